What follows belongs to an exercise in optimizing a design on an open flow for small area, a short achievable clock period and few clock cycles; a production flow would make more cautious choices.
Where RTL was checked, it was by simulation tests only, not by an equivalence proof against the original.
Runs are listed by start time; runs that overlapped did not see each other's results, and the first one shown may already differ from the original design.
Not every run is shown, and edits may drop behaviour that the tests do not exercise.
Only the layout flow was run in runs 2 to 9, 11 and 12; the RTL was not checked for function there.
Power figures rest on the tool's default switching activity, not on a simulated workload.

==> flow/design.v <==
module MCPU_Alu(in1, in2, imm, mem, s_and, s_or, s_xor, s_add, s_lsl, s_rsl, s_mov, s_load, s_short, out);
input [15:0] in1, in2, mem;
input [7:0] imm;
input s_and, s_or, s_xor, s_add, s_lsl, s_rsl, s_mov, s_load, s_short;
output [15:0] out;
wire big = |in2[15:4];
wire [15:0] shl = big ? 16'd0 : (in1 << in2[3:0]);
wire [15:0] shr = big ? 16'd0 : (in1 >> in2[3:0]);
wire [15:0] sum = in1 + in2;
assign out = ({16{s_and}}   & (in1 & in2))
           | ({16{s_or}}    & (in1 | in2))
           | ({16{s_xor}}   & (in1 ^ in2))
           | ({16{s_add}}   & sum)
           | ({16{s_lsl}}   & shl)
           | ({16{s_rsl}}   & shr)
           | ({16{s_mov}}   & in1)
           | ({16{s_load}}  & mem)
           | ({16{s_short}} & {8'd0, imm});
endmodule
module MCPU_Registerfile(clk, rs1, rs2, we, wd, rd1, rd2);
input clk;
input [3:0] rs1, rs2;
input [15:0] we;
input [15:0] wd;
output [15:0] rd1, rd2;
reg [15:0] R [0:15];
assign rd1 = R[rs1];
assign rd2 = R[rs2];
integer i;
always @(posedge clk)
  for (i = 0; i < 16; i = i + 1)
    if (we[i]) R[i] <= wd;
endmodule
module MCPU(clk, reset, imem_addr, imem_rdata, dmem_addr, dmem_we, dmem_wdata, dmem_rdata);
input clk;
input reset;
output [7:0]  imem_addr;
input  [15:0] imem_rdata;
output [7:0]  dmem_addr;
output        dmem_we;
output [15:0] dmem_wdata;
input  [15:0] dmem_rdata;
localparam [3:0] OP_AND = 0, OP_OR = 1, OP_XOR = 2, OP_ADD = 3, OP_LSL = 4,
                 OP_RSL = 5, OP_MOV = 6, OP_LOAD = 7, OP_STORE = 8,
                 OP_SHORT = 9, OP_BNZ = 10;
reg  [7:0] pc;
assign imem_addr = pc;
wire [3:0] op  = imem_rdata[15:12];
wire [3:0] fa  = imem_rdata[11:8];
wire [3:0] fb  = imem_rdata[7:4];
wire [3:0] fc  = imem_rdata[3:0];
wire [7:0] fimm = imem_rdata[7:0];
wire f_writes = (op <= OP_LOAD) | (op == OP_SHORT);
wire f_bnz    = (op == OP_BNZ);
wire f_store  = (op == OP_STORE);
reg [15:0] x_we;       
reg [3:0]  x_rs1;      
reg [3:0]  x_rs2;      
reg [7:0]  x_imm;
reg [7:0]  x_pc1;      
reg        x_store, x_bnz;
reg        x_and, x_or, x_xor, x_add, x_lsl, x_rsl, x_mov, x_load, x_short;
wire [15:0] r1, r2;
wire [15:0] res;
MCPU_Registerfile rf(.clk(clk), .rs1(x_rs1), .rs2(x_rs2), .we(x_we), .wd(res), .rd1(r1), .rd2(r2));
MCPU_Alu alu(.in1(r1), .in2(r2), .imm(x_imm), .mem(dmem_rdata),
             .s_and(x_and), .s_or(x_or), .s_xor(x_xor), .s_add(x_add), .s_lsl(x_lsl),
             .s_rsl(x_rsl), .s_mov(x_mov), .s_load(x_load), .s_short(x_short), .out(res));
assign dmem_addr  = x_imm;
assign dmem_we    = x_store;
assign dmem_wdata = r1;
wire mispredict = x_bnz & ~(|r1);          
wire smc        = x_store & (x_imm == pc);  
wire squash     = mispredict | smc;
always @(posedge clk or posedge reset) begin
  if (reset) begin
    pc      <= 8'd0;
    x_we    <= 16'd0;
    x_store <= 1'b0;
    x_bnz   <= 1'b0;
  end else begin
    if (mispredict)  pc <= x_pc1;
    else if (smc)    pc <= pc;
    else if (f_bnz)  pc <= fimm;
    else             pc <= pc + 8'd1;
    x_we    <= (squash | ~f_writes) ? 16'd0 : (16'd1 << fa);
    x_store <= ~squash & f_store;
    x_bnz   <= ~squash & f_bnz;
  end
end
always @(posedge clk) begin
  x_rs1   <= (f_store | f_bnz) ? fa : fb;
  x_rs2   <= fc;
  x_imm   <= fimm;
  x_pc1   <= pc + 8'd1;
  x_and   <= (op == OP_AND);
  x_or    <= (op == OP_OR);
  x_xor   <= (op == OP_XOR);
  x_add   <= (op == OP_ADD);
  x_lsl   <= (op == OP_LSL);
  x_rsl   <= (op == OP_RSL);
  x_mov   <= (op == OP_MOV);
  x_load  <= (op == OP_LOAD);
  x_short <= (op == OP_SHORT);
end
endmodule
==> flow/run.sh <==
#!/bin/bash
# synth_recipe.tcl (not shown) runs the flow's synth.tcl, then flattens the netlist and writes it again
# the make line also repeats each setting of config.mk as NAME=value (left out here)
make -C /OpenROAD-flow-scripts/flow DESIGN_CONFIG=/design/flow/config.mk WORK_HOME=/design/flow/orfs CLKGATE_MAP_FILE= SYNTH_SCRIPT=/design/flow/synth_recipe.tcl finish
==> flow/config.mk <==
export PLATFORM = sky130hd
export DESIGN_NAME = MCPU
export DESIGN_NICKNAME = MCPU
export VERILOG_FILES = /design/flow/design.v
export SDC_FILE = /design/flow/constraint.sdc
export NUM_CORES = 4
export LEC_CHECK = 0
export CAP_MARGIN = 20
export CORE_MARGIN = 2
export CORE_UTILIZATION = 40
export SLEW_MARGIN = 20
==> flow/constraint.sdc <==
create_clock -name core_clock -period 5.5 [get_ports {clk}]
set_input_delay 1.1000 -clock core_clock [delete_from_list [all_inputs] [get_ports {clk}]]
set_output_delay 1.1000 -clock core_clock [all_outputs]
set_load 0.01 [all_outputs]
==> impl_metrics.env, run 1 <==
export IMPL_critPathArrivalTime_ns=5.60
export IMPL_synthToLayoutAreaGrowth_pct=16.35
export IMPL_slew_headroom_pct=19.43
export IMPL_grt_first_pass_wirelength_um=108600
export IMPL_grt_max_degree=40
export IMPL_critPathMaxStageDelay_ns=0.84
export IMPL_ios=67
export IMPL_hold_ws_ns=0.4352
export IMPL_ys_warn_count=3
export IMPL_drt_pre_antenna_iters=8
export IMPL_antenna_found_initial=1
export IMPL_synthesis_instances=1589
export IMPL_required_ns=5.80
export IMPL_synth_nets=1658
export IMPL_path_class="reg2reg"
export IMPL_cts_setup_buffers=0
export IMPL_via_count=15550
export IMPL_fin_tns_setup_ns=0
export IMPL_ys_flop_type="edfxtp_1"
export IMPL_clock_path_buffers=3
export IMPL_htree_num_levels=2
export IMPL_synth_area_um2=17700
export IMPL_place_port_buffers=66
export IMPL_route_detailed_drc=0
export IMPL_cts_tree="yes"
export IMPL_final_hold_viol_count=0
export IMPL_gp_congestion=1.040
export IMPL_cpMostUsedCell="a21oi_1"
export IMPL_critical_path_top_delay_family="compound AO/OA/AOI/OAI gates"
export IMPL_die_x_um=214.4
export IMPL_crit_path_cell_trace="nand3b_1 -> o221ai_1 -> a22oi_1 -> a31oi_2 -> ha_1 -> a21oi_1 -> o22ai_1 -> nor4_1 -> o31a_1 -> a21boi_0 -> nand2_1 -> a21oi_1 -> xor2_1 -> a221oi_1 -> o21ai_1 -> buf_4"
export IMPL_final_nets=1767
export IMPL_p_per_area_nw_per_um2=330.2
export IMPL_max_cap_violations=0
export IMPL_critPathBufInv=1
export IMPL_cts_reportedPaths_clkPinSlew_ns=0.06
export IMPL_drt_total_wl_um=76070
export IMPL_async_flop_share_pct=8.360
export IMPL_cp_slowest_cell="dfxtp_2"
export IMPL_path_depth=16
export IMPL_worstPathMaxFanout=31
export IMPL_fin_skew_ns=0.02197
export IMPL_clock_root_buffer="clkbuf_16"
export IMPL_max_vdd_ir_drop_mv=0.3003
export IMPL_antennaDiodeCount=0
export IMPL_grt_pass1_vias=14930
export IMPL_finalPower_mw=6.801
export IMPL_overflow=0
export IMPL_clkSinkCount=311
export IMPL_outcome="no timing/DRC/antenna violations"
export IMPL_synth_edf_count=256
export IMPL_p_leak_nw=7.386
export IMPL_synth_seq_area_share_pct=50.38
export IMPL_grt_util_all_layers_pct=32.60
export IMPL_wl_per_cell_um=32.80
export IMPL_ys_types=89
export IMPL_clock_latency_ns=0.57
export IMPL_ys_ff_latch=311
export IMPL_cts_buffers_inserted=37
export IMPL_avgSynthCellArea_um2=11.14
export IMPL_startpoint_type="flip-flop"
export IMPL_post_route_period_util_pct=96.41
export IMPL_min_period_ns=5.302
export IMPL_row_count=77
export IMPL_layout_drive_gt1_share_pct=16.33
export IMPL_dp_hpwl_um=53530
export IMPL_maxSlewViolCount=0
export IMPL_vias_per_cell=6.704
export IMPL_end_kind="flip-flop"
export IMPL_worstHoldPathType="reg2reg"
export IMPL_coreArea_um2=43930
export IMPL_max_clock_freq_mhz=188.6
export IMPL_ant_nets=0
export IMPL_r2r_cells=16
export IMPL_rsz0062_at_grt="no"
export IMPL_holdPathStages=2
export IMPL_start_util_pct=40.30
export IMPL_die_area_um2=45960
export IMPL_die_h_um=214.4
export IMPL_drtIter0Drc=2483
export IMPL_setup_viol=0
export IMPL_tightest_slew_ns=1.204
[sequential cells by signal (all words and copies together), names as in the netlist, 4 cells and up]
register / count
x_we: 16
x_rs1: 4
rf.R: 256
x_imm: 8
x_pc1: 8
pc: 8
[final timing paths]
check                           startpoint      endpoint  slack (ns)
worst max-delay path              x_rs1[2]  rf.R[12][15]        0.20
worst min-delay path              x_pc1[5]         pc[5]        0.44
worst max register to register    x_rs1[2]  rf.R[12][15]        0.20
worst min register to register    x_pc1[5]         pc[5]        0.44
max in group asynchronous            reset      x_we[13]        4.32
min in group asynchronous            reset         pc[6]        0.78
[timing repair]
item | CTS | global route
resized for setup | 0 | 4
hold buffers | 0 | 0
endpoints found under the setup margin | 0 | 16
[through the flow]
stage	util, %	worst slack, ns	std cells	area [um^2]
final	46.89	0.1977	2319	20600
after global routing	46.89	0.001664	2319	20600
after CTS	46.80	0.1934	2318	20560
after detailed placement	44.24	0.2027	2250	19440
after global placement	44.24	0.1726	2250	19440
after floorplan	-	0.9099	1589	17700
[power by group]
group | switching [mW] | internal [mW] | total [mW] | leakage (nW)
Combinational | 1.00 | 0.663 | 1.66 | 3.90
Sequential | 0.146 | 2.71 | 2.85 | 2.95
Clock | 1.02 | 1.26 | 2.29 | 0.530
Total | 2.17 | 4.63 | 6.80 | 7.39
[synth_stat cells, types with 13 or more instances]
cell	number	area share, %
edfxtp_1	256	43
nand2_1	97	2.1
nor2_1	84	1.8
mux2i_1	77	4.4
o21ai_0	70	2.0
a21oi_1	65	1.8
buf_2	54	1.5
inv_1	53	1.1
mux2_2	50	3.2
nand3_1	50	1.4
a22oi_1	47	2.0
clkbuf_1	40	0.85
ha_1	34	2.4
a221oi_1	30	1.5
nor2b_1	30	1.1
o22ai_1	30	1.1
dfxtp_1	29	3.3
nand2b_1	28	0.99
dfrtp_1	26	3.7
a31oi_1	25	0.88
nor4_1	23	0.81
a22o_1	22	1.1
nor3_1	22	0.62
a32oi_1	19	0.94
a32o_1	15	0.85
a221o_1	14	0.79
and2_1	14	0.49
o211ai_1	14	0.59
xor2_1	14	0.69
and3_1	13	0.46
nand3b_1	13	0.55
[cells in the final DEF (no fill, tap or decap), drive strengths merged, types with 15 or more instances in the layout]
master         synthesis  routed
o21ai                 77      77
mux2                  54      54
inv                   58      62
nor4                  25      25
a32oi                 19      19
o22ai                 30      30
edfxtp               256     256
buf                   82     126
a22o                  22      22
nor2b                 30      30
dfxtp                 29      29
a32o                  15      15
clkinv                 2      15
and2                  15      15
mux2i                 77      77
nor3                  23      23
nand2                 97      97
ha                    34      34
clkdlybuf4s50          0      66
nor2                  85      85
clkbuf                40      44
a22oi                 47      47
nand2b                28      28
a221oi                30      30
a21oi                 65      65
a31oi                 28      28
dfrtp                 26      26
nand3                 50      50
[kinds of logic after synthesis]
kind of cell / after synthesis / share of synthesized area (%)
compound gates: 473 / 19.73
buf+inv: 182 / 4.919
mux: 138 / 8.700
xor+xnor: 25 / 1.237
flops: 311 / 50.38
fa+ha+maj: 35 / 2.516
simple gates: 425 / 12.52
[cell type report]
class	instances	area, um^2
Fill cell	4130	23330
Sequential cell	311	8939
Multi-Input combinational cell	1096	7931
Timing Repair Buffer	192	1639
Clock buffer	44	952.2
Tap cell	592	740.7
Inverter	60	225.2
Clock inverter	24	171.4
[routing by layer]
layer | part of all wire [%] | GRT usage [%] | up-vias
met1 | 40 | 45.41 | 7684
li1 | - | - | 6444
met5 | 0.011 | 0 | -
met3 | 12 | 7.447 | 272
met4 | 5.4 | 14.68 | 2
met2 | 43 | 48.47 | 1145
[worst register-to-register path: cells and delay by family (launching register included)]
kind / cells / cell delay (ns)
adder cells (fa/ha/maj): 1 / 0.38
AO/OA/AOI/OAI: 10 / 2.53
flip-flops: 1 / 0.84
buffers and inverters: 1 / 0.29
XOR/XNOR: 1 / 0.15
AND/OR/NAND/NOR: 3 / 0.86
Testbench counts, summed over its fixed seeds: cycles 30,096.
==> run 2, diff against run 1 <==
==> flow/design.v (replaced) <==
module MCPU_Alu(in1, in2, imm, mem, s_and, s_or, s_xor, s_add, s_lsl, s_rsl, s_mov, s_load, s_short, out);
input [15:0] in1, in2, mem;
input [7:0] imm;
input s_and, s_or, s_xor, s_add, s_lsl, s_rsl, s_mov, s_load, s_short;
output [15:0] out;
wire big = |in2[15:4];
wire [15:0] shl = big ? 16'd0 : (in1 << in2[3:0]);
wire [15:0] shr = big ? 16'd0 : (in1 >> in2[3:0]);
wire [15:0] sum = in1 + in2;
assign out = ({16{s_and}}   & (in1 & in2))
           | ({16{s_or}}    & (in1 | in2))
           | ({16{s_xor}}   & (in1 ^ in2))
           | ({16{s_add}}   & sum)
           | ({16{s_lsl}}   & shl)
           | ({16{s_rsl}}   & shr)
           | ({16{s_mov}}   & in1)
           | ({16{s_load}}  & mem)
           | ({16{s_short}} & {8'd0, imm});
endmodule
module MCPU_Registerfile(clk, rs1, rs2, we, rd, wd, rd1, rd2);
input clk;
input [3:0] rs1, rs2;
input we;
input [3:0] rd;
input [15:0] wd;
output [15:0] rd1, rd2;
reg [255:0] R;
assign rd1 = R[{rs1, 4'd0} +: 16];
assign rd2 = R[{rs2, 4'd0} +: 16];
genvar i;
generate
  for (i = 0; i < 16; i = i + 1) begin : g_reg
    always @(posedge clk)
      if (we && rd == i) R[16*i +: 16] <= wd;
  end
endgenerate
endmodule
module MCPU(clk, reset, imem_addr, imem_rdata, dmem_addr, dmem_we, dmem_wdata, dmem_rdata);
input clk;
input reset;
output [7:0]  imem_addr;
input  [15:0] imem_rdata;
output [7:0]  dmem_addr;
output        dmem_we;
output [15:0] dmem_wdata;
input  [15:0] dmem_rdata;
localparam [3:0] OP_AND = 0, OP_OR = 1, OP_XOR = 2, OP_ADD = 3, OP_LSL = 4,
                 OP_RSL = 5, OP_MOV = 6, OP_LOAD = 7, OP_STORE = 8,
                 OP_SHORT = 9, OP_BNZ = 10;
reg  [7:0] pc;
assign imem_addr = pc;
wire [3:0] f_op  = imem_rdata[15:12];
wire       f_ra  = (f_op == OP_STORE) | (f_op == OP_BNZ);
reg        d_v;        
reg [15:0] d_ins;
reg [3:0]  d_rs1;      
reg [7:0]  d_pc;
wire [3:0] d_op  = d_ins[15:12];
wire [3:0] d_a   = d_ins[11:8];
wire [3:0] d_rs2 = d_ins[3:0];
wire [7:0] d_imm = d_ins[7:0];
reg        e_wr;       
reg        e_store, e_bnz;
reg [3:0]  e_rd;
reg [15:0] e_op1, e_op2;
reg [7:0]  e_imm;
reg [7:0]  e_pc;
reg        e_and, e_or, e_xor, e_add, e_lsl, e_rsl, e_mov, e_load, e_short;
wire [15:0] res;
wire [15:0] r1, r2;
MCPU_Registerfile rf(.clk(clk), .rs1(d_rs1), .rs2(d_rs2), .we(e_wr), .rd(e_rd), .wd(res), .rd1(r1), .rd2(r2));
MCPU_Alu alu(.in1(e_op1), .in2(e_op2), .imm(e_imm), .mem(dmem_rdata),
             .s_and(e_and), .s_or(e_or), .s_xor(e_xor), .s_add(e_add), .s_lsl(e_lsl),
             .s_rsl(e_rsl), .s_mov(e_mov), .s_load(e_load), .s_short(e_short), .out(res));
assign dmem_addr  = e_imm;
assign dmem_we    = e_store;
assign dmem_wdata = e_op1;
wire mispredict = e_bnz & ~(|e_op1);                         
wire smc        = e_store & ((e_imm == d_pc) | (e_imm == pc));  
wire squash     = mispredict | smc;
wire fwd1 = e_wr & (e_rd == d_rs1);
wire fwd2 = e_wr & (e_rd == d_rs2);
wire d_live = d_v & ~squash;
always @(posedge clk or posedge reset) begin
  if (reset) begin
    pc      <= 8'd0;
    d_v     <= 1'b0;
    e_wr    <= 1'b0;
    e_store <= 1'b0;
    e_bnz   <= 1'b0;
  end else begin
    if (mispredict)             pc <= e_pc + 8'd1;
    else if (smc)               pc <= d_pc;
    else if (f_op == OP_BNZ)    pc <= imem_rdata[7:0];
    else                        pc <= pc + 8'd1;
    d_v     <= ~squash;
    e_wr    <= d_live & ((d_op <= OP_LOAD) | (d_op == OP_SHORT));
    e_store <= d_live & (d_op == OP_STORE);
    e_bnz   <= d_live & (d_op == OP_BNZ);
  end
end
always @(posedge clk) begin
  d_ins   <= imem_rdata;
  d_rs1   <= f_ra ? imem_rdata[11:8] : imem_rdata[7:4];
  d_pc    <= pc;
  e_rd    <= d_a;
  e_op1   <= fwd1 ? res : r1;
  e_op2   <= fwd2 ? res : r2;
  e_imm   <= d_imm;
  e_pc    <= d_pc;
  e_and   <= (d_op == OP_AND);
  e_or    <= (d_op == OP_OR);
  e_xor   <= (d_op == OP_XOR);
  e_add   <= (d_op == OP_ADD);
  e_lsl   <= (d_op == OP_LSL);
  e_rsl   <= (d_op == OP_RSL);
  e_mov   <= (d_op == OP_MOV);
  e_load  <= (d_op == OP_LOAD);
  e_short <= (d_op == OP_SHORT);
end
endmodule
==> run 2 against run 1 <==
  * Clock skew grew 0.0041 ns
  * Global-route usage is 11 points lower
  * Count of clock-buffer cells in the layout grew 5
  * Combinational power fell by 11%
  * Critical path type unchanged
  * Largest power group unchanged
==> impl_metrics.env, run 2 <==
export IMPL_outcome="no timing/DRC/antenna violations"
export IMPL_clock_root_buffer="clkbuf_16"
export IMPL_cts_hold_buf=0
export IMPL_antennaDiodeCount=0
export IMPL_fin_skew_ns=0.02606
export IMPL_critPathArrivalTime_ns=4.00
export IMPL_row_count=78
export IMPL_post_route_period_util_pct=68.71
export IMPL_p_seq_share_pct=45.5
export IMPL_ys_ff_latch=357
export IMPL_crit_path_cell_trace="clkinv_1 -> ha_1 -> a21o_1 -> a21oi_1 -> a21oi_1 -> o22ai_1 -> nor3_1 -> a311oi_1 -> o21bai_2"
export IMPL_fin_tns_setup_ns=0
export IMPL_end_kind="flip-flop"
export IMPL_finalPower_mw=7.556
export IMPL_layout_cells_non_filler=1902
export IMPL_required_ns=5.72
export IMPL_clockPowerShare_pct=35.0
export IMPL_ys_flop_type="edfxtp_1"
export IMPL_die_h_um=217.3
export IMPL_rsz0062_at_grt="no"
export IMPL_synth_area_um2=18200
export IMPL_synth_nets=1283
export IMPL_holdPathStages=0
export IMPL_die_area_um2=47210
export IMPL_slew_headroom_pct=31.39
export IMPL_largest_reg_flops=256
export IMPL_route_detailed_drc=0
export IMPL_r2r_end="rf.R[29]"
export IMPL_switching_power_mw=2.139
export IMPL_vias_per_cell=6.050
export IMPL_synth_edf_count=256
export IMPL_wl_per_cell_um=26.56
export IMPL_ys_warn_count=2
export IMPL_avgSynthCellArea_um2=15.00
export IMPL_p_sw_share_pct=28.31
export IMPL_antenna_found_initial=0
export IMPL_die_x_um=217.3
export IMPL_cts_buffers_inserted=39
export IMPL_p_leak_nw=7.129
export IMPL_startpoint_type="flip-flop"
export IMPL_max_vdd_ir_drop_mv=0.3190
export IMPL_coreArea_um2=45190
export IMPL_async_flop_share_pct=3.361
export IMPL_r2r_cells=9
export IMPL_largest_register="rf.R"
export IMPL_final_nets=1345
export IMPL_htree_num_levels=2
export IMPL_overflow=0
export IMPL_yosys_area_top_type="edfxtp_1"
export IMPL_fillCellCount=3899
export IMPL_start_util_pct=40.27
export IMPL_via_count=11510
export IMPL_ant_nets=0
export IMPL_ios=67
export IMPL_synth_commonest_cells="edfxtp_1 (256), mux4_2 (172), dfxtp_1 (89)"
export IMPL_drt_total_wl_um=50510
export IMPL_r2r_setup_slack_ns=1.72
export IMPL_max_clock_freq_mhz=264.6
export IMPL_critPathMaxStageDelay_ns=0.77
export IMPL_layout_common_cells="edfxtp_1 (256), mux4_2 (172), dfxtp_1 (84), nand2_1 (77), clkdlybuf4s50_1 (66)"
export IMPL_max_cap_violations=0
export IMPL_synthToLayoutAreaGrowth_pct=14.87
export IMPL_final_hold_viol_count=0
export IMPL_place_port_buffers=66
export IMPL_min_from="d_ins[7]"
export IMPL_ys_types=70
export IMPL_drtIter0Drc=1150
export IMPL_cts_repair_resized=0
export IMPL_setup_viol=0
export IMPL_cts_tree="yes"
export IMPL_cts_reportedPaths_clkPinSlew_ns=0.07
export IMPL_netlist_area_leader_share_pct=42.24
export IMPL_synth_most_common_cell="edfxtp_1"
export IMPL_worstHoldPathType="reg2reg"
export IMPL_grt_first_pass_wirelength_um=76030
export IMPL_layout_drive_gt1_share_pct=26.34
export IMPL_clkSinkCount=357
export IMPL_cp_slowest_cell="dfxtp_1"
export IMPL_cpMostUsedCell="a21oi_1"
export IMPL_final_common_cell="edfxtp_1"
export IMPL_min_period_ns=3.779
export IMPL_grt_max_degree=43
export IMPL_synthTopCellsByArea="edfxtp_1 (42%), mux4_2 (21%), dfxtp_1 (9.8%)"
export IMPL_path_class="reg2reg"
export IMPL_maxSlewViolCount=0
export IMPL_tightest_slew_ns=1.029
export IMPL_worstPathMaxFanout=20
export IMPL_r2r_start="e_op2[3]"
export IMPL_gp_congestion=0.9365
export IMPL_synthesis_instances=1213
export IMPL_dpl_cell_count=1832
export IMPL_grt_util_all_layers_pct=21.68
export IMPL_cts_setup_buffers=0
export IMPL_clock_path_buffers=3
export IMPL_grt_pass1_vias=11510
export IMPL_pwr_share_comb_pct=19.5
export IMPL_p_per_area_nw_per_um2=361.4
export IMPL_hold_end="e_imm[7]"
export IMPL_clock_latency_ns=0.57
export IMPL_drt_pre_antenna_iters=5
export IMPL_p_int_mw=5.417
export IMPL_synth_seq_area_share_pct=53.69
export IMPL_dp_hpwl_um=31710
-- run 2: layout make-up --
cell class	instances	area (um^2)	area share, %
multi-input cells	732	7990	38.22
clock buffers	49	1066	5.100
repair buffers	107	968.4	4.633
clock inverters	19	205.2	0.9816
inverters	38	142.6	0.6823
flip-flops and latches	357	9781	46.79
well taps	600	750.7	3.591
-- run 2: cell families after synthesis --
group / share of synthesized area (%)
mux: 25.91
flops: 53.69
buf+inv: 2.888
fa+ha+maj: 2.517
compound gates: 7.013
xor+xnor: 2.070
simple gates: 5.920
-- run 2: worst max-delay path, delay by kind of cell, from the launching register on --
family	cells	cell delay, ns
compound gates	6	1.65
flops	1	0.77
fa+ha+maj	1	0.47
buf+inv	1	0.44
simple gates	1	0.08
-- run 2: power by group through the flow --
| stage | combinational (mW) | sequential [mW] | clock [mW] |
|---|---|---|---|
| floorplan | 1.06 | 3.35 | 0 |
| global placement | 1.46 | 3.48 | 0 |
| detailed placement | 1.46 | 3.49 | 0 |
| CTS | 1.47 | 3.43 | 2.69 |
| global route | 1.61 | 3.46 | 2.80 |
| finish | 1.48 | 3.43 | 2.64 |
-- run 2: per-stage QoR --
step | cell area [um^2] | utilization, % | setup WS (ns) | hold WS (ns)
6_report | 20900 | 46.26 | 1.721 | 0.3226
5_1_grt | 20900 | 46.26 | 1.346 | 0.3306
4_1_cts | 20890 | 46.22 | 1.386 | 0.3261
3_5_place_dp | 19610 | 43.41 | 1.415 | 0.3121
3_3_place_gp | 19610 | 43.39 | 1.611 | 0.3102
2_1_floorplan | 18200 | - | 2.366 | 0.3096
-- run 2: worst max-delay path by stage --
stage	from	endpoint	slack, ns
finish	e_op2[3]	rf.R[29]	1.72
global route	e_op2[3]	rf.R[29]	1.35
CTS	e_op2[3]	rf.R[29]	1.39
detailed placement	e_op2[3]	rf.R[189]	1.41
global placement	e_op2[3]	rf.R[109]	1.61
floorplan	e_op1[8]	e_op1[11]	2.37
-- run 2: routing by layer --
metal	track usage [%]	part of all wire [%]
met5	0	0
met4	6.164	2.9
met3	3.005	6.8
met2	36.36	49
met1	29.60	41
==> run 3, diff against run 2 <==
--- a/flow/config.mk
+++ b/flow/config.mk
@@ -7,5 +7,7 @@
 export LEC_CHECK = 0
+export ABC_CLOCK_PERIOD_IN_PS = 2500
 export CAP_MARGIN = 20
 export CORE_MARGIN = 2
-export CORE_UTILIZATION = 40
+export CORE_UTILIZATION = 55
+export SETUP_SLACK_MARGIN = 2.5
 export SLEW_MARGIN = 20
==> run 3 against run 2 <==
  * Combinational power increased by 7%
  * Via count increased by 2.7%
  * Final area is 0.55% higher
==> impl_metrics.env, run 3 <==
export IMPL_grt_pass1_vias=11470
export IMPL_start_util_pct=55.93
export IMPL_dpl_cell_area_um2=19410
export IMPL_coreArea_um2=32540
export IMPL_drtIter0Drc=1237
export IMPL_ys_flop_type="edfxtp_1"
export IMPL_ant_nets=0
export IMPL_dpl_cell_count=1675
export IMPL_final_common_cell="edfxtp_1"
export IMPL_synth_nets=1283
export IMPL_required_ns=4.40
export IMPL_synthTopCellsByArea="edfxtp_1 (42%), mux4_2 (21%), dfxtp_1 (9.8%)"
export IMPL_p_per_area_nw_per_um2=361.0
export IMPL_ys_ff_latch=357
export IMPL_final_nets=1356
export IMPL_avgSynthCellArea_um2=15.00
export IMPL_end_kind="output port"
export IMPL_dp_hpwl_um=32460
export IMPL_drt_total_wl_um=50770
export IMPL_ys_types=70
export IMPL_largest_register="rf.R"
export IMPL_max_cap_violations=0
export IMPL_row_count=66
export IMPL_rsz0062_at_grt="no"
export IMPL_vias_per_cell=6.721
export IMPL_place_ws_ns=1.713
export IMPL_die_x_um=185.9
export IMPL_cts_buffers_inserted=39
export IMPL_min_period_ns=2.959
export IMPL_tightest_slew_ns=0.8918
export IMPL_fin_area_um2=21020
export IMPL_setup_ws_ns=2.541
export IMPL_clock_latency_ns=0.56
export IMPL_path_class="reg2out"
export IMPL_critical_path_top_delay_family="flip-flops"
export IMPL_htree_num_levels=2
export IMPL_p_leak_nw=7.206
export IMPL_startpoint_type="flip-flop"
export IMPL_cts_reportedPaths_clkPinSlew_ns=0.06
export IMPL_antenna_found_initial=0
export IMPL_clock_root_buffer="clkbuf_16"
export IMPL_critPathArrivalTime_ns=1.86
export IMPL_grt_max_degree=53
export IMPL_max_clock_freq_mhz=338.0
export IMPL_critPathBufInv=1
export IMPL_fillCellCount=2391
export IMPL_synth_edf_count=256
export IMPL_netlist_area_leader_share_pct=42.24
export IMPL_synth_area_um2=18200
export IMPL_critPathMaxStageDelay_ns=0.66
export IMPL_die_area_um2=34560
export IMPL_gp_congestion=0.9435
export IMPL_worstHoldPathType="reg2reg"
export IMPL_grt_util_all_layers_pct=29.81
export IMPL_drt_pre_antenna_iters=5
export IMPL_clock_path_buffers=3
export IMPL_post_route_period_util_pct=53.79
export IMPL_fin_skew_ns=0.02979
export IMPL_wl_per_cell_um=28.88
export IMPL_slew_headroom_pct=40.23
export IMPL_finalPower_mw=7.587
export IMPL_overflow=0
export IMPL_yosys_area_top_type="edfxtp_1"
export IMPL_synth_most_common_cell="edfxtp_1"
export IMPL_setup_viol=0
export IMPL_clkSinkCount=357
export IMPL_synth_seq_area_share_pct=53.69
export IMPL_cp_slowest_cell="dfxtp_1"
export IMPL_fin_tns_setup_ns=0
export IMPL_ios=67
export IMPL_ys_warn_count=2
export IMPL_layout_drive_gt1_share_pct=29.79
export IMPL_maxSlewViolCount=0
export IMPL_largest_reg_flops=256
export IMPL_synth_commonest_cells="edfxtp_1 (256), mux4_2 (172), dfxtp_1 (89)"
export IMPL_max_vdd_ir_drop_mv=0.2810
export IMPL_via_count=11820
export IMPL_grt_first_pass_wirelength_um=74410
export IMPL_final_hold_viol_count=0
export IMPL_layout_common_cells="edfxtp_1 (256), mux4_2 (172), nand2_1 (77), dfxtp_1 (69), clkdlybuf4s50_1 (66)"
export IMPL_antennaDiodeCount=0
export IMPL_route_detailed_drc=0
export IMPL_async_flop_share_pct=3.361
export IMPL_synthesis_instances=1213
export IMPL_crit_path_cell_trace="clkdlybuf4s50_1"
export IMPL_place_port_buffers=66
export IMPL_cts_tree="yes"
export IMPL_synthToLayoutAreaGrowth_pct=15.50
export IMPL_worstPathMaxFanout=10
export IMPL_outcome="no timing/DRC/antenna violations"
export IMPL_layout_cells_non_filler=1758
export IMPL_die_h_um=185.9
==> run 3: kinds of logic (layout without fill, tap and decap cells) <==
| family | after synthesis | after routing | synth area share (%) |
|---|---|---|---|
| AO/OA/AOI/OAI | 189 | 189 | 7.013 |
| flip-flops | 357 | 357 | 53.69 |
| adder cells (fa/ha/maj) | 36 | 36 | 2.517 |
| buffers and inverters | 124 | 227 | 2.888 |
| multiplexers | 246 | 246 | 25.91 |
| AND/OR/NAND/NOR | 218 | 218 | 5.920 |
| XOR/XNOR | 43 | 43 | 2.070 |
==> run 3: final timing paths <==
| check | slack [ns] | cells past startpoint | endpoint | start |
|---|---|---|---|---|
| setup reg to reg | 2.60 | 10 | rf.R[30] | e_op2[0] |
| max in group asynchronous | 4.28 | 2 | d_v | reset |
| hold reg to reg | 0.33 | 0 | e_imm[4] | d_ins[4] |
| setup / recovery | 2.54 | 1 | dmem_wdata[15] | e_op1[15] |
| min in group asynchronous | 0.86 | 2 | pc[7] | reset |
| hold / removal | 0.33 | 0 | e_imm[4] | d_ins[4] |
==> run 3: routing by layer <==
layer | GRT usage [%] | vias up | share of wire (%)
met3 | 4.637 | 130 | 8.7
met2 | 47.02 | 617 | 47
met1 | 42.33 | 6043 | 40
li1 | - | 5026 | -
met5 | 0 | - | 0
met4 | 11.18 | 0 | 3.9
==> run 3: power breakdown <==
| part | switching (mW) | internal [mW] | leakage [nW] | total (mW) |
|---|---|---|---|---|
| combinational | 0.825 | 0.769 | 3.35 | 1.59 |
| sequential | 0.296 | 3.14 | 3.25 | 3.43 |
| clock | 1.10 | 1.46 | 0.603 | 2.56 |
| total | 2.22 | 5.37 | 7.21 | 7.59 |
==> run 3: layout make-up <==
type                    count  area (um^2)  share of cell area [%]
flip-flops and latches    357         9814                   46.69
multi-input cells         732         8098                   38.53
repair buffers            118         1149                   5.465
clock buffers              50         1047                   4.982
well taps                 442        553.0                   2.631
clock inverters            21        206.4                  0.9822
inverters                  38        151.4                  0.7203
==> run 3: timing repair <==
action                     CTS  global route
pin swaps                    3             4
hold buffers                 0             0
setup endpoints to repair  259           102
buffers inserted             7             3
cloned                       0             2
gates resized for setup     33            32
==> run 3: metrics by stage <==
stage | utilization [%] | hold slack, ns
finish | 64.60 | 0.3284
global route | 64.60 | 0.3323
CTS | 64.07 | 0.3280
detailed placement | 59.65 | 0.3128
global placement | 59.65 | 0.3100
floorplan | - | 0.3096
==> run 4, diff against run 3 <==
--- a/flow/design.v
+++ b/flow/design.v
@@ -1,10 +1,16 @@
-module MCPU_Alu(in1, in2, imm, mem, s_and, s_or, s_xor, s_add, s_lsl, s_rsl, s_mov, s_load, s_short, out);
+module MCPU_Alu(in1, in2, imm, mem, s_and, s_or, s_xor, s_add, s_sh, s_right, s_mov, s_load, s_short, out);
 input [15:0] in1, in2, mem;
 input [7:0] imm;
-input s_and, s_or, s_xor, s_add, s_lsl, s_rsl, s_mov, s_load, s_short;
+input s_and, s_or, s_xor, s_add, s_sh, s_right, s_mov, s_load, s_short;
 output [15:0] out;
-wire big = |in2[15:4];
-wire [15:0] shl = big ? 16'd0 : (in1 << in2[3:0]);
-wire [15:0] shr = big ? 16'd0 : (in1 >> in2[3:0]);
+function [15:0] rev16(input [15:0] x);
+  integer k;
+  for (k = 0; k < 16; k = k + 1) rev16[k] = x[15-k];
+endfunction
+wire        big = |in2[15:4];
+wire [15:0] sin = s_right ? rev16(in1) : in1;
+wire [15:0] sl  = sin << in2[3:0];
+wire [15:0] sh  = s_right ? rev16(sl) : sl;
 wire [15:0] sum = in1 + in2;
+wire        s_shv = s_sh & ~big;
 assign out = ({16{s_and}}   & (in1 & in2))
@@ -13,4 +19,3 @@
            | ({16{s_add}}   & sum)
-           | ({16{s_lsl}}   & shl)
-           | ({16{s_rsl}}   & shr)
+           | ({16{s_shv}}   & sh)
            | ({16{s_mov}}   & in1)
@@ -19,5 +24,5 @@
 endmodule
-module MCPU_Registerfile(clk, rs1, rs2, we, rd, wd, rd1, rd2);
+module MCPU_Registerfile(clk, sel1, sel2, we, rd, wd, rd1, rd2);
 input clk;
-input [3:0] rs1, rs2;
+input [15:0] sel1, sel2;    
 input we;
@@ -25,6 +30,13 @@
 input [15:0] wd;
-output [15:0] rd1, rd2;
+output reg [15:0] rd1, rd2;
 reg [255:0] R;
-assign rd1 = R[{rs1, 4'd0} +: 16];
-assign rd2 = R[{rs2, 4'd0} +: 16];
+integer k;
+always @(*) begin
+  rd1 = 16'd0;
+  rd2 = 16'd0;
+  for (k = 0; k < 16; k = k + 1) begin
+    rd1 = rd1 | ({16{sel1[k]}} & R[16*k +: 16]);
+    rd2 = rd2 | ({16{sel2[k]}} & R[16*k +: 16]);
+  end
+end
 genvar i;
@@ -55,3 +67,4 @@
 reg [15:0] d_ins;
-reg [3:0]  d_rs1;      
+reg [15:0] d_sel1;     
+reg [15:0] d_sel2;     
 reg [7:0]  d_pc;
@@ -59,3 +72,2 @@
 wire [3:0] d_a   = d_ins[11:8];
-wire [3:0] d_rs2 = d_ins[3:0];
 wire [7:0] d_imm = d_ins[7:0];
@@ -67,9 +79,9 @@
 reg [7:0]  e_pc;
-reg        e_and, e_or, e_xor, e_add, e_lsl, e_rsl, e_mov, e_load, e_short;
+reg        e_and, e_or, e_xor, e_add, e_sh, e_right, e_mov, e_load, e_short;
 wire [15:0] res;
 wire [15:0] r1, r2;
-MCPU_Registerfile rf(.clk(clk), .rs1(d_rs1), .rs2(d_rs2), .we(e_wr), .rd(e_rd), .wd(res), .rd1(r1), .rd2(r2));
+MCPU_Registerfile rf(.clk(clk), .sel1(d_sel1), .sel2(d_sel2), .we(e_wr), .rd(e_rd), .wd(res), .rd1(r1), .rd2(r2));
 MCPU_Alu alu(.in1(e_op1), .in2(e_op2), .imm(e_imm), .mem(dmem_rdata),
-             .s_and(e_and), .s_or(e_or), .s_xor(e_xor), .s_add(e_add), .s_lsl(e_lsl),
-             .s_rsl(e_rsl), .s_mov(e_mov), .s_load(e_load), .s_short(e_short), .out(res));
+             .s_and(e_and), .s_or(e_or), .s_xor(e_xor), .s_add(e_add), .s_sh(e_sh),
+             .s_right(e_right), .s_mov(e_mov), .s_load(e_load), .s_short(e_short), .out(res));
 assign dmem_addr  = e_imm;
@@ -80,4 +92,4 @@
 wire squash     = mispredict | smc;
-wire fwd1 = e_wr & (e_rd == d_rs1);
-wire fwd2 = e_wr & (e_rd == d_rs2);
+wire fwd1 = e_wr & d_sel1[e_rd];
+wire fwd2 = e_wr & d_sel2[e_rd];
 wire d_live = d_v & ~squash;
@@ -103,3 +115,4 @@
   d_ins   <= imem_rdata;
-  d_rs1   <= f_ra ? imem_rdata[11:8] : imem_rdata[7:4];
+  d_sel1  <= 16'd1 << (f_ra ? imem_rdata[11:8] : imem_rdata[7:4]);
+  d_sel2  <= 16'd1 << imem_rdata[3:0];
   d_pc    <= pc;
@@ -114,4 +127,4 @@
   e_add   <= (d_op == OP_ADD);
-  e_lsl   <= (d_op == OP_LSL);
-  e_rsl   <= (d_op == OP_RSL);
+  e_sh    <= (d_op == OP_LSL) | (d_op == OP_RSL);
+  e_right <= (d_op == OP_RSL);
   e_mov   <= (d_op == OP_MOV);
--- a/flow/config.mk
+++ b/flow/config.mk
@@ -7,7 +7,6 @@
 export LEC_CHECK = 0
-export ABC_CLOCK_PERIOD_IN_PS = 2500
 export CAP_MARGIN = 20
 export CORE_MARGIN = 2
-export CORE_UTILIZATION = 55
-export SETUP_SLACK_MARGIN = 2.5
+export CORE_UTILIZATION = 60
+export SETUP_SLACK_MARGIN = 2.8
 export SLEW_MARGIN = 20
==> run 4 against run 3 <==
  * Utilization rose by 7.3 points
  * Clock skew is 0.0048 ns higher
  * Count of clock-buffer cells in the layout down 1
  * Global-route usage grew 9.9 points
  * Sequential power is 6.7% higher
  * Die area shrank 9.2%
  * Combinational power grew 6%
  * Synthesized area down 1.2%
  * Critical path depth is 8 higher
  * Register-to-register slack improved by 0.18 ns
  * Fmax grew 8.8%
  * Clock power hardly changed
==> impl_metrics.env, run 4 <==
export IMPL_final_common_cell="edfxtp_1"
export IMPL_setup_viol=0
export IMPL_slew_headroom_pct=37.13
export IMPL_ys_warn_count=3
export IMPL_clock_path_buffers=3
export IMPL_cp_slowest_cell="mux4_2"
export IMPL_ys_types=68
export IMPL_synth_area_um2=17990
export IMPL_yosys_area_share_simple_pct=9.732
export IMPL_cts_reportedPaths_clkPinSlew_ns=0.07
export IMPL_fin_skew_ns=0.03464
export IMPL_met1_usage_pct=52.45
export IMPL_grt_max_degree=31
export IMPL_switching_power_mw=2.356
export IMPL_layout_drive_gt1_share_pct=19.24
export IMPL_gp_congestion=0.9374
export IMPL_start_util_pct=60.85
export IMPL_grt_first_pass_wirelength_um=90330
export IMPL_clkSinkCount=385
export IMPL_route_detailed_drc=0
export IMPL_row_count=63
export IMPL_muxShareOfSynthArea_pct=5.510
export IMPL_final_hold_viol_count=0
export IMPL_synth_commonest_cells="edfxtp_1 (256), a22oi_1 (161), dfxtp_1 (117)"
export IMPL_max_vdd_ir_drop_mv=0.3336
export IMPL_ant_nets=0
export IMPL_required_ns=5.72
export IMPL_min_period_ns=2.719
export IMPL_synthesis_instances=1512
export IMPL_met3_usage_pct=10.85
export IMPL_startpoint_type="flip-flop"
export IMPL_max_clock_freq_mhz=367.8
export IMPL_clock_latency_ns=0.55
export IMPL_p_sw_share_pct=29.84
export IMPL_synth_xor_area_share_pct=1.656
export IMPL_cts_buffers_inserted=39
export IMPL_grt_pass1_vias=13870
export IMPL_htree_num_levels=2
export IMPL_fin_tns_setup_ns=0
export IMPL_yosys_area_top_type="edfxtp_1"
export IMPL_clockPowerShare_pct=32.4
export IMPL_path_class="reg2reg"
export IMPL_synth_seq_area_share_pct=57.43
export IMPL_pwr_share_comb_pct=21.3
export IMPL_place_port_buffers=66
export IMPL_cts_hold_buf=0
export IMPL_die_h_um=177.1
export IMPL_cts_tree="yes"
export IMPL_netlist_area_leader_share_pct=42.74
export IMPL_synth_adder_area_share_pct=2.477
export IMPL_vias_per_cell=7.440
export IMPL_synthTopCellsByArea="edfxtp_1 (43%), dfxtp_1 (13%), a22oi_1 (6.7%)"
export IMPL_fillCellCount=2124
export IMPL_critPathBufInv=3
export IMPL_largest_reg_flops=256
export IMPL_tightest_slew_ns=0.9409
export IMPL_overflow=0
export IMPL_die_area_um2=31380
export IMPL_post_route_period_util_pct=49.43
export IMPL_p_per_area_nw_per_um2=371.3
export IMPL_finalPower_mw=7.895
export IMPL_coreArea_um2=29560
export IMPL_synth_most_common_cell="edfxtp_1"
export IMPL_outcome="no timing/DRC/antenna violations"
export IMPL_grt_util_all_layers_pct=39.69
export IMPL_final_nets=1665
export IMPL_synth_nets=1581
export IMPL_critPathArrivalTime_ns=2.93
export IMPL_critical_path_top_delay_family="compound AO/OA/AOI/OAI gates"
export IMPL_avgSynthCellArea_um2=11.90
export IMPL_p_seq_share_pct=46.3
export IMPL_rsz0062_at_grt="yes"
export IMPL_ys_ff_latch=385
export IMPL_grt_busiest_layer="met2"
export IMPL_end_kind="flip-flop"
export IMPL_async_flop_share_pct=3.117
export IMPL_use_met2_pct=60.12
export IMPL_ys_flop_type="edfxtp_1"
export IMPL_antenna_found_initial=2
export IMPL_drtIter0Drc=2298
export IMPL_drt_pre_antenna_iters=6
export IMPL_ios=67
export IMPL_p_leak_nw=7.468
export IMPL_via_count=15010
export IMPL_synth_compound_area_share_pct=19.45
export IMPL_largest_register="rf.R"
export IMPL_p_int_mw=5.539
export IMPL_multi_input_area_um2=7420
export IMPL_critPathMaxStageDelay_ns=0.53
export IMPL_seqCellArea_um2=10440
export IMPL_worstHoldPathType="reg2reg"
export IMPL_layout_common_cells="edfxtp_1 (256), a22oi_1 (161), dfxtp_1 (79), buf_4 (74), nand2_1 (70)"
export IMPL_clock_root_buffer="clkbuf_16"
export IMPL_synthToLayoutAreaGrowth_pct=18.21
export IMPL_maxSlewViolCount=0
export IMPL_worstPathMaxFanout=15
export IMPL_die_x_um=177.1
export IMPL_synth_edf_count=256
export IMPL_synth_top_family_by_area="compound AO/OA/AOI/OAI gates"
export IMPL_crit_path_cell_trace="buf_12 -> mux4_2 -> a22o_1 -> a31oi_1 -> o211ai_1 -> buf_4 -> a21oi_2 -> buf_6 -> nand3_2"
export IMPL_dp_hpwl_um=37720
export IMPL_max_cap_violations=0
export IMPL_wl_per_cell_um=31.77
export IMPL_drt_total_wl_um=64110
[run 4: worst paths after layout]
check	from	to	slack (ns)	depth (start not counted)
worst min register to register	d_ins[1]	e_imm[1]	0.31	0
max in group asynchronous	reset	pc[1]	4.17	2
worst max-delay path	e_right	rf.R[111]	2.78	9
worst max register to register	e_right	rf.R[111]	2.78	9
worst min-delay path	d_ins[1]	e_imm[1]	0.31	0
min in group asynchronous	reset	pc[2]	0.92	2
[run 4: through the flow]
step / util, % / setup WS [ns] / hold WS, ns / area [um^2] / std cells
finish: 71.93 / 2.781 / 0.3141 / 21260 / 2018
global route: 71.93 / 2.747 / 0.3107 / 21260 / 2018
CTS: 70.32 / 2.800 / 0.3167 / 20780 / 1987
detailed placement: 64.65 / 1.643 / 0.3121 / 19110 / 1900
global placement: 64.65 / 1.727 / 0.3106 / 19110 / 1900
floorplan: - / 2.809 / 0.3096 / 18020 / 1512
[run 4: cell families after synthesis]
logic type               count (synthesis)
buffers and inverters                  167
AND/OR/NAND/NOR                        357
AO/OA/AOI/OAI                          464
XOR/XNOR                                34
multiplexers                            70
flip-flops                             385
adder cells (fa/ha/maj)                 35
[run 4: metal layers]
| metal | up-vias | wire length, um |
|---|---|---|
| met5 | - | 33 |
| met4 | 4 | 4062 |
| met3 | 342 | 9132 |
| met2 | 1392 | 27790 |
| met1 | 7120 | 23080 |
| li1 | 6156 | - |
[run 4: layout make-up]
type | instances | share of cell area [%]
well taps | 390 | 2.295
clock inverters | 23 | 0.9533
clock buffers | 49 | 4.861
flip-flops and latches | 385 | 49.09
repair buffers | 153 | 6.856
multi-input cells | 962 | 34.90
inverters | 55 | 1.042
diodes | 1 | 0.01177
[run 4: timing repair]
item | 4_1_cts | 5_1_grt
gates resized for setup | 104 | 43
buffers inserted | 15 | 24
gates cloned | 0 | 6
pin swaps | 12 | 15
setup endpoints to repair | 322 | 281
[run 4: power groups by stage]
stage	combinational, mW	clock, mW	sequential (mW)
2_1_floorplan	0.966	0	3.57
3_3_place_gp	1.42	0	3.69
3_5_place_dp	1.42	0	3.69
4_1_cts	1.52	2.57	3.64
5_1_grt	1.79	2.67	3.67
6_report	1.68	2.55	3.66
==> run 5, diff against run 4 <==
--- a/flow/config.mk
+++ b/flow/config.mk
@@ -10,3 +10,3 @@
 export CORE_UTILIZATION = 60
-export SETUP_SLACK_MARGIN = 2.8
+export SETUP_SLACK_MARGIN = 3.2
 export SLEW_MARGIN = 20
==> run 5 against run 4 <==
  * Count of clock-buffer cells in the layout up 5
  * Synthesized cell count unchanged
  * Utilization increased by 7.9 points
  * Power rose by 11%
  * Largest cell class unchanged
  * Largest power group unchanged
  * Highest routed layer unchanged
==> impl_metrics.env, run 5 <==
export IMPL_worstHoldPathType="reg2reg"
export IMPL_critPathBufInv=6
export IMPL_outcome="no timing/DRC/antenna violations"
export IMPL_antenna_found_initial=2
export IMPL_rsz0062_at_grt="yes"
export IMPL_ys_warn_count=3
export IMPL_cts_reportedPaths_clkPinSlew_ns=0.07
export IMPL_p_sw_share_pct=30.88
export IMPL_maxSlewViolCount=0
export IMPL_post_route_period_util_pct=47.57
export IMPL_via_count=16180
export IMPL_cp_slowest_cell="dfxtp_4"
export IMPL_ios=67
export IMPL_avgSynthCellArea_um2=11.90
export IMPL_fin_tns_setup_ns=0
export IMPL_drt_total_wl_um=71330
export IMPL_synth_nets=1581
export IMPL_layout_common_cells="edfxtp_1 (256), a22oi_1 (161), buf_4 (137), dfxtp_1 (82), nand2_1 (67)"
export IMPL_drt_pre_antenna_iters=8
export IMPL_die_h_um=177.1
export IMPL_synthTopCellsByArea="edfxtp_1 (43%), dfxtp_1 (13%), a22oi_1 (6.7%)"
export IMPL_die_area_um2=31380
export IMPL_synth_commonest_cells="edfxtp_1 (256), a22oi_1 (161), dfxtp_1 (117)"
export IMPL_start_util_pct=60.85
export IMPL_worstPathMaxFanout=11
export IMPL_max_clock_freq_mhz=382.2
export IMPL_cts_tree="yes"
export IMPL_vias_per_cell=7.560
export IMPL_pwr_share_comb_pct=27.7
export IMPL_r2r_cells=11
export IMPL_synthToLayoutAreaGrowth_pct=31.14
export IMPL_cts_hold_buf=0
export IMPL_clock_latency_ns=0.56
export IMPL_max_vdd_ir_drop_mv=0.3188
export IMPL_final_nets=1788
export IMPL_fillCellCount=1718
export IMPL_path_class="reg2reg"
export IMPL_largest_register="rf.R"
export IMPL_final_hold_viol_count=0
export IMPL_ys_ff_latch=385
export IMPL_p_int_mw=6.059
export IMPL_route_detailed_drc=0
export IMPL_overflow=0
export IMPL_synth_area_um2=17990
export IMPL_drtIter0Drc=3104
export IMPL_grt_first_pass_wirelength_um=98500
export IMPL_setup_viol=0
export IMPL_required_ns=5.89
export IMPL_htree_num_levels=2
export IMPL_grt_max_degree=32
export IMPL_clkSinkCount=385
export IMPL_critPathMaxStageDelay_ns=0.39
export IMPL_antennaDiodeCount=0
export IMPL_holdPathStages=0
export IMPL_r2r_setup_slack_ns=2.88
export IMPL_synth_most_common_cell="edfxtp_1"
export IMPL_crit_path_cell_trace="buf_6 -> buf_12 -> clkinvlp_4 -> buf_4 -> nand3_1 -> and2_1 -> a221o_1 -> a211oi_2 -> buf_6 -> buf_6 -> a21oi_4"
export IMPL_ys_flop_type="edfxtp_1"
export IMPL_grt_pass1_vias=15140
export IMPL_tightest_slew_ns=0.9742
export IMPL_synth_edf_count=256
export IMPL_switching_power_mw=2.707
export IMPL_yosys_area_top_type="edfxtp_1"
export IMPL_async_flop_share_pct=3.117
export IMPL_die_x_um=177.1
export IMPL_min_from="d_ins[7]"
export IMPL_cpMostUsedCell="buf_6"
export IMPL_critical_path_top_delay_family="buffers and inverters"
export IMPL_hold_ws_ns=0.3250
export IMPL_clock_path_buffers=3
export IMPL_r2r_start="e_right"
export IMPL_slew_headroom_pct=34.90
export IMPL_wl_per_cell_um=33.33
export IMPL_end_kind="flip-flop"
export IMPL_gp_congestion=0.9680
export IMPL_synth_seq_area_share_pct=57.43
export IMPL_place_port_buffers=66
export IMPL_r2r_end="e_op2[12]"
export IMPL_fin_skew_ns=0.03815
export IMPL_p_leak_nw=8.496
export IMPL_max_cap_violations=0
export IMPL_ant_nets=0
export IMPL_final_common_cell="edfxtp_1"
export IMPL_clockPowerShare_pct=31.6
export IMPL_critPathArrivalTime_ns=3.00
export IMPL_largest_reg_flops=256
export IMPL_clock_root_buffer="clkbuf_16"
export IMPL_hold_end="e_imm[7]"
export IMPL_min_period_ns=2.617
export IMPL_startpoint_type="flip-flop"
export IMPL_synthesis_instances=1512
export IMPL_dp_hpwl_um=38660
export IMPL_ys_types=68
export IMPL_grt_util_all_layers_pct=43.58
export IMPL_netlist_area_leader_share_pct=42.74
export IMPL_layout_drive_gt1_share_pct=31.20
export IMPL_cts_buffers_inserted=39
export IMPL_p_per_area_nw_per_um2=371.6
export IMPL_p_seq_share_pct=40.7
export IMPL_coreArea_um2=29560
export IMPL_row_count=63
==> run 5: cell counts after synthesis <==
Identical to the previous run, type by type.
==> run 5: worst max-delay path by stage <==
stage	endpoint	depth (start not counted)	slack [ns]	start
floorplan	pc[1]	6	2.90	imem_rdata[14]
global placement	pc[1]	6	1.74	imem_rdata[14]
detailed placement	pc[1]	6	1.64	imem_rdata[14]
CTS	rf.R[157]	8	2.94	e_op2[1]
global route	e_op2[12]	11	2.81	e_right
finish	e_op2[12]	11	2.88	e_right
==> run 5: layer usage <==
metal  share of wire, %  global-route usage (%)  up-vias
met4                8.1                   25.72        6
met2                 43                   65.90     1660
li1                   -                       -     6416
met3                 15                   12.01      448
met5               0.10                   1.282        -
met1                 34                   56.30     7648
==> run 5: cell type report <==
type | instances | area (um^2) | area share (%)
clock inverters | 18 | 192.7 | 0.8169
repair buffers | 269 | 2549 | 10.81
inverters | 55 | 260.3 | 1.103
flip-flops and latches | 385 | 10450 | 44.31
clock buffers | 54 | 1166 | 4.944
well taps | 390 | 488.0 | 2.069
repair inverters | 2 | 22.52 | 0.09548
multi-input cells | 967 | 8457 | 35.85
==> run 5: cells by family after synthesis <==
| group | share of synthesized area [%] |
|---|---|
| adders and majority gates | 2.477 |
| muxes | 5.510 |
| AOI/OAI and AO/OA | 19.45 |
| and+or+nand+nor | 9.732 |
| xor gates and xnor gates | 1.656 |
| DFF | 57.43 |
| buffers and inverters | 3.743 |
==> run 5: power by group through the flow <==
stage / clock (mW) / combinational, mW / sequential (mW)
after detailed placement: 0 / 1.48 / 3.71
after CTS: 2.76 / 2.01 / 3.55
after global routing: 2.88 / 2.52 / 3.58
final: 2.77 / 2.43 / 3.57
after global placement: 0 / 1.46 / 3.70
after floorplan: 0 / 1.03 / 3.57
==> run 5: timing repair <==
item | CTS | global route
resized for setup | 271 | 156
endpoints found under the setup margin | 386 | 334
cloned | 4 | 8
buffers inserted | 110 | 40
pin swaps | 42 | 51
==> run 5: worst reg2reg max path, cell delays in order, from the launching register on <==
cell	delay (ns)
dfxtp_4	0.39
buf_6	0.15
buf_12	0.12
clkinvlp_4	0.10
buf_4	0.22
nand3_1	0.24
and2_1	0.29
a221o_1	0.34
a211oi_2	0.22
buf_6	0.21
buf_6	0.14
a21oi_4	0.05
==> run 5: metrics by stage <==
stage	instances	cell area, um^2	util (%)	setup WS, ns	total power, mW
after floorplan	1512	18220	-	2.898	4.597
after global routing	2140	23590	79.80	2.807	8.978
after CTS	2092	22450	75.96	2.939	8.329
after global placement	1906	19320	65.35	1.736	5.160
after detailed placement	1906	19320	65.35	1.637	5.183
final	2140	23590	79.80	2.883	8.766
==> run 6, diff against run 5 <==
--- a/flow/design.v
+++ b/flow/design.v
@@ -80,5 +80,8 @@
 reg        e_and, e_or, e_xor, e_add, e_sh, e_right, e_mov, e_load, e_short;
+reg        w_wr;
+reg [3:0]  w_rd;
+reg [15:0] w_res;
 wire [15:0] res;
 wire [15:0] r1, r2;
-MCPU_Registerfile rf(.clk(clk), .sel1(d_sel1), .sel2(d_sel2), .we(e_wr), .rd(e_rd), .wd(res), .rd1(r1), .rd2(r2));
+MCPU_Registerfile rf(.clk(clk), .sel1(d_sel1), .sel2(d_sel2), .we(w_wr), .rd(w_rd), .wd(w_res), .rd1(r1), .rd2(r2));
 MCPU_Alu alu(.in1(e_op1), .in2(e_op2), .imm(e_imm), .mem(dmem_rdata),
@@ -94,3 +97,9 @@
 wire fwd2 = e_wr & d_sel2[e_rd];
+wire fww1 = w_wr & d_sel1[w_rd];
+wire fww2 = w_wr & d_sel2[w_rd];
+wire [15:0] q1 = fww1 ? w_res : r1;
+wire [15:0] q2 = fww2 ? w_res : r2;
 wire d_live = d_v & ~squash;
+wire       f_bnz  = (f_op == OP_BNZ);
+wire [7:0] pc_seq = mispredict ? e_pc + 8'd1 : smc ? d_pc : pc + 8'd1;
 always @(posedge clk or posedge reset) begin
@@ -102,7 +111,5 @@
     e_bnz   <= 1'b0;
+    w_wr    <= 1'b0;
   end else begin
-    if (mispredict)             pc <= e_pc + 8'd1;
-    else if (smc)               pc <= d_pc;
-    else if (f_op == OP_BNZ)    pc <= imem_rdata[7:0];
-    else                        pc <= pc + 8'd1;
+    pc      <= (f_bnz & ~squash) ? imem_rdata[7:0] : pc_seq;
     d_v     <= ~squash;
@@ -111,2 +118,3 @@
     e_bnz   <= d_live & (d_op == OP_BNZ);
+    w_wr    <= e_wr;
   end
@@ -119,4 +127,6 @@
   e_rd    <= d_a;
-  e_op1   <= fwd1 ? res : r1;
-  e_op2   <= fwd2 ? res : r2;
+  e_op1   <= fwd1 ? res : q1;
+  e_op2   <= fwd2 ? res : q2;
+  w_rd    <= e_rd;
+  w_res   <= res;
   e_imm   <= d_imm;
--- a/flow/config.mk
+++ b/flow/config.mk
@@ -10,3 +10,3 @@
 export CORE_UTILIZATION = 60
-export SETUP_SLACK_MARGIN = 3.2
+export SETUP_SLACK_MARGIN = 3.0
 export SLEW_MARGIN = 20
==> run 6 against run 5 <==
  * Still clean
  * First-iteration DRC count shrank 9.5%
  * Cell count down 3.4%
  * Count of clock-buffer cells in the layout unchanged
  * Register-to-register slack hardly changed
  * Via count down 4.8%
  * Final area fell by 6.6%
  * Sequential power is 11% higher
  * Utilization is 9.4 points lower
  * Critical endpoint is now e_op2[4]
  * Largest power group unchanged
==> impl_metrics.env, run 6 <==
export IMPL_synth_xor_area_share_pct=1.574
export IMPL_fin_area_um2=22030
export IMPL_async_flop_share_pct=3.202
export IMPL_route_detailed_drc=0
export IMPL_r2r_end="e_op2[4]"
export IMPL_synth_nets=1618
export IMPL_holdPathStages=0
export IMPL_netlist_area_leader_share_pct=40.63
export IMPL_muxShareOfSynthArea_pct=6.607
export IMPL_coreArea_um2=31310
export IMPL_final_common_cell="edfxtp_1"
export IMPL_via_count=15400
export IMPL_dp_hpwl_um=39880
export IMPL_clkSinkCount=406
export IMPL_yosys_area_share_simple_pct=8.631
export IMPL_clock_path_buffers=3
export IMPL_startpoint_type="flip-flop"
export IMPL_place_ws_ns=1.671
export IMPL_ys_ff_latch=406
export IMPL_yosys_area_top_type="edfxtp_1"
export IMPL_required_ns=5.94
export IMPL_start_util_pct=60.42
export IMPL_drt_total_wl_um=65770
export IMPL_worstHoldPathType="reg2reg"
export IMPL_ys_types=74
export IMPL_max_cap_violations=0
export IMPL_antenna_found_initial=1
export IMPL_ios=67
export IMPL_grt_pass1_vias=14720
export IMPL_cts_buffers_inserted=43
export IMPL_pwr_share_comb_pct=20.4
export IMPL_post_route_period_util_pct=47.45
export IMPL_synthToLayoutAreaGrowth_pct=16.44
export IMPL_htree_num_levels=2
export IMPL_fin_skew_ns=0.01437
export IMPL_tightest_slew_ns=0.8897
export IMPL_rsz0062_at_grt="yes"
export IMPL_gp_congestion=0.9698
export IMPL_drtIter0Drc=2809
export IMPL_synth_adder_area_share_pct=2.354
export IMPL_p_per_area_nw_per_um2=383.6
export IMPL_place_port_buffers=66
export IMPL_die_x_um=181.6
export IMPL_layout_common_cells="edfxtp_1 (256), a22o_1 (125), a221oi_1 (125), dfxtp_1 (97), nor2_1 (84)"
export IMPL_antennaDiodeCount=0
export IMPL_grt_util_all_layers_pct=39.53
export IMPL_dpl_cell_area_um2=20060
export IMPL_layout_drive_gt1_share_pct=17.90
export IMPL_drt_pre_antenna_iters=6
export IMPL_largest_register="rf.R"
export IMPL_synth_compound_area_share_pct=20.56
export IMPL_die_h_um=181.6
export IMPL_cts_reportedPaths_clkPinSlew_ns=0.06
export IMPL_p_int_mw=5.893
export IMPL_clock_latency_ns=0.56
export IMPL_worstPathMaxFanout=5
export IMPL_grt_first_pass_wirelength_um=95230
export IMPL_synthTopCellsByArea="edfxtp_1 (41%), dfxtp_1 (14%), a221oi_1 (5.9%)"
export IMPL_final_hold_viol_count=0
export IMPL_synth_seq_area_share_pct=56.85
export IMPL_cts_tree="yes"
export IMPL_r2r_start="e_op2[0]"
export IMPL_outcome="no timing/DRC/antenna violations"
export IMPL_fin_tns_setup_ns=0
export IMPL_vias_per_cell=7.452
export IMPL_ys_flop_type="edfxtp_1"
export IMPL_synth_commonest_cells="edfxtp_1 (256), dfxtp_1 (137), a221oi_1 (128)"
export IMPL_hold_end="e_rd[3]"
export IMPL_switching_power_mw=2.556
export IMPL_r2r_setup_slack_ns=2.89
export IMPL_p_leak_nw=7.981
export IMPL_end_kind="flip-flop"
export IMPL_min_period_ns=2.610
export IMPL_min_from="d_ins[11]"
export IMPL_row_count=65
export IMPL_setup_ws_ns=2.890
export IMPL_avgSynthCellArea_um2=12.21
export IMPL_synth_area_um2=18920
export IMPL_path_class="reg2reg"
export IMPL_largest_reg_flops=256
export IMPL_maxSlewViolCount=0
export IMPL_clockPowerShare_pct=32.6
export IMPL_overflow=0
export IMPL_grt_max_degree=23
export IMPL_max_clock_freq_mhz=383.2
export IMPL_ys_warn_count=3
export IMPL_clock_root_buffer="clkbuf_16"
export IMPL_setup_viol=0
export IMPL_p_seq_share_pct=46.9
export IMPL_ant_nets=0
export IMPL_synthesis_instances=1549
export IMPL_final_nets=1700
export IMPL_die_area_um2=32970
export IMPL_wl_per_cell_um=31.82
export IMPL_slew_headroom_pct=40.36
export IMPL_r2r_cells=7
export IMPL_max_vdd_ir_drop_mv=0.3182
export IMPL_synth_edf_count=256
export IMPL_synth_top_family_by_area="compound AO/OA/AOI/OAI gates"
export IMPL_p_sw_share_pct=30.25
export IMPL_critPathArrivalTime_ns=3.05
export IMPL_synth_most_common_cell="edfxtp_1"
run 6: cell count changes in the layout (fill, tap and decap cells not counted), moves of 19 or more:
| cell | delta |
|---|---|
| a221oi_1 | +68 |
| a22o_1 | +66 |
| a22oi_1 | -126 |
| buf_4 | -66 |
| buf_6 | -41 |
| dlygate4sd2_1 | +24 |
| mux2_2 | +19 |
| nand3_1 | -37 |
| nor2_1 | +32 |
run 6: through the flow:
stage               hold slack (ns)  total power, mW  utilization (%)  cells
finish                       0.3215            8.449            70.35   2067
global route                 0.3263            8.734            70.35   2067
CTS                          0.3230            8.344            69.77   2058
detailed placement           0.3121            5.550            64.06   1951
global placement             0.3104            5.530            63.99   1950
floorplan                    0.3096            4.902                -   1549
run 6: kinds of logic (layout without fill, tap and decap cells):
| kind of cell | after synthesis | after routing |
|---|---|---|
| fa+ha+maj | 35 | 35 |
| compound gates | 485 | 485 |
| simple gates | 337 | 337 |
| mux | 87 | 87 |
| xor+xnor | 34 | 34 |
| flops | 406 | 406 |
| buf+inv | 165 | 281 |
run 6: worst max path at each step:
| stage | start | to | slack [ns] | cells after the start |
|---|---|---|---|---|
| after CTS | e_op2[0] | e_op2[4] | 2.91 | 7 |
| after global placement | imem_rdata[15] | pc[1] | 1.87 | 6 |
| after global routing | e_op2[0] | e_op2[4] | 2.87 | 7 |
| after detailed placement | imem_rdata[15] | pc[1] | 1.67 | 6 |
| after floorplan | e_op2[2] | w_res[14] | 3.02 | 9 |
| final | e_op2[0] | e_op2[4] | 2.89 | 7 |
run 6: power by group through the flow:
stage / combinational, mW / clock, mW / sequential, mW
finish: 1.73 / 2.76 / 3.96
global route: 1.85 / 2.91 / 3.98
detailed placement: 1.54 / 0 / 4.01
global placement: 1.52 / 0 / 4.01
floorplan: 1.07 / 0 / 3.83
CTS: 1.64 / 2.77 / 3.94
run 6: timing repair:
item / CTS / global route
buffers inserted: 27 / 7
pin swaps: 7 / 10
gates resized for setup: 136 / 22
hold buffers: 0 / 0
endpoints found under the setup margin: 139 / 31
cloned: 1 / 2
run 6: layer usage:
metal	track usage [%]	share of wire, %
met3	10.83	15
met5	0	0
met2	57.03	43
met1	55.38	37
met4	19.64	5.3
run 6: cell type report:
type / instances / area (um^2)
clock buffers: 54 / 1169
clock inverters: 25 / 172.7
fillers: 2212 / 9283
inverters: 54 / 216.5
multi-input cells: 978 / 7734
flip-flops and latches: 406 / 10900
well taps: 402 / 503.0
repair buffers: 148 / 1339
run 6: critical path, stage by stage (launching register included):
cell	delay (ns)
dfxtp_4	0.39
buf_12	0.13
mux4_2	0.54
mux4_2	0.50
a22oi_2	0.18
mux2i_1	0.16
a221o_1	0.39
o21a_1	0.21
==> run 7, diff against run 6 <==
--- a/flow/config.mk
+++ b/flow/config.mk
@@ -10,3 +10,3 @@
 export CORE_UTILIZATION = 60
-export SETUP_SLACK_MARGIN = 3.0
+export SETUP_SLACK_MARGIN = 2.6
 export SLEW_MARGIN = 20
==> run 7 against run 6 <==
  * Sequential power is essentially flat
  * Sequential share of layout area up 0.60 points
  * Count of clock-buffer cells in the layout shrank 6
  * Critical path depth down 6
  * Largest cell class unchanged
  * Highest routed layer unchanged
  * Die area stayed put
  * Non-clock buffer count shrank 32
  * Wire length down 0.17%
  * Hold slack about the same
  * First-iteration DRC count down 3.3%
==> impl_metrics.env, run 7 <==
export IMPL_ys_ff_latch=406
export IMPL_pwr_share_comb_pct=18.9
export IMPL_tightest_slew_ns=1.338
export IMPL_p_int_mw=5.893
export IMPL_outcome="no timing/DRC/antenna violations"
export IMPL_place_port_buffers=66
export IMPL_wl_per_cell_um=32.28
export IMPL_final_common_cell="edfxtp_1"
export IMPL_grt_pass1_vias=14520
export IMPL_die_h_um=181.6
export IMPL_setup_ws_ns=2.631
export IMPL_final_hold_viol_count=0
export IMPL_worstPathMaxFanout=9
export IMPL_p_seq_share_pct=47.3
export IMPL_synth_seq_area_share_pct=56.85
export IMPL_post_route_period_util_pct=52.17
export IMPL_path_class="reg2out"
export IMPL_crit_path_cell_trace="clkdlybuf4s50_1"
export IMPL_htree_num_levels=2
export IMPL_critPathArrivalTime_ns=1.77
export IMPL_utilization_pct=68.78
export IMPL_dp_hpwl_um=40270
export IMPL_grt_util_all_layers_pct=39.29
export IMPL_rsz0062_at_grt="no"
export IMPL_min_period_ns=2.869
export IMPL_max_vdd_ir_drop_mv=0.4143
export IMPL_cts_tree="yes"
export IMPL_slew_headroom_pct=10.66
export IMPL_ios=67
export IMPL_largest_reg_flops=256
export IMPL_synth_commonest_cells="edfxtp_1 (256), dfxtp_1 (137), a221oi_1 (128)"
export IMPL_overflow=0
export IMPL_ys_flop_type="edfxtp_1"
export IMPL_fin_tns_setup_ns=0
export IMPL_finalPower_mw=8.409
export IMPL_clockPowerShare_pct=33.8
export IMPL_yosys_area_top_type="edfxtp_1"
export IMPL_synth_edf_count=256
export IMPL_p_per_area_nw_per_um2=390.5
export IMPL_die_area_um2=32970
export IMPL_startpoint_type="flip-flop"
export IMPL_layout_drive_gt1_share_pct=13.17
export IMPL_max_cap_violations=0
export IMPL_ys_types=74
export IMPL_p_leak_nw=7.703
export IMPL_clkSinkCount=406
export IMPL_coreArea_um2=31310
export IMPL_critical_path_top_delay_family="buffers and inverters"
export IMPL_layout_cells_non_filler=2034
export IMPL_clock_root_buffer="clkbuf_16"
export IMPL_cts_reportedPaths_clkPinSlew_ns=0.06
export IMPL_drt_total_wl_um=65660
export IMPL_route_detailed_drc=0
export IMPL_vias_per_cell=7.484
export IMPL_cp_slowest_cell="clkdlybuf4s50_1"
export IMPL_max_clock_freq_mhz=348.5
export IMPL_netlist_area_leader_share_pct=40.63
export IMPL_required_ns=4.40
export IMPL_antenna_found_initial=0
export IMPL_critPathBufInv=1
export IMPL_drt_pre_antenna_iters=7
export IMPL_clock_latency_ns=0.57
export IMPL_gp_congestion=0.9692
export IMPL_place_ws_ns=2.167
export IMPL_cts_buffers_inserted=42
export IMPL_setup_viol=0
export IMPL_critPathMaxStageDelay_ns=0.62
export IMPL_end_kind="output port"
export IMPL_worstHoldPathType="reg2reg"
export IMPL_drtIter0Drc=2715
export IMPL_largest_register="rf.R"
export IMPL_avgSynthCellArea_um2=12.21
export IMPL_synth_area_um2=18920
export IMPL_synthesis_instances=1549
export IMPL_grt_first_pass_wirelength_um=94620
export IMPL_start_util_pct=60.42
export IMPL_layout_common_cells="edfxtp_1 (256), a221oi_1 (128), a22o_1 (125), dfxtp_1 (122), nor2_1 (85)"
export IMPL_switching_power_mw=2.515
export IMPL_dpl_cell_count=1954
export IMPL_via_count=15220
export IMPL_p_sw_share_pct=29.91
export IMPL_clock_path_buffers=3
export IMPL_async_flop_share_pct=3.202
export IMPL_ant_nets=0
export IMPL_die_x_um=181.6
export IMPL_row_count=65
export IMPL_synthTopCellsByArea="edfxtp_1 (41%), dfxtp_1 (14%), a221oi_1 (5.9%)"
export IMPL_synth_most_common_cell="edfxtp_1"
export IMPL_synth_nets=1618
export IMPL_fin_skew_ns=0.03031
export IMPL_maxSlewViolCount=0
export IMPL_ys_warn_count=3
export IMPL_synthToLayoutAreaGrowth_pct=13.84
export IMPL_cts_hold_buf=0
export IMPL_final_nets=1667
export IMPL_grt_max_degree=23
export IMPL_antennaDiodeCount=0
==> run 7: area by class of cell <==
class	instances	area, um^2
multi-input cells	978	7587
clock inverters	30	277.8
fillers	2242	9776
inverters	54	210.2
well taps	402	503.0
clock buffers	48	1125
repair buffers	116	1052
flip-flops and latches	406	10780
==> run 7: per-layer routing <==
layer | vias to the layer above | global-route usage [%] | part of all wire (%)
li1 | 6318 | - | -
met1 | 7398 | 54.90 | 38
met2 | 1222 | 58.28 | 43
met3 | 285 | 9.146 | 13
met4 | 0 | 18.99 | 5.7
met5 | - | 0 | 0
==> run 7: final timing paths <==
check / from / end / slack, ns / depth (start not counted)
worst max-delay path: e_op1[9] / dmem_wdata[9] / 2.63 / 1
worst min-delay path: d_ins[4] / e_imm[4] / 0.32 / 0
worst max register to register: d_sel2[6] / e_op2[3] / 2.69 / 7
worst min register to register: d_ins[4] / e_imm[4] / 0.32 / 0
max in group asynchronous: reset / e_store / 4.20 / 2
min in group asynchronous: reset / pc[2] / 0.90 / 2
==> run 7: power groups by stage <==
stage          sequential [mW]  combinational [mW]  clock (mW)
2_1_floorplan             3.83                1.07           0
3_3_place_gp              4.01                1.52           0
3_5_place_dp              4.02                1.54           0
4_1_cts                   3.96                1.55        2.86
5_1_grt                   4.00                1.70        2.98
6_report                  3.98                1.59        2.84
==> run 7: stage by stage <==
| step | hold WS [ns] | instance area [um^2] |
|---|---|---|
| floorplan | 0.3096 | 18920 |
| global placement | 0.3101 | 20050 |
| detailed placement | 0.3121 | 20060 |
| CTS | 0.3265 | 21480 |
| global route | 0.3228 | 21540 |
| finish | 0.3217 | 21540 |
==> run 7: cell families (layout without fill, tap and decap cells) <==
kind of cell             count (synthesis)  after routing  share of synthesized area (%)
AO/OA/AOI/OAI                          485            485                          20.56
XOR/XNOR                                34             34                          1.574
adder cells (fa/ha/maj)                 35             35                          2.355
buffers and inverters                  165            248                          3.426
flip-flops                             406            406                          56.85
multiplexers                            87             87                          6.607
AND/OR/NAND/NOR                        337            337                          8.631
==> run 7: repair_timing <==
item,4_1_cts,5_1_grt
setup endpoints to repair,49,44
buffers inserted,0,2
resized for setup,12,12
cloned,0,0
pin swaps,0,0
hold endpoints to repair,0,0
==> run 8, diff against run 7 <==
--- a/flow/config.mk
+++ b/flow/config.mk
@@ -10,3 +10,4 @@
 export CORE_UTILIZATION = 60
-export SETUP_SLACK_MARGIN = 2.6
+export CTS_BUF_LIST = sky130_fd_sc_hd__clkbuf_4 sky130_fd_sc_hd__clkbuf_8
+export SETUP_SLACK_MARGIN = 3.0
 export SLEW_MARGIN = 20
==> run 8 against run 7 <==
  * Via count up 2.8%
  * Critical path type is now reg2reg
  * Combinational power up 11%
  * Register-to-register slack better by 0.23 ns
  * First-iteration DRC count up 2.9%
  * Critical path depth up 9
  * Die area unchanged
  * Non-clock buffer count up 39
  * Sequential power about the same
  * Power up 0.44%
  * Still clean on timing, DRC and antenna
  * Fmax up 11%
==> impl_metrics.env, run 8 <==
export IMPL_outcome="no timing/DRC/antenna violations"
export IMPL_drt_pre_antenna_iters=7
export IMPL_ios=67
export IMPL_use_met2_pct=57.59
export IMPL_place_port_buffers=66
export IMPL_worstHoldPathType="reg2reg"
export IMPL_cts_reportedPaths_clkPinSlew_ns=0.07
export IMPL_final_hold_viol_count=0
export IMPL_wl_per_cell_um=31.25
export IMPL_yosys_area_top_type="edfxtp_1"
export IMPL_r2r_end="e_op1[8]"
export IMPL_setup_viol=0
export IMPL_drtIter0Drc=2795
export IMPL_p_leak_nw=8.069
export IMPL_place_ws_ns=1.671
export IMPL_fin_tns_setup_ns=0
export IMPL_synthesis_instances=1549
export IMPL_startpoint_type="flip-flop"
export IMPL_dp_hpwl_um=39880
export IMPL_clock_root_buffer="clkbuf_8"
export IMPL_post_route_period_util_pct=46.94
export IMPL_met3_usage_pct=11.85
export IMPL_critPathArrivalTime_ns=3.06
export IMPL_synth_edf_count=256
export IMPL_via_count=15650
export IMPL_ant_nets=0
export IMPL_maxSlewViolCount=0
export IMPL_tightest_slew_ns=0.8082
export IMPL_synth_nets=1618
export IMPL_ys_warn_count=3
export IMPL_avgSynthCellArea_um2=12.21
export IMPL_max_vdd_ir_drop_mv=0.2989
export IMPL_setup_ws_ns=2.918
export IMPL_path_class="reg2reg"
export IMPL_grt_busiest_layer="met2"
export IMPL_required_ns=5.98
export IMPL_htree_num_levels=3
export IMPL_r2r_setup_slack_ns=2.92
export IMPL_grt_pass1_vias=14880
export IMPL_layout_common_cells="edfxtp_1 (256), a221oi_1 (126), a22o_1 (125), dfxtp_1 (96), nor2_1 (84)"
export IMPL_critPathCapture="e_op1[8]"
export IMPL_row_count=65
export IMPL_largest_reg_flops=256
export IMPL_p_per_area_nw_per_um2=381.3
export IMPL_cts_hold_buf=0
export IMPL_fillCellCount=2190
export IMPL_met1_usage_pct=54.69
export IMPL_max_cap_violations=0
export IMPL_layout_cells_non_filler=2112
export IMPL_clkSinkCount=406
export IMPL_synth_area_um2=18920
export IMPL_start_util_pct=60.42
export IMPL_largest_register="rf.R"
export IMPL_antenna_found_initial=3
export IMPL_grt_util_all_layers_pct=39.66
export IMPL_r2r_start="e_op2[0]"
export IMPL_layout_drive_gt1_share_pct=21.30
export IMPL_synth_most_common_cell="edfxtp_1"
export IMPL_final_common_cell="edfxtp_1"
export IMPL_r2r_cells=10
export IMPL_utilization_pct=70.73
export IMPL_ys_ff_latch=406
export IMPL_crit_path_start="e_op2[0]"
export IMPL_vias_per_cell=7.411
export IMPL_route_detailed_drc=0
export IMPL_slew_headroom_pct=45.83
export IMPL_end_kind="flip-flop"
export IMPL_clock_path_buffers=3
export IMPL_cts_buffers_inserted=67
export IMPL_coreArea_um2=31310
export IMPL_dpl_cell_count=1951
export IMPL_fin_skew_ns=0.01969
export IMPL_grt_first_pass_wirelength_um=95490
export IMPL_worstPathMaxFanout=6
export IMPL_clock_latency_ns=0.59
export IMPL_max_clock_freq_mhz=387.3
export IMPL_die_x_um=181.6
export IMPL_synth_commonest_cells="edfxtp_1 (256), dfxtp_1 (137), a221oi_1 (128)"
export IMPL_die_area_um2=32970
export IMPL_grt_max_degree=23
export IMPL_drt_total_wl_um=65990
export IMPL_synthTopCellsByArea="edfxtp_1 (41%), dfxtp_1 (14%), a221oi_1 (5.9%)"
export IMPL_finalPower_mw=8.446
export IMPL_ys_types=74
export IMPL_final_nets=1731
export IMPL_synth_seq_area_share_pct=56.85
export IMPL_cts_tree="yes"
export IMPL_rsz0062_at_grt="yes"
export IMPL_ys_flop_type="edfxtp_1"
export IMPL_synthToLayoutAreaGrowth_pct=17.07
export IMPL_async_flop_share_pct=3.202
export IMPL_die_h_um=181.6
export IMPL_overflow=0
export IMPL_min_period_ns=2.582
export IMPL_netlist_area_leader_share_pct=40.63
export IMPL_gp_congestion=0.9698
## run 8: cell counts after synthesis
No cell type changed its count.
## run 8: metal layers
| layer | vias up | part of all wire [%] |
|---|---|---|
| met5 | - | 0.020 |
| met4 | 2 | 5.4 |
| met3 | 278 | 14 |
| met2 | 1389 | 43 |
| met1 | 7528 | 38 |
| li1 | 6456 | - |
## run 8: cells by family (layout without fill, tap and decap cells)
family / Yosys count / in the layout / share of synthesized area (%)
AO/OA/AOI/OAI: 485 / 485 / 20.56
flip-flops: 406 / 406 / 56.85
AND/OR/NAND/NOR: 337 / 337 / 8.631
buffers and inverters: 165 / 325 / 3.426
multiplexers: 87 / 87 / 6.607
adder cells (fa/ha/maj): 35 / 35 / 2.355
XOR/XNOR: 34 / 34 / 1.574
other: 0 / 1 / 0
## run 8: critical path, cell delays in order (launching register included)
cell	delay [ns]
dfxtp_4	0.35
buf_12	0.13
buf_8	0.13
ha_4	0.17
fa_2	0.42
a21oi_4	0.16
o211a_1	0.21
a21oi_2	0.09
xor2_1	0.17
a221o_1	0.42
o21a_1	0.20
## run 8: worst min-delay path by stage
stage                   from       end  slack [ns]  cells past startpoint
CTS                 d_ins[3]  e_imm[3]        0.33                      0
detailed placement  d_ins[8]   e_rd[0]        0.31                      0
global placement    d_ins[5]  e_imm[5]        0.31                      0
finish              d_ins[3]  e_imm[3]        0.32                      0
global route        d_ins[5]  e_imm[5]        0.33                      0
floorplan           d_ins[0]  e_imm[0]        0.31                      0
## run 8: report_power, final
group / leakage, nW / internal, mW / total (mW) / switching, mW
Clock: 0.730 / 1.53 / 2.71 / 1.19
Combinational: 3.67 / 0.801 / 1.77 / 0.968
Sequential: 3.67 / 3.55 / 3.96 / 0.407
Total: 8.07 / 5.89 / 8.45 / 2.56
## run 8: area by class of cell
cell class                      instances  area [um^2]  share of cell area [%]
Clock buffer                           97         1229                   5.548
Antenna cell                            1        2.502                 0.01130
Timing Repair Buffer                  155         1370                   6.186
Tap cell                              402        503.0                   2.271
Multi-Input combinational cell        978         7787                   35.16
Inverter                               54        214.0                  0.9660
Sequential cell                       406        10890                   49.19
Clock inverter                         19        147.6                  0.6666
## run 8: per-stage QoR
stage / hold slack [ns] / instance area (um^2)
3_3_place_gp: 0.3104 / 20040
6_report: 0.3248 / 22150
3_5_place_dp: 0.3121 / 20060
2_1_floorplan: 0.3096 / 18930
5_1_grt: 0.3292 / 22150
4_1_cts: 0.3251 / 21880
## run 8: repair_timing
action	CTS	global route
pin swaps	8	23
hold endpoints to repair	0	0
cloned	1	1
gates resized for setup	140	39
endpoints found under the setup margin	119	28
setup buffers	28	14
==> run 9, diff against run 8 <==
--- a/flow/config.mk
+++ b/flow/config.mk
@@ -10,4 +10,3 @@
 export CORE_UTILIZATION = 60
-export CTS_BUF_LIST = sky130_fd_sc_hd__clkbuf_4 sky130_fd_sc_hd__clkbuf_8
-export SETUP_SLACK_MARGIN = 3.0
+export SETUP_SLACK_MARGIN = 3.2
 export SLEW_MARGIN = 20
==> run 9 against run 8 <==
  * Die area unchanged
  * Flip-flop and latch count unchanged
  * Still clean
  * Non-clock buffer count increased by 69
  * Combinational power increased by 18%
  * Count of clock-buffer cells in the layout decreased by 38
  * Synthesized cell count unchanged
  * Register-to-register slack about the same
  * Largest power group unchanged
==> impl_metrics.env, run 9 <==
export IMPL_avgSynthCellArea_um2=12.21
export IMPL_startpoint_type="flip-flop"
export IMPL_fin_skew_ns=0.02156
export IMPL_drt_total_wl_um=68540
export IMPL_crit_path_start="e_op2[0]"
export IMPL_synth_most_common_cell="edfxtp_1"
export IMPL_slew_headroom_pct=41.20
export IMPL_grt_util_all_layers_pct=41.15
export IMPL_crit_path_cell_trace="buf_12 -> mux4_2 -> mux4_2 -> a22oi_2 -> mux2i_1 -> a221o_1 -> o21a_1"
export IMPL_min_period_ns=2.588
export IMPL_vias_per_cell=7.461
export IMPL_synth_edf_count=256
export IMPL_dpl_cell_area_um2=20130
export IMPL_pwr_share_comb_pct=23.5
export IMPL_rsz0062_at_grt="yes"
export IMPL_drt_pre_antenna_iters=8
export IMPL_yosys_area_top_type="edfxtp_1"
export IMPL_cp_slowest_cell="mux4_2"
export IMPL_die_x_um=181.6
export IMPL_ant_nets=0
export IMPL_synthTopCellsByArea="edfxtp_1 (41%), dfxtp_1 (14%), a221oi_1 (5.9%)"
export IMPL_overflow=0
export IMPL_required_ns=5.95
export IMPL_final_common_cell="edfxtp_1"
export IMPL_ys_types=74
export IMPL_largest_register="rf.R"
export IMPL_switching_power_mw=2.690
export IMPL_ys_warn_count=3
export IMPL_worstPathMaxFanout=5
export IMPL_min_from="d_ins[5]"
export IMPL_clockPowerShare_pct=32.6
export IMPL_max_vdd_ir_drop_mv=0.3844
export IMPL_antenna_found_initial=1
export IMPL_end_kind="flip-flop"
export IMPL_cpMostUsedCell="mux4_2"
export IMPL_final_nets=1774
export IMPL_critical_path_top_delay_family="multiplexers"
export IMPL_r2r_cells=7
export IMPL_path_depth=7
export IMPL_htree_num_levels=2
export IMPL_ys_ff_latch=406
export IMPL_largest_reg_flops=256
export IMPL_place_ws_ns=1.979
export IMPL_p_int_mw=6.201
export IMPL_cts_reportedPaths_clkPinSlew_ns=0.06
export IMPL_critPathBufInv=1
export IMPL_fin_tns_setup_ns=0
export IMPL_finalPower_mw=8.891
export IMPL_cts_tree="yes"
export IMPL_row_count=65
export IMPL_netlist_area_leader_share_pct=40.63
export IMPL_holdPathStages=0
export IMPL_synth_nets=1618
export IMPL_critPathArrivalTime_ns=3.04
export IMPL_dp_hpwl_um=39700
export IMPL_synth_commonest_cells="edfxtp_1 (256), dfxtp_1 (137), a221oi_1 (128)"
export IMPL_start_util_pct=60.42
export IMPL_ios=67
export IMPL_grt_first_pass_wirelength_um=98890
export IMPL_synth_seq_area_share_pct=56.85
export IMPL_place_port_buffers=66
export IMPL_post_route_period_util_pct=47.06
export IMPL_grt_max_degree=23
export IMPL_clock_latency_ns=0.56
export IMPL_p_seq_share_pct=43.9
export IMPL_via_count=15970
export IMPL_setup_ws_ns=2.912
export IMPL_max_clock_freq_mhz=386.4
export IMPL_p_sw_share_pct=30.25
export IMPL_maxSlewViolCount=0
export IMPL_outcome="no timing/DRC/antenna violations"
export IMPL_worstHoldPathType="reg2reg"
export IMPL_grt_pass1_vias=15160
export IMPL_clock_root_buffer="clkbuf_16"
export IMPL_critPathMaxStageDelay_ns=0.53
export IMPL_r2r_start="e_op2[0]"
export IMPL_die_h_um=181.6
export IMPL_drtIter0Drc=2749
export IMPL_synth_area_um2=18920
export IMPL_tightest_slew_ns=0.8800
export IMPL_fin_area_um2=23070
export IMPL_layout_common_cells="edfxtp_1 (256), a221oi_1 (126), a22o_1 (125), buf_4 (124), dfxtp_1 (101)"
export IMPL_ys_flop_type="edfxtp_1"
export IMPL_synthesis_instances=1549
export IMPL_synthToLayoutAreaGrowth_pct=21.94
export IMPL_async_flop_share_pct=3.202
export IMPL_route_detailed_drc=0
export IMPL_p_per_area_nw_per_um2=385.4
export IMPL_hold_ws_ns=0.3250
export IMPL_cts_buffers_inserted=41
export IMPL_coreArea_um2=31310
export IMPL_max_cap_violations=0
export IMPL_die_area_um2=32970
export IMPL_gp_congestion=0.9585
export IMPL_path_class="reg2reg"
export IMPL_layout_drive_gt1_share_pct=25.32
export IMPL_p_leak_nw=8.449
export IMPL_setup_viol=0
export IMPL_wl_per_cell_um=32.01
export IMPL_clkSinkCount=406
export IMPL_clock_path_buffers=3
export IMPL_final_hold_viol_count=0
## run 9: cell counts after synthesis
Identical to the previous run, type by type.
## run 9: layout make-up
type | instances | area, um^2
clock buffer | 59 | 1185
clock inverter | 17 | 219.0
fill | 2091 | 8243
inverter | 54 | 222.7
tap | 402 | 503.0
sequential | 406 | 10890
timing repair buffer | 224 | 2036
antenna | 1 | 2.502
multi-input combinational | 978 | 8011
## run 9: what timing repair did
item,4_1_cts,5_1_grt
hold buffers,0,0
buffers inserted,79,27
resized for setup,244,85
endpoints found under the setup margin,224,102
pin swaps,28,30
cloned,2,0
## run 9: power groups by stage
stage / sequential (mW) / clock [mW] / combinational, mW
after floorplan: 3.83 / 0 / 1.08
after global placement: 4.01 / 0 / 1.52
after detailed placement: 4.02 / 0 / 1.54
after CTS: 3.89 / 2.91 / 1.84
after global routing: 3.92 / 3.02 / 2.20
final: 3.90 / 2.90 / 2.09
## run 9: cells by family (layout without fill, tap and decap cells)
kind of cell	Yosys count	after routing	synth area share [%]
AOI/OAI and AO/OA	485	485	20.56
DFF	406	406	56.85
and+or+nand+nor	337	337	8.631
buffers and inverters	165	354	3.426
muxes	87	87	6.607
adders and majority gates	35	35	2.355
xor gates and xnor gates	34	34	1.574
other	0	1	0
## run 9: layer usage
| layer | GRT usage [%] | up-vias | wire length, um | part of all wire (%) |
|---|---|---|---|---|
| met5 | 0 | - | 0 | 0 |
| met3 | 12.11 | 367 | 10000 | 15 |
| li1 | - | 6533 | - | - |
| met4 | 22.34 | 0 | 4548 | 6.6 |
| met1 | 56.83 | 7661 | 25500 | 37 |
| met2 | 58.74 | 1413 | 28490 | 42 |
## run 9: path summary, 6_finish.rpt
check,end,slack [ns]
max in group asynchronous,e_store,4.23
min in group asynchronous,pc[2],0.88
setup reg to reg,e_op2[4],2.91
setup / recovery,e_op2[4],2.91
hold reg to reg,e_imm[5],0.32
hold / removal,e_imm[5],0.32
## run 9: metrics by stage
stage,std cells,utilization (%)
2_1_floorplan,1549,-
3_3_place_gp,1956,64.29
3_5_place_dp,1956,64.29
4_1_cts,2113,71.93
5_1_grt,2140,73.67
6_report,2141,73.67
==> run 10, diff against run 9 <==
--- a/flow/design.v
+++ b/flow/design.v
@@ -1,5 +1,6 @@
-module MCPU_Alu(in1, in2, imm, mem, s_and, s_or, s_xor, s_add, s_sh, s_right, s_mov, s_load, s_short, out);
+module MCPU_Alu(in1, in2, imm, mem, tt, s_add, s_sh, s_right, s_load, s_short, out);
 input [15:0] in1, in2, mem;
 input [7:0] imm;
-input s_and, s_or, s_xor, s_add, s_sh, s_right, s_mov, s_load, s_short;
+input [3:1] tt;         
+input s_add, s_sh, s_right, s_load, s_short;
 output [15:0] out;
@@ -15,8 +16,8 @@
 wire        s_shv = s_sh & ~big;
-assign out = ({16{s_and}}   & (in1 & in2))
-           | ({16{s_or}}    & (in1 | in2))
-           | ({16{s_xor}}   & (in1 ^ in2))
+wire [15:0] lg = ({16{tt[3]}} &  in1 &  in2)
+               | ({16{tt[2]}} &  in1 & ~in2)
+               | ({16{tt[1]}} & ~in1 &  in2);
+assign out = lg
            | ({16{s_add}}   & sum)
            | ({16{s_shv}}   & sh)
-           | ({16{s_mov}}   & in1)
            | ({16{s_load}}  & mem)
@@ -69,3 +70,2 @@
 reg [15:0] d_sel2;     
-reg [7:0]  d_pc;
 wire [3:0] d_op  = d_ins[15:12];
@@ -78,4 +78,4 @@
 reg [7:0]  e_imm;
-reg [7:0]  e_pc;
-reg        e_and, e_or, e_xor, e_add, e_sh, e_right, e_mov, e_load, e_short;
+reg [3:1]  e_tt;       
+reg        e_add, e_sh, e_right, e_load, e_short;
 reg        w_wr;
@@ -87,4 +87,4 @@
 MCPU_Alu alu(.in1(e_op1), .in2(e_op2), .imm(e_imm), .mem(dmem_rdata),
-             .s_and(e_and), .s_or(e_or), .s_xor(e_xor), .s_add(e_add), .s_sh(e_sh),
-             .s_right(e_right), .s_mov(e_mov), .s_load(e_load), .s_short(e_short), .out(res));
+             .tt(e_tt), .s_add(e_add), .s_sh(e_sh),
+             .s_right(e_right), .s_load(e_load), .s_short(e_short), .out(res));
 assign dmem_addr  = e_imm;
@@ -92,5 +92,6 @@
 assign dmem_wdata = e_op1;
-wire mispredict = e_bnz & ~(|e_op1);                         
-wire smc        = e_store & ((e_imm == d_pc) | (e_imm == pc));  
-wire squash     = mispredict | smc;
+wire mispredict = e_bnz & ~(|e_op1);       
+wire smc_e  = e_store & (e_imm == pc);
+wire smc_d  = d_v & (d_op == OP_STORE) & (d_imm == pc);
+wire squash = mispredict | smc_e | smc_d;
 wire fwd1 = e_wr & d_sel1[e_rd];
@@ -101,5 +102,5 @@
 wire [15:0] q2 = fww2 ? w_res : r2;
-wire d_live = d_v & ~squash;
+wire d_live = d_v & ~mispredict;
 wire       f_bnz  = (f_op == OP_BNZ);
-wire [7:0] pc_seq = mispredict ? e_pc + 8'd1 : smc ? d_pc : pc + 8'd1;
+wire [7:0] pc_seq = mispredict ? e_imm : (smc_e | smc_d) ? pc : pc + 8'd1;
 always @(posedge clk or posedge reset) begin
@@ -122,6 +123,5 @@
 always @(posedge clk) begin
-  d_ins   <= imem_rdata;
+  d_ins   <= {imem_rdata[15:8], f_bnz ? pc + 8'd1 : imem_rdata[7:0]};
   d_sel1  <= 16'd1 << (f_ra ? imem_rdata[11:8] : imem_rdata[7:4]);
   d_sel2  <= 16'd1 << imem_rdata[3:0];
-  d_pc    <= pc;
   e_rd    <= d_a;
@@ -132,6 +132,5 @@
   e_imm   <= d_imm;
-  e_pc    <= d_pc;
-  e_and   <= (d_op == OP_AND);
-  e_or    <= (d_op == OP_OR);
-  e_xor   <= (d_op == OP_XOR);
+  e_tt[3] <= (d_op == OP_AND) | (d_op == OP_OR) | (d_op == OP_MOV);
+  e_tt[2] <= (d_op == OP_OR) | (d_op == OP_XOR) | (d_op == OP_MOV);
+  e_tt[1] <= (d_op == OP_OR) | (d_op == OP_XOR);
   e_add   <= (d_op == OP_ADD);
@@ -139,3 +138,2 @@
   e_right <= (d_op == OP_RSL);
-  e_mov   <= (d_op == OP_MOV);
   e_load  <= (d_op == OP_LOAD);
--- a/flow/config.mk
+++ b/flow/config.mk
@@ -10,3 +10,3 @@
 export CORE_UTILIZATION = 60
-export SETUP_SLACK_MARGIN = 3.2
+export SETUP_SLACK_MARGIN = 3.0
 export SLEW_MARGIN = 20
==> run 10 against run 9 <==
  * Still clean on timing, DRC and antenna
  * Register-to-register slack gained 0.11 ns
  * Global-route usage is 0.97 points lower
  * Fmax is 4.2% higher
  * Critical path type unchanged
  * Critical endpoint is now e_op2[12]
  * Largest cell class unchanged
==> impl_metrics.env, run 10 <==
export IMPL_finalPower_mw=8.926
export IMPL_setup_viol=0
export IMPL_ys_warn_count=3
export IMPL_synthesis_instances=1556
export IMPL_worstPathMaxFanout=7
export IMPL_fin_skew_ns=0.02503
export IMPL_clock_path_buffers=3
export IMPL_via_count=15680
export IMPL_end_kind="flip-flop"
export IMPL_gp_congestion=0.9926
export IMPL_path_depth=8
export IMPL_utilization_pct=71.85
export IMPL_tightest_slew_ns=0.9497
export IMPL_worstHoldPathType="reg2reg"
export IMPL_max_clock_freq_mhz=402.7
export IMPL_clkSinkCount=389
export IMPL_final_hold_viol_count=0
export IMPL_r2r_start="e_op2[0]"
export IMPL_ys_types=89
export IMPL_synthToLayoutAreaGrowth_pct=18.76
export IMPL_r2r_setup_slack_ns=3.02
export IMPL_largest_reg_flops=256
export IMPL_dpl_cell_count=1939
export IMPL_row_count=65
export IMPL_antenna_found_initial=2
export IMPL_synth_nets=1607
export IMPL_critPathMaxStageDelay_ns=0.42
export IMPL_async_flop_share_pct=3.342
export IMPL_startpoint_type="flip-flop"
export IMPL_synth_seq_area_share_pct=54.98
export IMPL_avgSynthCellArea_um2=12.17
export IMPL_cts_buffers_inserted=39
export IMPL_p_leak_nw=8.050
export IMPL_max_cap_violations=0
export IMPL_overflow=0
export IMPL_wl_per_cell_um=32.43
export IMPL_slew_headroom_pct=36.54
export IMPL_critPathCapture="e_op2[12]"
export IMPL_yosys_area_top_type="edfxtp_1"
export IMPL_max_vdd_ir_drop_mv=0.3869
export IMPL_maxSlewViolCount=0
export IMPL_coreArea_um2=31310
export IMPL_largest_register="rf.R"
export IMPL_critPathArrivalTime_ns=2.88
export IMPL_layout_common_cells="edfxtp_1 (256), buf_4 (119), a221oi_1 (112), a22o_1 (107), dfxtp_1 (87)"
export IMPL_synth_most_common_cell="edfxtp_1"
export IMPL_vias_per_cell=7.491
export IMPL_die_area_um2=33010
export IMPL_synthTopCellsByArea="edfxtp_1 (41%), dfxtp_1 (13%), a221oi_1 (5.2%)"
export IMPL_post_route_period_util_pct=45.15
export IMPL_drtIter0Drc=2290
export IMPL_place_port_buffers=66
export IMPL_die_x_um=181.7
export IMPL_synth_edf_count=256
export IMPL_grt_first_pass_wirelength_um=96170
export IMPL_layout_drive_gt1_share_pct=21.72
export IMPL_grt_util_all_layers_pct=40.18
export IMPL_route_detailed_drc=0
export IMPL_netlist_area_leader_share_pct=40.58
export IMPL_critical_path_top_delay_family="compound AO/OA/AOI/OAI gates"
export IMPL_final_nets=1710
export IMPL_die_h_um=181.7
export IMPL_ios=67
export IMPL_crit_path_start="e_op2[0]"
export IMPL_fin_tns_setup_ns=0
export IMPL_critPathBufInv=0
export IMPL_cts_tree="yes"
export IMPL_final_common_cell="edfxtp_1"
export IMPL_dp_hpwl_um=38290
export IMPL_rsz0062_at_grt="yes"
export IMPL_synth_commonest_cells="edfxtp_1 (256), dfxtp_1 (120), a221oi_1 (112)"
export IMPL_grt_max_degree=34
export IMPL_ys_flop_type="edfxtp_1"
export IMPL_drt_pre_antenna_iters=6
export IMPL_ant_nets=0
export IMPL_r2r_end="e_op2[12]"
export IMPL_p_per_area_nw_per_um2=396.8
export IMPL_crit_path_cell_trace="ha_4 -> fa_2 -> a211oi_4 -> o211a_1 -> o311ai_2 -> a21o_1 -> a311oi_4 -> a21oi_1"
export IMPL_min_period_ns=2.483
export IMPL_path_class="reg2reg"
export IMPL_clock_latency_ns=0.55
export IMPL_clock_root_buffer="clkbuf_16"
export IMPL_outcome="no timing/DRC/antenna violations"
export IMPL_start_util_pct=60.50
export IMPL_cp_slowest_cell="fa_2"
export IMPL_ys_ff_latch=389
export IMPL_layout_cells_non_filler=2093
export IMPL_htree_num_levels=2
export IMPL_cts_reportedPaths_clkPinSlew_ns=0.06
export IMPL_synth_area_um2=18940
export IMPL_drt_total_wl_um=67870
export IMPL_required_ns=5.89
export IMPL_grt_pass1_vias=14790
export IMPL_r2r_cells=8
[run 10: cell count changes after synthesis, moves of 11 or more]
cell	delta
mux2i_1	+21
inv_1	-25
xor2_1	+11
dfxtp_1	-17
buf_2	+19
xnor2_1	-15
a21oi_1	+46
ha_1	-18
nand2b_1	+11
o21ai_0	-16
a221oi_1	-16
nor2_1	-15
a22o_1	-18
a22oi_1	+11
[run 10: final cells by class]
cell class                      instances  area (um^2)
Fill cell                            2214         8815
Sequential cell                       389        10520
Multi-Input combinational cell       1000         8195
Tap cell                              402        503.0
Clock inverter                         25        240.2
Clock buffer                           47         1079
Inverter                               27        105.1
Timing Repair Buffer                  202         1851
Antenna cell                            1        2.502
[run 10: through the flow]
stage	worst slack [ns]	instance area (um^2)	hold WS, ns
after global placement	1.772	19970	0.3161
final	3.017	22500	0.3315
after detailed placement	1.712	19970	0.3135
after CTS	2.919	21930	0.3323
after global routing	2.941	22490	0.3355
after floorplan	2.945	18980	0.3096
[run 10: how the worst min path moves through the flow]
stage	from	end	slack, ns	cells past startpoint
3_3_place_gp	d_ins[8]	e_rd[0]	0.32	0
6_report	d_ins[10]	e_rd[2]	0.33	0
2_1_floorplan	d_ins[8]	e_rd[0]	0.31	0
3_5_place_dp	d_ins[9]	e_rd[1]	0.31	0
5_1_grt	d_ins[11]	e_rd[3]	0.34	0
4_1_cts	d_ins[11]	e_rd[3]	0.33	0
[run 10: what timing repair did]
item	CTS	global route
cloned	3	3
setup endpoints to repair	103	59
pin swaps	9	22
setup buffers	39	36
hold buffers	0	0
gates resized for setup	125	43
[run 10: cell families (layout without fill, tap and decap cells)]
logic type               after synthesis  after routing  synth area share, %
buffers and inverters                167            301                3.897
AO/OA/AOI/OAI                        492            492                20.64
multiplexers                         110            110                8.302
XOR/XNOR                              31             31                1.473
flip-flops                           389            389                54.98
AND/OR/NAND/NOR                      350            350                9.544
other                                  0              1                    0
adder cells (fa/ha/maj)               17             17                1.162
[run 10: power by group]
part | internal, mW | switching, mW | leakage, nW
clock network | 1.59 | 1.11 | 0.651
logic | 1.06 | 1.28 | 3.91
registers | 3.49 | 0.395 | 3.49
[run 10: worst reg2reg max path: stages, from the launching register on]
cell,delay [ns]
dfxtp_4,0.40
ha_4,0.19
fa_2,0.42
a211oi_4,0.28
o211a_1,0.23
o311ai_2,0.13
a21o_1,0.24
a311oi_4,0.35
a21oi_1,0.12
[run 10: per-layer routing]
metal  global-route usage [%]  part of all wire [%]  up-vias
li1                         -                     -     6484
met1                    52.36                    36     7531
met2                    61.66                    45     1339
met3                    11.37                    14      323
met4                    20.98                   6.0        2
met5                        0                 0.018        -
Testbench counts for the RTL of run 10, summed over its fixed seeds: cycles 31,575.
==> run 11, diff against run 10 <==
--- a/flow/design.v
+++ b/flow/design.v
@@ -25,5 +25,7 @@
 endmodule
-module MCPU_Registerfile(clk, sel1, sel2, we, rd, wd, rd1, rd2);
+module MCPU_Registerfile(clk, rs1, rs2, we, rd, wd, rd1, rd2);
 input clk;
-input [15:0] sel1, sel2;    
+input [3:0] rs1, rs2;
+wire [15:0] sel1 = 16'd1 << rs1;
+wire [15:0] sel2 = 16'd1 << rs2;
 input we;
@@ -68,4 +70,4 @@
 reg [15:0] d_ins;
-reg [15:0] d_sel1;     
-reg [15:0] d_sel2;     
+reg [3:0]  d_rs1;      
+wire [3:0] d_rs2 = d_ins[3:0];
 wire [3:0] d_op  = d_ins[15:12];
@@ -85,3 +87,3 @@
 wire [15:0] r1, r2;
-MCPU_Registerfile rf(.clk(clk), .sel1(d_sel1), .sel2(d_sel2), .we(w_wr), .rd(w_rd), .wd(w_res), .rd1(r1), .rd2(r2));
+MCPU_Registerfile rf(.clk(clk), .rs1(d_rs1), .rs2(d_rs2), .we(w_wr), .rd(w_rd), .wd(w_res), .rd1(r1), .rd2(r2));
 MCPU_Alu alu(.in1(e_op1), .in2(e_op2), .imm(e_imm), .mem(dmem_rdata),
@@ -96,6 +98,6 @@
 wire squash = mispredict | smc_e | smc_d;
-wire fwd1 = e_wr & d_sel1[e_rd];
-wire fwd2 = e_wr & d_sel2[e_rd];
-wire fww1 = w_wr & d_sel1[w_rd];
-wire fww2 = w_wr & d_sel2[w_rd];
+wire fwd1 = e_wr & (e_rd == d_rs1);
+wire fwd2 = e_wr & (e_rd == d_rs2);
+wire fww1 = w_wr & (w_rd == d_rs1);
+wire fww2 = w_wr & (w_rd == d_rs2);
 wire [15:0] q1 = fww1 ? w_res : r1;
@@ -124,4 +126,3 @@
   d_ins   <= {imem_rdata[15:8], f_bnz ? pc + 8'd1 : imem_rdata[7:0]};
-  d_sel1  <= 16'd1 << (f_ra ? imem_rdata[11:8] : imem_rdata[7:4]);
-  d_sel2  <= 16'd1 << imem_rdata[3:0];
+  d_rs1   <= f_ra ? imem_rdata[11:8] : imem_rdata[7:4];
   e_rd    <= d_a;
==> run 11 against run 10 <==
  * Largest power group unchanged
  * Combinational power rose by 21%
  * Still clean on timing, DRC and antenna
  * Cell count up 5.5%
  * Flip-flop and latch count shrank 28
  * Hold slack lost 0.0054 ns
  * Fmax is 6.4% lower
  * Critical path type unchanged
  * Count of clock-buffer cells in the layout rose by 3
  * Die area fell by 0.44%
==> impl_metrics.env, run 11 <==
export IMPL_grt_first_pass_wirelength_um=108500
export IMPL_final_nets=1832
export IMPL_worstPathMaxFanout=8
export IMPL_coreArea_um2=30750
export IMPL_critPathArrivalTime_ns=3.06
export IMPL_cts_hold_buf=0
export IMPL_fin_area_um2=23030
export IMPL_critPathMaxStageDelay_ns=0.49
export IMPL_synth_adder_area_share_pct=1.168
export IMPL_gp_congestion=1.052
export IMPL_overflow=0
export IMPL_place_ws_ns=1.455
export IMPL_path_class="reg2reg"
export IMPL_startpoint_type="flip-flop"
export IMPL_maxSlewViolCount=0
export IMPL_final_hold_viol_count=0
export IMPL_cts_reportedPaths_clkPinSlew_ns=0.06
export IMPL_fin_tns_setup_ns=0
export IMPL_required_ns=5.91
export IMPL_post_route_period_util_pct=48.25
export IMPL_setup_ws_ns=2.846
export IMPL_fin_skew_ns=0.02551
export IMPL_yosys_area_share_simple_pct=10.20
export IMPL_outcome="no timing/DRC/antenna violations"
export IMPL_async_flop_share_pct=3.601
export IMPL_ys_flop_type="edfxtp_1"
export IMPL_r2r_setup_slack_ns=2.85
export IMPL_layout_cells_non_filler=2208
export IMPL_tightest_slew_ns=1.163
export IMPL_clock_root_buffer="clkbuf_16"
export IMPL_max_vdd_ir_drop_mv=0.3610
export IMPL_largest_reg_flops=256
export IMPL_p_per_area_nw_per_um2=401.7
export IMPL_dpl_cell_count=2020
export IMPL_cpMostUsedCell="buf_6"
export IMPL_ant_nets=0
export IMPL_worstHoldPathType="reg2reg"
export IMPL_grt_max_degree=36
export IMPL_die_h_um=181.3
export IMPL_hold_ws_ns=0.3261
export IMPL_clkSinkCount=361
export IMPL_synth_top_family_by_area="compound AO/OA/AOI/OAI gates"
export IMPL_synthTopCellsByArea="edfxtp_1 (41%), dfxtp_1 (9.8%), mux2_2 (3.5%)"
export IMPL_avgSynthCellArea_um2=11.51
export IMPL_drt_pre_antenna_iters=9
export IMPL_dpl_cell_area_um2=19960
export IMPL_rsz0062_at_grt="yes"
export IMPL_setup_viol=0
export IMPL_layout_common_cells="edfxtp_1 (256), buf_4 (128), a21oi_1 (77), nor2_1 (76), nand2_1 (74)"
export IMPL_yosys_area_top_type="edfxtp_1"
export IMPL_start_util_pct=61.33
export IMPL_end_kind="flip-flop"
export IMPL_layout_drive_gt1_share_pct=26.41
export IMPL_max_clock_freq_mhz=376.8
export IMPL_largest_register="rf.R"
export IMPL_ios=67
export IMPL_grt_util_all_layers_pct=45.53
export IMPL_netlist_area_leader_share_pct=40.76
export IMPL_synth_xor_area_share_pct=2.322
export IMPL_cts_tree="yes"
export IMPL_muxShareOfSynthArea_pct=10.36
export IMPL_clock_path_buffers=3
export IMPL_p_leak_nw=8.260
export IMPL_finalPower_mw=9.251
export IMPL_via_count=17490
export IMPL_cts_buffers_inserted=38
export IMPL_min_period_ns=2.654
export IMPL_synth_seq_area_share_pct=52.26
export IMPL_clock_latency_ns=0.56
export IMPL_synth_edf_count=256
export IMPL_die_x_um=181.3
export IMPL_synthesis_instances=1638
export IMPL_cp_slowest_cell="mux4_2"
export IMPL_drtIter0Drc=3620
export IMPL_dp_hpwl_um=47590
export IMPL_route_detailed_drc=0
export IMPL_synth_nets=1689
export IMPL_ys_warn_count=3
export IMPL_place_port_buffers=66
export IMPL_synth_most_common_cell="edfxtp_1"
export IMPL_vias_per_cell=7.923
export IMPL_synthToLayoutAreaGrowth_pct=22.12
export IMPL_drt_total_wl_um=79130
export IMPL_antenna_found_initial=1
export IMPL_wl_per_cell_um=35.84
export IMPL_htree_num_levels=2
export IMPL_synth_commonest_cells="edfxtp_1 (256), nor2_1 (103), dfxtp_1 (92)"
export IMPL_synth_area_um2=18860
export IMPL_grt_pass1_vias=15920
export IMPL_ys_types=80
export IMPL_final_common_cell="edfxtp_1"
export IMPL_utilization_pct=74.89
export IMPL_row_count=64
export IMPL_slew_headroom_pct=22.21
export IMPL_die_area_um2=32860
export IMPL_ys_ff_latch=361
export IMPL_crit_path_cell_trace="buf_12 -> buf_6 -> buf_6 -> mux4_2 -> o211a_1 -> a311o_1 -> a22o_1 -> a21oi_4 -> o22ai_1"
export IMPL_synth_compound_area_share_pct=20.21
export IMPL_max_cap_violations=0
-- run 11: cell types whose count changed in the layout (fill, tap and decap cells not counted), sizes merged, moves of 22 or more --
| cell | change |
|---|---|
| nand4 | -22 |
| o21ai | +58 |
| a221oi | -84 |
| a22o | -60 |
| a32oi | +28 |
| mux2 | +39 |
| buf | +28 |
| dfxtp | -28 |
| a22oi | +28 |
-- run 11: cells by family (layout without fill, tap and decap cells) --
family                     Yosys count  in the layout
AOI/OAI and AO/OA                  517            517
xor gates and xnor gates            50             50
adders and majority gates           17             17
buffers and inverters              158            326
DFF                                361            361
muxes                              150            150
other                                0              2
and+or+nand+nor                    385            389
-- run 11: final timing paths --
check | cells after the start | end | start
max | 9 | e_op2[1] | e_op2[0]
min | 0 | e_rd[2] | d_ins[10]
max reg2reg | 9 | e_op2[1] | e_op2[0]
min reg2reg | 0 | e_rd[2] | d_ins[10]
max in group asynchronous | 2 | pc[7] | reset
min in group asynchronous | 2 | pc[5] | reset
-- run 11: what timing repair did --
action                     CTS  global route
buffers inserted            78            35
setup endpoints to repair   89            50
cloned                       1             3
resized for setup          179            76
pin swaps                   17            36
-- run 11: critical path, delay by kind of cell, from the launching register on --
kind                   cells  cell delay (ns)
DFF                        1             0.41
muxes                      1             0.49
buffers and inverters      3             0.36
AOI/OAI and AO/OA          5             1.26
-- run 11: cell type report --
class | count | area, um^2
Inverter | 31 | 120.1
Timing Repair Buffer | 226 | 2083
Fill cell | 2045 | 7720
Clock buffer | 50 | 1049
Sequential cell | 361 | 9976
Clock inverter | 19 | 197.7
Antenna cell | 2 | 5.005
Tap cell | 396 | 495.5
Multi-Input combinational cell | 1123 | 9104
-- run 11: power by group --
group	leakage [nW]	internal, mW	total, mW	switching [mW]
registers	3.27	3.32	3.78	0.461
logic	4.38	1.23	2.84	1.61
clock network	0.612	1.50	2.63	1.13
total	8.26	6.05	9.25	3.20
-- run 11: layer usage --
metal / vias to the layer above / global-route usage (%) / wire [um]
met2: 1945 / 62.34 / 31350
li1: 6812 / - / -
met3: 422 / 18.12 / 14440
met1: 8310 / 62.01 / 27410
met4: 4 / 23.84 / 5751
met5: - / 2.074 / 170
==> run 12, diff against run 11 <==
--- a/flow/design.v
+++ b/flow/design.v
@@ -1,6 +1,5 @@
-module MCPU_Alu(in1, in2, imm, mem, tt, s_add, s_sh, s_right, s_load, s_short, out);
+module MCPU_Alu(in1, in2, mem, tt, s_add, s_sh, s_right, s_load, out);
 input [15:0] in1, in2, mem;
-input [7:0] imm;
 input [3:1] tt;         
-input s_add, s_sh, s_right, s_load, s_short;
+input s_add, s_sh, s_right, s_load;
 output [15:0] out;
@@ -22,4 +21,3 @@
            | ({16{s_shv}}   & sh)
-           | ({16{s_load}}  & mem)
-           | ({16{s_short}} & {8'd0, imm});
+           | ({16{s_load}}  & mem);
 endmodule
@@ -79,5 +77,4 @@
 reg [15:0] e_op1, e_op2;
-reg [7:0]  e_imm;
 reg [3:1]  e_tt;       
-reg        e_add, e_sh, e_right, e_load, e_short;
+reg        e_add, e_sh, e_right, e_load;
 reg        w_wr;
@@ -88,5 +85,6 @@
 MCPU_Registerfile rf(.clk(clk), .rs1(d_rs1), .rs2(d_rs2), .we(w_wr), .rd(w_rd), .wd(w_res), .rd1(r1), .rd2(r2));
-MCPU_Alu alu(.in1(e_op1), .in2(e_op2), .imm(e_imm), .mem(dmem_rdata),
+MCPU_Alu alu(.in1(e_op1), .in2(e_op2), .mem(dmem_rdata),
              .tt(e_tt), .s_add(e_add), .s_sh(e_sh),
-             .s_right(e_right), .s_load(e_load), .s_short(e_short), .out(res));
+             .s_right(e_right), .s_load(e_load), .out(res));
+wire [7:0] e_imm  = e_op2[7:0];
 assign dmem_addr  = e_imm;
@@ -99,3 +97,4 @@
 wire fwd1 = e_wr & (e_rd == d_rs1);
-wire fwd2 = e_wr & (e_rd == d_rs2);
+wire d_imm_op = (d_op == OP_LOAD) | (d_op == OP_STORE) | (d_op == OP_SHORT) | (d_op == OP_BNZ);
+wire fwd2 = e_wr & (e_rd == d_rs2) & ~d_imm_op;
 wire fww1 = w_wr & (w_rd == d_rs1);
@@ -103,3 +102,3 @@
 wire [15:0] q1 = fww1 ? w_res : r1;
-wire [15:0] q2 = fww2 ? w_res : r2;
+wire [15:0] q2 = d_imm_op ? {8'd0, d_imm} : fww2 ? w_res : r2;
 wire d_live = d_v & ~mispredict;
@@ -132,6 +131,5 @@
   w_res   <= res;
-  e_imm   <= d_imm;
-  e_tt[3] <= (d_op == OP_AND) | (d_op == OP_OR) | (d_op == OP_MOV);
+  e_tt[3] <= (d_op == OP_AND) | (d_op == OP_OR) | (d_op == OP_MOV) | (d_op == OP_SHORT);
   e_tt[2] <= (d_op == OP_OR) | (d_op == OP_XOR) | (d_op == OP_MOV);
-  e_tt[1] <= (d_op == OP_OR) | (d_op == OP_XOR);
+  e_tt[1] <= (d_op == OP_OR) | (d_op == OP_XOR) | (d_op == OP_SHORT);
   e_add   <= (d_op == OP_ADD);
@@ -140,3 +138,2 @@
   e_load  <= (d_op == OP_LOAD);
-  e_short <= (d_op == OP_SHORT);
 end
==> run 12 against run 11 <==
  * Clock skew up 0.0060 ns
  * Final area down 0.72%
  * Synthesized area up 0.25%
  * Utilization down 0.73 points
  * Cell count up 0.68%
  * Fmax up 1.2%
  * Register-to-register slack better by 0.03 ns
  * Critical path type unchanged
  * Sequential power down 4%
  * Still clean on timing, DRC and antenna
  * Clock power about the same
  * Non-clock buffer count down 12
  * Combinational power about the same
  * Synthesized cell count up 3.4%
==> impl_metrics.env, run 12 <==
export IMPL_synthesis_instances=1694
export IMPL_max_cap_violations=0
export IMPL_start_util_pct=61.32
export IMPL_avgSynthCellArea_um2=11.16
export IMPL_row_count=64
export IMPL_fillCellCount=2083
export IMPL_async_flop_share_pct=3.693
export IMPL_fin_skew_ns=0.03155
export IMPL_use_met2_pct=63.28
export IMPL_clock_path_buffers=3
export IMPL_vias_per_cell=7.885
export IMPL_maxSlewViolCount=0
export IMPL_ys_types=80
export IMPL_p_leak_nw=8.271
export IMPL_critPathMaxStageDelay_ns=0.51
export IMPL_largest_register="rf.R"
export IMPL_drt_pre_antenna_iters=7
export IMPL_clkSinkCount=352
export IMPL_slew_headroom_pct=29.22
export IMPL_end_kind="flip-flop"
export IMPL_critPathArrivalTime_ns=3.00
export IMPL_grt_first_pass_wirelength_um=109400
export IMPL_cts_buffers_inserted=37
export IMPL_p_per_area_nw_per_um2=397.7
export IMPL_post_route_period_util_pct=47.68
export IMPL_layout_common_cells="edfxtp_1 (256), buf_4 (118), nand2_1 (104), nor2_1 (98), a21oi_1 (75)"
export IMPL_grt_pass1_vias=16320
export IMPL_route_detailed_drc=0
export IMPL_largest_reg_flops=256
export IMPL_wl_per_cell_um=34.94
export IMPL_met1_usage_pct=63.19
export IMPL_final_nets=1849
export IMPL_yosys_area_top_type="edfxtp_1"
export IMPL_min_period_ns=2.622
export IMPL_synth_nets=1745
export IMPL_utilization_pct=74.16
export IMPL_max_clock_freq_mhz=381.3
export IMPL_met3_usage_pct=15.30
export IMPL_synthToLayoutAreaGrowth_pct=20.93
export IMPL_outcome="no timing/DRC/antenna violations"
export IMPL_via_count=17530
export IMPL_synth_most_common_cell="edfxtp_1"
export IMPL_ys_flop_type="edfxtp_1"
export IMPL_path_class="reg2reg"
export IMPL_cts_hold_buf=0
export IMPL_ios=67
export IMPL_place_port_buffers=66
export IMPL_worstPathMaxFanout=7
export IMPL_drt_total_wl_um=77670
export IMPL_tightest_slew_ns=1.059
export IMPL_grt_util_all_layers_pct=45.68
export IMPL_die_x_um=181.5
export IMPL_die_area_um2=32950
export IMPL_fin_area_um2=22860
export IMPL_die_h_um=181.5
export IMPL_crit_path_cell_trace="buf_6 -> mux4_2 -> mux2_4 -> a21bo_1 -> a211o_1 -> a221o_1 -> nor2_1 -> a21oi_1"
export IMPL_htree_num_levels=2
export IMPL_dpl_cell_area_um2=19910
export IMPL_synth_area_um2=18910
export IMPL_ys_warn_count=3
export IMPL_dp_hpwl_um=46750
export IMPL_synth_edf_count=256
export IMPL_cp_slowest_cell="mux4_2"
export IMPL_synth_commonest_cells="edfxtp_1 (256), nor2_1 (124), nand2_1 (107)"
export IMPL_antenna_found_initial=2
export IMPL_ant_nets=0
export IMPL_synthTopCellsByArea="edfxtp_1 (41%), dfxtp_1 (8.8%), mux4_2 (4.3%)"
export IMPL_final_hold_viol_count=0
export IMPL_grt_max_degree=38
export IMPL_required_ns=5.88
export IMPL_gp_congestion=1.014
export IMPL_cts_tree="yes"
export IMPL_netlist_area_leader_share_pct=40.66
export IMPL_rsz0062_at_grt="yes"
export IMPL_fin_tns_setup_ns=0
export IMPL_setup_viol=0
export IMPL_grt_busiest_layer="met2"
export IMPL_startpoint_type="flip-flop"
export IMPL_final_common_cell="edfxtp_1"
export IMPL_ys_ff_latch=352
export IMPL_synth_seq_area_share_pct=51.17
export IMPL_layout_drive_gt1_share_pct=24.38
export IMPL_drtIter0Drc=3656
export IMPL_overflow=0
export IMPL_cts_reportedPaths_clkPinSlew_ns=0.07
export IMPL_max_vdd_ir_drop_mv=0.3283
export IMPL_coreArea_um2=30830
export IMPL_clock_root_buffer="clkbuf_16"
export IMPL_worstHoldPathType="reg2reg"
export IMPL_clock_latency_ns=0.54
export IMPL_hold_ws_ns=0.3265
## run 12: cell types whose count changed in the layout (fill, tap and decap cells not counted), sizes merged, moves of 10 or more
cell,previous run,this run
a22o,47,28
a31oi,7,21
a32oi,28,18
buf,159,144
mux2,58,43
mux2i,62,79
nand2,76,107
nor2,103,124
## run 12: worst paths after layout
path,cells past startpoint,endpoint,startpoint,slack [ns]
worst max-delay path,8,e_op2[0],e_op2[0],2.88
worst min-delay path,0,e_rd[2],d_ins[10],0.33
worst max register to register,8,e_op2[0],e_op2[0],2.88
worst min register to register,0,e_rd[2],d_ins[10],0.33
max in group asynchronous,2,pc[3],reset,4.17
min in group asynchronous,2,pc[2],reset,0.92
## run 12: layout make-up
cell class              count  area [um^2]  share of cell area (%)
flip-flops and latches    352         9802                   42.87
multi-input cells        1163         9092                   39.77
repair buffers            214         2083                   9.112
clock buffers              53         1111                   4.860
well taps                 396        495.5                   2.167
clock inverters            13        157.7                  0.6895
inverters                  30        116.4                  0.5089
diodes                      2        5.005                 0.02189
## run 12: kinds of logic after synthesis
group	Yosys count	synth area share (%)
DFF	352	51.17
and+or+nand+nor	445	11.47
xor gates and xnor gates	50	2.316
adders and majority gates	17	1.165
AOI/OAI and AO/OA	492	18.97
muxes	158	11.03
buffers and inverters	180	3.872
## run 12: what timing repair did
item | in CTS | in global routing
endpoints found under the setup margin | 89 | 50
cloned | 4 | 2
endpoints found under the hold margin | 0 | 0
gates resized for setup | 198 | 53
pin swaps | 14 | 22
buffers inserted | 75 | 25
## run 12: metal layers
layer  vias to the layer above  part of all wire (%)
met5                         -                 0.070
met4                         2                   7.3
met2                      1884                    40
met3                       430                    17
met1                      8324                    35
li1                       6888                     -
## run 12: metrics by stage
stage          std cells  total power [mW]  setup slack [ns]
3_5_place_dp        2049             5.849             1.831
6_report            2223             9.092             2.878
5_1_grt             2221             9.289             2.821
2_1_floorplan       1694             4.997             3.002
4_1_cts             2194             8.776             2.855
3_3_place_gp        2049             5.819             1.891
## run 12: power breakdown
part	internal (mW)	leakage [nW]	switching (mW)
logic	1.23	4.45	1.61
clock network	1.55	0.618	1.07
registers	3.22	3.20	0.412
## run 12: worst max-delay path: cells and delay by family, from the launching register on
family,cells,cell delay [ns]
AOI/OAI and AO/OA,4,0.95
muxes,2,0.83
DFF,1,0.43
buffers and inverters,1,0.15
and+or+nand+nor,1,0.11
==> run 13, diff against run 12 <==
==> flow/design.v: back to that of run 10 <==
==> flow/flow/run.sh (new file) <==
#!/bin/bash
# The standard layout, with the port buffers made of plain buffers
# (buffer_ports otherwise picks a slow delay buffer for every port).
set -euo pipefail
export BUFFER_PORTS_ARGS="-buffer_cell sky130_fd_sc_hd__buf_2"
bash standard.sh > standard.log 2>&1
==> flow/standard.sh (new file) <==
#!/bin/bash
# synth_recipe.tcl (not shown) runs the flow's synth.tcl, then flattens the netlist and writes it again
# the make line also repeats each setting of config.mk as NAME=value (left out here)
make -C /OpenROAD-flow-scripts/flow DESIGN_CONFIG=/design/flow/config.mk WORK_HOME=/design/flow/orfs CLKGATE_MAP_FILE= SYNTH_SCRIPT=/design/flow/synth_recipe.tcl "${@:-finish}"
removed: flow/run.sh
==> run 13 against run 12 <==
  * Fmax grew 4.5%
  * Count of clock-buffer cells in the layout unchanged
  * Combinational power decreased by 32%
  * First-iteration DRC count fell by 30%
  * Flip-flop and latch count increased by 37
  * Die area grew 0.19%
  * Cell count is 8.3% lower
  * Sequential share of layout area increased by 5.5 points
  * Wire length down 15%
  * Global-route usage decreased by 6.6 points
==> impl_metrics.env, run 13 <==
export IMPL_utilization_pct=69.08
export IMPL_die_area_um2=33010
export IMPL_synth_commonest_cells="edfxtp_1 (256), dfxtp_1 (120), a221oi_1 (112)"
export IMPL_p_leak_nw=7.687
export IMPL_row_count=65
export IMPL_critPathArrivalTime_ns=2.96
export IMPL_overflow=0
export IMPL_grt_pass1_vias=14290
export IMPL_synthesis_instances=1556
export IMPL_ant_nets=0
export IMPL_critPathMaxStageDelay_ns=0.42
export IMPL_clock_root_buffer="clkbuf_16"
export IMPL_max_cap_violations=0
export IMPL_place_port_buffers=66
export IMPL_grt_first_pass_wirelength_um=94480
export IMPL_cp_slowest_cell="a221o_1"
export IMPL_die_h_um=181.7
export IMPL_synthToLayoutAreaGrowth_pct=14.19
export IMPL_max_clock_freq_mhz=398.3
export IMPL_synthTopCellsByArea="edfxtp_1 (41%), dfxtp_1 (13%), a221oi_1 (5.2%)"
export IMPL_min_from="d_ins[10]"
export IMPL_cts_hold_buf=0
export IMPL_gp_congestion=0.9481
export IMPL_final_common_cell="edfxtp_1"
export IMPL_critical_path_top_delay_family="compound AO/OA/AOI/OAI gates"
export IMPL_worstHoldPathType="reg2reg"
export IMPL_crit_path_cell_trace="buf_12 -> ha_4 -> and3_1 -> a221o_1 -> a221oi_4 -> o211ai_1 -> buf_4 -> a211o_1 -> nand4_1"
export IMPL_netlist_area_leader_share_pct=40.58
export IMPL_startpoint_type="flip-flop"
export IMPL_yosys_area_top_type="edfxtp_1"
export IMPL_coreArea_um2=31310
export IMPL_cts_buffers_inserted=40
export IMPL_post_route_period_util_pct=45.64
export IMPL_antenna_found_initial=1
export IMPL_hold_ws_ns=0.3283
export IMPL_r2r_end="e_op1[13]"
export IMPL_max_vdd_ir_drop_mv=0.3291
export IMPL_die_x_um=181.7
export IMPL_clkSinkCount=389
export IMPL_dp_hpwl_um=38700
export IMPL_cts_reportedPaths_clkPinSlew_ns=0.06
export IMPL_worstPathMaxFanout=5
export IMPL_r2r_setup_slack_ns=2.99
export IMPL_antennaDiodeCount=0
export IMPL_avgSynthCellArea_um2=12.17
export IMPL_ys_flop_type="edfxtp_1"
export IMPL_min_period_ns=2.510
export IMPL_fin_tns_setup_ns=0
export IMPL_drt_pre_antenna_iters=7
export IMPL_route_detailed_drc=0
export IMPL_required_ns=5.95
export IMPL_synth_nets=1607
export IMPL_layout_common_cells="edfxtp_1 (256), a221oi_1 (112), a22o_1 (107), dfxtp_1 (91)"
export IMPL_slew_headroom_pct=46.79
export IMPL_crit_path_start="e_op2[2]"
export IMPL_layout_drive_gt1_share_pct=21.64
export IMPL_ios=67
export IMPL_drtIter0Drc=2547
export IMPL_path_depth=9
export IMPL_vias_per_cell=7.541
export IMPL_fillCellCount=2309
export IMPL_r2r_cells=9
export IMPL_wl_per_cell_um=32.37
export IMPL_drt_total_wl_um=65970
export IMPL_rsz0062_at_grt="yes"
export IMPL_ys_types=89
export IMPL_final_hold_viol_count=0
export IMPL_outcome="no timing/DRC/antenna violations"
export IMPL_largest_register="rf.R"
export IMPL_maxSlewViolCount=0
export IMPL_critPathBufInv=2
export IMPL_clock_path_buffers=3
export IMPL_p_per_area_nw_per_um2=405.9
export IMPL_setup_viol=0
export IMPL_clock_latency_ns=0.56
export IMPL_end_kind="flip-flop"
export IMPL_via_count=15370
export IMPL_path_class="reg2reg"
export IMPL_synth_area_um2=18940
export IMPL_ys_ff_latch=389
export IMPL_grt_util_all_layers_pct=39.11
export IMPL_synth_most_common_cell="edfxtp_1"
export IMPL_async_flop_share_pct=3.342
export IMPL_holdPathStages=0
export IMPL_start_util_pct=60.50
export IMPL_cts_tree="yes"
export IMPL_synth_edf_count=256
export IMPL_ys_warn_count=3
export IMPL_synth_seq_area_share_pct=54.98
export IMPL_hold_end="e_rd[2]"
export IMPL_largest_reg_flops=256
export IMPL_final_nets=1655
export IMPL_htree_num_levels=2
export IMPL_tightest_slew_ns=0.7971
export IMPL_r2r_start="e_op2[2]"
export IMPL_fin_skew_ns=0.03993
export IMPL_grt_max_degree=34
-- run 13: cell types whose count changed after synthesis, moves of 25 or more --
cell / delta
a22o_1: +79
a221oi_1: +82
o21ai_0: -51
nand2_1: -39
nand4_1: +25
dfxtp_1: +37
nor2_1: -42
-- run 13: how the worst max path moves through the flow --
stage                endpoint  slack, ns
floorplan               pc[4]       2.94
global placement        pc[7]       2.18
detailed placement      pc[7]       2.08
CTS                 e_op2[12]       2.95
global route        e_op2[12]       2.90
finish              e_op1[13]       2.99
-- run 13: layout make-up --
type | instances | area (um^2) | share of cell area (%)
clock buffer | 53 | 1111 | 5.137
clock inverter | 21 | 275.3 | 1.273
inverter | 27 | 105.1 | 0.4859
multi-input combinational | 1000 | 8059 | 37.26
sequential | 389 | 10470 | 48.42
tap | 402 | 503.0 | 2.325
timing repair buffer | 146 | 1104 | 5.102
-- run 13: worst register-to-register path, stage by stage (launching register included) --
cell and delay [ns]:
dfxtp_4 0.37, buf_12 0.14, ha_4 0.24, and3_1 0.17, a221o_1 0.42, a221oi_4 0.33
o211ai_1 0.23, buf_4 0.20, a211o_1 0.25, nand4_1 0.08
-- run 13: layer usage --
metal / global-route usage, % / part of all wire (%) / vias to the layer above
li1: - / - / 6377
met1: 53.72 / 37 / 7462
met2: 59.95 / 45 / 1309
met3: 9.968 / 14 / 221
met4: 15.67 / 4.3 / 0
met5: 0 / 0 / -
-- run 13: kinds of logic after synthesis --
kind of cell,Yosys count,share of synthesized area [%]
DFF,389,54.98
buffers and inverters,167,3.897
AOI/OAI and AO/OA,492,20.64
and+or+nand+nor,350,9.544
adders and majority gates,17,1.162
xor gates and xnor gates,31,1.473
muxes,110,8.302
-- run 13: where the power goes --
part | leakage (nW) | internal, mW | switching [mW] | total (mW)
combinational | 3.53 | 0.876 | 1.07 | 1.94
clock | 0.660 | 1.67 | 1.15 | 2.83
sequential | 3.50 | 3.48 | 0.535 | 4.01
total | 7.69 | 6.03 | 2.75 | 8.78
-- run 13: stage by stage --
stage          setup slack (ns)  power, mW  cell area (um^2)  instances
2_1_floorplan             2.945      5.100             18980       1556
6_report                  2.990      8.780             21630       2038
5_1_grt                   2.902      9.059             21630       2038
3_3_place_gp              2.177      5.684             19620       1935
3_5_place_dp              2.082      5.713             19620       1935
4_1_cts                   2.946      8.597             21270       2018
-- run 13: repair_timing --
item	in CTS	in global routing
endpoints found under the setup margin	66	39
resized for setup	52	30
gates cloned	1	3
pin swaps	7	14
setup buffers	8	17
Testbench counts for the RTL of run 13, summed over its fixed seeds: cycles 31,575.
==> run 14, diff against run 13 <==
--- a/flow/config.mk
+++ b/flow/config.mk
@@ -10,3 +10,3 @@
 export CORE_UTILIZATION = 60
-export SETUP_SLACK_MARGIN = 3.0
+export SETUP_SLACK_MARGIN = 3.2
 export SLEW_MARGIN = 20
==> run 14 against run 13 <==
  * Still clean
  * Final area grew 5.3%
  * Hold slack lost 0.0048 ns
  * Critical path depth shrank 1
  * Global-route usage grew 1.6 points
  * Clock power grew 3%
  * Critical endpoint is now e_op1[2]
==> impl_metrics.env, run 14 <==
export IMPL_outcome="no timing/DRC/antenna violations"
export IMPL_finalPower_mw=9.405
export IMPL_die_x_um=181.7
export IMPL_via_count=15940
export IMPL_cts_hold_buf=0
export IMPL_row_count=65
export IMPL_avgSynthCellArea_um2=12.17
export IMPL_r2r_end="e_op1[2]"
export IMPL_post_route_period_util_pct=46.70
export IMPL_drtIter0Drc=2360
export IMPL_r2r_setup_slack_ns=2.93
export IMPL_synth_area_um2=18940
export IMPL_overflow=0
export IMPL_synthTopCellsByArea="edfxtp_1 (41%), dfxtp_1 (13%), a221oi_1 (5.2%)"
export IMPL_holdPathStages=0
export IMPL_synth_commonest_cells="edfxtp_1 (256), dfxtp_1 (120), a221oi_1 (112)"
export IMPL_crit_path_cell_trace="buf_4 -> buf_4 -> mux4_2 -> nor2b_1 -> a21oi_1 -> o211ai_1 -> a31o_2 -> o21a_1"
export IMPL_ant_nets=0
export IMPL_cpMostUsedCell="buf_4"
export IMPL_start_util_pct=60.50
export IMPL_grt_util_all_layers_pct=40.67
export IMPL_startpoint_type="flip-flop"
export IMPL_multi_input_area_um2=8539
export IMPL_setup_viol=0
export IMPL_rsz0062_at_grt="yes"
export IMPL_layout_drive_gt1_share_pct=27.57
export IMPL_cts_buffers_inserted=41
export IMPL_route_detailed_drc=0
export IMPL_synth_most_common_cell="edfxtp_1"
export IMPL_place_port_buffers=66
export IMPL_final_nets=1721
export IMPL_min_from="d_ins[10]"
export IMPL_async_flop_share_pct=3.342
export IMPL_ys_warn_count=3
export IMPL_dpl_cell_count=1940
export IMPL_seqCellArea_um2=10520
export IMPL_synth_edf_count=256
export IMPL_critPathArrivalTime_ns=3.01
export IMPL_yosys_area_top_type="edfxtp_1"
export IMPL_fin_area_um2=22780
export IMPL_worstHoldPathType="reg2reg"
export IMPL_clock_root_buffer="clkbuf_16"
export IMPL_p_per_area_nw_per_um2=412.8
export IMPL_min_period_ns=2.569
export IMPL_synthToLayoutAreaGrowth_pct=20.28
export IMPL_final_common_cell="edfxtp_1"
export IMPL_critPathMaxStageDelay_ns=0.46
export IMPL_path_class="reg2reg"
export IMPL_critical_path_top_delay_family="compound AO/OA/AOI/OAI gates"
export IMPL_p_leak_nw=8.159
export IMPL_largest_reg_flops=256
export IMPL_die_h_um=181.7
export IMPL_fillCellCount=2116
export IMPL_drt_pre_antenna_iters=9
export IMPL_worstPathMaxFanout=5
export IMPL_tightest_slew_ns=0.9023
export IMPL_maxSlewViolCount=0
export IMPL_slew_headroom_pct=39.70
export IMPL_dpl_cell_area_um2=19670
export IMPL_coreArea_um2=31310
export IMPL_max_clock_freq_mhz=389.3
export IMPL_gp_congestion=0.9867
export IMPL_drt_total_wl_um=68600
export IMPL_final_hold_viol_count=0
export IMPL_htree_num_levels=2
export IMPL_netlist_area_leader_share_pct=40.58
export IMPL_max_vdd_ir_drop_mv=0.3121
export IMPL_ys_ff_latch=389
export IMPL_ys_flop_type="edfxtp_1"
export IMPL_fin_tns_setup_ns=0
export IMPL_vias_per_cell=7.577
export IMPL_clkSinkCount=389
export IMPL_dp_hpwl_um=38900
export IMPL_cts_reportedPaths_clkPinSlew_ns=0.06
export IMPL_grt_first_pass_wirelength_um=98390
export IMPL_synthesis_instances=1556
export IMPL_largest_register="rf.R"
export IMPL_synth_seq_area_share_pct=54.98
export IMPL_critPathBufInv=2
export IMPL_layout_cells_non_filler=2104
export IMPL_r2r_start="e_op1[1]"
export IMPL_grt_max_degree=31
export IMPL_fin_skew_ns=0.04414
export IMPL_die_area_um2=33010
export IMPL_layout_common_cells="edfxtp_1 (256), a221oi_1 (111), buf_4 (111), a22o_1 (107), dfxtp_1 (90)"
export IMPL_end_kind="flip-flop"
export IMPL_ios=67
export IMPL_r2r_cells=8
export IMPL_antenna_found_initial=3
export IMPL_hold_end="e_rd[2]"
export IMPL_clock_path_buffers=3
export IMPL_cp_slowest_cell="mux4_2"
export IMPL_synth_nets=1607
export IMPL_clock_latency_ns=0.55
export IMPL_cts_tree="yes"
export IMPL_max_cap_violations=0
export IMPL_required_ns=5.94
export IMPL_ys_types=89
export IMPL_grt_pass1_vias=15080
export IMPL_wl_per_cell_um=32.60
[run 14: cell counts after synthesis]
No cell type changed its count.
[run 14: where the power goes]
part	switching, mW	total, mW	internal [mW]
registers	0.477	3.97	3.49
clock network	1.14	2.92	1.78
logic	1.34	2.52	1.18
total	2.96	9.41	6.45
[run 14: worst register-to-register path: stages (launching register included)]
cell and delay (ns):
dfxtp_4 0.38, buf_4 0.15, buf_4 0.13, mux4_2 0.46
nor2b_1 0.17, a21oi_1 0.46, o211ai_1 0.20, a31o_2 0.30
o21a_1 0.20
[run 14: metal layers]
metal	vias to the layer above	track usage [%]	wire length (um)
met2	1406	61.76	30310
met3	357	11.03	9373
li1	6521	-	-
met5	-	0	13
met1	7656	53.57	24400
met4	2	22.11	4506
[run 14: how the worst max path moves through the flow]
| stage | startpoint | to | slack (ns) | cells after the start |
|---|---|---|---|---|
| after detailed placement | imem_rdata[14] | pc[6] | 2.09 | 6 |
| after global placement | imem_rdata[14] | pc[6] | 2.18 | 6 |
| after CTS | e_op2[0] | e_op2[10] | 3.01 | 10 |
| final | e_op1[1] | e_op1[2] | 2.93 | 8 |
| after floorplan | imem_rdata[14] | pc[4] | 2.95 | 6 |
| after global routing | e_op1[1] | e_op1[13] | 2.87 | 8 |
[run 14: timing repair]
item	in CTS	in global routing
gates cloned	4	1
gates resized for setup	137	67
pin swaps	46	45
buffers inserted	46	38
setup endpoints to repair	110	86
[run 14: final cells by class]
cell class | count | area share [%]
Sequential cell | 389 | 46.15
Multi-Input combinational cell | 1002 | 37.48
Timing Repair Buffer | 209 | 7.435
Clock buffer | 54 | 4.948
Tap cell | 402 | 2.208
Clock inverter | 20 | 1.307
Inverter | 27 | 0.4613
Antenna cell | 1 | 0.01098
[run 14: per-stage QoR]
step | util [%] | hold WS [ns] | setup WS [ns]
after global placement | 62.81 | 0.3137 | 2.180
after detailed placement | 62.81 | 0.3193 | 2.087
after floorplan | - | 0.3096 | 2.946
after CTS | 70.69 | 0.3258 | 3.007
final | 72.77 | 0.3235 | 2.931
after global routing | 72.77 | 0.3275 | 2.873
[run 14: cell families after synthesis]
family,after synthesis,synth area share (%)
AOI/OAI and AO/OA,492,20.64
DFF,389,54.98
and+or+nand+nor,350,9.544
buffers and inverters,167,3.897
muxes,110,8.302
xor gates and xnor gates,31,1.473
adders and majority gates,17,1.162
==> run 15, diff against run 14 <==
--- a/flow/config.mk
+++ b/flow/config.mk
@@ -10,3 +10,5 @@
 export CORE_UTILIZATION = 60
-export SETUP_SLACK_MARGIN = 3.2
+export CTS_CLUSTER_DIAMETER = 100
+export CTS_CLUSTER_SIZE = 30
+export SETUP_SLACK_MARGIN = 3.0
 export SLEW_MARGIN = 20
==> run 15 against run 14 <==
  * First-iteration DRC count decreased by 1.5%
  * Via count decreased by 4.4%
  * Still clean
  * Fmax increased by 4.2%
  * Sequential power about the same
  * Non-clock buffer count decreased by 62
  * Power decreased by 21%
  * Final area decreased by 9.1%
  * Synthesized cell count unchanged
  * Count of clock-buffer cells in the layout decreased by 31
==> impl_metrics.env, run 15 <==
export IMPL_route_detailed_drc=0
export IMPL_r2r_setup_slack_ns=3.03
export IMPL_synth_seq_area_share_pct=54.98
export IMPL_max_vdd_ir_drop_mv=0.3682
export IMPL_cts_hold_buf=0
export IMPL_outcome="no timing/DRC/antenna violations"
export IMPL_drtIter0Drc=2324
export IMPL_coreArea_um2=31310
export IMPL_p_seq_share_pct=53.9
export IMPL_final_hold_viol_count=0
export IMPL_pwr_share_comb_pct=25.9
export IMPL_setup_ws_ns=3.035
export IMPL_utilization_pct=66.17
export IMPL_cts_buffers_inserted=17
export IMPL_ant_nets=0
export IMPL_ys_warn_count=3
export IMPL_cp_slowest_cell="nor3_1"
export IMPL_max_cap_violations=0
export IMPL_clkSinkCount=389
export IMPL_yosys_area_top_type="edfxtp_1"
export IMPL_ys_ff_latch=389
export IMPL_grt_pass1_vias=13970
export IMPL_die_area_um2=33010
export IMPL_post_route_period_util_pct=44.83
export IMPL_hold_ws_ns=0.3395
export IMPL_tightest_slew_ns=0.8528
export IMPL_maxSlewViolCount=0
export IMPL_synth_commonest_cells="edfxtp_1 (256), dfxtp_1 (120), a221oi_1 (112)"
export IMPL_layout_drive_gt1_share_pct=19.69
export IMPL_via_count=15240
export IMPL_required_ns=5.99
export IMPL_crit_path_start="e_op2[1]"
export IMPL_rsz0062_at_grt="yes"
export IMPL_worstPathMaxFanout=32
export IMPL_clock_root_buffer="clkbuf_16"
export IMPL_drt_pre_antenna_iters=7
export IMPL_wl_per_cell_um=32.58
export IMPL_max_clock_freq_mhz=405.6
export IMPL_fin_skew_ns=0.05299
export IMPL_crit_path_cell_trace="buf_6 -> mux2_2 -> a2bb2oi_1 -> a31oi_2 -> nor3_1 -> o21ai_0 -> nand4_1"
export IMPL_dp_hpwl_um=38700
export IMPL_critPathArrivalTime_ns=2.96
export IMPL_start_util_pct=60.50
export IMPL_clockPowerShare_pct=20.2
export IMPL_critPathMaxStageDelay_ns=0.63
export IMPL_grt_util_all_layers_pct=38.35
export IMPL_dpl_cell_area_um2=19620
export IMPL_ys_flop_type="edfxtp_1"
export IMPL_p_leak_nw=7.267
export IMPL_grt_max_degree=34
export IMPL_fin_tns_setup_ns=0
export IMPL_synth_edf_count=256
export IMPL_synthToLayoutAreaGrowth_pct=9.366
export IMPL_finalPower_mw=7.427
export IMPL_layout_common_cells="edfxtp_1 (256), a221oi_1 (112), a22o_1 (107), dfxtp_1 (90), a21oi_1 (71)"
export IMPL_setup_viol=0
export IMPL_largest_register="rf.R"
export IMPL_netlist_area_leader_share_pct=40.58
export IMPL_final_nets=1633
export IMPL_ios=67
export IMPL_largest_reg_flops=256
export IMPL_critical_path_top_delay_family="simple AND/OR/NAND/NOR gates"
export IMPL_place_port_buffers=66
export IMPL_clock_path_buffers=3
export IMPL_cts_reportedPaths_clkPinSlew_ns=0.11
export IMPL_overflow=0
export IMPL_die_x_um=181.7
export IMPL_dpl_cell_count=1935
export IMPL_fin_area_um2=20720
export IMPL_p_int_mw=4.937
export IMPL_switching_power_mw=2.489
export IMPL_p_per_area_nw_per_um2=358.5
export IMPL_vias_per_cell=7.649
export IMPL_grt_first_pass_wirelength_um=92830
export IMPL_synthesis_instances=1556
export IMPL_ys_types=89
export IMPL_min_period_ns=2.465
export IMPL_cts_tree="yes"
export IMPL_critPathBufInv=1
export IMPL_async_flop_share_pct=3.342
export IMPL_antenna_found_initial=3
export IMPL_clock_latency_ns=0.55
export IMPL_drt_total_wl_um=64900
export IMPL_p_sw_share_pct=33.52
export IMPL_avgSynthCellArea_um2=12.17
export IMPL_synth_most_common_cell="edfxtp_1"
export IMPL_startpoint_type="flip-flop"
export IMPL_die_h_um=181.7
export IMPL_r2r_start="e_op2[1]"
export IMPL_antennaDiodeCount=0
export IMPL_place_ws_ns=2.082
export IMPL_row_count=65
export IMPL_htree_num_levels=1
export IMPL_path_class="reg2reg"
export IMPL_synth_area_um2=18940
export IMPL_end_kind="flip-flop"
export IMPL_synthTopCellsByArea="edfxtp_1 (41%), dfxtp_1 (13%), a221oi_1 (5.2%)"
export IMPL_worstHoldPathType="reg2reg"
export IMPL_layout_cells_non_filler=1992
export IMPL_synth_nets=1607
export IMPL_min_from="d_ins[10]"
export IMPL_slew_headroom_pct=43.09
export IMPL_gp_congestion=0.9481
export IMPL_final_common_cell="edfxtp_1"
## run 15: cell families (layout without fill, tap and decap cells)
group / Yosys count / count (layout) / synth area share (%)
compound gates: 492 / 492 / 20.64
flops: 389 / 389 / 54.98
simple gates: 350 / 350 / 9.544
buf+inv: 167 / 201 / 3.897
mux: 110 / 110 / 8.302
xor+xnor: 31 / 31 / 1.473
fa+ha+maj: 17 / 17 / 1.162
## run 15: final cells by class
| type | count | area, um^2 |
|---|---|---|
| Fill cell | 2419 | 10590 |
| Sequential cell | 389 | 10480 |
| Multi-Input combinational cell | 1000 | 8028 |
| Timing Repair Buffer | 147 | 1111 |
| Tap cell | 402 | 503.0 |
| Clock buffer | 23 | 447.9 |
| Inverter | 27 | 101.3 |
| Clock inverter | 4 | 46.29 |
## run 15: worst register-to-register path, delay by kind of cell, from the launching register on
family | cells | cell delay, ns
mux | 1 | 0.21
compound gates | 3 | 0.65
simple gates | 2 | 0.76
flops | 1 | 0.50
buf+inv | 1 | 0.31
## run 15: per-layer routing
layer / GRT usage (%) / routed length, um / up-vias
li1: - / - / 6314
met1: 52.90 / 24420 / 7411
met2: 59.46 / 28630 / 1259
met3: 9.065 / 8606 / 248
met4: 14.57 / 3216 / 4
met5: 0 / 21 / -
## run 15: power by group through the flow
stage | Combinational [mW] | Sequential [mW] | Clock, mW
after floorplan | 1.35 | 3.75 | 0
after global placement | 1.67 | 4.01 | 0
after detailed placement | 1.69 | 4.02 | 0
after CTS | 1.78 | 3.97 | 1.51
after global routing | 2.06 | 4.02 | 1.61
final | 1.92 | 4.00 | 1.50
## run 15: final timing paths
check,endpoint,depth (start not counted)
max,e_op2[13],7
min,e_rd[2],0
max reg2reg,e_op2[13],7
min reg2reg,e_rd[2],0
max in group asynchronous,e_store,2
min in group asynchronous,pc[6],2
## run 15: what timing repair did
| action | 4_1_cts | 5_1_grt |
|---|---|---|
| setup endpoints to repair | 77 | 40 |
| gates cloned | 1 | 3 |
| resized for setup | 53 | 30 |
| pin swaps | 9 | 13 |
| buffers inserted | 7 | 19 |
==> run 16, diff against run 15 <==
--- a/flow/config.mk
+++ b/flow/config.mk
@@ -7,2 +7,3 @@
 export LEC_CHECK = 0
+export ABC_AREA = 1
 export CAP_MARGIN = 20
@@ -10,4 +11,2 @@
 export CORE_UTILIZATION = 60
-export CTS_CLUSTER_DIAMETER = 100
-export CTS_CLUSTER_SIZE = 30
 export SETUP_SLACK_MARGIN = 3.0
==> run 16 against run 15 <==
  * Clock power up 84%
  * Sequential share of layout area down 1.0 points
  * Count of clock-buffer cells in the layout up 33
  * Final area up 1.6%
  * Global-route usage up 2.0 points
  * Critical path type is now reg2out
  * Critical endpoint is now dmem_wdata[8]
==> impl_metrics.env, run 16 <==
export IMPL_ys_types=49
export IMPL_grt_util_all_layers_pct=40.32
export IMPL_ant_nets=0
export IMPL_cp_slowest_cell="dfxtp_1"
export IMPL_clock_path_buffers=3
export IMPL_max_clock_freq_mhz=398.3
export IMPL_grt_first_pass_wirelength_um=98360
export IMPL_synth_nets=2243
export IMPL_crit_path_start="e_op1[8]"
export IMPL_synth_commonest_cells="nand2_1 (703), nand3_1 (280), edfxtp_1 (256)"
export IMPL_ys_ff_latch=389
export IMPL_start_util_pct=60.45
export IMPL_r2r_start="e_op2[5]"
export IMPL_clock_latency_ns=0.56
export IMPL_fin_tns_setup_ns=0
export IMPL_drtIter0Drc=2829
export IMPL_finalPower_mw=8.136
export IMPL_via_count=17550
export IMPL_htree_num_levels=2
export IMPL_synth_most_common_cell="nand2_1"
export IMPL_drt_pre_antenna_iters=8
export IMPL_layout_common_cells="nand2_1 (703), nand3_1 (278), edfxtp_1 (256), inv_1 (145), nor2_1 (111)"
export IMPL_outcome="no timing/DRC/antenna violations"
export IMPL_path_class="reg2out"
export IMPL_worstPathMaxFanout=7
export IMPL_largest_reg_flops=256
export IMPL_synthTopCellsByArea="edfxtp_1 (41%), nand2_1 (14%), dfxtp_1 (13%)"
export IMPL_critical_path_top_delay_family="flip-flops"
export IMPL_overflow=0
export IMPL_row_count=65
export IMPL_clock_root_buffer="clkbuf_16"
export IMPL_antenna_found_initial=0
export IMPL_post_route_period_util_pct=45.65
export IMPL_wl_per_cell_um=25.16
export IMPL_cts_setup_buffers=0
export IMPL_dp_hpwl_um=42030
export IMPL_synth_area_um2=18930
export IMPL_fin_skew_ns=0.01701
export IMPL_rsz0062_at_grt="no"
export IMPL_layout_drive_gt1_share_pct=10.70
export IMPL_critPathMaxStageDelay_ns=0.63
export IMPL_worstHoldPathType="reg2reg"
export IMPL_final_common_cell="nand2_1"
export IMPL_startpoint_type="flip-flop"
export IMPL_synth_seq_area_share_pct=55.03
export IMPL_slew_headroom_pct=34.46
export IMPL_yosys_area_top_type="edfxtp_1"
export IMPL_netlist_area_leader_share_pct=40.62
export IMPL_clkSinkCount=389
export IMPL_die_x_um=181.6
export IMPL_max_cap_violations=0
export IMPL_place_port_buffers=66
export IMPL_avgSynthCellArea_um2=8.635
export IMPL_setup_viol=0
export IMPL_antennaDiodeCount=0
export IMPL_max_vdd_ir_drop_mv=0.3382
export IMPL_coreArea_um2=31310
export IMPL_die_area_um2=32980
export IMPL_synthesis_instances=2192
export IMPL_die_h_um=181.6
export IMPL_min_from="d_ins[10]"
export IMPL_vias_per_cell=6.566
export IMPL_end_kind="output port"
export IMPL_final_nets=2291
export IMPL_ios=67
export IMPL_cts_reportedPaths_clkPinSlew_ns=0.06
export IMPL_maxSlewViolCount=0
export IMPL_async_flop_share_pct=3.342
export IMPL_critPathBufInv=1
export IMPL_drt_total_wl_um=67230
export IMPL_required_ns=4.40
export IMPL_ys_flop_type="edfxtp_1"
export IMPL_crit_path_cell_trace="buf_2"
export IMPL_ys_warn_count=3
export IMPL_synthToLayoutAreaGrowth_pct=11.24
export IMPL_cts_tree="yes"
export IMPL_final_hold_viol_count=0
export IMPL_critPathArrivalTime_ns=1.41
export IMPL_p_per_area_nw_per_um2=386.5
export IMPL_synth_edf_count=256
export IMPL_p_leak_nw=8.504
export IMPL_grt_max_degree=39
export IMPL_cts_hold_buf=0
export IMPL_largest_register="rf.R"
export IMPL_route_detailed_drc=0
export IMPL_tightest_slew_ns=0.9808
export IMPL_min_period_ns=2.511
export IMPL_grt_pass1_vias=16120
export IMPL_gp_congestion=1.033
export IMPL_cts_buffers_inserted=40
-- run 16: changes by cell type after synthesis, moves of 19 or more --
cell / change
nand2_1: +635
nand2b_1: -24
nor2_1: +45
a31oi_1: -19
clkbuf_1: -29
nand4_1: +34
a22o_1: -83
mux4_2: -27
nand3_1: +243
inv_1: +119
a221oi_1: -74
a22oi_1: -30
mux2i_1: -57
o21ai_0: +55
-- run 16: final timing paths --
check                                 to  slack (ns)  depth (start not counted)
setup reg to reg               e_op2[10]        3.14                          9
setup / recovery           dmem_wdata[8]        2.99                          1
hold / removal                   e_rd[2]        0.33                          0
min in group asynchronous           w_wr        0.60                          2
max in group asynchronous          pc[1]        4.52                          2
hold reg to reg                  e_rd[2]        0.33                          0
-- run 16: timing repair --
action                     CTS  global route
hold endpoints to repair     0             0
resized for setup            6            19
setup endpoints to repair   36            47
gates cloned                 0             0
-- run 16: per-layer routing --
metal / track usage [%] / part of all wire (%) / up-vias / routed length, um
met5: 0 / 0 / - / 0
met4: 21.20 / 6.1 / 0 / 4099
met3: 12.45 / 15 / 326 / 10120
met2: 58.61 / 42 / 1440 / 28310
met1: 54.51 / 37 / 8113 / 24710
li1: - / - / 7666 / -
-- run 16: cells by family after synthesis --
group                      Yosys count  share of synthesized area (%)
and+or+nand+nor                   1255                          28.88
xor gates and xnor gates            15                         0.6941
AOI/OAI and AO/OA                  254                          8.594
adders and majority gates           17                          1.163
buffers and inverters              262                          5.646
DFF                                389                          55.03
-- run 16: layout make-up --
class / count / area (um^2)
flip-flops and latches: 389 / 10440
fillers: 2540 / 10260
multi-input cells: 1541 / 7510
clock buffers: 56 / 1166
repair buffers: 113 / 686.9
inverters: 155 / 585.6
well taps: 402 / 503.0
clock inverters: 16 / 163.9
-- run 16: metrics by stage --
stage	instance area (um^2)	hold slack, ns	util, %	setup WS (ns)	instances
floorplan	18930	0.3096	-	3.222	2192
global placement	19660	0.3148	62.80	2.786	2599
detailed placement	19660	0.3171	62.80	2.814	2599
CTS	21000	0.3319	67.07	3.002	2671
global route	21050	0.3449	67.24	3.011	2672
finish	21050	0.3291	67.24	2.989	2672
-- run 16: where the power goes --
group	internal, mW	switching [mW]
Combinational	0.517	0.976
Sequential	3.43	0.456
Clock	1.62	1.14
Total	5.57	2.57
==> run 17, diff against run 16 <==
--- a/flow/config.mk
+++ b/flow/config.mk
@@ -7,3 +7,2 @@
 export LEC_CHECK = 0
-export ABC_AREA = 1
 export CAP_MARGIN = 20
@@ -11,2 +10,4 @@
 export CORE_UTILIZATION = 60
+export CTS_CLUSTER_DIAMETER = 90
+export CTS_CLUSTER_SIZE = 24
 export SETUP_SLACK_MARGIN = 3.0
==> run 17 against run 16 <==
  * First-iteration DRC count is 20% lower
  * Via count down 13%
  * Count of clock-buffer cells in the layout decreased by 22
  * Global-route usage down 1.8 points
  * Wire length decreased by 3.3%
  * Combinational power increased by about 30%
  * Final area fell by 1.0%
  * Critical endpoint is now e_op2[12]
  * Largest power group unchanged
==> impl_metrics.env, run 17 <==
export IMPL_outcome="no timing/DRC/antenna violations"
export IMPL_synthTopCellsByArea="edfxtp_1 (41%), dfxtp_1 (13%), a221oi_1 (5.2%)"
export IMPL_critPathMaxStageDelay_ns=0.41
export IMPL_tightest_slew_ns=0.8314
export IMPL_synth_edf_count=256
export IMPL_r2r_end="e_op2[12]"
export IMPL_coreArea_um2=31310
export IMPL_p_leak_nw=7.312
export IMPL_drtIter0Drc=2276
export IMPL_grt_pass1_vias=14080
export IMPL_clock_latency_ns=0.56
export IMPL_grt_util_all_layers_pct=38.49
export IMPL_r2r_start="e_op1[0]"
export IMPL_max_vdd_ir_drop_mv=0.2842
export IMPL_largest_register="rf.R"
export IMPL_min_period_ns=2.491
export IMPL_ys_ff_latch=389
export IMPL_layout_cells_non_filler=2002
export IMPL_max_cap_violations=0
export IMPL_via_count=15190
export IMPL_grt_first_pass_wirelength_um=93270
export IMPL_overflow=0
export IMPL_ios=67
export IMPL_critPathBufInv=0
export IMPL_ant_nets=0
export IMPL_synth_most_common_cell="edfxtp_1"
export IMPL_dp_hpwl_um=38700
export IMPL_wl_per_cell_um=32.49
export IMPL_slew_headroom_pct=44.51
export IMPL_path_class="reg2reg"
export IMPL_critical_path_top_delay_family="compound AO/OA/AOI/OAI gates"
export IMPL_multi_input_area_um2=8059
export IMPL_cp_slowest_cell="a311oi_4"
export IMPL_final_nets=1636
export IMPL_antenna_found_initial=2
export IMPL_vias_per_cell=7.587
export IMPL_hold_ws_ns=0.3272
export IMPL_setup_viol=0
export IMPL_r2r_setup_slack_ns=3.01
export IMPL_dpl_cell_count=1935
export IMPL_gp_congestion=0.9481
export IMPL_min_from="d_ins[10]"
export IMPL_cts_reportedPaths_clkPinSlew_ns=0.10
export IMPL_ys_flop_type="edfxtp_1"
export IMPL_holdPathStages=0
export IMPL_die_x_um=181.7
export IMPL_cts_tree="yes"
export IMPL_hold_end="e_rd[2]"
export IMPL_synth_commonest_cells="edfxtp_1 (256), dfxtp_1 (120), a221oi_1 (112)"
export IMPL_synth_area_um2=18940
export IMPL_final_hold_viol_count=0
export IMPL_fin_tns_setup_ns=0
export IMPL_row_count=65
export IMPL_layout_common_cells="edfxtp_1 (256), a221oi_1 (112), a22o_1 (107), dfxtp_1 (90), a21oi_1 (71)"
export IMPL_startpoint_type="flip-flop"
export IMPL_max_clock_freq_mhz=401.5
export IMPL_r2r_cells=8
export IMPL_grt_max_degree=34
export IMPL_clock_path_buffers=3
export IMPL_die_area_um2=33010
export IMPL_ys_warn_count=3
export IMPL_ys_types=89
export IMPL_synthesis_instances=1556
export IMPL_crit_path_cell_trace="ha_4 -> fa_2 -> a211oi_2 -> o211a_1 -> o311ai_2 -> a21o_1 -> a311oi_4 -> a21oi_2"
export IMPL_fillCellCount=2400
export IMPL_end_kind="flip-flop"
export IMPL_clock_root_buffer="clkbuf_16"
export IMPL_p_per_area_nw_per_um2=363.4
export IMPL_synth_seq_area_share_pct=54.98
export IMPL_route_detailed_drc=0
export IMPL_synthToLayoutAreaGrowth_pct=10.01
export IMPL_place_port_buffers=66
export IMPL_htree_num_levels=1
export IMPL_drt_pre_antenna_iters=8
export IMPL_cts_hold_buf=0
export IMPL_yosys_area_top_type="edfxtp_1"
export IMPL_cts_buffers_inserted=20
export IMPL_maxSlewViolCount=0
export IMPL_largest_reg_flops=256
export IMPL_critPathArrivalTime_ns=2.89
export IMPL_rsz0062_at_grt="yes"
export IMPL_seqCellArea_um2=10490
export IMPL_worstPathMaxFanout=8
export IMPL_clkSinkCount=389
export IMPL_die_h_um=181.7
export IMPL_drt_total_wl_um=65040
export IMPL_required_ns=5.90
export IMPL_synth_nets=1607
export IMPL_utilization_pct=66.55
export IMPL_fin_skew_ns=0.06093
export IMPL_worstHoldPathType="reg2reg"
export IMPL_netlist_area_leader_share_pct=40.58
export IMPL_post_route_period_util_pct=45.29
export IMPL_final_common_cell="edfxtp_1"
export IMPL_start_util_pct=60.50
export IMPL_avgSynthCellArea_um2=12.17
export IMPL_layout_drive_gt1_share_pct=19.76
export IMPL_async_flop_share_pct=3.342
==> run 17: cell count changes after synthesis, sizes merged, moves of 48 or more <==
| cell | change |
|---|---|
| nor2 | -48 |
| mux2i | +59 |
| a22o | +83 |
| nand3 | -247 |
| inv | -124 |
| a221oi | +75 |
| nand2 | -649 |
| o21ai | -49 |
==> run 17: layout make-up <==
type / instances / share of cell area [%]
antenna: 1 / 0.01201
clock buffer: 34 / 2.654
clock inverter: 2 / 0.1741
inverter: 27 / 0.4863
multi-input combinational: 1000 / 38.67
sequential: 389 / 50.32
tap: 402 / 2.414
timing repair buffer: 147 / 5.272
==> run 17: cell families (layout without fill, tap and decap cells) <==
group           after synthesis  after routing  share of synthesized area [%]
mux                         110            110                          8.302
flops                       389            389                          54.98
other cells                   0              1                              0
compound gates              492            492                          20.64
fa+ha+maj                    17             17                          1.162
simple gates                350            350                          9.544
xor+xnor                     31             31                          1.473
buf+inv                     167            210                          3.897
==> run 17: layer usage <==
layer	vias to the layer above	routed length, um	global-route usage [%]
met2	1253	28880	59.65
met4	2	2948	14.99
met5	-	12	0
met3	211	8761	9.326
met1	7405	24430	52.82
li1	6318	-	-
==> run 17: how the worst max path moves through the flow <==
stage / startpoint / endpoint / slack, ns / cells after the start
final: e_op1[0] / e_op2[12] / 3.01 / 8
after global routing: e_op1[0] / e_op2[12] / 2.91 / 8
after CTS: e_op1[0] / e_op2[12] / 2.96 / 8
after global placement: imem_rdata[14] / pc[7] / 2.18 / 6
after floorplan: imem_rdata[14] / pc[4] / 2.94 / 6
after detailed placement: imem_rdata[14] / pc[7] / 2.08 / 6
==> run 17: through the flow <==
stage / cell area, um^2 / power [mW] / setup WS [ns]
4_1_cts: 20490 / 7.401 / 2.958
3_5_place_dp: 19620 / 5.713 / 2.082
2_1_floorplan: 18980 / 5.100 / 2.945
3_3_place_gp: 19620 / 5.684 / 2.177
6_report: 20840 / 7.574 / 3.009
5_1_grt: 20840 / 7.837 / 2.908
==> run 17: power by group <==
group          leakage, nW  internal (mW)  switching, mW
clock                0.280          0.708          0.928
sequential            3.50           3.47          0.528
combinational         3.53          0.872           1.07
total                 7.31           5.05           2.52
==> run 17: worst register-to-register path, stage by stage (launching register included) <==
cell,delay [ns]
dfxtp_4,0.40
ha_4,0.18
fa_2,0.39
a211oi_2,0.28
o211a_1,0.24
o311ai_2,0.11
a21o_1,0.24
a311oi_4,0.41
a21oi_2,0.11
==> run 17: timing repair <==
action                                  4_1_cts  5_1_grt
endpoints found under the setup margin       77       40
gates resized for setup                      52       36
pin swaps                                     6       14
hold endpoints to repair                      0        0
setup buffers                                 9       17
cloned                                        1        3
==> run 18, diff against run 17 <==
--- a/flow/config.mk
+++ b/flow/config.mk
@@ -7,2 +7,3 @@
 export LEC_CHECK = 0
+export ABC_AREA = 1
 export CAP_MARGIN = 20
@@ -10,4 +11,4 @@
 export CORE_UTILIZATION = 60
-export CTS_CLUSTER_DIAMETER = 90
-export CTS_CLUSTER_SIZE = 24
+export CTS_CLUSTER_DIAMETER = 100
+export CTS_CLUSTER_SIZE = 30
 export SETUP_SLACK_MARGIN = 3.0
==> run 18 against run 17 <==
  * Final area is 2.9% lower
  * Still clean
  * Non-clock buffer count decreased by 34
  * First-iteration DRC count is 17% higher
  * Clock skew decreased by 0.034 ns
  * Synthesized cell count rose by 41%
  * Power decreased by 9.1%
  * Register-to-register slack improved by 0.15 ns
  * Global-route usage up 0.89 points
  * Fmax down 0.51%
  * Critical endpoint is now dmem_wdata[8]
  * Clock power shrank 7%
==> impl_metrics.env, run 18 <==
export IMPL_outcome="no timing/DRC/antenna violations"
export IMPL_slew_headroom_pct=32.74
export IMPL_path_class="reg2out"
export IMPL_tightest_slew_ns=1.006
export IMPL_wl_met3_um=9538
export IMPL_clock_root_buffer="clkbuf_16"
export IMPL_die_h_um=181.6
export IMPL_fin_tns_setup_ns=0
export IMPL_via_count=17200
export IMPL_overflow=0
export IMPL_synthToLayoutAreaGrowth_pct=6.895
export IMPL_ys_types=49
export IMPL_cts_hold_buf=0
export IMPL_max_vdd_ir_drop_mv=0.2638
export IMPL_avgSynthCellArea_um2=8.635
export IMPL_clock_latency_ns=0.55
export IMPL_gp_congestion=1.033
export IMPL_min_from="d_ins[8]"
export IMPL_post_route_period_util_pct=45.52
export IMPL_drtIter0Drc=2668
export IMPL_path_depth=1
export IMPL_highest_layer="met5"
export IMPL_finalPower_mw=6.887
export IMPL_startpoint_type="flip-flop"
export IMPL_cts_tree="yes"
export IMPL_ys_flop_type="edfxtp_1"
export IMPL_required_ns=4.40
export IMPL_seqCellArea_um2=10440
export IMPL_row_count=65
export IMPL_setup_ws_ns=2.996
export IMPL_p_leak_nw=8.095
export IMPL_start_util_pct=60.45
export IMPL_holdPathStages=0
export IMPL_fillCellCount=2625
export IMPL_wl_per_cell_um=25.10
export IMPL_die_area_um2=32980
export IMPL_grt_first_pass_wirelength_um=96320
export IMPL_netlist_area_leader_share_pct=40.62
export IMPL_drt_met1_wl_um=24710
export IMPL_yosys_area_top_type="edfxtp_1"
export IMPL_cts_buffers_inserted=17
export IMPL_critical_path_top_delay_family="flip-flops"
export IMPL_layout_common_cells="nand2_1 (703), nand3_1 (277), edfxtp_1 (256), inv_1 (145), nor2_1 (111)"
export IMPL_grt_pass1_vias=15780
export IMPL_synth_edf_count=256
export IMPL_min_period_ns=2.504
export IMPL_rsz0062_at_grt="no"
export IMPL_ys_warn_count=3
export IMPL_maxSlewViolCount=0
export IMPL_grt_max_degree=39
export IMPL_max_clock_freq_mhz=399.4
export IMPL_clkSinkCount=389
export IMPL_critPathBufInv=1
export IMPL_antenna_found_initial=1
export IMPL_synthesis_instances=2192
export IMPL_ios=67
export IMPL_route_detailed_drc=0
export IMPL_coreArea_um2=31310
export IMPL_place_port_buffers=66
export IMPL_critPathArrivalTime_ns=1.40
export IMPL_vias_per_cell=6.541
export IMPL_die_x_um=181.6
export IMPL_final_nets=2268
export IMPL_r2r_cells=9
export IMPL_utilization_pct=64.62
export IMPL_grt_util_all_layers_pct=39.38
export IMPL_synth_area_um2=18930
export IMPL_synth_most_common_cell="nand2_1"
export IMPL_worstPathMaxFanout=7
export IMPL_synth_seq_area_share_pct=55.03
export IMPL_cp_slowest_cell="dfxtp_1"
export IMPL_fin_area_um2=20230
export IMPL_worstHoldPathType="reg2reg"
export IMPL_final_hold_viol_count=0
export IMPL_synth_nets=2243
export IMPL_clock_path_buffers=3
export IMPL_drt_pre_antenna_iters=7
export IMPL_p_per_area_nw_per_um2=340.4
export IMPL_end_kind="output port"
export IMPL_synthTopCellsByArea="edfxtp_1 (41%), nand2_1 (14%), dfxtp_1 (13%)"
export IMPL_layout_drive_gt1_share_pct=9.201
export IMPL_crit_path_cell_trace="buf_2"
export IMPL_htree_num_levels=1
export IMPL_dp_hpwl_um=42030
export IMPL_ys_ff_latch=389
export IMPL_place_ws_ns=2.814
export IMPL_final_common_cell="nand2_1"
export IMPL_synth_commonest_cells="nand2_1 (703), nand3_1 (280), edfxtp_1 (256)"
export IMPL_cts_reportedPaths_clkPinSlew_ns=0.11
export IMPL_critPathMaxStageDelay_ns=0.65
export IMPL_antennaDiodeCount=0
export IMPL_fin_skew_ns=0.02684
export IMPL_max_cap_violations=0
export IMPL_drt_total_wl_um=66010
export IMPL_ant_nets=0
export IMPL_r2r_start="e_op1[2]"
export IMPL_setup_viol=0
export IMPL_crit_path_start="e_op1[8]"
export IMPL_largest_register="rf.R"
export IMPL_met2_length_um=27750
export IMPL_async_flop_share_pct=3.342
export IMPL_dpl_cell_area_um2=19660
export IMPL_largest_reg_flops=256
export IMPL_multi_input_area_um2=7515
-- run 18: changes by cell type in the layout (fill, tap and decap cells not counted), moves of 23 or more --
cell / before / now
mux2i_1: 57 / 0
o21ai_0: 9 / 63
nand2_1: 67 / 703
buf_4: 69 / 46
a22oi_1: 46 / 16
nor2_1: 69 / 111
nand3_1: 37 / 277
a221oi_1: 112 / 38
mux4_2: 28 / 0
nand4_1: 39 / 73
nand2b_1: 24 / 0
a22o_1: 107 / 24
inv_1: 26 / 145
-- run 18: through the flow --
stage / hold WS [ns] / cells
floorplan: 0.3096 / 2192
global placement: 0.3148 / 2599
detailed placement: 0.3171 / 2599
CTS: 0.3375 / 2629
global route: 0.3402 / 2630
finish: 0.3370 / 2630
-- run 18: repair_timing --
action,CTS,global route
pin swaps,0,0
buffers inserted,0,0
endpoints found under the setup margin,41,40
gates resized for setup,10,17
-- run 18: layout make-up --
cell class | instances | area share, %
multi-input combinational | 1541 | 37.14
clock inverter | 4 | 0.2165
timing repair buffer | 113 | 3.395
sequential | 389 | 51.60
clock buffer | 26 | 2.270
inverter | 155 | 2.894
tap | 402 | 2.486
-- run 18: cell families (layout without fill, tap and decap cells) --
logic type / after synthesis / count (layout) / share of synthesized area (%)
AOI/OAI and AO/OA: 254 / 254 / 8.594
and+or+nand+nor: 1255 / 1255 / 28.88
DFF: 389 / 389 / 55.03
adders and majority gates: 17 / 17 / 1.163
xor gates and xnor gates: 15 / 15 / 0.6941
buffers and inverters: 262 / 298 / 5.646
-- run 18: worst paths after layout --
path	to	slack (ns)
setup reg to reg	e_op1[5]	3.16
min in group asynchronous	pc[4]	0.59
setup / recovery	dmem_wdata[8]	3.00
hold / removal	e_rd[0]	0.34
hold reg to reg	e_rd[0]	0.34
max in group asynchronous	e_wr	4.52
-- run 18: routing by layer --
metal / vias to the layer above / track usage, %
met5: - / 0
met4: 2 / 19.67
met3: 291 / 11.03
met2: 1308 / 57.84
met1: 8016 / 53.92
li1: 7585 / -
-- run 18: power breakdown --
part / switching [mW] / total (mW) / internal [mW]
clock network: 0.908 / 1.52 / 0.608
registers: 0.457 / 3.88 / 3.42
logic: 0.976 / 1.49 / 0.517
total: 2.34 / 6.89 / 4.55
==> run 19, diff against run 18 <==
--- a/flow/config.mk
+++ b/flow/config.mk
@@ -11,4 +11,4 @@
 export CORE_UTILIZATION = 60
-export CTS_CLUSTER_DIAMETER = 100
-export CTS_CLUSTER_SIZE = 30
+export CTS_CLUSTER_DIAMETER = 90
+export CTS_CLUSTER_SIZE = 24
 export SETUP_SLACK_MARGIN = 3.0
==> run 19 against run 18 <==
  * Sequential power is essentially flat
  * Final area grew 0.41%
  * Die area unchanged
  * Count of clock-buffer cells in the layout is 7 higher
  * Fmax increased by 0.87%
  * Synthesized cell count is the same
  * First-iteration DRC count rose by 6.0%
  * Wire length rose by 0.30%
  * Utilization rose by 0.26 points
  * Sequential share of layout area down 0.20 points
  * Synthesized area unchanged
  * Hold slack got worse by 0.0032 ns
  * Critical endpoint is now dmem_wdata[12]
  * Largest cell class unchanged
==> impl_metrics.env, run 19 <==
export IMPL_synthesis_instances=2192
export IMPL_die_x_um=181.6
export IMPL_die_area_um2=32980
export IMPL_finalPower_mw=7.022
export IMPL_ys_flop_type="edfxtp_1"
export IMPL_fin_skew_ns=0.04579
export IMPL_final_nets=2271
export IMPL_netlist_area_leader_share_pct=40.62
export IMPL_synth_most_common_cell="nand2_1"
export IMPL_post_route_period_util_pct=45.13
export IMPL_yosys_area_top_type="edfxtp_1"
export IMPL_max_cap_violations=0
export IMPL_synth_edf_count=256
export IMPL_p_leak_nw=8.130
export IMPL_worstPathMaxFanout=7
export IMPL_tightest_slew_ns=0.9900
export IMPL_startpoint_type="flip-flop"
export IMPL_final_common_cell="nand2_1"
export IMPL_cts_reportedPaths_clkPinSlew_ns=0.10
export IMPL_final_hold_viol_count=0
export IMPL_via_count=17270
export IMPL_outcome="no timing/DRC/antenna violations"
export IMPL_p_per_area_nw_per_um2=345.7
export IMPL_p_sw_share_pct=33.87
export IMPL_dpl_cell_count=2599
export IMPL_grt_pass1_vias=15820
export IMPL_htree_num_levels=1
export IMPL_drt_total_wl_um=66200
export IMPL_clock_path_buffers=3
export IMPL_clock_root_buffer="clkbuf_16"
export IMPL_grt_util_all_layers_pct=39.68
export IMPL_critPathBufInv=1
export IMPL_crit_path_cell_trace="buf_2"
export IMPL_rsz0062_at_grt="no"
export IMPL_slew_headroom_pct=33.85
export IMPL_wl_per_cell_um=25.11
export IMPL_ys_types=49
export IMPL_cts_hold_buf=0
export IMPL_setup_viol=0
export IMPL_cp_slowest_cell="dfxtp_1"
export IMPL_row_count=65
export IMPL_synth_commonest_cells="nand2_1 (703), nand3_1 (280), edfxtp_1 (256)"
export IMPL_grt_first_pass_wirelength_um=97080
export IMPL_vias_per_cell=6.552
export IMPL_die_h_um=181.6
export IMPL_cts_buffers_inserted=20
export IMPL_drtIter0Drc=2829
export IMPL_clkSinkCount=389
export IMPL_critPathMaxStageDelay_ns=0.62
export IMPL_path_class="reg2out"
export IMPL_start_util_pct=60.45
export IMPL_ant_nets=0
export IMPL_synthToLayoutAreaGrowth_pct=7.331
export IMPL_synth_seq_area_share_pct=55.03
export IMPL_largest_reg_flops=256
export IMPL_clock_latency_ns=0.58
export IMPL_drt_pre_antenna_iters=7
export IMPL_required_ns=4.40
export IMPL_p_seq_share_pct=55.2
export IMPL_utilization_pct=64.88
export IMPL_layout_drive_gt1_share_pct=9.311
export IMPL_antennaDiodeCount=0
export IMPL_worstHoldPathType="reg2reg"
export IMPL_max_vdd_ir_drop_mv=0.3606
export IMPL_maxSlewViolCount=0
export IMPL_async_flop_share_pct=3.342
export IMPL_place_port_buffers=66
export IMPL_ys_warn_count=3
export IMPL_synth_nets=2243
export IMPL_layout_cells_non_filler=2636
export IMPL_ios=67
export IMPL_pwr_share_comb_pct=21.2
export IMPL_gp_congestion=1.033
export IMPL_avgSynthCellArea_um2=8.635
export IMPL_route_detailed_drc=0
export IMPL_min_period_ns=2.482
export IMPL_antenna_found_initial=0
export IMPL_cts_tree="yes"
export IMPL_clockPowerShare_pct=23.6
export IMPL_end_kind="output port"
export IMPL_critPathArrivalTime_ns=1.38
export IMPL_largest_register="rf.R"
export IMPL_critical_path_top_delay_family="flip-flops"
export IMPL_coreArea_um2=31310
export IMPL_switching_power_mw=2.378
export IMPL_grt_max_degree=39
export IMPL_fin_tns_setup_ns=0
export IMPL_layout_common_cells="nand2_1 (703), nand3_1 (278), edfxtp_1 (256), inv_1 (145), nor2_1 (111)"
export IMPL_cts_setup_buffers=0
export IMPL_synth_area_um2=18930
export IMPL_r2r_setup_slack_ns=3.13
export IMPL_p_int_mw=4.644
export IMPL_synthTopCellsByArea="edfxtp_1 (41%), nand2_1 (14%), dfxtp_1 (13%)"
export IMPL_ys_ff_latch=389
export IMPL_dp_hpwl_um=42030
export IMPL_overflow=0
export IMPL_max_clock_freq_mhz=402.9
## run 19: cell counts after synthesis
No cell type changed its count.
## run 19: worst register-to-register path: stages, from the launching register on
cell,delay (ns)
dfxtp_1,0.44
inv_2,0.05
nor2_2,0.32
nand2_1,0.27
nor2_2,0.60
buf_4,0.35
## run 19: cells by family (layout without fill, tap and decap cells)
family	count (synthesis)	count (layout)	synth area share, %
fa+ha+maj	17	17	1.163
compound gates	254	254	8.594
flops	389	389	55.03
buf+inv	262	304	5.646
simple gates	1255	1255	28.88
xor+xnor	15	15	0.6941
## run 19: worst paths after layout
path                       depth (start not counted)  startpoint        endpoint
min reg2reg                                        0    d_ins[8]         e_rd[0]
min                                                0    d_ins[8]         e_rd[0]
max                                                1   e_op1[12]  dmem_wdata[12]
max in group asynchronous                          2       reset            e_wr
max reg2reg                                        5     w_rd[0]        rf.R[91]
min in group asynchronous                          2       reset            w_wr
## run 19: metrics by stage
| stage | area [um^2] | hold slack, ns | setup WS [ns] |
|---|---|---|---|
| 2_1_floorplan | 18930 | 0.3096 | 3.222 |
| 3_3_place_gp | 19660 | 0.3148 | 2.786 |
| 3_5_place_dp | 19660 | 0.3171 | 2.814 |
| 4_1_cts | 20260 | 0.3345 | 3.003 |
| 5_1_grt | 20310 | 0.3371 | 3.000 |
| 6_report | 20310 | 0.3338 | 3.018 |
## run 19: area by class of cell
| type | instances | area (um^2) |
|---|---|---|
| sequential | 389 | 10440 |
| clock buffer | 33 | 549.3 |
| multi-input combinational | 1541 | 7510 |
| inverter | 155 | 585.6 |
| fill | 2610 | 11000 |
| clock inverter | 3 | 38.79 |
| timing repair buffer | 113 | 686.9 |
| tap | 402 | 503.0 |
## run 19: power by group through the flow
stage	clock, mW	combinational, mW	sequential [mW]
after floorplan	0	1.05	3.70
after global placement	0	1.43	3.90
after detailed placement	0	1.44	3.91
after CTS	1.65	1.45	3.84
after global routing	1.76	1.65	3.89
final	1.66	1.49	3.88
## run 19: metal layers
layer  part of all wire [%]  wire length, um  vias to the layer above  track usage (%)
met4                    6.3             4144                        0            20.36
li1                       -                -                     7589                -
met1                     37            24660                     7991            55.11
met2                     42            27550                     1394            57.50
met5                      0                0                        -                0
met3                     15             9852                      298            10.65
## run 19: what timing repair did
item | CTS | global route
setup endpoints to repair | 40 | 44
pin swaps | 0 | 0
resized for setup | 11 | 16
gates cloned | 0 | 0
==> run 20, diff against run 19 <==
--- a/flow/config.mk
+++ b/flow/config.mk
@@ -13,3 +13,3 @@
 export CTS_CLUSTER_SIZE = 24
-export SETUP_SLACK_MARGIN = 3.0
+export SETUP_SLACK_MARGIN = 3.1
 export SLEW_MARGIN = 20
==> run 20 against run 19 <==
  * Setup slack improved by 0.038 ns
  * Die area unchanged
  * Final area increased by 0.31%
  * Synthesized area unchanged
  * Synthesized cell count unchanged
  * Critical endpoint is now rf.R[91]
==> impl_metrics.env, run 20 <==
export IMPL_drt_total_wl_um=66440
export IMPL_row_count=65
export IMPL_synth_edf_count=256
export IMPL_critical_path_top_delay_family="simple AND/OR/NAND/NOR gates"
export IMPL_clock_latency_ns=0.58
export IMPL_outcome="no timing/DRC/antenna violations"
export IMPL_max_cap_violations=0
export IMPL_fin_area_um2=20380
export IMPL_cts_tree="yes"
export IMPL_finalPower_mw=7.056
export IMPL_seqCellArea_um2=10460
export IMPL_worstPathMaxFanout=9
export IMPL_layout_common_cells="nand2_1 (703), nand3_1 (276), edfxtp_1 (256), inv_1 (145), nor2_1 (111)"
export IMPL_fillCellCount=2608
export IMPL_layout_drive_gt1_share_pct=10.01
export IMPL_r2r_start="w_rd[0]"
export IMPL_clock_path_buffers=3
export IMPL_maxSlewViolCount=0
export IMPL_critPathMaxStageDelay_ns=0.68
export IMPL_required_ns=5.75
export IMPL_gp_congestion=1.033
export IMPL_r2r_end="rf.R[91]"
export IMPL_wl_per_cell_um=25.16
export IMPL_place_port_buffers=66
export IMPL_grt_first_pass_wirelength_um=97190
export IMPL_start_util_pct=60.45
export IMPL_die_x_um=181.6
export IMPL_final_common_cell="nand2_1"
export IMPL_r2r_setup_slack_ns=3.06
export IMPL_path_depth=5
export IMPL_synthToLayoutAreaGrowth_pct=7.668
export IMPL_synth_most_common_cell="nand2_1"
export IMPL_dpl_cell_count=2599
export IMPL_crit_path_cell_trace="inv_2 -> nor2_2 -> nand2_1 -> nor2_2 -> buf_4"
export IMPL_yosys_area_top_type="edfxtp_1"
export IMPL_tightest_slew_ns=0.9853
export IMPL_critPathArrivalTime_ns=2.69
export IMPL_fin_skew_ns=0.04805
export IMPL_ys_ff_latch=389
export IMPL_max_clock_freq_mhz=409.2
export IMPL_synthesis_instances=2192
export IMPL_setup_viol=0
export IMPL_synth_commonest_cells="nand2_1 (703), nand3_1 (280), edfxtp_1 (256)"
export IMPL_synthTopCellsByArea="edfxtp_1 (41%), nand2_1 (14%), dfxtp_1 (13%)"
export IMPL_die_h_um=181.6
export IMPL_cpMostUsedCell="nor2_2"
export IMPL_ys_types=49
export IMPL_htree_num_levels=1
export IMPL_fin_tns_setup_ns=0
export IMPL_post_route_period_util_pct=44.43
export IMPL_p_leak_nw=8.146
export IMPL_vias_per_cell=6.550
export IMPL_cts_reportedPaths_clkPinSlew_ns=0.11
export IMPL_end_kind="flip-flop"
export IMPL_multi_input_area_um2=7522
export IMPL_synth_seq_area_share_pct=55.03
export IMPL_die_area_um2=32980
export IMPL_ys_flop_type="edfxtp_1"
export IMPL_async_flop_share_pct=3.342
export IMPL_synth_area_um2=18930
export IMPL_clkSinkCount=389
export IMPL_ant_nets=0
export IMPL_final_hold_viol_count=0
export IMPL_largest_reg_flops=256
export IMPL_crit_path_start="w_rd[0]"
export IMPL_critPathCapture="rf.R[91]"
export IMPL_cts_buffers_inserted=20
export IMPL_coreArea_um2=31310
export IMPL_overflow=0
export IMPL_ios=67
export IMPL_worstHoldPathType="reg2reg"
export IMPL_avgSynthCellArea_um2=8.635
export IMPL_grt_pass1_vias=15830
export IMPL_rsz0062_at_grt="no"
export IMPL_largest_register="rf.R"
export IMPL_grt_util_all_layers_pct=39.72
export IMPL_startpoint_type="flip-flop"
export IMPL_final_nets=2275
export IMPL_via_count=17300
export IMPL_p_per_area_nw_per_um2=346.2
export IMPL_clock_root_buffer="clkbuf_16"
export IMPL_grt_max_degree=39
export IMPL_route_detailed_drc=0
export IMPL_drt_pre_antenna_iters=6
export IMPL_cts_hold_buf=0
export IMPL_drtIter0Drc=2821
export IMPL_critPathBufInv=2
export IMPL_path_class="reg2reg"
export IMPL_synth_nets=2243
export IMPL_netlist_area_leader_share_pct=40.62
export IMPL_slew_headroom_pct=34.16
export IMPL_max_vdd_ir_drop_mv=0.3575
export IMPL_dpl_cell_area_um2=19660
export IMPL_dp_hpwl_um=42030
export IMPL_layout_cells_non_filler=2641
export IMPL_hold_ws_ns=0.3339
export IMPL_cp_slowest_cell="nor2_2"
export IMPL_ys_warn_count=3
export IMPL_min_period_ns=2.444
export IMPL_r2r_cells=5
export IMPL_antenna_found_initial=1
-- run 20: cell counts after synthesis --
Identical to the previous run, type by type.
-- run 20: repair_timing --
item	in CTS	in global routing
buffers inserted	0	4
setup endpoints to repair	59	54
endpoints found under the hold margin	0	0
gates resized for setup	22	24
-- run 20: stage by stage --
stage	utilization (%)	setup slack (ns)
2_1_floorplan	-	3.222
3_3_place_gp	62.80	2.786
3_5_place_dp	62.80	2.814
4_1_cts	64.76	3.102
5_1_grt	65.07	3.101
6_report	65.08	3.056
-- run 20: worst register-to-register path, stage by stage (launching register included) --
cell	delay, ns
dfxtp_1	0.44
inv_2	0.05
nor2_2	0.31
nand2_1	0.27
nor2_2	0.68
buf_4	0.37
-- run 20: worst min path at each step --
stage	from	to	slack, ns	cells past startpoint
after CTS	d_ins[8]	e_rd[0]	0.33	0
after detailed placement	d_ins[11]	e_rd[3]	0.32	0
after floorplan	d_ins[8]	e_rd[0]	0.31	0
after global routing	d_ins[8]	e_rd[0]	0.34	0
final	d_ins[8]	e_rd[0]	0.33	0
after global placement	d_ins[11]	e_rd[3]	0.31	0
-- run 20: kinds of logic (layout without fill, tap and decap cells) --
kind of cell / count (synthesis) / count (layout) / share of synthesized area, %
buffers and inverters: 262 / 308 / 5.646
adders and majority gates: 17 / 17 / 1.163
DFF: 389 / 389 / 55.03
AOI/OAI and AO/OA: 254 / 254 / 8.594
and+or+nand+nor: 1255 / 1255 / 28.88
other: 0 / 1 / 0
xor gates and xnor gates: 15 / 15 / 0.6941
-- run 20: report_power, final --
| part | internal (mW) | switching, mW | leakage (nW) |
|---|---|---|---|
| registers | 3.43 | 0.444 | 3.50 |
| logic | 0.526 | 0.988 | 4.36 |
| clock network | 0.706 | 0.964 | 0.280 |
| total | 4.66 | 2.40 | 8.15 |
-- run 20: area by class of cell --
class                      instances  area share (%)
clock buffer                      33           2.695
inverter                         155           2.898
sequential                       389           51.30
antenna                            1         0.01228
multi-input combinational       1541           36.91
clock inverter                     3          0.1903
timing repair buffer             117           3.518
tap                              402           2.468
-- run 20: layer usage --
metal  GRT usage [%]  vias to the layer above  share of wire, %
met1           55.16                     7960                37
li1                -                     7595                 -
met4           20.16                        0               6.1
met3           10.81                      310                15
met2           57.53                     1434                42
met5               0                        -                 0
==> run 21, diff against run 20 <==
--- a/flow/config.mk
+++ b/flow/config.mk
@@ -10,6 +10,6 @@
 export CORE_MARGIN = 2
-export CORE_UTILIZATION = 60
+export CORE_UTILIZATION = 70
 export CTS_CLUSTER_DIAMETER = 90
 export CTS_CLUSTER_SIZE = 24
-export SETUP_SLACK_MARGIN = 3.1
+export SETUP_SLACK_MARGIN = 3.0
 export SLEW_MARGIN = 20
==> run 21 against run 20 <==
  * Still clean on timing, DRC and antenna
  * Sequential share of layout area is 0.20 points higher
  * Synthesized cell count stayed put
  * Cell count is 2.5% lower
  * Utilization is 11 points higher
  * Clock skew is 0.027 ns lower
  * Clock power hardly changed
  * Synthesized area stayed put
  * Power is 1.2% lower
  * Fmax is 2.9% lower
  * Register-to-register slack worse by 0.07 ns
  * Critical path depth stayed put
  * Largest cell class unchanged
==> impl_metrics.env, run 21 <==
export IMPL_outcome="no timing/DRC/antenna violations"
export IMPL_worstPathMaxFanout=9
export IMPL_die_h_um=168.4
export IMPL_met1_usage_pct=60.33
export IMPL_cts_buffers_inserted=20
export IMPL_ys_flop_type="edfxtp_1"
export IMPL_r2r_cells=5
export IMPL_critPathMaxStageDelay_ns=0.71
export IMPL_synth_most_common_cell="nand2_1"
export IMPL_muxShareOfSynthArea_pct=0
export IMPL_synth_commonest_cells="nand2_1 (703), nand3_1 (280), edfxtp_1 (256)"
export IMPL_synthTopCellsByArea="edfxtp_1 (41%), nand2_1 (14%), dfxtp_1 (13%)"
export IMPL_antennaDiodeCount=0
export IMPL_die_area_um2=28370
export IMPL_netlist_area_leader_share_pct=40.62
export IMPL_final_nets=2272
export IMPL_cts_hold_buf=0
export IMPL_synth_edf_count=256
export IMPL_finalPower_mw=6.973
export IMPL_avgSynthCellArea_um2=8.635
export IMPL_cts_setup_buffers=0
export IMPL_critPathBufInv=2
export IMPL_fillCellCount=1911
export IMPL_start_util_pct=70.82
export IMPL_drt_total_wl_um=64120
export IMPL_use_met2_pct=64.77
export IMPL_critical_path_top_delay_family="simple AND/OR/NAND/NOR gates"
export IMPL_synth_area_um2=18930
export IMPL_synth_compound_area_share_pct=8.594
export IMPL_setup_viol=0
export IMPL_final_hold_viol_count=0
export IMPL_die_x_um=168.4
export IMPL_end_kind="flip-flop"
export IMPL_place_port_buffers=66
export IMPL_path_class="reg2reg"
export IMPL_synthToLayoutAreaGrowth_pct=6.921
export IMPL_cp_slowest_cell="nor2_2"
export IMPL_critPathArrivalTime_ns=2.76
export IMPL_largest_reg_flops=256
export IMPL_maxSlewViolCount=0
export IMPL_cts_tree="yes"
export IMPL_yosys_area_share_simple_pct=28.88
export IMPL_grt_max_degree=39
export IMPL_ios=67
export IMPL_grt_util_all_layers_pct=44.72
export IMPL_clock_root_buffer="clkbuf_16"
export IMPL_ant_nets=0
export IMPL_ys_ff_latch=389
export IMPL_synthesis_instances=2192
export IMPL_max_clock_freq_mhz=397.1
export IMPL_synth_top_family_by_area="simple AND/OR/NAND/NOR gates"
export IMPL_synth_adder_area_share_pct=1.163
export IMPL_clock_path_buffers=3
export IMPL_dp_hpwl_um=40890
export IMPL_final_common_cell="nand2_1"
export IMPL_via_count=17520
export IMPL_p_per_area_nw_per_um2=344.6
export IMPL_layout_drive_gt1_share_pct=8.770
export IMPL_yosys_area_top_type="edfxtp_1"
export IMPL_clkSinkCount=389
export IMPL_clock_latency_ns=0.55
export IMPL_slew_headroom_pct=40.91
export IMPL_antenna_found_initial=0
export IMPL_ys_warn_count=3
export IMPL_cts_reportedPaths_clkPinSlew_ns=0.10
export IMPL_startpoint_type="flip-flop"
export IMPL_tightest_slew_ns=0.8783
export IMPL_rsz0062_at_grt="no"
export IMPL_cpMostUsedCell="nor2_2"
export IMPL_htree_num_levels=1
export IMPL_met3_usage_pct=13.92
export IMPL_hold_ws_ns=0.3271
export IMPL_vias_per_cell=6.800
export IMPL_fin_tns_setup_ns=0
export IMPL_required_ns=5.74
export IMPL_crit_path_cell_trace="inv_2 -> nor2_2 -> nand2_1 -> nor2_2 -> buf_4"
export IMPL_max_cap_violations=0
export IMPL_synth_seq_area_share_pct=55.03
export IMPL_synth_xor_area_share_pct=0.6941
export IMPL_async_flop_share_pct=3.342
export IMPL_grt_first_pass_wirelength_um=94520
export IMPL_grt_busiest_layer="met2"
export IMPL_wl_per_cell_um=24.89
export IMPL_grt_pass1_vias=16210
export IMPL_drtIter0Drc=3180
export IMPL_coreArea_um2=26730
export IMPL_ys_types=49
export IMPL_path_depth=5
export IMPL_gp_congestion=0.9987
export IMPL_row_count=60
export IMPL_largest_register="rf.R"
export IMPL_post_route_period_util_pct=45.78
export IMPL_p_leak_nw=8.134
export IMPL_drt_pre_antenna_iters=12
export IMPL_fin_skew_ns=0.02104
export IMPL_worstHoldPathType="reg2reg"
export IMPL_overflow=0
export IMPL_layout_common_cells="nand2_1 (703), nand3_1 (279), edfxtp_1 (256), inv_1 (145), dfxtp_1 (114)"
export IMPL_holdPathStages=0
export IMPL_min_period_ns=2.518
export IMPL_synth_nets=2243
export IMPL_route_detailed_drc=0
export IMPL_max_vdd_ir_drop_mv=0.3304
## run 21: final cells by class
cell class | instances | area (um^2) | area share [%]
Clock buffer | 35 | 578.1 | 2.856
Tap cell | 341 | 426.7 | 2.108
Timing Repair Buffer | 114 | 698.2 | 3.450
Clock inverter | 1 | 20.02 | 0.09892
Sequential cell | 389 | 10420 | 51.50
Multi-Input combinational cell | 1541 | 7505 | 37.08
Inverter | 155 | 586.8 | 2.900
## run 21: timing repair
action | in CTS | in global routing
setup endpoints to repair | 28 | 47
resized for setup | 3 | 7
hold endpoints to repair | 0 | 0
gates cloned | 0 | 0
## run 21: worst paths after layout
kind | startpoint | to | slack (ns)
min reg2reg | d_ins[8] | e_rd[0] | 0.33
min in group asynchronous | reset | e_bnz | 0.58
max reg2reg | w_rd[0] | rf.R[216] | 2.98
max in group asynchronous | reset | pc[0] | 4.56
max | w_rd[0] | rf.R[216] | 2.98
min | d_ins[8] | e_rd[0] | 0.33
## run 21: cell families after synthesis
logic type,after synthesis
flip-flops,389
adder cells (fa/ha/maj),17
XOR/XNOR,15
buffers and inverters,262
AND/OR/NAND/NOR,1255
AO/OA/AOI/OAI,254
## run 21: worst reg2reg max path: cells and delay by family, from the launching register on
kind,cells,cell delay (ns)
buffers and inverters,2,0.44
DFF,1,0.45
and+or+nand+nor,3,1.31
## run 21: power by group
group          switching (mW)  internal [mW]
combinational           0.966          0.514
sequential              0.431           3.42
clock                   0.915          0.731
## run 21: stage by stage
step	setup WS [ns]	area, um^2	cells	utilization (%)
after floorplan	3.222	18930	2192	-
after global placement	2.856	19590	2539	73.30
after detailed placement	2.818	19610	2540	73.38
after CTS	3.021	20220	2576	75.65
after global routing	3.000	20240	2576	75.72
final	2.982	20240	2576	75.72
## run 21: routing by layer
layer / vias up / part of all wire [%]
li1: 7596 / -
met1: 7959 / 35
met2: 1584 / 42
met3: 378 / 16
met4: 0 / 7.1
met5: - / 0

[afterwards: timing with drivers on the ports]
The results above use ideal ports. As a check the final layouts listed here were re-extracted and re-timed, cells and wires unchanged. Step 1, drivers: a clkbuf_16 drives clk and a buf_2 each remaining input, both assumed. Step 2 moves the port delays by t, midway between the first and last clock arrival at a register: inputs arrive t later, outputs are due t later. That takes back most of the time a late clock gives input paths. Three values: no drivers, after step 1, after step 2; two values: the first two.
run | t, ns | slack for setup (ns) | hold slack, ns | worst setup path at the end | pins driven straight from the clock port
run 1 | 0.614 | 0.198 / 0.198 / 0.198 | 0.435 / 0.435 / 0.435 | register to register | 1
run 2 | 0.605 | 1.721 / 1.721 / 1.721 | 0.323 / 0.323 / 0.323 | register to register | 1
run 3 | 0.603 | 2.541 / 2.488 / 2.228 | 0.328 / 0.328 / 0.328 | input to register | 1
run 4 | 0.587 | 2.781 / 2.758 / 2.369 | 0.314 / 0.314 / 0.314 | input to register | 1
run 5 | 0.589 | 2.883 / 2.883 / 2.526 | 0.325 / 0.325 / 0.325 | input to register | 1
run 6 | 0.607 | 2.890 / 2.890 / 2.503 | 0.322 / 0.322 / 0.322 | input to register | 1
run 7 | 0.613 | 2.631 / 2.573 / 2.325 | 0.322 / 0.322 / 0.322 | input to register | 1
run 8 | 0.633 | 2.918 / 2.918 / 2.549 | 0.325 / 0.325 / 0.325 | input to register | 1
run 9 | 0.612 | 2.912 / 2.912 / 2.589 | 0.325 / 0.325 / 0.325 | input to register | 1
run 10 | 0.591 | 3.017 / 3.017 / 2.484 | 0.332 / 0.332 / 0.332 | input to register | 1
run 11 | 0.600 | 2.846 / 2.846 / 2.536 | 0.326 / 0.326 / 0.326 | input to register | 1
run 12 | 0.581 | 2.878 / 2.878 / 2.563 | 0.326 / 0.326 / 0.326 | input to register | 1
run 13 | 0.585 | 2.990 / 2.990 / 2.820 | 0.328 / 0.328 / 0.328 | input to register | 1
run 14 | 0.580 | 2.931 / 2.931 / 2.745 | 0.323 / 0.323 / 0.323 | input to register | 1
run 15 | 0.582 | 3.035 / 3.021 / 2.859 | 0.339 / 0.339 / 0.339 | input to register | 1
run 16 | 0.603 | 2.989 / 2.933 / 2.817 | 0.329 / 0.329 / 0.329 | input to register | 1
run 17 | 0.589 | 3.009 / 3.009 / 2.847 | 0.327 / 0.327 / 0.327 | input to register | 1
run 18 | 0.587 | 2.996 / 2.941 / 2.844 | 0.337 / 0.337 / 0.337 | input to register | 1
run 19 | 0.609 | 3.018 / 2.963 / 2.855 | 0.334 / 0.334 / 0.334 | input to register | 1
run 20 | 0.611 | 3.056 / 3.056 / 2.848 | 0.334 / 0.334 / 0.334 | input to register | 1
run 21 | 0.593 | 2.982 / 2.944 / 2.814 | 0.327 / 0.327 / 0.327 | input to register | 1
After both steps every run listed still meets setup and hold. For run 10, which loses most, drivers alone change the setup slack by 0.000 ns; drivers and shift together by -0.533 ns.
